This design comes from an exercise in tuning for small area, a short achievable clock period and few clock cycles on the open sky130 flow, not from production work. RTL that was checked went through simulation tests only; none was proved equivalent to the original. The runs stand in the order in which they began. Some may have run side by side, so a run need not build on the results above it, and the first need not be the original design. Some runs may be left out. An edit can pass the tests and still lose a function that they never use. Function not checked in runs 3 to 6: the RTL went through the layout flow alone.

==> design/flow/config.mk <==
export PLATFORM = sky130hd
export DESIGN_NAME = MPQ
export DESIGN_NICKNAME = MPQ
export VERILOG_FILES = /design/flow/design.v
export SDC_FILE = /design/flow/constraint.sdc
export NUM_CORES = 4
export LEC_CHECK = 0
export CAP_MARGIN = 20
export CORE_MARGIN = 2
export CORE_UTILIZATION = 30
export PLACE_DENSITY = 0.5
export SLEW_MARGIN = 20
==> design/flow/run.sh <==
#!/bin/bash
# synth_recipe.tcl (not shown) runs the flow's synth.tcl, then flattens the netlist and writes it again
# the make line also repeats each setting of config.mk as NAME=value (left out here)
make -C /OpenROAD-flow-scripts/flow DESIGN_CONFIG=/design/flow/config.mk WORK_HOME=/design/flow/orfs CLKGATE_MAP_FILE= SYNTH_SCRIPT=/design/flow/synth_recipe.tcl finish
==> design/flow/constraint.sdc <==
create_clock -name core_clock -period 7.0 [get_ports {clk}]
set_input_delay 1.4000 -clock core_clock [delete_from_list [all_inputs] [get_ports {clk}]]
set_output_delay 1.4000 -clock core_clock [all_outputs]
set_load 0.01 [all_outputs]
==> design/flow/design.v <==
module MPQ(clk,rst,data_valid,data,cmd_valid,cmd,index,value,busy,RAM_valid,RAM_A,RAM_D,done);
input clk;
input rst;
input data_valid;
input [7:0] data;
input cmd_valid;
input [2:0] cmd;
input [7:0] index;
input [7:0] value;
output reg busy;
output reg RAM_valid;
output reg[7:0]RAM_A;
output reg [7:0]RAM_D;
output reg done;
reg [7:0] a [15:0]; 
reg [2:0] cs,ns;
reg [3:0] read_counter;
reg [2:0] up_counter;
reg [2:0] down_counter;
reg [3:0] write_counter,max_heap;
parameter read=3'd0,hold=3'd1,up_build=3'd2,down_build=3'd3,ex_max=3'd4,inc_val=3'd5,ins_val=3'd6,write=3'd7,finish=3'd8; 
always@(posedge clk or posedge rst)begin
	if(rst)begin	
		cs <= read;
	end
	else begin
		cs <= ns;
	end
end
always@(*)begin
	case(cs)
		read:
		begin
			if(read_counter==4'd11)begin 
				ns = hold;
			end
			else begin
				ns = read;
			end
		end
		hold: 
		begin
			if(cmd == 3'd0)begin
				ns = up_build;
			end
			else if(cmd == 3'd1)begin
				ns = ex_max;
			end
			else if(cmd == 3'd2)begin
				ns = inc_val;
			end
			else if(cmd == 3'd3)begin
				ns = ins_val;
			end
			else if(cmd == 3'd4)begin
				ns = write;
			end
			else begin
				ns = hold;
			end
		end
		up_build: 
		begin
			if(up_counter==3'd0)begin
				ns = down_build;
			end
			else begin
				ns = up_build;
			end
		end
		down_build: 
		begin
			if(((down_counter<<1)+4'd1)>=(max_heap-4'd1))begin
				ns = hold;
			end
			else begin
				ns = down_build;
			end
		end
		ex_max:ns=up_build;	 
		inc_val:ns=up_build;		 
		ins_val:ns=up_build;		 
		write: 
		begin
			if(write_counter== max_heap+4'd1)begin
				ns = finish;
			end
			else begin
				ns = write;
			end
		end
		finish:ns = read;
		default:ns = read;
	endcase
end
always@(*)begin
	if(cs==hold) busy = 1'd0;
	else busy = 1'd1;
end
always@(posedge clk or posedge rst)begin
	if(rst)begin
		done<=1'd0;
	end
	else begin
		if(cs==write && write_counter== max_heap+4'd1) done <= 1'd1;
		else done <= 1'd0;
	end
end
always@(*)begin
	if(cs==write) RAM_valid=1'd1;
	else RAM_valid=1'd0;
end
always@(posedge clk or posedge rst)begin
	if(rst)begin
		read_counter<=4'd0;
	end
	else begin
		if(cs==read && read_counter<4'd11)begin 
			read_counter<=read_counter+4'd1;
		end
		else begin
			read_counter<=4'd0;
		end
	end
end
always@(posedge clk or posedge rst)begin
	if(rst)begin
		up_counter<=3'd0;
	end
	else if(cs==hold && cmd ==3'd0)begin 
		up_counter<=(max_heap-4'd1)>>1;  
	end
	else if(cs==ex_max)begin 
		up_counter<=(max_heap-4'd2)>>1;
	end
	else if(cs==inc_val)begin 
		up_counter<=(max_heap-4'd1)>>1;
	end
	else if(cs==ins_val)begin 
		up_counter<=(max_heap)>>1;
	end		
	else if(cs==up_build && ((up_counter<<1)+4'd1)<= max_heap && up_counter>3'd0)begin 
		up_counter<=up_counter-3'd1;
	end
	else begin
		up_counter<=3'd0;
	end
end
always@(posedge clk or posedge rst)begin
	if(rst)begin
		down_counter<=3'd0;
	end
	else if(cs==down_build && down_counter>=3'd0 && ((down_counter<<1)+4'd1)< (max_heap-4'd1))begin 
		down_counter<=down_counter+3'd1;
	end
	else begin
		down_counter<=3'd0;
	end
end
always@(posedge clk or posedge rst)begin
	if(rst)begin
		write_counter<=4'd0;
	end
	else if(cs==hold && cmd==3'd4)begin
		write_counter<=write_counter+4'd1;
	end
	else if(cs==write && write_counter>=4'd0 && write_counter<max_heap+4'd1)begin 
		write_counter<=write_counter+4'd1;
	end
	else if(cs==write && write_counter>=4'd0 && write_counter== max_heap+4'd1)begin 
		write_counter<=4'd0;
	end
	else begin
		write_counter<=write_counter;
	end
end
always@(posedge clk or posedge rst)begin
	if(rst)begin
		max_heap<=4'd0;
	end
	else begin
		if(cs==read)begin
			max_heap<=4'd11;
		end
		else if(cs==ex_max)begin 
			max_heap<=max_heap-4'd1;
		end
		else if(cs==ins_val)begin  
			max_heap<=max_heap+4'd1;
		end
		else begin
			max_heap<=max_heap;
		end
	end
end
always@(posedge clk or posedge rst)begin
	if(rst)begin
		a[0]<=8'd0;
		a[1]<=8'd0;
		a[2]<=8'd0;
		a[3]<=8'd0;
		a[4]<=8'd0;
		a[5]<=8'd0;
		a[6]<=8'd0;
		a[7]<=8'd0;
		a[8]<=8'd0;
		a[9]<=8'd0;
		a[10]<=8'd0;
		a[11]<=8'd0;
		a[12]<=8'd0;
		a[13]<=8'd0;
		a[14]<=8'd0;
		a[15]<=8'd0;
	end
	else begin
		if(cs==read && read_counter>=4'd0 && read_counter<4'd12)begin 
			a[read_counter] <= data;
		end
		else if(cs==up_build)begin 
			if(((up_counter<<1)+4'd1)<= max_heap && a[(up_counter<<1)+4'd1]>a[up_counter] && a[(up_counter<<1)+4'd1]>=a[(up_counter<<1)+4'd2])begin 
				a[up_counter]<=a[(up_counter<<1)+4'd1];
				a[(up_counter<<1)+4'd1]<=a[up_counter];
			end
			else if(((up_counter<<1)+4'd2)<= max_heap && a[(up_counter<<1)+4'd2]>a[up_counter] && a[(up_counter<<1)+4'd2]>a[(up_counter<<1)+4'd1])begin 
				a[up_counter]<=a[(up_counter<<1)+4'd2];
				a[(up_counter<<1)+4'd2]<=a[up_counter];
			end
			else begin
				a[up_counter]<=a[up_counter];
			end
		end
		else if(cs==ex_max)begin
			a[0]<=a[max_heap]; 
			a[max_heap]<=8'd0;
		end
		else if(cs==down_build)begin  
			if(((down_counter<<1)+4'd1) <= max_heap && a[(down_counter<<1)+4'd1]>a[down_counter] && a[(down_counter<<1)+4'd1]>=a[(down_counter<<1)+4'd2])begin 
				a[down_counter]<=a[(down_counter<<1)+4'd1];
				a[(down_counter<<1)+4'd1]<=a[down_counter];
			end
			else if(((down_counter<<1)+4'd2)<= max_heap && a[(down_counter<<1)+4'd2]>a[down_counter] && a[(down_counter<<1)+4'd2]>a[(down_counter<<1)+4'd1])begin 
				a[down_counter]<=a[(down_counter<<1)+4'd2];
				a[(down_counter<<1)+4'd2]<=a[down_counter];
			end
			else begin
				a[down_counter]<=a[down_counter];
			end
		end	
		else if(cs==hold && cmd==3'd2)begin 
			if(value>a[index])begin	
				a[index]<=value;
			end
			else begin
				a[index]<=a[index];
			end
		end
		else if(cs==hold && cmd==3'd3)begin 
			a[max_heap+1]<=value;
		end
		else if(cs==finish)begin
			a[0]<=8'd0;
			a[1]<=8'd0;
			a[2]<=8'd0;
			a[3]<=8'd0;
			a[4]<=8'd0;
			a[5]<=8'd0;
			a[6]<=8'd0;
			a[7]<=8'd0;
			a[8]<=8'd0;
			a[9]<=8'd0;
			a[10]<=8'd0;
			a[11]<=8'd0;
			a[12]<=8'd0;
			a[13]<=8'd0;
			a[14]<=8'd0;
			a[15]<=8'd0;
		end
		else begin
			a[read_counter] <= a[read_counter];
		end
	end
end
always@(posedge clk or posedge rst)begin
	if(rst)begin
		RAM_D<=8'd0;
	end
	else begin
		if(cs==write && write_counter<max_heap+4'd1)begin 
			RAM_D<=a[write_counter];
		end
		else if(cs==hold &&cmd==3'd4)begin
			RAM_D<=a[write_counter];
		end
		else begin
			RAM_D<=RAM_D;
		end
	end
end
always@(posedge clk or posedge rst)begin
	if(rst)begin
		RAM_A<=8'd0;
	end
	else begin
		if(cs==write && write_counter<max_heap+4'd1)begin 
			RAM_A<=RAM_A+8'd1;
		end
		else if(cs==finish)begin
			RAM_A<=8'd0;
		end
		else begin
			RAM_A<=RAM_A;
		end
	end
end
endmodule
==> results of run 1 <==
-- registers in the layout (all words and copies together), names as in the netlist --
name and flops:
done 1, RAM_A 8, down_counter 3, a 128, up_counter 3, cs 3, max_heap 4, read_counter 4
RAM_D 8, write_counter 4
-- logic make-up (layout without fill, tap and decap cells) --
group | count (synthesis) | in the layout | share of synthesized area
compound gates | 1060 | 1060 | 0.366
simple gates | 743 | 743 | 0.168
buf+inv | 380 | 347 | 0.0735
mux | 227 | 227 | 0.118
flops | 166 | 166 | 0.196
fa+ha+maj | 123 | 123 | 0.0731
xor+xnor | 12 | 12 | 0.00497
other cells | 0 | 3 | 0
-- routing by layer --
metal  track usage  wire [um]  vias to the layer above
li1              -          -                    10400
met1         0.453      52000                    12200
met2         0.534      56300                     1806
met3         0.100      15000                      436
met4         0.194       8360                        6
met5             0         36                        -
-- Yosys cell counts, drive strengths merged, types with 14 or more instances --
cell / instances / area share
nand2: 241 / 0.043
nor2: 196 / 0.035
clkbuf: 185 / 0.033
a21oi: 179 / 0.043
o21ai: 178 / 0.044
dfrtp: 166 / 0.20
mux2: 146 / 0.078
ha: 122 / 0.072
buf: 106 / 0.025
inv: 86 / 0.015
nand3: 84 / 0.020
a22oi: 83 / 0.029
a222oi: 78 / 0.037
mux2i: 78 / 0.037
a31oi: 65 / 0.020
o211ai: 60 / 0.021
a211oi: 59 / 0.023
nor3: 49 / 0.013
a221oi: 44 / 0.019
nor2b: 40 / 0.012
a22o: 37 / 0.015
and2: 24 / 0.0072
a41oi: 22 / 0.0091
and3: 22 / 0.0065
o22ai: 22 / 0.0065
a21o: 21 / 0.0075
nand4: 20 / 0.0062
a311oi: 18 / 0.0080
a32oi: 17 / 0.0070
o21a: 16 / 0.0057
o2111ai: 14 / 0.0058
-- worst reg2reg max path: stages (launching register included) --
cell      delay (ns)
dfrtp_1         0.44
inv_1           0.09
ha_1            0.49
or3_1           0.61
or3_1           0.57
nor2_1          0.20
a31oi_2         0.05
buf_4           0.22
inv_1           0.27
ha_1            0.32
a211oi_1        0.24
nor2_1          0.09
o221ai_2        0.16
a221o_1         0.52
nand2_1         0.40
buf_4           0.35
a211oi_1        0.77
o311ai_0        0.28
o22a_1          0.21
-- how the worst min path moves through the flow --
stage                                          from  depth (start not counted)                         to
after detailed placement       RAM_D[7]$_DFFE_PP0P_                          2       RAM_D[7]$_DFFE_PP0P_
after floorplan           down_counter[0]$_DFF_PP0_                          1  down_counter[0]$_DFF_PP0_
final                          RAM_D[5]$_DFFE_PP0P_                          2       RAM_D[5]$_DFFE_PP0P_
after CTS                      RAM_D[7]$_DFFE_PP0P_                          2       RAM_D[7]$_DFFE_PP0P_
after global routing      down_counter[0]$_DFF_PP0_                          1  down_counter[0]$_DFF_PP0_
after global placement         RAM_A[7]$_DFFE_PP0P_                          1       RAM_A[7]$_DFFE_PP0P_
-- per-stage QoR --
| stage | setup WS [ns] | util | hold WS (ns) |
|---|---|---|---|
| final | 0.631 | 0.337 | 0.484 |
| after global routing | 0.516 | 0.337 | 0.523 |
| after CTS | 0.769 | 0.337 | 0.494 |
| after detailed placement | 0.790 | 0.328 | 0.476 |
| after global placement | 0.813 | 0.328 | 0.471 |
| after floorplan | 1.11 | - | 0.456 |
-- final cells by class --
| type | count | area share |
|---|---|---|
| antenna | 3 | 0.000318 |
| multi-input combinational | 2165 | 0.656 |
| sequential | 166 | 0.176 |
| tap | 940 | 0.0499 |
| timing repair buffer | 226 | 0.0768 |
| clock buffer | 17 | 0.0180 |
| clock inverter | 15 | 0.00849 |
| inverter | 89 | 0.0144 |
==> notes.md, run 1 <==
status no timing/DRC/antenna violations; flops & latches, synth about 170; Hold-fix buffers, CTS 0; RSZ-0062 raised after global routing no; Syn-to-layout area delta 11.5%; Crit. End Element register; Setup Viol. Count Final 0; startpoint types register; multi-input logic area 0.0155 sq mm; Synth Flop Type dfrtp_1; Die X about 270 um; H-Tree Depth 4; Clock Latency Late Sink ~0.54 ns; Critical path origin down_counter[1]$_DFF_PP0_; f_max about 0.16 GHz; GPL Wtd Cong between 1 and 1.5; DRC 0; total routed wirelength about 130 mm; first-pass GRT wire length 186 mm; critical path peak fanout 25; max cap viols 0; Initial Util 0.302; Worst Tran Pin Value ~1.1 ns; Via-to-Cell Ratio a little under 7; chip height approximately 270 um; placed cell area roughly 0.023 sq mm; Seq/Total Area, Yosys 0.196; Mapped Cells approximately 2700; vias in the first global route 23900; Buf/Inv on CP 4; CTS Sinks roughly 170; DRT Pass-1 Iters 10; period utilisation layout 0.910; setup TNS 0 ns; Total GRT Usage 0.353; I/O Pins 50; HPWL after DPL between 90 and 100 mm; Critical R2R Launch down_counter[1]$_DFF_PP0_; Worst R2R End a[7][1]$_DFFE_PP0P_; Critical Path RT 7.41 ns; Ys Warns 3; Inserted Clock Buffers 17; maximum number of pins on one net before global-route repair slightly above 90; reg2reg setup slack 0.63 ns; post-CTS sizing 0; number of cells on the critical path 18; Longest Clk Path Bufs 2; Vias 24900; relative slew slack 0.250; Final Hold Fails 0; critical path's top delay family compound AO/OA/AOI/OAI gates; slowest CP cell a211oi_1; Slowest Stage Delay on Critical Path approximately 0.75 ns; crit path capture a[7][1]$_DFFE_PP0P_; Tightest Hold Check Type register to register; Netlist cell types roughly 110; commonest cells after routing, fill and taps aside 241 x nand2_1, 195 x nor2_1, 182 x buf_4, 176 x a21oi_1; most common cell after layout, fill and taps aside nand2_1; Nets 2819; layout cells sized above 1 0.162; post-DR wirelength/cell 36.4 um; clock-pin slew on the worst setup and hold paths ~0.080 ns; port bufs between 40 and 50; Post-synth EDFFs 0; Root Driver clkbuf_16; Iter 0 DRT Violations between 4000 and 5000; core area roughly 0.070 sq mm; Fill cells 7509; CTS tree yes; Mapped Area 0.0211 sq mm; flip-flop and latch area just over 0.004 sq mm; Avg Inst Size Synth between 7 and 8 sq um; final clock skew ~0.026 ns; min Tclk post-route between 6 and 7 ns; post-CTS setup buffer count 0; Die Area about 0.073 sq mm; number of antenna violations at the first check in global routing 6; R2R cell count 18; FFs w/ async S/R, synth 1.00; CP arrival roughly 6.8 ns; Finished Cell Area 0.0236 sq mm; Post-Layout Cell Count between 3000 and 4000; Max Slew Vio Count 0; Routed Antenna Nets 0; Inst Count DP 3586; worst-path cell chain inv_1 > ha_1 > or3_1 > or3_1 > nor2_1 > a31oi_2 > buf_4 > inv_1 > ha_1 > a211oi_1 > nor2_1 > o221ai_2 > a221o_1 > nand2_1 > buf_4 > a211oi_1 > o311ai_0 > o22a_1; Setup CP Type register to register; Rows slightly below 100; total grt overflow 0
Testbench counts, summed over its fixed seeds: cycles 30,564.
Power of run 1 is not shown: the default activity estimate is doubtful for this run.
==> run 2, diff against run 1 <==
==> design/flow/design.v (replaced) <==
module MPQ(clk,rst,data_valid,data,cmd_valid,cmd,index,value,busy,RAM_valid,RAM_A,RAM_D,done);
input clk;
input rst;
input data_valid;
input [7:0] data;
input cmd_valid;
input [2:0] cmd;
input [7:0] index;
input [7:0] value;
output reg busy;
output reg RAM_valid;
output reg [7:0] RAM_A;
output reg [7:0] RAM_D;
output reg done;
localparam S_LOAD = 3'd0, S_IDLE = 3'd1, S_PRE = 3'd2, S_R1 = 3'd3,
           S_R2 = 3'd4, S_R3 = 3'd5, S_WR = 3'd6;
localparam C_BUILD = 3'd0, C_EXT = 3'd1, C_INC = 3'd2, C_INS = 3'd3, C_WR = 3'd4;
reg [2:0] st;
reg [3:0] cnt;     
reg [3:0] m;       
reg [3:0] rsel;    
reg [7:0] valr;    
reg [2:0] cr;      
reg       pend;    
reg       fixed;   
reg [119:0] A;
wire [7:0] a0 = A[7:0],   a1 = A[15:8],   a2 = A[23:16],  a3 = A[31:24];
wire [7:0] a4 = A[39:32], a5 = A[47:40],  a6 = A[55:48],  a7 = A[63:56];
wire [7:0] a8 = A[71:64], a9 = A[79:72],  a10 = A[87:80], a11 = A[95:88];
wire [7:0] a12 = A[103:96], a13 = A[111:104], a14 = A[119:112];
function [23:0] step;
	input [7:0] U, L, R;
	input lok, rok, en, frc;
	reg sl, sr;
	begin
		sl = en & lok & (L > U) & ((L >= R) | frc);
		sr = en & rok & (R > U) & ~(L >= R);
		step = sl ? {L, U, R} : (sr ? {R, L, U} : {U, L, R});
	end
endfunction
wire is_cmd = (cmd <= 3'd4);
wire issue  = is_cmd & ((st == S_IDLE) | (st == S_R2));
wire en1 = (st == S_R2) | (st == S_R3);
wire en0 = (st == S_R2);
wire en2 = (st == S_R1) | (st == S_R3);
wire r1ext = (st == S_R1) & (cr == C_EXT);
wire [6:0] lok, rok;
genvar g;
generate
	for (g = 0; g < 7; g = g + 1) begin : okg
		assign lok[g] = (2*g+1 <= m);
		assign rok[g] = (2*g+2 <= m);
	end
endgenerate
wire f3 = r1ext & (rsel == 4'd8);
wire f4 = r1ext & (rsel == 4'd10);
wire f5 = r1ext & (rsel == 4'd12);
wire f6 = r1ext & (rsel == 4'd14);
wire [23:0] s1 = step(a1, a3, a4, lok[1], rok[1], en1, 1'b0);
wire [23:0] s2 = step(a2, a5, a6, lok[2], rok[2], en1, 1'b0);
wire [23:0] s0 = step(a0, s1[23:16], s2[23:16], lok[0], rok[0], en0, 1'b0);
wire [23:0] s3 = step(s1[15:8], a7,  a8,  lok[3], rok[3], en2, f3);
wire [23:0] s4 = step(s1[7:0],  a9,  a10, lok[4], rok[4], en2, f4);
wire [23:0] s5 = step(s2[15:8], a11, a12, lok[5], rok[5], en2, f5);
wire [23:0] s6 = step(s2[7:0],  a13, a14, lok[6], rok[6], en2, f6);
wire [119:0] N = {s6[7:0], s6[15:8], s5[7:0], s5[15:8], s4[7:0], s4[15:8],
                  s3[7:0], s3[15:8], s6[23:16], s5[23:16], s4[23:16], s3[23:16],
                  s0[7:0], s0[15:8], s0[23:16]};
reg [7:0] rd;
always @(*) begin
	case (rsel)
		4'd0: rd = a0;   4'd1: rd = a1;   4'd2: rd = a2;   4'd3: rd = a3;
		4'd4: rd = a4;   4'd5: rd = a5;   4'd6: rd = a6;   4'd7: rd = a7;
		4'd8: rd = a8;   4'd9: rd = a9;   4'd10: rd = a10; 4'd11: rd = a11;
		4'd12: rd = a12; 4'd13: rd = a13; default: rd = a14;
	endcase
end
wire start = (st == S_PRE) | ((st == S_R3) & pend);
wire wval  = (start & (cr == C_INS)) | ((st == S_PRE) & (cr == C_INC) & (valr > rd));
reg [119:0] An;
integer k;
always @(*) begin
	An = N;
	for (k = 0; k < 15; k = k + 1) begin
		if (st == S_LOAD && cnt == k)
			An[8*k +: 8] = data;
		else if (wval && rsel == k)
			An[8*k +: 8] = valr;
		else if (r1ext && rsel == k)
			An[8*k +: 8] = 8'd0;
		else if (r1ext && k == 0)
			An[8*k +: 8] = rd;
	end
end
always @(posedge clk) begin
	A[95:0] <= An[95:0];
end
always @(posedge clk or posedge rst) begin
	if (rst) A[119:96] <= 24'd0;
	else     A[119:96] <= An[119:96];
end
reg [2:0] nst;
always @(*) begin
	nst = st;
	case (st)
		S_LOAD: if (cnt == 4'd11) nst = S_IDLE;
		S_IDLE: if (is_cmd) begin
			case (cmd)
				C_BUILD: nst = fixed ? S_R2 : S_R1;
				C_WR:    nst = S_WR;
				default: nst = S_PRE;
			endcase
		end
		S_PRE:  nst = ((cr == C_INC) && fixed && rsel <= 4'd6) ? S_R2 : S_R1;
		S_R1:   nst = S_R2;
		S_R2:   nst = S_R3;
		S_R3:   if (pend) begin
			case (cr)
				C_BUILD: nst = S_R2;
				C_INC:   nst = S_PRE;
				C_WR:    nst = S_WR;
				default: nst = S_R1;
			endcase
		end else nst = S_IDLE;
		S_WR:   if (RAM_A[3:0] == m) nst = S_LOAD;
		default: nst = S_LOAD;
	endcase
end
always @(posedge clk or posedge rst) begin
	if (rst) begin
		st <= S_LOAD;
		cnt <= 4'd0;
		m <= 4'd11;
		rsel <= 4'd0;
		valr <= 8'd0;
		cr <= 3'd0;
		pend <= 1'b0;
		fixed <= 1'b0;
		busy <= 1'b1;
		RAM_valid <= 1'b0;
		RAM_A <= 8'd0;
		RAM_D <= 8'd0;
		done <= 1'b0;
	end else begin
		st <= nst;
		busy <= ~((nst == S_IDLE) | (nst == S_R2));
		done <= 1'b0;
		if (st == S_LOAD) begin
			cnt <= cnt + 4'd1;
			fixed <= 1'b0;
			if (cnt == 4'd11) m <= 4'd11;
		end else
			cnt <= 4'd0;
		if (st == S_R3) begin
			fixed <= 1'b1;
			pend <= 1'b0;
		end
		if (issue) begin
			cr <= cmd;
			valr <= value;
			if (st == S_R2) pend <= 1'b1;
			case (cmd)
				C_EXT:   rsel <= m;
				C_INC:   rsel <= index[3:0];
				C_INS:   rsel <= m + 4'd1;
				default: rsel <= 4'd1;
			endcase
			if (cmd == C_WR) begin
				RAM_valid <= 1'b1;
				RAM_A <= 8'd0;
				RAM_D <= N[7:0];
			end
		end
		if (start) begin
			if (cr == C_INS) m <= m + 4'd1;
			if (cr == C_EXT) m <= m - 4'd1;
		end
		if (st == S_R3 && pend && cr == C_WR) begin
			RAM_A <= 8'd1;
			RAM_D <= N[15:8];
			rsel <= 4'd2;
		end
		if (st == S_WR) begin
			if (RAM_A[3:0] == m) begin
				RAM_valid <= 1'b0;
				done <= 1'b1;
			end else begin
				RAM_A <= RAM_A + 8'd1;
				RAM_D <= rd;
				rsel <= rsel + 4'd1;
			end
		end
	end
end
endmodule
==> notes.md, run 2 <==
Tightest Hold Check Type register to register; FFs w/ async S/R, synth 0.425 (-0.575); port bufs 43 (unchanged); Rows 82 (-15%); Finished Cell Area 0.0170 sq mm (-28%); Mapped Cells 1813 (-33%); largest area contributor in the netlist ha_1; Nets 2045 (-27%); post-CTS setup buffer count 0 (unchanged); Post-Layout Cell Count 2509 (-31%); Inserted Clock Buffers 17 (unchanged); period utilisation layout 0.843 (-0.0672); Synth Flop Type dfrtp_1; min Tclk post-route 5.90 ns (-0.471 ns); flops & latches, synth 167 (+0.60%); core area 0.0500 sq mm (-29%); Die Area 0.0522 sq mm (-28%); Via-to-Cell Ratio 6.24 (-9.0%); Mapped Area 0.0151 sq mm (-28%); max cap viols 0 (unchanged); chip height 229 um (-15%); H-Tree Depth 4 (unchanged); crit path capture RAM_D[3]$_DFF_PP0_; Inst Count DP 2477 (-31%); Hold-fix buffers, CTS 0 (unchanged); Ys Warns 1 (-2); Synth top area share 0.157 (-0.0393); Critical R2R Launch m[1]$_DFF_PP1_; f_max 0.170 GHz (+8.0%); Largest register FFs 120 (-6.3%); R2R cell count 16 (-2); vias in the first global route 15200 (-36%); Setup CP Type register to register; Initial Util 0.303 (about the same); CTS Sinks 167 (+0.60%); Iter 0 DRT Violations 2133 (-48%); DRC 0 (unchanged); total grt overflow 0 (unchanged); DRT Pass-1 Iters 9 (-1); Clock Latency Late Sink 0.47 ns (-0.07 ns); CP arrival 6.23 ns (-0.55 ns); Seq/Total Area, Yosys 0.271 (+0.0749); ranking of synthesized cells by area ha_1 16%, dfrtp_1 11%, edfxtp_1 7.9%, dfxtp_1 7.4%, a22oi_1 3.9%; startpoint types register; CTS tree yes; diode count 0 (-3); Crit. End Element register; final clock skew 0.00805 ns (-0.0183 ns); clock-pin slew on the worst setup and hold paths 0.07 ns (about the same); final hold slack 0.495 ns (+0.0111 ns); reg2reg setup slack 1.10 ns (+0.47 ns); Critical path origin m[1]$_DFF_PP1_; HPWL after DPL 51.2 mm (-48%); commonest cells after routing, fill and taps aside 190 x ha_1, 143 x nor2_1, 138 x nand2_1, 122 x inv_1, 97 x a21oi_1; Total GRT Usage 0.262 (-0.0916); top cells by instance count after synthesis 190 x ha_1, 144 x nor2_1, 138 x nand2_1; Longest Clk Path Bufs 2 (unchanged); Root Driver clkbuf_16; Syn-to-layout area delta 12.6%; Vias 15700 (-37%); Largest Register A; Max Slew Vio Count 0 (unchanged); placed cell area 0.0164 sq mm (-29%); number of antenna violations at the first check in global routing 2 (-4); total routed wirelength 69.3 mm (-47%); Setup Viol. Count Final 0 (unchanged); Die X 229 um (-15%); first-pass GRT wire length 102 mm (-45%); maximum number of pins on one net before global-route repair 60 (-35%); Routed Antenna Nets 0 (unchanged); Critical Path RT 7.33 ns (-0.08 ns); I/O Pins 50 (unchanged); Avg Inst Size Synth 8.34 sq um (+7.0%); Worst Tran Pin Value 1.23 ns (+0.110 ns); Netlist cell types 91 (-14%); layout cells sized above 1 0.0740 (-0.0884); critical path peak fanout 11 (-56%); most common cell after layout, fill and taps aside ha_1; Final Hold Fails 0 (unchanged); relative slew slack 0.179 (-0.0708); status no timing/DRC/antenna violations; Worst R2R End RAM_D[3]$_DFF_PP0_; setup TNS 0 ns (unchanged); post-CTS sizing 0 (unchanged); RSZ-0062 raised after global routing no; Post-synth EDFFs 40 (+40); GPL Wtd Cong 0.967 (-5.1%); most frequent cell after synthesis ha_1; post-DR wirelength/cell 27.6 um (-24%)
run 2: changes by cell type in the layout (fill, tap and decap cells not counted), moves of 40 or more:
cell | previous run | this run
edfxtp_1 | 0 | 40
o21ai_1 | 9 | 59
a21oi_1 | 176 | 97
a222oi_1 | 78 | 12
dfxtp_1 | 0 | 56
nand2_1 | 241 | 138
ha_1 | 121 | 190
o21ai_0 | 163 | 94
nor2_1 | 195 | 143
mux2_2 | 146 | 17
dfrtp_1 | 163 | 66
buf_4 | 182 | 54
run 2: kinds of logic (layout without fill, tap and decap cells):
| group | count (synthesis) | after routing | synth area share |
|---|---|---|---|
| xor gates and xnor gates | 15 | 15 | 0.00869 |
| adders and majority gates | 190 | 190 | 0.157 |
| buffers and inverters | 228 | 252 | 0.0600 |
| DFF | 167 | 167 | 0.271 |
| and+or+nand+nor | 509 | 509 | 0.160 |
| muxes | 63 | 63 | 0.0439 |
| AOI/OAI and AO/OA | 641 | 641 | 0.299 |
run 2: metal layers:
layer	GRT usage	part of all wire	vias to the layer above	routed length, um
li1	-	-	6912	-
met1	0.360	0.43	7648	29800
met2	0.392	0.42	907	29200
met3	0.0554	0.099	194	6880
met4	0.118	0.048	4	3320
met5	0	0.00039	-	27
run 2: worst min-delay path by stage:
| stage | startpoint | to | slack [ns] | depth (start not counted) |
|---|---|---|---|---|
| 6_report | RAM_valid$_DFF_PP0_ | RAM_valid$_DFF_PP0_ | 0.50 | 2 |
| 5_1_grt | cnt[0]$_DFF_PP0_ | cnt[0]$_DFF_PP0_ | 0.55 | 1 |
| 4_1_cts | RAM_valid$_DFF_PP0_ | RAM_valid$_DFF_PP0_ | 0.50 | 2 |
| 3_5_place_dp | RAM_valid$_DFF_PP0_ | RAM_valid$_DFF_PP0_ | 0.49 | 2 |
| 3_3_place_gp | RAM_valid$_DFF_PP0_ | RAM_valid$_DFF_PP0_ | 0.48 | 2 |
| 2_1_floorplan | cnt[0]$_DFF_PP0_ | cnt[0]$_DFF_PP0_ | 0.48 | 1 |
run 2: layout make-up:
| cell class | count | area (sq um) |
|---|---|---|
| Multi-Input combinational cell | 1418 | 10100 |
| Clock buffer | 19 | 454 |
| Inverter | 123 | 463 |
| Clock inverter | 13 | 200 |
| Fill cell | 5243 | 32900 |
| Tap cell | 672 | 841 |
| Timing Repair Buffer | 97 | 831 |
| Sequential cell | 167 | 4110 |
run 2: worst max-delay path: stages, from the launching register on:
cell and delay, ns:
dfstp_2 0.71, ha_1 0.53, o21ai_1 0.14, nand2_1 0.08, o21ai_0 0.12, a2111oi_4 0.80, mux2i_1 0.38, nand2_1 0.09
o21ai_1 0.31, ha_1 0.33, a211oi_1 0.21, o21ai_0 0.16, a211oi_1 0.49, o311a_1 0.63, nor2_1 0.14, a221oi_1 0.47
a22oi_1 0.16
run 2: through the flow:
stage	util	setup slack [ns]
final	0.341	1.10
after detailed placement	0.328	1.23
after global routing	0.341	0.595
after floorplan	-	2.49
after global placement	0.328	1.18
after CTS	0.341	1.20
Testbench counts for the RTL of run 2, summed over its fixed seeds: cycles 10,421.
Power of run 2 is not shown: the default activity estimate is doubtful for this run.
==> run 3, diff against run 2 <==
--- a/design/flow/design.v
+++ b/design/flow/design.v
@@ -30,2 +30,22 @@
 wire [7:0] a12 = A[103:96], a13 = A[111:104], a14 = A[119:112];
+function gt8;
+	input [7:0] a, b;
+	reg [7:0] g, l;
+	reg [3:0] g2, l2;
+	reg [1:0] g4, l4;
+	integer i;
+	begin
+		g = a & ~b;
+		l = ~a & b;
+		for (i = 0; i < 4; i = i + 1) begin
+			g2[i] = g[2*i+1] | (~l[2*i+1] & g[2*i]);
+			l2[i] = l[2*i+1] | (~g[2*i+1] & l[2*i]);
+		end
+		for (i = 0; i < 2; i = i + 1) begin
+			g4[i] = g2[2*i+1] | (~l2[2*i+1] & g2[2*i]);
+			l4[i] = l2[2*i+1] | (~g2[2*i+1] & l2[2*i]);
+		end
+		gt8 = g4[1] | (~l4[1] & g4[0]);
+	end
+endfunction
 function [23:0] step;
@@ -35,4 +55,4 @@
 	begin
-		sl = en & lok & (L > U) & ((L >= R) | frc);
-		sr = en & rok & (R > U) & ~(L >= R);
+		sl = en & lok & gt8(L, U) & (~gt8(R, L) | frc);
+		sr = en & rok & gt8(R, U) & gt8(R, L);
 		step = sl ? {L, U, R} : (sr ? {R, L, U} : {U, L, R});
@@ -46,10 +66,22 @@
 wire r1ext = (st == S_R1) & (cr == C_EXT);
-wire [6:0] lok, rok;
-genvar g;
-generate
-	for (g = 0; g < 7; g = g + 1) begin : okg
-		assign lok[g] = (2*g+1 <= m);
-		assign rok[g] = (2*g+2 <= m);
-	end
-endgenerate
+reg [6:0] lok, rok;
+always @(*) begin
+	case (m)
+		4'd0:  begin lok = 7'b0000000; rok = 7'b0000000; end
+		4'd1:  begin lok = 7'b0000001; rok = 7'b0000000; end
+		4'd2:  begin lok = 7'b0000001; rok = 7'b0000001; end
+		4'd3:  begin lok = 7'b0000011; rok = 7'b0000001; end
+		4'd4:  begin lok = 7'b0000011; rok = 7'b0000011; end
+		4'd5:  begin lok = 7'b0000111; rok = 7'b0000011; end
+		4'd6:  begin lok = 7'b0000111; rok = 7'b0000111; end
+		4'd7:  begin lok = 7'b0001111; rok = 7'b0000111; end
+		4'd8:  begin lok = 7'b0001111; rok = 7'b0001111; end
+		4'd9:  begin lok = 7'b0011111; rok = 7'b0001111; end
+		4'd10: begin lok = 7'b0011111; rok = 7'b0011111; end
+		4'd11: begin lok = 7'b0111111; rok = 7'b0011111; end
+		4'd12: begin lok = 7'b0111111; rok = 7'b0111111; end
+		4'd13: begin lok = 7'b1111111; rok = 7'b0111111; end
+		default: begin lok = 7'b1111111; rok = 7'b1111111; end
+	endcase
+end
 wire f3 = r1ext & (rsel == 4'd8);
@@ -78,3 +110,3 @@
 wire start = (st == S_PRE) | ((st == S_R3) & pend);
-wire wval  = (start & (cr == C_INS)) | ((st == S_PRE) & (cr == C_INC) & (valr > rd));
+wire wval  = (start & (cr == C_INS)) | ((st == S_PRE) & (cr == C_INC) & gt8(valr, rd));
 reg [119:0] An;
@@ -132,6 +164,2 @@
 		cnt <= 4'd0;
-		m <= 4'd11;
-		rsel <= 4'd0;
-		valr <= 8'd0;
-		cr <= 3'd0;
 		pend <= 1'b0;
@@ -140,4 +168,2 @@
 		RAM_valid <= 1'b0;
-		RAM_A <= 8'd0;
-		RAM_D <= 8'd0;
 		done <= 1'b0;
@@ -150,3 +176,2 @@
 			fixed <= 1'b0;
-			if (cnt == 4'd11) m <= 4'd11;
 		end else
@@ -158,36 +183,40 @@
 		if (issue) begin
-			cr <= cmd;
-			valr <= value;
 			if (st == S_R2) pend <= 1'b1;
-			case (cmd)
-				C_EXT:   rsel <= m;
-				C_INC:   rsel <= index[3:0];
-				C_INS:   rsel <= m + 4'd1;
-				default: rsel <= 4'd1;
-			endcase
-			if (cmd == C_WR) begin
-				RAM_valid <= 1'b1;
-				RAM_A <= 8'd0;
-				RAM_D <= N[7:0];
-			end
-		end
-		if (start) begin
-			if (cr == C_INS) m <= m + 4'd1;
-			if (cr == C_EXT) m <= m - 4'd1;
-		end
-		if (st == S_R3 && pend && cr == C_WR) begin
-			RAM_A <= 8'd1;
-			RAM_D <= N[15:8];
-			rsel <= 4'd2;
-		end
-		if (st == S_WR) begin
-			if (RAM_A[3:0] == m) begin
-				RAM_valid <= 1'b0;
-				done <= 1'b1;
-			end else begin
-				RAM_A <= RAM_A + 8'd1;
-				RAM_D <= rd;
-				rsel <= rsel + 4'd1;
-			end
-		end
+			if (cmd == C_WR) RAM_valid <= 1'b1;
+		end
+		if (st == S_WR && RAM_A[3:0] == m) begin
+			RAM_valid <= 1'b0;
+			done <= 1'b1;
+		end
+	end
+end
+always @(posedge clk) begin
+	if (st == S_LOAD && cnt == 4'd11) m <= 4'd11;
+	if (issue) begin
+		cr <= cmd;
+		valr <= value;
+		case (cmd)
+			C_EXT:   rsel <= m;
+			C_INC:   rsel <= index[3:0];
+			C_INS:   rsel <= m + 4'd1;
+			default: rsel <= 4'd1;
+		endcase
+		if (cmd == C_WR) begin
+			RAM_A <= 8'd0;
+			RAM_D <= N[7:0];
+		end
+	end
+	if (start) begin
+		if (cr == C_INS) m <= m + 4'd1;
+		if (cr == C_EXT) m <= m - 4'd1;
+	end
+	if (st == S_R3 && pend && cr == C_WR) begin
+		RAM_A <= 8'd1;
+		RAM_D <= N[15:8];
+		rsel <= 4'd2;
+	end
+	if (st == S_WR && RAM_A[3:0] != m) begin
+		RAM_A <= RAM_A + 8'd1;
+		RAM_D <= rd;
+		rsel <= rsel + 4'd1;
 	end
--- a/design/flow/config.mk
+++ b/design/flow/config.mk
@@ -11,2 +11,3 @@
 export PLACE_DENSITY = 0.5
+export SETUP_SLACK_MARGIN = 3.0
 export SLEW_MARGIN = 20
==> notes.md, run 3 <==
status no timing/DRC/antenna violations; Largest register FFs 120 (unchanged); Critical path origin A[51]$_DFF_P_; Inserted Clock Buffers 17 (unchanged); port bufs 43 (unchanged); min Tclk post-route 4.36 ns (-1.54 ns); FFs w/ async S/R, synth 0.200 (-0.225); total grt overflow 0 (unchanged); period utilisation layout 0.622 (-0.220); DRC 0 (unchanged); Mapped Area 0.0148 sq mm (-2.2%); number of cells on the critical path 18 (+2); Die X 226 um (-1.1%); Ys Warns 1 (unchanged); Setup Viol. Count Final 0 (unchanged); Synth Flop Type dfxtp_1; largest area contributor in the netlist edfxtp_1; layout cells sized above 1 0.337 (+0.263); GPL Wtd Cong 0.948 (-2.0%); Iter 0 DRT Violations 2162 (+1.4%); Vias 16900 (+7.9%); CTS Sinks 180 (+7.8%); Post-synth EDFFs 71 (+78%); startpoint types register; Synth top area share 0.144 (-0.0130); HPWL after DPL 47.2 mm (-7.9%); commonest cells after routing, fill and taps aside 175 x nand2_1, 152 x buf_4, 114 x nor2_1, 95 x a21oi_1, 82 x inv_1; Tightest Hold Check Type register to register; Die Area 0.0511 sq mm (-2.2%); CP arrival 4.65 ns (-1.58 ns); DRT Pass-1 Iters 8 (-1); chip height 226 um (-1.1%); clock-pin slew on the worst setup and hold paths 0.08 ns (about the same); critical path peak fanout 8 (-3); Crit. End Element register; Routed Antenna Nets 0 (unchanged); most common cell after layout, fill and taps aside nand2_1; Largest Register A; top cells by instance count after synthesis 184 x nand2_1, 125 x nor2_1, 124 x a21oi_1; most frequent cell after synthesis nand2_1; Post-Layout Cell Count 2662 (+6.1%); Setup CP Type register to register; core area 0.0487 sq mm (-2.4%); hold path cells 1 (-1); I/O Pins 50 (unchanged); Hold-fix buffers, CTS 0 (unchanged); flops & latches, synth 180 (+7.8%); H-Tree Depth 4 (unchanged); first-pass GRT wire length 107 mm (+4.6%); total routed wirelength 73.9 mm (+6.6%); Root Driver clkbuf_16; relative slew slack 0.352 (+0.173); Worst Tran Pin Value 0.970 ns (-0.258 ns); Syn-to-layout area delta 39.1%; vias in the first global route 16000 (+5.6%); Initial Util 0.303 (+0.000579); slowest CP cell dfxtp_2; Buf/Inv on CP 5 (+5); Slowest Stage Delay on Critical Path 0.42 ns (-0.38 ns); Clock Latency Late Sink 0.48 ns (about the same); Total GRT Usage 0.284 (+0.0219); max cap viols 0 (unchanged); post-DR wirelength/cell 27.7 um (+0.52%); Max Slew Vio Count 0 (unchanged); final clock skew 0.0124 ns (+0.00433 ns); RSZ-0062 raised after global routing yes; Fill cells 4741 (-9.6%); maximum number of pins on one net before global-route repair 37 (-38%); Mapped Cells 1825 (+0.66%); number of antenna violations at the first check in global routing 2 (unchanged); CTS tree yes; Netlist cell types 98 (+7.7%); ranking of synthesized cells by area edfxtp_1 14%, dfxtp_1 9.9%, dfrtp_1 5.9%, nand2_1 4.7%, a21oi_1 4.2%; worst-path cell chain inv_2 > o21ai_0 > a311o_1 > buf_4 > a211oi_4 > buf_4 > a211oi_2 > a311oi_4 > buf_6 > a21boi_4 > maj3_2 > a21oi_2 > o32a_1 > maj3_2 > nand2b_4 > buf_12 > mux2i_4 > o211ai_1; setup TNS 0 ns (unchanged); Inst Count DP 2423 (-2.2%); critical path's top delay family compound AO/OA/AOI/OAI gates; Final Hold Fails 0 (unchanged); Critical Path RT 7.29 ns (-0.04 ns); Longest Clk Path Bufs 2 (unchanged); f_max 0.230 GHz (+35%); Seq/Total Area, Yosys 0.304 (+0.0327); Via-to-Cell Ratio 6.35 (+1.7%); Nets 2024 (-1.0%); Critical R2R Launch A[51]$_DFF_P_; R2R cell count 18 (+2); Hold Startpoint cnt[0]$_DFF_PP0_; Avg Inst Size Synth 8.10 sq um (-2.9%); Rows 81 (-1.2%)
run 3: layout make-up:
type / count / area (sq um) / share of cell area
clock inverter: 14 / 125 / 0.00608
timing repair buffer: 281 / 2820 / 0.137
tap: 664 / 831 / 0.0404
clock buffer: 18 / 429 / 0.0209
inverter: 89 / 339 / 0.0165
sequential: 180 / 4580 / 0.223
antenna: 3 / 7.51 / 0.000365
multi-input combinational: 1413 / 11400 / 0.556
run 3: through the flow:
step	hold slack (ns)	setup slack, ns	utilization	cell area, sq um
2_1_floorplan	0.479	2.94	-	15000
3_3_place_gp	0.505	1.62	0.325	15900
3_5_place_dp	0.510	1.58	0.325	15900
4_1_cts	0.520	2.68	0.396	19300
5_1_grt	0.575	2.58	0.422	20600
6_report	0.533	2.64	0.422	20600
run 3: path summary, 6_finish.rpt:
kind | end | slack, ns
setup / recovery | RAM_D[0]$_DFFE_PP_ | 2.64
hold / removal | cnt[0]$_DFF_PP0_ | 0.53
setup reg to reg | RAM_D[0]$_DFFE_PP_ | 2.64
hold reg to reg | cnt[0]$_DFF_PP0_ | 0.53
max in group asynchronous | A[96]$_DFFE_PP0P_ | 5.25
min in group asynchronous | pend$_DFF_PP0_ | 1.36
run 3: metal layers:
metal  global-route usage  wire length, um
met5                    0                0
met4                0.146             4150
met3               0.0566             7480
met2                0.443            32900
met1                0.370            29300
run 3: what timing repair did:
action | CTS | global route
resized for setup | 380 | 212
setup buffers | 145 | 47
pin swaps | 119 | 98
setup endpoints to repair | 185 | 184
gates cloned | 9 | 3
run 3: kinds of logic (layout without fill, tap and decap cells):
kind of cell               Yosys count  in the layout  synth area share
AOI/OAI and AO/OA                  706            710             0.336
and+or+nand+nor                    530            532             0.172
buffers and inverters              238            402            0.0648
DFF                                180            180             0.304
muxes                               90             90            0.0674
adders and majority gates           62             62            0.0443
xor gates and xnor gates            19             19            0.0113
other                                0              3                 0
Power of run 3 is not shown: the default activity estimate is doubtful for this run.
==> run 4, diff against run 3 <==
--- a/design/flow/design.v
+++ b/design/flow/design.v
@@ -11,3 +11,3 @@
 output reg RAM_valid;
-output reg [7:0] RAM_A;
+output [7:0] RAM_A;
 output reg [7:0] RAM_D;
@@ -18,5 +18,5 @@
 reg [2:0] st;
-reg [3:0] cnt;     
 reg [3:0] m;       
 reg [3:0] rsel;    
+reg [3:0] wa;      
 reg [7:0] valr;    
@@ -25,2 +25,3 @@
 reg       fixed;   
+assign RAM_A = {4'd0, wa};
 reg [119:0] A;
@@ -50,18 +51,17 @@
 endfunction
-function [23:0] step;
-	input [7:0] U, L, R;
-	input lok, rok, en, frc;
-	reg sl, sr;
+function [7:0] pick;
+	input s0, s1, s2, s3, s4, s5, s6;
+	input [7:0] v0, v1, v2, v3, v4, v5, v6;
 	begin
-		sl = en & lok & gt8(L, U) & (~gt8(R, L) | frc);
-		sr = en & rok & gt8(R, U) & gt8(R, L);
-		step = sl ? {L, U, R} : (sr ? {R, L, U} : {U, L, R});
+		pick = ({8{s0}} & v0) | ({8{s1}} & v1) | ({8{s2}} & v2) | ({8{s3}} & v3) |
+		       ({8{s4}} & v4) | ({8{s5}} & v5) | ({8{s6}} & v6);
 	end
 endfunction
-wire is_cmd = (cmd <= 3'd4);
-wire issue  = is_cmd & ((st == S_IDLE) | (st == S_R2));
-wire en1 = (st == S_R2) | (st == S_R3);
-wire en0 = (st == S_R2);
-wire en2 = (st == S_R1) | (st == S_R3);
-wire r1ext = (st == S_R1) & (cr == C_EXT);
+wire r1 = (st == S_R1);
+wire r2 = (st == S_R2);
+wire r3 = (st == S_R3);
+wire en1 = r2 | r3;           
+wire en0 = r2;                
+wire en2 = r1 | r3;           
+wire r1ext = r1 & (cr == C_EXT);
 reg [6:0] lok, rok;
@@ -86,2 +86,31 @@
 end
+wire c31 = gt8(a3, a1), c41 = gt8(a4, a1), c43 = gt8(a4, a3);
+wire c52 = gt8(a5, a2), c62 = gt8(a6, a2), c65 = gt8(a6, a5);
+wire c10 = gt8(a1, a0), c30 = gt8(a3, a0), c40 = gt8(a4, a0);
+wire c20 = gt8(a2, a0), c50 = gt8(a5, a0), c60 = gt8(a6, a0);
+wire c21 = gt8(a2, a1), c23 = gt8(a2, a3), c24 = gt8(a2, a4);
+wire c51 = gt8(a5, a1), c53 = gt8(a5, a3), c54 = gt8(a5, a4);
+wire c61 = gt8(a6, a1), c63 = gt8(a6, a3), c64 = gt8(a6, a4);
+wire c73 = gt8(a7, a3),   c83 = gt8(a8, a3),    c87 = gt8(a8, a7);
+wire c71 = gt8(a7, a1),   c81 = gt8(a8, a1);
+wire c94 = gt8(a9, a4),   c104 = gt8(a10, a4),  c109 = gt8(a10, a9);
+wire c91 = gt8(a9, a1),   c101 = gt8(a10, a1);
+wire c115 = gt8(a11, a5), c125 = gt8(a12, a5),  c1211 = gt8(a12, a11);
+wire c112 = gt8(a11, a2), c122 = gt8(a12, a2);
+wire c136 = gt8(a13, a6), c146 = gt8(a14, a6),  c1413 = gt8(a14, a13);
+wire c132 = gt8(a13, a2), c142 = gt8(a14, a2);
+wire sl1 = en1 & lok[1] & c31 & ~c43;
+wire sr1 = en1 & rok[1] & c41 & c43;
+wire n1  = ~sl1 & ~sr1;
+wire sl2 = en1 & lok[2] & c52 & ~c65;
+wire sr2 = en1 & rok[2] & c62 & c65;
+wire n2  = ~sl2 & ~sr2;
+wire b1g0 = (n1 & c10) | (sl1 & c30) | (sr1 & c40);
+wire b2g0 = (n2 & c20) | (sl2 & c50) | (sr2 & c60);
+wire b2g1 = (n2 & ((n1 & c21) | (sl1 & c23) | (sr1 & c24))) |
+            (sl2 & ((n1 & c51) | (sl1 & c53) | (sr1 & c54))) |
+            (sr2 & ((n1 & c61) | (sl1 & c63) | (sr1 & c64)));
+wire sl0 = en0 & lok[0] & b1g0 & ~b2g1;
+wire sr0 = en0 & rok[0] & b2g0 & b2g1;
+wire n0  = ~sl0 & ~sr0;
 wire f3 = r1ext & (rsel == 4'd8);
@@ -90,12 +119,45 @@
 wire f6 = r1ext & (rsel == 4'd14);
-wire [23:0] s1 = step(a1, a3, a4, lok[1], rok[1], en1, 1'b0);
-wire [23:0] s2 = step(a2, a5, a6, lok[2], rok[2], en1, 1'b0);
-wire [23:0] s0 = step(a0, s1[23:16], s2[23:16], lok[0], rok[0], en0, 1'b0);
-wire [23:0] s3 = step(s1[15:8], a7,  a8,  lok[3], rok[3], en2, f3);
-wire [23:0] s4 = step(s1[7:0],  a9,  a10, lok[4], rok[4], en2, f4);
-wire [23:0] s5 = step(s2[15:8], a11, a12, lok[5], rok[5], en2, f5);
-wire [23:0] s6 = step(s2[7:0],  a13, a14, lok[6], rok[6], en2, f6);
-wire [119:0] N = {s6[7:0], s6[15:8], s5[7:0], s5[15:8], s4[7:0], s4[15:8],
-                  s3[7:0], s3[15:8], s6[23:16], s5[23:16], s4[23:16], s3[23:16],
-                  s0[7:0], s0[15:8], s0[23:16]};
+wire sl3 = en2 & lok[3] & (sl1 ? c71 : c73) & (~c87 | f3);
+wire sr3 = en2 & rok[3] & (sl1 ? c81 : c83) & c87;
+wire n3  = ~sl3 & ~sr3;
+wire sl4 = en2 & lok[4] & (sr1 ? c91 : c94) & (~c109 | f4);
+wire sr4 = en2 & rok[4] & (sr1 ? c101 : c104) & c109;
+wire n4  = ~sl4 & ~sr4;
+wire sl5 = en2 & lok[5] & (sl2 ? c112 : c115) & (~c1211 | f5);
+wire sr5 = en2 & rok[5] & (sl2 ? c122 : c125) & c1211;
+wire n5  = ~sl5 & ~sr5;
+wire sl6 = en2 & lok[6] & (sr2 ? c132 : c136) & (~c1413 | f6);
+wire sr6 = en2 & rok[6] & (sr2 ? c142 : c146) & c1413;
+wire n6  = ~sl6 & ~sr6;
+wire [7:0] n_0 = pick(n0, sl0 & n1, sl0 & sl1, sl0 & sr1, sr0 & n2, sr0 & sl2, sr0 & sr2,
+                      a0, a1, a3, a4, a2, a5, a6);
+wire [7:0] n_1 = pick(sl0, ~sl0 & n1, ~sl0 & sl1, ~sl0 & sr1, 1'b0, 1'b0, 1'b0,
+                      a0, a1, a3, a4, 8'd0, 8'd0, 8'd0);
+wire [7:0] n_2 = pick(sr0, ~sr0 & n2, ~sr0 & sl2, ~sr0 & sr2, 1'b0, 1'b0, 1'b0,
+                      a0, a2, a5, a6, 8'd0, 8'd0, 8'd0);
+wire [7:0] n_3 = pick(sl3, sr3, n3 & ~sl1, n3 & sl1, 1'b0, 1'b0, 1'b0,
+                      a7, a8, a3, a1, 8'd0, 8'd0, 8'd0);
+wire [7:0] n_4 = pick(sl4, sr4, n4 & ~sr1, n4 & sr1, 1'b0, 1'b0, 1'b0,
+                      a9, a10, a4, a1, 8'd0, 8'd0, 8'd0);
+wire [7:0] n_5 = pick(sl5, sr5, n5 & ~sl2, n5 & sl2, 1'b0, 1'b0, 1'b0,
+                      a11, a12, a5, a2, 8'd0, 8'd0, 8'd0);
+wire [7:0] n_6 = pick(sl6, sr6, n6 & ~sr2, n6 & sr2, 1'b0, 1'b0, 1'b0,
+                      a13, a14, a6, a2, 8'd0, 8'd0, 8'd0);
+wire [7:0] n_7  = pick(~sl3, sl3 & ~sl1, sl3 & sl1, 1'b0, 1'b0, 1'b0, 1'b0,
+                       a7, a3, a1, 8'd0, 8'd0, 8'd0, 8'd0);
+wire [7:0] n_8  = pick(~sr3, sr3 & ~sl1, sr3 & sl1, 1'b0, 1'b0, 1'b0, 1'b0,
+                       a8, a3, a1, 8'd0, 8'd0, 8'd0, 8'd0);
+wire [7:0] n_9  = pick(~sl4, sl4 & ~sr1, sl4 & sr1, 1'b0, 1'b0, 1'b0, 1'b0,
+                       a9, a4, a1, 8'd0, 8'd0, 8'd0, 8'd0);
+wire [7:0] n_10 = pick(~sr4, sr4 & ~sr1, sr4 & sr1, 1'b0, 1'b0, 1'b0, 1'b0,
+                       a10, a4, a1, 8'd0, 8'd0, 8'd0, 8'd0);
+wire [7:0] n_11 = pick(~sl5, sl5 & ~sl2, sl5 & sl2, 1'b0, 1'b0, 1'b0, 1'b0,
+                       a11, a5, a2, 8'd0, 8'd0, 8'd0, 8'd0);
+wire [7:0] n_12 = pick(~sr5, sr5 & ~sl2, sr5 & sl2, 1'b0, 1'b0, 1'b0, 1'b0,
+                       a12, a5, a2, 8'd0, 8'd0, 8'd0, 8'd0);
+wire [7:0] n_13 = pick(~sl6, sl6 & ~sr2, sl6 & sr2, 1'b0, 1'b0, 1'b0, 1'b0,
+                       a13, a6, a2, 8'd0, 8'd0, 8'd0, 8'd0);
+wire [7:0] n_14 = pick(~sr6, sr6 & ~sr2, sr6 & sr2, 1'b0, 1'b0, 1'b0, 1'b0,
+                       a14, a6, a2, 8'd0, 8'd0, 8'd0, 8'd0);
+wire [119:0] N = {n_14, n_13, n_12, n_11, n_10, n_9, n_8, n_7, n_6, n_5, n_4, n_3, n_2, n_1, n_0};
 reg [7:0] rd;
@@ -109,4 +171,9 @@
 end
-wire start = (st == S_PRE) | ((st == S_R3) & pend);
-wire wval  = (start & (cr == C_INS)) | ((st == S_PRE) & (cr == C_INC) & gt8(valr, rd));
+wire is_cmd = (cmd <= 3'd4);
+wire issue  = is_cmd & ((st == S_IDLE) | r2);
+wire start  = (st == S_PRE) | (r3 & pend);
+wire ld     = (st == S_LOAD);
+wire wval   = (start & (cr == C_INS)) | ((st == S_PRE) & (cr == C_INC) & gt8(valr, rd));
+wire wone   = ld | wval | r1ext;
+wire [7:0] bus = ld ? data : (r1ext ? 8'd0 : valr);
 reg [119:0] An;
@@ -116,8 +183,4 @@
 	for (k = 0; k < 15; k = k + 1) begin
-		if (st == S_LOAD && cnt == k)
-			An[8*k +: 8] = data;
-		else if (wval && rsel == k)
-			An[8*k +: 8] = valr;
-		else if (r1ext && rsel == k)
-			An[8*k +: 8] = 8'd0;
+		if (wone && rsel == k)
+			An[8*k +: 8] = bus;
 		else if (r1ext && k == 0)
@@ -137,3 +200,3 @@
 	case (st)
-		S_LOAD: if (cnt == 4'd11) nst = S_IDLE;
+		S_LOAD: if (rsel == 4'd11) nst = S_IDLE;
 		S_IDLE: if (is_cmd) begin
@@ -145,3 +208,3 @@
 		end
-		S_PRE:  nst = ((cr == C_INC) && fixed && rsel <= 4'd6) ? S_R2 : S_R1;
+		S_PRE:  nst = ((cr == C_INC) && fixed && (rsel <= 4'd6)) ? S_R2 : S_R1;
 		S_R1:   nst = S_R2;
@@ -156,3 +219,3 @@
 		end else nst = S_IDLE;
-		S_WR:   if (RAM_A[3:0] == m) nst = S_LOAD;
+		S_WR:   if (wa == m) nst = S_LOAD;
 		default: nst = S_LOAD;
@@ -163,3 +226,3 @@
 		st <= S_LOAD;
-		cnt <= 4'd0;
+		rsel <= 4'd0;
 		pend <= 1'b0;
@@ -173,8 +236,7 @@
 		done <= 1'b0;
-		if (st == S_LOAD) begin
-			cnt <= cnt + 4'd1;
+		if (ld) begin
+			rsel <= rsel + 4'd1;
 			fixed <= 1'b0;
-		end else
-			cnt <= 4'd0;
-		if (st == S_R3) begin
+		end
+		if (r3) begin
 			fixed <= 1'b1;
@@ -183,8 +245,20 @@
 		if (issue) begin
-			if (st == S_R2) pend <= 1'b1;
+			if (r2) pend <= 1'b1;
 			if (cmd == C_WR) RAM_valid <= 1'b1;
-		end
-		if (st == S_WR && RAM_A[3:0] == m) begin
-			RAM_valid <= 1'b0;
-			done <= 1'b1;
+			case (cmd)
+				C_EXT:   rsel <= m;
+				C_INC:   rsel <= index[3:0];
+				C_INS:   rsel <= m + 4'd1;
+				default: rsel <= 4'd1;
+			endcase
+		end
+		if (r3 && pend && cr == C_WR)
+			rsel <= 4'd2;
+		if (st == S_WR) begin
+			if (wa == m) begin
+				RAM_valid <= 1'b0;
+				done <= 1'b1;
+				rsel <= 4'd0;
+			end else
+				rsel <= rsel + 4'd1;
 		end
@@ -193,3 +267,3 @@
 always @(posedge clk) begin
-	if (st == S_LOAD && cnt == 4'd11) m <= 4'd11;
+	if (ld && rsel == 4'd11) m <= 4'd11;
 	if (issue) begin
@@ -197,11 +271,5 @@
 		valr <= value;
-		case (cmd)
-			C_EXT:   rsel <= m;
-			C_INC:   rsel <= index[3:0];
-			C_INS:   rsel <= m + 4'd1;
-			default: rsel <= 4'd1;
-		endcase
 		if (cmd == C_WR) begin
-			RAM_A <= 8'd0;
-			RAM_D <= N[7:0];
+			wa <= 4'd0;
+			RAM_D <= n_0;
 		end
@@ -212,11 +280,9 @@
 	end
-	if (st == S_R3 && pend && cr == C_WR) begin
-		RAM_A <= 8'd1;
-		RAM_D <= N[15:8];
-		rsel <= 4'd2;
-	end
-	if (st == S_WR && RAM_A[3:0] != m) begin
-		RAM_A <= RAM_A + 8'd1;
+	if (r3 && pend && cr == C_WR) begin
+		wa <= 4'd1;
+		RAM_D <= n_1;
+	end
+	if (st == S_WR && wa != m) begin
+		wa <= wa + 4'd1;
 		RAM_D <= rd;
-		rsel <= rsel + 4'd1;
 	end
--- a/design/flow/config.mk
+++ b/design/flow/config.mk
@@ -11,3 +11,2 @@
 export PLACE_DENSITY = 0.5
-export SETUP_SLACK_MARGIN = 3.0
 export SLEW_MARGIN = 20
==> notes.md, run 4 <==
Largest register FFs 120 (unchanged); layout cells sized above 1 0.0793 (-0.258); status no timing/DRC/antenna violations; Die X 231 um (+2.2%); clock-pin slew on the worst setup and hold paths 0.08 ns (about the same); Max Slew Vio Count 0 (unchanged); Mapped Area 0.0155 sq mm (+4.5%); worst-path cell chain inv_1 > ha_1 > clkinv_1 > o21ai_0 > a22oi_1 > o2111ai_1 > o21ai_1 > maj3_1 > a21o_1 > a211oi_4 > nor3_1 > nand2_1 > mux2_2; CTS Sinks 172 (-4.4%); startpoint types register; Place WS 1.80 ns (+0.221 ns); Worst Tran Pin Value 1.11 ns (+0.137 ns); Ys Warns 1 (unchanged); critical path peak fanout 10 (+2); GPL Wtd Cong 1.02 (+7.4%); Syn-to-layout area delta 9.07%; Largest Register A; Mapped Cells 2002 (+9.7%); total routed wirelength 73.0 mm (-1.2%); Initial Util 0.302 (-0.000899); Root Driver clkbuf_16; number of antenna violations at the first check in global routing 1 (-1); maximum number of pins on one net before global-route repair 42 (+14%); Crit. End Element register; I/O Pins 50 (unchanged); Synth Flop Type dfxtp_1; Iter 0 DRT Violations 2413 (+12%); setup TNS 0 ns (unchanged); Final Hold Fails 0 (unchanged); Compound-Gate Fraction of Synth Area 0.328 (-0.00742); Avg Inst Size Synth 7.72 sq um (-4.7%); Rows 83 (+2.5%); max cap viols 0 (unchanged); post-DR wirelength/cell 28.0 um (+0.77%); adder-cell share of the synthesized area 0.0643 (+0.0200); diode count 0 (-3); f_max 0.178 GHz (-22%); Regs by FF count A x120, RAM_D x8, valr x8; Inserted Clock Buffers 17 (unchanged); CTS tree yes; Nets 1955 (-3.4%); Setup CP Type register to register; main combinational cell family by area after synthesis compound AO/OA/AOI/OAI gates; most common cell after layout, fill and taps aside nand2_1; Via-to-Cell Ratio 6.48 (+2.1%); relative slew slack 0.258 (-0.0939); post-CTS setup buffer count 0 (-100%); Longest Clk Path Bufs 2 (unchanged); total grt overflow 0 (unchanged); most frequent cell after synthesis nand2_1; Routed Antenna Nets 0 (unchanged); first-pass GRT wire length 107 mm (-0.51%); Critical Path RT 7.40 ns (+0.11 ns); Post-synth EDFFs 23 (-68%); Clock Latency Late Sink 0.51 ns (+0.03 ns); HPWL after DPL 51.0 mm (+8.0%); slowest CP cell clkinv_1; Seq/Total Area, Yosys 0.249 (-0.0546); top cells by instance count after synthesis 180 x nand2_1, 142 x a21oi_1, 138 x nor2_1; port bufs 39 (-9.3%); post-synthesis xor/xnor area fraction 0.00680 (-0.00445); Setup Viol. Count Final 0 (unchanged); period utilisation layout 0.803 (+0.181); Netlist cell types 102 (+4.1%); Total GRT Usage 0.269 (-0.0150); chip height 231 um (+2.2%); fraction of synthesized area in multiplexers 0.0929 (+0.0255); DRC 0 (unchanged); final clock skew 0.0162 ns (+0.00378 ns); flops & latches, synth 172 (-4.4%); post-CTS sizing 0 (-100%); core area 0.0511 sq mm (+4.8%); Slowest Stage Delay on Critical Path 0.77 ns (+0.35 ns); vias in the first global route 15800 (-1.4%); Buf/Inv on CP 2 (-3); Synth top area share 0.146 (+0.00221); Tightest Hold Check Type register to register; FFs w/ async S/R, synth 0.209 (+0.00930); RSZ-0062 raised after global routing no; H-Tree Depth 4 (unchanged); critical path's top delay family compound AO/OA/AOI/OAI gates; Vias 16900 (+0.12%); Hold-fix buffers, CTS 0 (unchanged); ranking of synthesized cells by area dfxtp_1 15%, mux2i_1 7.9%, dfrtp_1 5.7%, maj3_1 5.0%, a21oi_1 4.6%; Die Area 0.0533 sq mm (+4.4%); Post-Synth Simple-Gate Area 0.177 (+0.00415); min Tclk post-route 5.62 ns (+1.26 ns); CP arrival 6.02 ns (+1.37 ns); commonest cells after routing, fill and taps aside 180 x nand2_1, 138 x nor2_1, 136 x a21oi_1, 123 x o21ai_0, 122 x mux2i_1; DRT Pass-1 Iters 6 (-2); largest area contributor in the netlist dfxtp_1; setup slack after layout 1.38 ns (-1.26 ns)
## run 4: cell count changes after synthesis, sizes merged, moves of 17 or more
cell / before / now
edfxtp: 71 / 23
dfxtp: 73 / 113
o211ai: 53 / 24
clkbuf: 98 / 123
a22oi: 66 / 49
maj3: 51 / 89
o21ai: 153 / 131
nor3: 8 / 34
inv: 87 / 111
mux2i: 63 / 122
a21oi: 126 / 144
## run 4: per-layer routing
layer,wire length (um),up-vias,share of wire,global-route usage
met5,10,-,0.00014,0
met4,3820,2,0.052,0.144
met3,7610,203,0.10,0.0589
met2,31100,1132,0.43,0.399
met1,30400,8230,0.42,0.361
li1,-,7357,-,-
## run 4: area by class of cell
class                   count  area, sq um
clock buffers              18          429
clock inverters            14          160
fillers                  5470        34200
inverters                 116          435
multi-input cells        1530        10400
flip-flops and latches    172         3850
well taps                 680          851
repair buffers             80          698
## run 4: final timing paths
path / depth (start not counted) / slack, ns / endpoint / start
max in group asynchronous: 3 / 5.29 / busy$_DFF_PP1_ / rst
worst max register to register: 13 / 1.38 / A[16]$_DFF_P_ / rsel[0]$_DFFE_PP0P_
worst max-delay path: 13 / 1.38 / A[16]$_DFF_P_ / rsel[0]$_DFFE_PP0P_
min in group asynchronous: 3 / 1.34 / A[103]$_DFF_PP0_ / rst
worst min-delay path: 2 / 0.53 / RAM_valid$_DFF_PP0_ / RAM_valid$_DFF_PP0_
worst min register to register: 2 / 0.53 / RAM_valid$_DFF_PP0_ / RAM_valid$_DFF_PP0_
## run 4: cells by family after synthesis
kind of cell | Yosys count
fa+ha+maj | 96
mux | 138
simple gates | 560
buf+inv | 303
other cells | 1
compound gates | 720
xor+xnor | 12
flops | 172
## run 4: worst register-to-register path, stage by stage (launching register included)
cell,delay [ns]
dfrtp_1,0.42
inv_1,0.13
ha_1,0.62
clkinv_1,0.77
o21ai_0,0.38
a22oi_1,0.12
o2111ai_1,0.26
o21ai_1,0.30
maj3_1,0.41
a21o_1,0.19
a211oi_4,0.72
nor3_1,0.28
nand2_1,0.50
mux2_2,0.40
## run 4: stage by stage
stage          instance area, sq um  utilization  hold slack [ns]  instances
3_5_place_dp                  16300        0.318            0.514       2578
6_report                      16900        0.330            0.527       2610
4_1_cts                       16900        0.330            0.539       2610
2_1_floorplan                 15500            -            0.496       2005
5_1_grt                       16900        0.330            0.584       2610
3_3_place_gp                  16300        0.318            0.499       2578
Power of run 4 is not shown: the default activity estimate is doubtful for this run.
==> run 5, diff against run 4 <==
--- a/design/flow/config.mk
+++ b/design/flow/config.mk
@@ -7,2 +7,3 @@
 export LEC_CHECK = 0
+export ABC_AREA = 1
 export CAP_MARGIN = 20
==> notes.md, run 5 <==
Final Util 0.330 (about the same); most common cell after layout, fill and taps aside nand2_1; Setup CP Type register to register; Largest Register A; status no timing/DRC/antenna violations; Synth top area share 0.175 (+0.0290); Nets 2776 (+42%); CP arrival 5.26 ns (-0.76 ns); Hold-fix buffers, CTS 0 (unchanged); DRC 0 (unchanged); largest area contributor in the netlist nand2_1; Max Slew Vio Count 0 (unchanged); Worst Tran Pin Value 1.22 ns (+0.110 ns); Vias 20900 (+23%); Regs by FF count A x120, RAM_D x8, valr x8; total routed wirelength 85.8 mm (+18%); post-CTS setup buffer count 0 (unchanged); Netlist cell types 62 (-39%); core area 0.0538 sq mm (+5.3%); Total GRT Usage 0.298 (+0.0294); HPWL after DPL 58.6 mm (+15%); final clock skew 0.0171 ns (+0.000900 ns); setup TNS 0 ns (unchanged); relative slew slack 0.183 (-0.0745); Routed Antenna Nets 0 (unchanged); critical path peak fanout 22 (+12); Final Hold Fails 0 (unchanged); Mapped Area 0.0163 sq mm (+5.7%); FFs w/ async S/R, synth 0.209 (unchanged); period utilisation layout 0.715 (-0.0876); maximum number of pins on one net before global-route repair 37 (-12%); Via-to-Cell Ratio 6.05 (-6.7%); top cells by instance count after synthesis 763 x nand2_1, 324 x nor2_1, 243 x inv_1; post-synthesis xor/xnor area fraction 0.00590 (-0.000902); Longest Clk Path Bufs 2 (unchanged); I/O Pins 50 (unchanged); Seq/Total Area, Yosys 0.236 (-0.0134); Critical Path RT 7.25 ns (-0.15 ns); first-pass GRT wire length 124 mm (+17%); Mapped Cells 2790 (+39%); Slowest Stage Delay on Critical Path 0.89 ns (+0.12 ns); post-CTS sizing 0 (unchanged); Setup Viol. Count Final 0 (unchanged); fraction of synthesized area in multiplexers 0 (-0.0929); layout cells sized above 1 0.0643 (-0.0149); Die Area 0.0563 sq mm (+5.6%); chip height 237 um (+2.8%); Post-synth EDFFs 23 (unchanged); startpoint types register; total grt overflow 0 (unchanged); worst-path cell chain inv_1 > nand2_1 > nand2_1 > nor2_1 > nand3_1 > nand2_2 > nand3_2 > inv_2 > nand2_1 > nand3_1 > nand2_1 > nand3_2 > nor2_2 > buf_4 > nand2_1 > nor2_1 > nor2_1 > nand2_1 > nand2_1 > nand3_1; vias in the first global route 19300 (+22%); number of antenna violations at the first check in global routing 0 (-1); Largest register FFs 120 (unchanged); Tightest Hold Check Type register to register; clock-pin slew on the worst setup and hold paths 0.08 ns (about the same); Ys Warns 1 (unchanged); Crit. End Element register; CTS tree yes; GPL Wtd Cong 0.997 (-2.1%); Clock Latency Late Sink 0.53 ns (+0.02 ns); DRT Pass-1 Iters 6 (unchanged); port bufs 39 (unchanged); Syn-to-layout area delta 8.75%; commonest cells after routing, fill and taps aside 763 x nand2_1, 324 x nor2_1, 243 x inv_1, 217 x o21ai_0, 200 x nand3_1; Inserted Clock Buffers 17 (unchanged); Post-Synth Simple-Gate Area 0.403 (+0.226); Compound-Gate Fraction of Synth Area 0.233 (-0.0954); main combinational cell family by area after synthesis simple AND/OR/NAND/NOR gates; slowest CP cell dfxtp_1; Rows 85 (+2.4%); Root Driver clkbuf_16; adder-cell share of the synthesized area 0.00536 (-0.0589); min Tclk post-route 5.01 ns (-0.613 ns); f_max 0.200 GHz (+12%); most frequent cell after synthesis nand2_1; CTS Sinks 172 (unchanged); max cap viols 0 (unchanged); crit-path most repeated cell nand2_1; Initial Util 0.303 (+0.00104); flops & latches, synth 172 (unchanged); ranking of synthesized cells by area nand2_1 18%, dfxtp_1 14%, nor2_1 7.4%, o21ai_0 6.7%, nand3_1 6.1%; Die X 237 um (+2.8%); Avg Inst Size Synth 5.85 sq um (-24%); Iter 0 DRT Violations 2816 (+17%); H-Tree Depth 4 (unchanged); Synth Flop Type dfxtp_1; RSZ-0062 raised after global routing no; post-DR wirelength/cell 24.9 um (-11%)
[run 5: critical path, delay by kind of cell, from the launching register on]
kind,cells,cell delay (ns)
buf+inv,3,1.32
flops,1,0.89
simple gates,17,2.52
[run 5: cell families after synthesis]
family,after synthesis
xor gates and xnor gates,11
and+or+nand+nor,1516
buffers and inverters,440
DFF,172
adders and majority gates,7
other,1
AOI/OAI and AO/OA,643
[run 5: per-layer routing]
metal	routed length [um]	track usage	up-vias
li1	-	-	9339
met1	33800	0.386	9662
met2	36500	0.452	1527
met3	10200	0.0634	323
met4	5290	0.185	0
met5	0	0	-
[run 5: worst paths after layout]
check | to | slack [ns] | start | cells after the start
worst min register to register | RAM_valid$_DFF_PP0_ | 0.52 | RAM_valid$_DFF_PP0_ | 2
max in group asynchronous | A[102]$_DFF_PP0_ | 5.29 | rst | 3
min in group asynchronous | RAM_valid$_DFF_PP0_ | 1.29 | rst | 3
worst max-delay path | RAM_D[0]$_DFFE_PP_ | 1.99 | A[39]$_DFF_P_ | 20
worst min-delay path | RAM_valid$_DFF_PP0_ | 0.52 | RAM_valid$_DFF_PP0_ | 2
worst max register to register | RAM_D[0]$_DFFE_PP_ | 1.99 | A[39]$_DFF_P_ | 20
[run 5: metrics by stage]
| stage | setup WS (ns) | instances | area, sq um | hold slack [ns] |
|---|---|---|---|---|
| floorplan | 3.98 | 2793 | 16300 | 0.487 |
| global placement | 2.26 | 3413 | 17100 | 0.493 |
| detailed placement | 2.22 | 3414 | 17100 | 0.507 |
| CTS | 2.21 | 3446 | 17700 | 0.526 |
| global route | 1.82 | 3447 | 17800 | 0.541 |
| finish | 1.99 | 3448 | 17800 | 0.516 |
[run 5: layout make-up]
| type | count | area [sq um] |
|---|---|---|
| Fill cell | 6046 | 36100 |
| Multi-Input combinational cell | 2181 | 10600 |
| Sequential cell | 172 | 3850 |
| Inverter | 278 | 1050 |
| Tap cell | 696 | 871 |
| Timing Repair Buffer | 88 | 798 |
| Clock buffer | 19 | 464 |
| Clock inverter | 13 | 140 |
| Antenna cell | 1 | 2.50 |
Power of run 5 is not shown: the default activity estimate is doubtful for this run.
==> run 6, diff against run 5 <==
--- a/design/flow/design.v
+++ b/design/flow/design.v
@@ -19,3 +19,3 @@
 reg [3:0] m;       
-reg [3:0] rsel;    
+reg [14:0] os;     
 reg [3:0] wa;      
@@ -64,3 +64,4 @@
 wire en0 = r2;                
-wire en2 = r1 | r3;           
+wire ib  = (st == S_IDLE) & ~fixed & (cmd == C_BUILD);
+wire en2 = r1 | r3 | ib;      
 wire r1ext = r1 & (cr == C_EXT);
@@ -115,6 +116,6 @@
 wire n0  = ~sl0 & ~sr0;
-wire f3 = r1ext & (rsel == 4'd8);
-wire f4 = r1ext & (rsel == 4'd10);
-wire f5 = r1ext & (rsel == 4'd12);
-wire f6 = r1ext & (rsel == 4'd14);
+wire f3 = r1ext & os[8];
+wire f4 = r1ext & os[10];
+wire f5 = r1ext & os[12];
+wire f6 = r1ext & os[14];
 wire sl3 = en2 & lok[3] & (sl1 ? c71 : c73) & (~c87 | f3);
@@ -163,9 +164,14 @@
 reg [7:0] rd;
-always @(*) begin
-	case (rsel)
-		4'd0: rd = a0;   4'd1: rd = a1;   4'd2: rd = a2;   4'd3: rd = a3;
-		4'd4: rd = a4;   4'd5: rd = a5;   4'd6: rd = a6;   4'd7: rd = a7;
-		4'd8: rd = a8;   4'd9: rd = a9;   4'd10: rd = a10; 4'd11: rd = a11;
-		4'd12: rd = a12; 4'd13: rd = a13; default: rd = a14;
-	endcase
+integer j;
+always @(*) begin
+	rd = 8'd0;
+	for (j = 0; j < 15; j = j + 1)
+		rd = rd | ({8{os[j]}} & A[8*j +: 8]);
+end
+reg [14:0] moh, ioh;
+always @(*) begin
+	for (j = 0; j < 15; j = j + 1) begin
+		moh[j] = (m == j);
+		ioh[j] = (index[3:0] == j);
+	end
 end
@@ -175,5 +181,5 @@
 wire ld     = (st == S_LOAD);
-wire wval   = (start & (cr == C_INS)) | ((st == S_PRE) & (cr == C_INC) & gt8(valr, rd));
-wire wone   = ld | wval | r1ext;
-wire [7:0] bus = ld ? data : (r1ext ? 8'd0 : valr);
+wire pinc   = (st == S_PRE) & (cr == C_INC);
+wire wone   = ld | (start & (cr == C_INS)) | pinc | r1ext;
+wire [7:0] bus = ld ? data : (r1ext ? 8'd0 : ((pinc & ~gt8(valr, rd)) ? rd : valr));
 reg [119:0] An;
@@ -183,3 +189,3 @@
 	for (k = 0; k < 15; k = k + 1) begin
-		if (wone && rsel == k)
+		if (wone && os[k])
 			An[8*k +: 8] = bus;
@@ -200,6 +206,6 @@
 	case (st)
-		S_LOAD: if (rsel == 4'd11) nst = S_IDLE;
+		S_LOAD: if (os[11]) nst = S_IDLE;
 		S_IDLE: if (is_cmd) begin
 			case (cmd)
-				C_BUILD: nst = fixed ? S_R2 : S_R1;
+				C_BUILD: nst = S_R2;
 				C_WR:    nst = S_WR;
@@ -208,3 +214,3 @@
 		end
-		S_PRE:  nst = ((cr == C_INC) && fixed && (rsel <= 4'd6)) ? S_R2 : S_R1;
+		S_PRE:  nst = ((cr == C_INC) && fixed && (|os[6:0])) ? S_R2 : S_R1;
 		S_R1:   nst = S_R2;
@@ -226,3 +232,3 @@
 		st <= S_LOAD;
-		rsel <= 4'd0;
+		os <= 15'd1;
 		pend <= 1'b0;
@@ -237,3 +243,3 @@
 		if (ld) begin
-			rsel <= rsel + 4'd1;
+			os <= {os[13:0], 1'b0};
 			fixed <= 1'b0;
@@ -248,6 +254,6 @@
 			case (cmd)
-				C_EXT:   rsel <= m;
-				C_INC:   rsel <= index[3:0];
-				C_INS:   rsel <= m + 4'd1;
-				default: rsel <= 4'd1;
+				C_EXT:   os <= moh;
+				C_INC:   os <= ioh;
+				C_INS:   os <= {moh[13:0], 1'b0};
+				default: os <= 15'd2;
 			endcase
@@ -255,3 +261,3 @@
 		if (r3 && pend && cr == C_WR)
-			rsel <= 4'd2;
+			os <= 15'd4;
 		if (st == S_WR) begin
@@ -260,5 +266,5 @@
 				done <= 1'b1;
-				rsel <= 4'd0;
+				os <= 15'd1;
 			end else
-				rsel <= rsel + 4'd1;
+				os <= {os[13:0], 1'b0};
 		end
@@ -267,3 +273,3 @@
 always @(posedge clk) begin
-	if (ld && rsel == 4'd11) m <= 4'd11;
+	if (ld && os[11]) m <= 4'd11;
 	if (issue) begin
--- a/design/flow/config.mk
+++ b/design/flow/config.mk
@@ -12,2 +12,3 @@
 export PLACE_DENSITY = 0.5
+export SETUP_SLACK_MARGIN = 3.0
 export SLEW_MARGIN = 20
==> notes.md, run 6 <==
Crit. End Element register; CTS Sinks 183 (+6.4%); Setup CP Type register to register; R2R cell count 17 (-15%); port bufs 39 (unchanged); placed cell area 0.0184 sq mm (+7.7%); Largest register FFs 120 (unchanged); f_max 0.251 GHz (+25%); M1 GR Usage 0.415 (+0.0285); Post-Layout Cell Count 3807 (+10%); clock-pin slew on the worst setup and hold paths 0.09 ns (about the same); Max Slew Vio Count 0 (unchanged); Finished Cell Area 0.0195 sq mm (+9.8%); CP arrival 4.38 ns (-0.88 ns); Die Area 0.0602 sq mm (+6.9%); Netlist cell types 59 (-4.8%); CTS tree yes; most frequent cell after synthesis nand2_1; Avg Inst Size Synth 5.72 sq um (-2.3%); Root Driver clkbuf_16; number of antenna violations at the first check in global routing 1 (+1); Worst Tran Pin Value 1.13 ns (-0.0829 ns); Syn-to-layout area delta 11.5%; status no timing/DRC/antenna violations; setup TNS 0 ns (unchanged); first-pass GRT wire length 138 mm (+11%); met3 usage 0.0742 (+0.0108); Setup Viol. Count Final 0 (unchanged); Largest Register A; Via-to-Cell Ratio 5.92 (-2.1%); chip height 245 um (+3.4%); RSZ-0062 raised after global routing no; I/O Pins 50 (unchanged); max cap viols 0 (unchanged); Mapped Cells 3058 (+9.6%); Die X 245 um (+3.4%); Synth top area share 0.200 (+0.0243); HPWL after DPL 65.7 mm (+12%); ranking of synthesized cells by area nand2_1 20%, dfxtp_1 13%, nand3_1 8.2%, nor2_1 8.0%, dfrtp_1 6.4%; setup slack after layout 3.01 ns (+1.02 ns); Post-synth EDFFs 23 (unchanged); hold path cells 2 (unchanged); Tightest Hold Check Type register to register; DRC 0 (unchanged); most common cell after layout, fill and taps aside nand2_1; flops & latches, synth 183 (+6.4%); Initial Util 0.303 (-0.000483); Inst Count DP 3749 (+9.8%); vias in the first global route 19800 (+3.0%); Vias 22500 (+8.1%); Clock Latency Late Sink 0.54 ns (about the same); startpoint types register; min Tclk post-route 3.99 ns (-1.02 ns); DRT Pass-1 Iters 8 (+2); Synth Flop Type dfxtp_1; total routed wirelength 96.7 mm (+13%); Mapped Area 0.0175 sq mm (+7.0%); layout cells sized above 1 0.0868 (+0.0225); Inserted Clock Buffers 17 (unchanged); Place WS 1.90 ns (-0.311 ns); GR peak layer met2; Rows 88 (+3.5%); Final Hold Fails 0 (unchanged); H-Tree Depth 4 (unchanged); post-DR wirelength/cell 25.4 um (+2.2%); Ys Warns 1 (unchanged); Fill cells 6595 (+9.1%); GPL Wtd Cong 1.03 (+3.1%); Nets 3064 (+10%); Routed Antenna Nets 0 (unchanged); relative slew slack 0.241 (+0.0574); Regs by FF count A x120, os x15; commonest cells after routing, fill and taps aside 926 x nand2_1, 364 x nor2_1, 284 x nand3_1, 239 x inv_1, 175 x o21ai_0; Iter 0 DRT Violations 3265 (+16%); final clock skew 0.0250 ns (+0.00798 ns); maximum number of pins on one net before global-route repair 48 (+30%); total grt overflow 0 (unchanged); period utilisation layout 0.570 (-0.145); top cells by instance count after synthesis 930 x nand2_1, 374 x nor2_1, 286 x nand3_1; largest area contributor in the netlist nand2_1; Total GRT Usage 0.315 (+0.0166); Critical Path RT 7.39 ns (+0.14 ns); Seq/Total Area, Yosys 0.236 (+0.000290); FFs w/ async S/R, synth 0.257 (+0.0475); core area 0.0577 sq mm (+7.2%); Longest Clk Path Bufs 2 (unchanged); met2 Usage GRT 0.462 (+0.0101); critical path peak fanout 16 (-27%)
## run 6: changes by cell type in the layout (fill, tap and decap cells not counted), sizes merged, moves of 13 or more
cell and delta:
a21oi +20, nand4 +41, o211ai +13, nand2 +158
a22oi -26, o21ai -64, buf +36, nor2 +50
inv +14, o22ai -61, nand3 +89, o221ai +14
## run 6: path summary, 6_finish.rpt
check / startpoint / end / slack (ns)
worst max-delay path: A[11]$_DFF_P_ / A[14]$_DFF_P_ / 3.01
worst min-delay path: pend$_DFF_PP0_ / pend$_DFF_PP0_ / 0.53
worst max register to register: A[11]$_DFF_P_ / A[14]$_DFF_P_ / 3.01
worst min register to register: pend$_DFF_PP0_ / pend$_DFF_PP0_ / 0.53
max in group asynchronous: rst / A[111]$_DFF_PP0_ / 5.04
min in group asynchronous: rst / A[96]$_DFF_PP0_ / 1.43
## run 6: cells by family after synthesis
| group | Yosys count | share of synthesized area |
|---|---|---|
| buffers and inverters | 482 | 0.116 |
| DFF | 183 | 0.236 |
| other | 1 | 0.000215 |
| and+or+nand+nor | 1851 | 0.459 |
| adders and majority gates | 5 | 0.00358 |
| xor gates and xnor gates | 9 | 0.00451 |
| AOI/OAI and AO/OA | 527 | 0.180 |
## run 6: per-stage QoR
| step | hold WS (ns) | utilization |
|---|---|---|
| after CTS | 0.533 | 0.332 |
| final | 0.529 | 0.338 |
| after global placement | 0.514 | 0.320 |
| after global routing | 0.568 | 0.338 |
| after detailed placement | 0.508 | 0.320 |
| after floorplan | 0.475 | - |
## run 6: critical path: stages (launching register included)
cell     delay [ns]
dfxtp_1        0.31
buf_4          0.23
inv_2          0.37
o21ai_0        0.24
nor3_1         0.41
nand2_1        0.34
inv_1          0.15
nand2_1        0.08
o21ai_0        0.08
nand2_1        0.08
nand2_1        0.08
nand3_2        0.18
nand2_2        0.20
nand2_1        0.08
nand3_1        0.11
nand2_1        0.35
inv_4          0.43
a21oi_1        0.11
## run 6: layout make-up
| type | instances | area, sq um | area share |
|---|---|---|---|
| Clock buffer | 17 | 425 | 0.0218 |
| Inverter | 303 | 1210 | 0.0621 |
| Timing Repair Buffer | 124 | 1060 | 0.0542 |
| Antenna cell | 1 | 2.50 | 0.000128 |
| Sequential cell | 183 | 4140 | 0.213 |
| Clock inverter | 15 | 194 | 0.00995 |
| Tap cell | 765 | 957 | 0.0491 |
| Multi-Input combinational cell | 2398 | 11500 | 0.590 |
| Timing Repair inverter | 1 | 7.51 | 0.000385 |
## run 6: timing repair
item,in CTS,in global routing
setup buffers,3,19
cloned,1,2
hold buffers,0,0
pin swaps,1,5
setup endpoints to repair,87,129
resized for setup,18,58
## run 6: layer usage
layer / share of wire / vias to the layer above
met4: 0.067 / 2
li1: - / 10200
met2: 0.42 / 1534
met1: 0.40 / 10500
met5: 0.00016 / -
met3: 0.11 / 370
Power of run 6 is not shown: the default activity estimate is doubtful for this run.
==> run 7, diff against run 6 <==
--- a/design/flow/design.v
+++ b/design/flow/design.v
@@ -12,8 +12,7 @@
 output [7:0] RAM_A;
-output reg [7:0] RAM_D;
+output [7:0] RAM_D;
 output reg done;
-localparam S_LOAD = 3'd0, S_IDLE = 3'd1, S_PRE = 3'd2, S_R1 = 3'd3,
-           S_R2 = 3'd4, S_R3 = 3'd5, S_WR = 3'd6;
+localparam S_LOAD = 0, S_IDLE = 1, S_PRE = 2, S_R1 = 3, S_R2 = 4, S_R3 = 5, S_WR = 6;
 localparam C_BUILD = 3'd0, C_EXT = 3'd1, C_INC = 3'd2, C_INS = 3'd3, C_WR = 3'd4;
-reg [2:0] st;
+reg [6:0] st;
 reg [3:0] m;       
@@ -26,2 +25,5 @@
 assign RAM_A = {4'd0, wa};
+reg [7:0] wd;
+reg       wf;
+assign RAM_D = wf ? a0 : wd;
 reg [119:0] A;
@@ -59,8 +61,8 @@
 endfunction
-wire r1 = (st == S_R1);
-wire r2 = (st == S_R2);
-wire r3 = (st == S_R3);
+wire r1 = st[S_R1];
+wire r2 = st[S_R2];
+wire r3 = st[S_R3];
 wire en1 = r2 | r3;           
 wire en0 = r2;                
-wire ib  = (st == S_IDLE) & ~fixed & (cmd == C_BUILD);
+wire ib  = st[S_IDLE] & ~fixed & (cmd == C_BUILD);
 wire en2 = r1 | r3 | ib;      
@@ -178,6 +180,6 @@
 wire is_cmd = (cmd <= 3'd4);
-wire issue  = is_cmd & ((st == S_IDLE) | r2);
-wire start  = (st == S_PRE) | (r3 & pend);
-wire ld     = (st == S_LOAD);
-wire pinc   = (st == S_PRE) & (cr == C_INC);
+wire issue  = is_cmd & (st[S_IDLE] | r2);
+wire start  = st[S_PRE] | (r3 & pend);
+wire ld     = st[S_LOAD];
+wire pinc   = st[S_PRE] & (cr == C_INC);
 wire wone   = ld | (start & (cr == C_INS)) | pinc | r1ext;
@@ -202,32 +204,18 @@
 end
-reg [2:0] nst;
-always @(*) begin
-	nst = st;
-	case (st)
-		S_LOAD: if (os[11]) nst = S_IDLE;
-		S_IDLE: if (is_cmd) begin
-			case (cmd)
-				C_BUILD: nst = S_R2;
-				C_WR:    nst = S_WR;
-				default: nst = S_PRE;
-			endcase
-		end
-		S_PRE:  nst = ((cr == C_INC) && fixed && (|os[6:0])) ? S_R2 : S_R1;
-		S_R1:   nst = S_R2;
-		S_R2:   nst = S_R3;
-		S_R3:   if (pend) begin
-			case (cr)
-				C_BUILD: nst = S_R2;
-				C_INC:   nst = S_PRE;
-				C_WR:    nst = S_WR;
-				default: nst = S_R1;
-			endcase
-		end else nst = S_IDLE;
-		S_WR:   if (wa == m) nst = S_LOAD;
-		default: nst = S_LOAD;
-	endcase
-end
+wire wlast = (wa == m);
+wire skip1 = (cr == C_INC) & fixed & (|os[6:0]);
+wire [6:0] nst;
+assign nst[S_LOAD] = (st[S_LOAD] & ~os[11]) | (st[S_WR] & wlast);
+assign nst[S_IDLE] = (st[S_LOAD] & os[11]) | (st[S_IDLE] & ~is_cmd) | (r3 & ~pend);
+assign nst[S_PRE]  = (st[S_IDLE] & is_cmd & (cmd != C_BUILD) & (cmd != C_WR)) |
+                     (r3 & pend & (cr == C_INC));
+assign nst[S_R1]   = (st[S_PRE] & ~skip1) | (r3 & pend & ((cr == C_EXT) | (cr == C_INS)));
+assign nst[S_R2]   = r1 | (st[S_IDLE] & (cmd == C_BUILD)) | (st[S_PRE] & skip1) |
+                     (r3 & pend & (cr == C_BUILD));
+assign nst[S_R3]   = r2;
+assign nst[S_WR]   = (st[S_IDLE] & (cmd == C_WR)) | (r3 & pend & (cr == C_WR)) |
+                     (st[S_WR] & ~wlast);
 always @(posedge clk or posedge rst) begin
 	if (rst) begin
-		st <= S_LOAD;
+		st <= 7'd1 << S_LOAD;
 		os <= 15'd1;
@@ -238,5 +226,7 @@
 		done <= 1'b0;
+		wf <= 1'b0;
 	end else begin
+		wf <= issue & (cmd == C_WR);
 		st <= nst;
-		busy <= ~((nst == S_IDLE) | (nst == S_R2));
+		busy <= ~(nst[S_IDLE] | nst[S_R2]);
 		done <= 1'b0;
@@ -262,4 +252,4 @@
 			os <= 15'd4;
-		if (st == S_WR) begin
-			if (wa == m) begin
+		if (st[S_WR]) begin
+			if (wlast) begin
 				RAM_valid <= 1'b0;
@@ -277,6 +267,3 @@
 		valr <= value;
-		if (cmd == C_WR) begin
-			wa <= 4'd0;
-			RAM_D <= n_0;
-		end
+		if (cmd == C_WR) wa <= 4'd0;
 	end
@@ -288,7 +275,7 @@
 		wa <= 4'd1;
-		RAM_D <= n_1;
-	end
-	if (st == S_WR && wa != m) begin
+		wd <= n_1;
+	end
+	if (st[S_WR] && !wlast) begin
 		wa <= wa + 4'd1;
-		RAM_D <= rd;
+		wd <= rd;
 	end
--- a/design/flow/config.mk
+++ b/design/flow/config.mk
@@ -7,3 +7,2 @@
 export LEC_CHECK = 0
-export ABC_AREA = 1
 export CAP_MARGIN = 20
==> notes.md, run 7 <==
status no timing/DRC/antenna violations; first-pass GRT wire length 117 mm (-15%); Final Hold Fails 0 (unchanged); FFs w/ async S/R, synth 0.277 (+0.0198); Longest Clk Path Bufs 2 (unchanged); Fill cells 5707 (-13%); Avg Inst Size Synth 7.54 sq um (+32%); flops & latches, synth 188 (+2.7%); post-DR wirelength/cell 28.9 um (+14%); Rows 85 (-3.4%); chip height 238 um (-2.8%); HPWL after DPL 56.5 mm (-14%); CTS tree yes; ranking of synthesized cells by area dfxtp_1 14%, dfrtp_1 7.4%, nand2_1 5.4%, mux2i_1 5.2%, maj3_1 4.6%; CTS Sinks 188 (+2.7%); Initial Util 0.305 (+0.00177); Largest Register A; Mapped Cells 2189 (-28%); slowest CP cell a222oi_1; Routed Antenna Nets 0 (unchanged); final clock skew 0.0213 ns (-0.00379 ns); Post-synth EDFFs 23 (unchanged); setup TNS 0 ns (unchanged); Worst Tran Pin Value 1.15 ns (+0.0144 ns); number of antenna violations at the first check in global routing 2 (+1); final hold slack 0.500 ns (-0.0292 ns); DRC 0 (unchanged); Crit. End Element register; Root Driver clkbuf_16; Vias 18500 (-18%); most frequent cell after synthesis nand2_1; f_max 0.253 GHz (+0.90%); Total GRT Usage 0.281 (-0.0337); total routed wirelength 81.5 mm (-16%); Synth Flop Type dfxtp_1; clock-pin slew on the worst setup and hold paths 0.08 ns (about the same); relative slew slack 0.233 (-0.00827); DRT Pass-1 Iters 7 (-1); Regs by FF count A x120, os x15; H-Tree Depth 4 (unchanged); Setup Viol. Count Final 0 (unchanged); total grt overflow 0 (unchanged); Tightest Hold Check Type register to register; core area 0.0541 sq mm (-6.2%); Syn-to-layout area delta 11.0%; Die X 238 um (-2.8%); vias in the first global route 16600 (-16%); Setup CP Type register to register; Synth top area share 0.137 (-0.0626); most common cell after layout, fill and taps aside nand2_1; max cap viols 0 (unchanged); Critical Path RT 7.40 ns (about the same); Mapped Area 0.0165 sq mm (-5.6%); Seq/Total Area, Yosys 0.258 (+0.0218); Die Area 0.0569 sq mm (-5.5%); critical path peak fanout 15 (-1); CP arrival 4.36 ns (-0.02 ns); Via-to-Cell Ratio 6.56 (+11%); Inserted Clock Buffers 17 (unchanged); Clock Latency Late Sink 0.52 ns (-0.02 ns); RSZ-0062 raised after global routing yes; top cells by instance count after synthesis 237 x nand2_1, 158 x nor2_1, 142 x clkbuf_1; Netlist cell types 99 (+68%); Largest register FFs 120 (unchanged); layout cells sized above 1 0.114 (+0.0268); maximum number of pins on one net before global-route repair 53 (+10%); min Tclk post-route 3.95 ns (-0.0356 ns); diode count 0 (-1); commonest cells after routing, fill and taps aside 237 x nand2_1, 157 x nor2_1, 125 x o21ai_0, 120 x a21oi_1, 102 x inv_1; I/O Pins 50 (unchanged); period utilisation layout 0.565 (-0.00509); GPL Wtd Cong 0.980 (-4.7%); startpoint types register; port bufs 39 (unchanged); worst-path cell chain a222oi_1 > nand3_2 > o21ai_2 > o21ai_0 > a311oi_2 > buf_4 > a31oi_2 > mux2_2 > a22oi_2 > buf_6 > nand2_1 > a22o_1; Slowest Stage Delay on Critical Path 0.80 ns (+0.37 ns); largest area contributor in the netlist dfxtp_1; Nets 2145 (-30%); Max Slew Vio Count 0 (unchanged); Ys Warns 1 (unchanged); Iter 0 DRT Violations 2651 (-19%)
==> run 7: cell type report <==
type,instances,area [sq um],share of cell area
multi-input cells,1675,11100,0.606
repair buffers,111,965,0.0527
clock buffers,17,425,0.0232
well taps,696,871,0.0476
inverters,116,454,0.0248
flip-flops and latches,188,4310,0.235
clock inverters,15,195,0.0107
==> run 7: logic make-up after synthesis <==
| family | count (synthesis) | share of synthesized area |
|---|---|---|
| AO/OA/AOI/OAI | 771 | 0.330 |
| AND/OR/NAND/NOR | 700 | 0.206 |
| adder cells (fa/ha/maj) | 87 | 0.0540 |
| XOR/XNOR | 7 | 0.00372 |
| other | 1 | 0.000227 |
| buffers and inverters | 329 | 0.0817 |
| flip-flops | 188 | 0.258 |
| multiplexers | 106 | 0.0660 |
==> run 7: path summary, 6_finish.rpt <==
path	startpoint	end	slack, ns	depth (start not counted)
worst max-delay path	os[5]$_DFFE_PP0P_	A[27]$_DFF_P_	3.05	12
worst min-delay path	RAM_valid$_DFF_PP0_	RAM_valid$_DFF_PP0_	0.50	2
worst max register to register	os[5]$_DFFE_PP0P_	A[27]$_DFF_P_	3.05	12
worst min register to register	RAM_valid$_DFF_PP0_	RAM_valid$_DFF_PP0_	0.50	2
max in group asynchronous	rst	os[5]$_DFFE_PP0P_	5.03	3
min in group asynchronous	rst	st[5]$_DFF_PP0_	1.42	3
==> run 7: worst max-delay path: cells and delay by family (launching register included) <==
family,cells,cell delay (ns)
AOI/OAI and AO/OA,7,1.98
DFF,1,0.61
buffers and inverters,2,0.48
and+or+nand+nor,2,0.39
muxes,1,0.35
==> run 7: metal layers <==
metal,up-vias,track usage,part of all wire
li1,8029,-,-
met1,9019,0.378,0.41
met2,1215,0.422,0.43
met3,226,0.0604,0.11
met4,2,0.145,0.053
met5,-,0,0.00016
==> run 7: repair_timing <==
action / in CTS / in global routing
resized for setup: 41 / 45
pin swaps: 5 / 7
endpoints found under the setup margin: 125 / 122
buffers inserted: 16 / 6
gates cloned: 0 / 0
hold buffers: 0 / 0
endpoints found under the hold margin: 0 / 0
==> run 7: through the flow <==
step / cell area [sq um] / worst slack (ns) / util / std cells
2_1_floorplan: 16500 / 3.12 / - / 2192
4_1_cts: 18100 / 2.92 / 0.335 / 2812
3_3_place_gp: 17300 / 1.96 / 0.319 / 2764
6_report: 18300 / 3.05 / 0.338 / 2818
3_5_place_dp: 17300 / 1.93 / 0.319 / 2764
5_1_grt: 18300 / 2.99 / 0.338 / 2818
Testbench counts for the RTL of run 7, summed over its fixed seeds: cycles 10,229.
Power of run 7 is not shown: the default activity estimate is doubtful for this run.
==> run 8, diff against run 7 <==
==> design/flow/design.v (replaced) <==
module MPQ(clk,rst,data_valid,data,cmd_valid,cmd,index,value,busy,RAM_valid,RAM_A,RAM_D,done);
input clk;
input rst;
input data_valid;
input [7:0] data;
input cmd_valid;
input [2:0] cmd;
input [7:0] index;
input [7:0] value;
output reg busy;
output reg RAM_valid;
output [7:0] RAM_A;
output [7:0] RAM_D;
output reg done;
localparam S_LOAD = 0, S_IDLE = 1, S_PRE = 2, S_R1 = 3, S_R2 = 4, S_R3 = 5, S_R4 = 6, S_WR = 7, S_RD = 8;
localparam C_BUILD = 3'd0, C_EXT = 3'd1, C_INC = 3'd2, C_INS = 3'd3, C_WR = 3'd4;
reg [8:0] st;
reg [3:0] m;       
reg [14:0] os;     
reg [3:0] wa;      
reg [7:0] valr;    
reg [7:0] rdr;     
reg [2:0] cr;      
reg       pend;    
reg       fixed;   
assign RAM_A = {4'd0, wa};
reg [7:0] wd;
reg       wf;
assign RAM_D = wf ? a0 : wd;
reg [119:0] A;
wire [7:0] a0 = A[7:0],   a1 = A[15:8],   a2 = A[23:16],  a3 = A[31:24];
wire [7:0] a4 = A[39:32], a5 = A[47:40],  a6 = A[55:48],  a7 = A[63:56];
wire [7:0] a8 = A[71:64], a9 = A[79:72],  a10 = A[87:80], a11 = A[95:88];
wire [7:0] a12 = A[103:96], a13 = A[111:104], a14 = A[119:112];
function gt8;
	input [7:0] a, b;
	reg [7:0] g, l;
	reg [3:0] g2, l2;
	reg [1:0] g4, l4;
	integer i;
	begin
		g = a & ~b;
		l = ~a & b;
		for (i = 0; i < 4; i = i + 1) begin
			g2[i] = g[2*i+1] | (~l[2*i+1] & g[2*i]);
			l2[i] = l[2*i+1] | (~g[2*i+1] & l[2*i]);
		end
		for (i = 0; i < 2; i = i + 1) begin
			g4[i] = g2[2*i+1] | (~l2[2*i+1] & g2[2*i]);
			l4[i] = l2[2*i+1] | (~g2[2*i+1] & l2[2*i]);
		end
		gt8 = g4[1] | (~l4[1] & g4[0]);
	end
endfunction
function [7:0] pick;
	input s0, s1, s2, s3, s4, s5, s6;
	input [7:0] v0, v1, v2, v3, v4, v5, v6;
	begin
		pick = ({8{s0}} & v0) | ({8{s1}} & v1) | ({8{s2}} & v2) | ({8{s3}} & v3) |
		       ({8{s4}} & v4) | ({8{s5}} & v5) | ({8{s6}} & v6);
	end
endfunction
wire r1 = st[S_R1];
wire r2 = st[S_R2];
wire r3 = st[S_R3];
wire r4 = st[S_R4];
wire en1 = r2 | r3;           
wire en0 = r3;                
wire ib  = st[S_IDLE] & ~fixed & (cmd == C_BUILD);
wire en2 = r1 | r4 | ib;      
wire r1ext = r1 & (cr == C_EXT);
reg [6:0] lok, rok;
always @(*) begin
	case (m)
		4'd0:  begin lok = 7'b0000000; rok = 7'b0000000; end
		4'd1:  begin lok = 7'b0000001; rok = 7'b0000000; end
		4'd2:  begin lok = 7'b0000001; rok = 7'b0000001; end
		4'd3:  begin lok = 7'b0000011; rok = 7'b0000001; end
		4'd4:  begin lok = 7'b0000011; rok = 7'b0000011; end
		4'd5:  begin lok = 7'b0000111; rok = 7'b0000011; end
		4'd6:  begin lok = 7'b0000111; rok = 7'b0000111; end
		4'd7:  begin lok = 7'b0001111; rok = 7'b0000111; end
		4'd8:  begin lok = 7'b0001111; rok = 7'b0001111; end
		4'd9:  begin lok = 7'b0011111; rok = 7'b0001111; end
		4'd10: begin lok = 7'b0011111; rok = 7'b0011111; end
		4'd11: begin lok = 7'b0111111; rok = 7'b0011111; end
		4'd12: begin lok = 7'b0111111; rok = 7'b0111111; end
		4'd13: begin lok = 7'b1111111; rok = 7'b0111111; end
		default: begin lok = 7'b1111111; rok = 7'b1111111; end
	endcase
end
wire c10 = gt8(a1, a0), c20 = gt8(a2, a0), c21 = gt8(a2, a1);
wire c31 = gt8(a3, a1), c41 = gt8(a4, a1), c43 = gt8(a4, a3);
wire c30 = gt8(a3, a0), c40 = gt8(a4, a0);
wire c52 = gt8(a5, a2), c62 = gt8(a6, a2), c65 = gt8(a6, a5);
wire c50 = gt8(a5, a0), c60 = gt8(a6, a0);
wire c73 = gt8(a7, a3),   c83 = gt8(a8, a3),    c87 = gt8(a8, a7);
wire c94 = gt8(a9, a4),   c104 = gt8(a10, a4),  c109 = gt8(a10, a9);
wire c115 = gt8(a11, a5), c125 = gt8(a12, a5),  c1211 = gt8(a12, a11);
wire c136 = gt8(a13, a6), c146 = gt8(a14, a6),  c1413 = gt8(a14, a13);
wire sl0 = en0 & lok[0] & c10 & ~c21;
wire sr0 = en0 & rok[0] & c20 & c21;
wire sl1 = en1 & lok[1] & (sl0 ? c30 : c31) & ~c43;
wire sr1 = en1 & rok[1] & (sl0 ? c40 : c41) & c43;
wire n1  = ~sl1 & ~sr1;
wire sl2 = en1 & lok[2] & (sr0 ? c50 : c52) & ~c65;
wire sr2 = en1 & rok[2] & (sr0 ? c60 : c62) & c65;
wire n2  = ~sl2 & ~sr2;
wire f3 = r1ext & os[8];
wire f4 = r1ext & os[10];
wire f5 = r1ext & os[12];
wire f6 = r1ext & os[14];
wire sl3 = en2 & lok[3] & c73 & (~c87 | f3);
wire sr3 = en2 & rok[3] & c83 & c87;
wire sl4 = en2 & lok[4] & c94 & (~c109 | f4);
wire sr4 = en2 & rok[4] & c104 & c109;
wire sl5 = en2 & lok[5] & c115 & (~c1211 | f5);
wire sr5 = en2 & rok[5] & c125 & c1211;
wire sl6 = en2 & lok[6] & c136 & (~c1413 | f6);
wire sr6 = en2 & rok[6] & c146 & c1413;
wire [7:0] n_0 = pick(~sl0 & ~sr0, sl0, sr0, 1'b0, 1'b0, 1'b0, 1'b0,
                      a0, a1, a2, 8'd0, 8'd0, 8'd0, 8'd0);
wire [7:0] n_1 = pick(sl1, sr1, n1 & sl0, n1 & ~sl0, 1'b0, 1'b0, 1'b0,
                      a3, a4, a0, a1, 8'd0, 8'd0, 8'd0);
wire [7:0] n_2 = pick(sl2, sr2, n2 & sr0, n2 & ~sr0, 1'b0, 1'b0, 1'b0,
                      a5, a6, a0, a2, 8'd0, 8'd0, 8'd0);
wire [7:0] n_3 = pick(sl1 & sl0, sl1 & ~sl0, sl3, sr3, ~sl1 & ~sl3 & ~sr3, 1'b0, 1'b0,
                      a0, a1, a7, a8, a3, 8'd0, 8'd0);
wire [7:0] n_4 = pick(sr1 & sl0, sr1 & ~sl0, sl4, sr4, ~sr1 & ~sl4 & ~sr4, 1'b0, 1'b0,
                      a0, a1, a9, a10, a4, 8'd0, 8'd0);
wire [7:0] n_5 = pick(sl2 & sr0, sl2 & ~sr0, sl5, sr5, ~sl2 & ~sl5 & ~sr5, 1'b0, 1'b0,
                      a0, a2, a11, a12, a5, 8'd0, 8'd0);
wire [7:0] n_6 = pick(sr2 & sr0, sr2 & ~sr0, sl6, sr6, ~sr2 & ~sl6 & ~sr6, 1'b0, 1'b0,
                      a0, a2, a13, a14, a6, 8'd0, 8'd0);
wire [7:0] n_7  = sl3 ? a3 : a7;
wire [7:0] n_8  = sr3 ? a3 : a8;
wire [7:0] n_9  = sl4 ? a4 : a9;
wire [7:0] n_10 = sr4 ? a4 : a10;
wire [7:0] n_11 = sl5 ? a5 : a11;
wire [7:0] n_12 = sr5 ? a5 : a12;
wire [7:0] n_13 = sl6 ? a6 : a13;
wire [7:0] n_14 = sr6 ? a6 : a14;
wire [119:0] N = {n_14, n_13, n_12, n_11, n_10, n_9, n_8, n_7, n_6, n_5, n_4, n_3, n_2, n_1, n_0};
reg [7:0] rd;
integer j;
always @(*) begin
	rd = 8'd0;
	for (j = 0; j < 15; j = j + 1)
		rd = rd | ({8{os[j]}} & A[8*j +: 8]);
end
reg [14:0] moh, ioh;
always @(*) begin
	for (j = 0; j < 15; j = j + 1) begin
		moh[j] = (m == j);
		ioh[j] = (index[3:0] == j);
	end
end
wire is_cmd = (cmd <= 3'd4);
wire issue  = is_cmd & (st[S_IDLE] | r3);
wire start  = st[S_PRE] | (r4 & pend);
wire ld     = st[S_LOAD];
wire pinc   = st[S_PRE] & (cr == C_INC);
wire wone   = ld | (start & (cr == C_INS)) | pinc | r1ext;
wire [7:0] bus = ld ? data : (r1ext ? 8'd0 : ((pinc & ~gt8(valr, rdr)) ? rdr : valr));
reg [119:0] An;
integer k;
always @(*) begin
	An = N;
	for (k = 0; k < 15; k = k + 1) begin
		if (wone && os[k])
			An[8*k +: 8] = bus;
		else if (r1ext && k == 0)
			An[8*k +: 8] = rd;
	end
end
always @(posedge clk) begin
	A[95:0] <= An[95:0];
end
always @(posedge clk or posedge rst) begin
	if (rst) A[119:96] <= 24'd0;
	else     A[119:96] <= An[119:96];
end
wire wcyc  = st[S_WR] | (r4 & pend & (cr == C_WR));
wire wlast = (wa == m);
wire skip1 = (cr == C_INC) & fixed & (|os[6:0]);
wire [8:0] nst;
assign nst[S_LOAD] = (st[S_LOAD] & ~os[11]) | (wcyc & wlast);
assign nst[S_IDLE] = (st[S_LOAD] & os[11]) | (st[S_IDLE] & ~is_cmd) | (r4 & ~pend);
assign nst[S_RD]   = (st[S_IDLE] & (cmd == C_INC)) | (r4 & pend & (cr == C_INC));
assign nst[S_PRE]  = (st[S_IDLE] & ((cmd == C_EXT) | (cmd == C_INS))) | st[S_RD];
assign nst[S_R1]   = (st[S_PRE] & ~skip1) | (r4 & pend & ((cr == C_EXT) | (cr == C_INS)));
assign nst[S_R2]   = r1 | (st[S_IDLE] & (cmd == C_BUILD)) | (st[S_PRE] & skip1) |
                     (r4 & pend & (cr == C_BUILD));
assign nst[S_R3]   = r2;
assign nst[S_R4]   = r3;
assign nst[S_WR]   = (st[S_IDLE] & (cmd == C_WR)) | (wcyc & ~wlast);
always @(posedge clk or posedge rst) begin
	if (rst) begin
		st <= 9'd1 << S_LOAD;
		os <= 15'd1;
		pend <= 1'b0;
		fixed <= 1'b0;
		busy <= 1'b1;
		RAM_valid <= 1'b0;
		done <= 1'b0;
		wf <= 1'b0;
	end else begin
		wf <= issue & (cmd == C_WR);
		st <= nst;
		busy <= ~(nst[S_IDLE] | nst[S_R3]);
		done <= 1'b0;
		if (ld) begin
			os <= {os[13:0], 1'b0};
			fixed <= 1'b0;
		end
		if (r4) begin
			fixed <= 1'b1;
			pend <= 1'b0;
		end
		if (issue) begin
			if (r3) pend <= 1'b1;
			if (cmd == C_WR) RAM_valid <= 1'b1;
			case (cmd)
				C_EXT:   os <= moh;
				C_INC:   os <= ioh;
				C_INS:   os <= {moh[13:0], 1'b0};
				default: os <= 15'd2;
			endcase
		end
		if (wcyc) begin
			if (wlast) begin
				RAM_valid <= 1'b0;
				done <= 1'b1;
				os <= 15'd1;
			end else
				os <= {os[13:0], 1'b0};
		end
	end
end
always @(posedge clk) begin
	if (ld && os[11]) m <= 4'd11;
	rdr <= rd;
	if (issue) begin
		cr <= cmd;
		valr <= value;
		if (cmd == C_WR) wa <= 4'd0;
	end
	if (start) begin
		if (cr == C_INS) m <= m + 4'd1;
		if (cr == C_EXT) m <= m - 4'd1;
	end
	if (wcyc && !wlast) begin
		wa <= wa + 4'd1;
		wd <= rd;
	end
end
endmodule
--- a/design/flow/config.mk
+++ b/design/flow/config.mk
@@ -11,3 +11,3 @@
 export PLACE_DENSITY = 0.5
-export SETUP_SLACK_MARGIN = 3.0
+export SETUP_SLACK_MARGIN = 4.0
 export SLEW_MARGIN = 20
==> notes.md, run 8 <==
Setup CP Type register to primary output; flip-flop and latch area 0.00497 sq mm (+15%); port bufs 39 (unchanged); Fill cells 4666 (-18%); worst-path cell chain buf_6 > buf_4 > mux2_2 > buf_6; diode count 0 (unchanged); Tightest Hold Check Type register to register; I/O Pins 50 (unchanged); Ys Warns 1 (unchanged); chip height 217 um (-9.0%); Seq/Total Area, Yosys 0.358 (+0.0999); first-pass GRT wire length 88.0 mm (-25%); Mapped Cells 1601 (-27%); Place WS 2.14 ns (+0.210 ns); total grt overflow 0 (unchanged); most frequent cell after synthesis nand2_1; Iter 0 DRT Violations 1908 (-28%); critical path's top delay family flip-flops; Netlist cell types 90 (-9.1%); post-DR wirelength/cell 26.9 um (-7.1%); setup TNS 0 ns (unchanged); Critical Path RT 5.60 ns (-1.80 ns); startpoint types register; Rows 78 (-8.2%); Mapped Area 0.0136 sq mm (-18%); critical path peak fanout 6 (-9); Root Driver clkbuf_16; Synth Flop Type dfxtp_1; Syn-to-layout area delta 19.0%; crit-path most repeated cell buf_6; DRT Pass-1 Iters 10 (+3); maximum number of pins on one net before global-route repair 55 (+3.8%); Synth top area share 0.139 (+0.00198); relative slew slack 0.460 (+0.227); total routed wirelength 60.1 mm (-26%); Finished Cell Area 0.0162 sq mm (-12%); Buf/Inv on CP 3 (+1); most common cell after layout, fill and taps aside nand2_1; vias in the first global route 13000 (-22%); clock-pin slew on the worst setup and hold paths 0.08 ns (about the same); multi-input logic area 0.00820 sq mm (-26%); Vias 14000 (-24%); CP arrival 1.65 ns (-2.71 ns); FFs w/ async S/R, synth 0.273 (-0.00387); core area 0.0451 sq mm (-17%); Regs by FF count A x120, os x15, st x9; Total GRT Usage 0.250 (-0.0306); Avg Inst Size Synth 8.49 sq um (+13%); Largest register FFs 120 (unchanged); Post-synth EDFFs 63 (+170%); final clock skew 0.0169 ns (-0.00435 ns); status no timing/DRC/antenna violations; Crit. End Element primary output; slowest CP cell dfrtp_2; largest area contributor in the netlist edfxtp_1; RSZ-0062 raised after global routing yes; min Tclk post-route 3.05 ns (-0.909 ns); number of antenna violations at the first check in global routing 0 (-2); flops & latches, synth 198 (+5.3%); Slowest Stage Delay on Critical Path 0.45 ns (-0.35 ns); CTS tree yes; ranking of synthesized cells by area edfxtp_1 14%, dfxtp_1 12%, dfrtp_1 9.4%, a22oi_1 5.2%, maj3_1 4.6%; Longest Clk Path Bufs 2 (unchanged); Initial Util 0.302 (-0.00311); CTS Sinks 198 (+5.3%); H-Tree Depth 4 (unchanged); Routed Antenna Nets 0 (unchanged); setup slack after layout 3.95 ns (+0.909 ns); HPWL after DPL 40.3 mm (-29%); DRC 0 (unchanged); GPL Wtd Cong 0.961 (-1.9%); Max Slew Vio Count 0 (unchanged); Nets 1659 (-23%); top cells by instance count after synthesis 139 x nand2_1, 112 x a21oi_1, 102 x nor2_1; placed cell area 0.0144 sq mm (-16%); Largest Register A; Worst Tran Pin Value 0.808 ns (-0.341 ns); Setup Viol. Count Final 0 (unchanged); Via-to-Cell Ratio 6.26 (-4.5%); Inserted Clock Buffers 17 (unchanged); Final Hold Fails 0 (unchanged); f_max 0.328 GHz (+30%); period utilisation layout 0.435 (-0.130); max cap viols 0 (unchanged); commonest cells after routing, fill and taps aside 137 x nand2_1, 103 x a21oi_1, 100 x nor2_1, 92 x a22oi_1, 89 x inv_1; Die Area 0.0470 sq mm (-17%); Clock Latency Late Sink 0.48 ns (-0.04 ns); Die X 217 um (-9.0%); layout cells sized above 1 0.193 (+0.0791)
[run 8: worst paths after layout]
check / start / end / slack, ns / depth (start not counted)
setup / recovery: wf$_DFF_PP0_ / RAM_D[6] / 3.95 / 4
hold / removal: st[4]$_DFF_PP0_ / st[5]$_DFF_PP0_ / 0.42 / 0
setup reg to reg: A[53]$_DFF_P_ / A[45]$_DFF_P_ / 4.04 / 10
hold reg to reg: st[4]$_DFF_PP0_ / st[5]$_DFF_PP0_ / 0.42 / 0
max in group asynchronous: rst / st[5]$_DFF_PP0_ / 4.96 / 3
min in group asynchronous: rst / A[106]$_DFFE_PP0P_ / 1.47 / 3
[run 8: through the flow]
| step | util | std cells | hold WS (ns) |
|---|---|---|---|
| final | 0.359 | 2235 | 0.418 |
| after global routing | 0.359 | 2235 | 0.439 |
| after CTS | 0.348 | 2206 | 0.427 |
| after detailed placement | 0.320 | 2123 | 0.409 |
| after global placement | 0.320 | 2123 | 0.411 |
| after floorplan | - | 1604 | 0.367 |
[run 8: cells by family (layout without fill, tap and decap cells)]
group / count (synthesis) / count (layout) / share of synthesized area
muxes: 44 / 44 / 0.0338
DFF: 198 / 198 / 0.358
adders and majority gates: 70 / 70 / 0.0528
and+or+nand+nor: 473 / 474 / 0.178
other: 1 / 4 / 0.000276
AOI/OAI and AO/OA: 569 / 570 / 0.301
xor gates and xnor gates: 7 / 7 / 0.00451
buffers and inverters: 239 / 268 / 0.0719
[run 8: final cells by class]
class                   instances  area share
multi-input cells            1169       0.507
well taps                     600      0.0464
clock buffers                  18      0.0278
flip-flops and latches        198       0.307
inverters                      99      0.0237
repair buffers                137      0.0802
clock inverters                14     0.00781
[run 8: timing repair]
| item | in CTS | in global routing |
|---|---|---|
| setup buffers | 49 | 29 |
| gates resized for setup | 141 | 84 |
| hold endpoints to repair | 0 | 0 |
| gates cloned | 2 | 0 |
| hold buffers | 0 | 0 |
| endpoints found under the setup margin | 194 | 130 |
| pin swaps | 15 | 28 |
[run 8: metal layers]
metal,GRT usage,vias to the layer above,routed length [um]
li1,-,6112,-
met1,0.337,6799,24200
met2,0.387,919,26400
met3,0.0574,170,6710
met4,0.103,0,2670
met5,0,-,0
Testbench counts for the RTL of run 8, summed over its fixed seeds: cycles 12,661.
Power of run 8 is not shown: the default activity estimate is doubtful for this run.
==> run 9, diff against run 8 <==
--- a/design/flow/design.v
+++ b/design/flow/design.v
@@ -188,4 +188,8 @@
 assign nst[S_IDLE] = (st[S_LOAD] & os[11]) | (st[S_IDLE] & ~is_cmd) | (r4 & ~pend);
-assign nst[S_RD]   = (st[S_IDLE] & (cmd == C_INC)) | (r4 & pend & (cr == C_INC));
-assign nst[S_PRE]  = (st[S_IDLE] & ((cmd == C_EXT) | (cmd == C_INS))) | st[S_RD];
+wire moved = |(os[6:3] & {sl6 | sr6, sl5 | sr5, sl4 | sr4, sl3 | sr3}) |
+             |(os[14:7] & {sr6, sl6, sr5, sl5, sr4, sl4, sr3, sl3});
+wire pinc4 = r4 & pend & (cr == C_INC);
+assign nst[S_RD]   = (st[S_IDLE] & (cmd == C_INC)) | (pinc4 & moved);
+assign nst[S_PRE]  = (st[S_IDLE] & ((cmd == C_EXT) | (cmd == C_INS))) | st[S_RD] |
+                     (pinc4 & ~moved);
 assign nst[S_R1]   = (st[S_PRE] & ~skip1) | (r4 & pend & ((cr == C_EXT) | (cr == C_INS)));
==> notes.md, run 9 <==
DRC 0 (unchanged); RSZ-0062 raised after global routing yes; Longest Clk Path Bufs 2 (unchanged); GPL Wtd Cong 0.962 (+0.15%); Netlist cell types 96 (+6.7%); Seq/Total Area, Yosys 0.348 (-0.0103); Synth top area share 0.135 (-0.00400); Root Driver clkbuf_16; Die X 220 um (+1.4%); HPWL after DPL 41.4 mm (+2.9%); H-Tree Depth 4 (unchanged); diode count 0 (unchanged); setup TNS 0 ns (unchanged); Worst Tran Pin Value 0.791 ns (-0.0172 ns); post-DR wirelength/cell 27.0 um (+0.49%); Post-Layout Cell Count 2292 (+2.6%); port bufs 39 (unchanged); Nets 1709 (+3.0%); Iter 0 DRT Violations 1970 (+3.2%); critical path peak fanout 4 (-2); Setup CP Type register to primary output; most frequent cell after synthesis nand2_1; max cap viols 0 (unchanged); FFs w/ async S/R, synth 0.273 (unchanged); Syn-to-layout area delta 18.9% (about the same); Max Slew Vio Count 0 (unchanged); Largest Register A; placed cell area 0.0148 sq mm (+2.6%); commonest cells after routing, fill and taps aside 185 x nand2_1, 126 x o21ai_0, 112 x inv_1, 103 x a22oi_1, 70 x nor2_1; min Tclk post-route 3.11 ns (+0.0634 ns); number of antenna violations at the first check in global routing 1 (+1); Post-synth EDFFs 63 (unchanged); startpoint types register; ranking of synthesized cells by area edfxtp_1 14%, dfxtp_1 12%, dfrtp_1 9.1%, a22oi_1 5.5%, nand2_1 5.3%; Final Util 0.359 (+0.000428); most common cell after layout, fill and taps aside nand2_1; vias in the first global route 13500 (+3.9%); chip height 220 um (+1.4%); Hold-fix buffers, CTS 0 (unchanged); period utilisation layout 0.444 (+0.00906); Inserted Clock Buffers 17 (unchanged); relative slew slack 0.473 (+0.0126); Largest register FFs 120 (unchanged); Mapped Area 0.0140 sq mm (+3.0%); CP arrival 1.71 ns (+0.06 ns); top cells by instance count after synthesis 196 x nand2_1, 134 x o21ai_0, 114 x inv_1; largest area contributor in the netlist edfxtp_1; clock-pin slew on the worst setup and hold paths 0.08 ns (about the same); Crit. End Element primary output; Vias 14300 (+1.9%); Setup Viol. Count Final 0 (unchanged); Die Area 0.0484 sq mm (+2.9%); Total GRT Usage 0.253 (+0.00305); total grt overflow 0 (unchanged); Regs by FF count A x120, os x15, st x9; maximum number of pins on one net before global-route repair 55 (unchanged); Mapped Cells 1654 (+3.3%); Clock Latency Late Sink 0.50 ns (+0.02 ns); status no timing/DRC/antenna violations; Via-to-Cell Ratio 6.22 (-0.65%); Tightest Hold Check Type register to register; CTS tree yes; Avg Inst Size Synth 8.47 sq um (-0.34%); CTS Sinks 198 (unchanged); flops & latches, synth 198 (unchanged); total routed wirelength 61.9 mm (+3.1%); I/O Pins 50 (unchanged); f_max 0.322 GHz (-2.0%); Inst Count DP 2188 (+3.1%); Final Hold Fails 0 (unchanged); Initial Util 0.302 (+0.000428); final clock skew 0.0160 ns (-0.000904 ns); layout cells sized above 1 0.192 (-0.000376); Ys Warns 1 (unchanged); Synth Flop Type dfxtp_1; first-pass GRT wire length 89.9 mm (+2.1%); core area 0.0464 sq mm (+2.8%); Finished Cell Area 0.0167 sq mm (+2.9%); Critical Path RT 5.60 ns (about the same); Routed Antenna Nets 0 (unchanged); Rows 79 (+1.3%); DRT Pass-1 Iters 6 (-4)
-- run 9: cell types whose count changed after synthesis, sizes merged, moves of 22 or more --
| cell | change |
|---|---|
| nand2 | +57 |
| a21oi | -50 |
| a221oi | -22 |
| nor2 | -29 |
| inv | +23 |
| o21ai | +62 |
-- run 9: worst paths after layout --
| kind | start | end | slack, ns | cells after the start |
|---|---|---|---|---|
| setup / recovery | wf$_DFF_PP0_ | RAM_D[5] | 3.89 | 5 |
| hold / removal | st[8]$_DFF_PP0_ | st[2]$_DFF_PP0_ | 0.48 | 1 |
| setup reg to reg | A[81]$_DFFE_PP_ | st[2]$_DFF_PP0_ | 3.97 | 10 |
| hold reg to reg | st[8]$_DFF_PP0_ | st[2]$_DFF_PP0_ | 0.48 | 1 |
| max in group asynchronous | rst | wf$_DFF_PP0_ | 4.97 | 3 |
| min in group asynchronous | rst | A[111]$_DFFE_PP0P_ | 1.46 | 3 |
-- run 9: worst max-delay path, stage by stage, from the launching register on --
cell	delay, ns
dfrtp_2	0.43
buf_12	0.14
buf_6	0.11
buf_6	0.10
mux2_4	0.31
buf_6	0.12
-- run 9: timing repair --
| action | in CTS | in global routing |
|---|---|---|
| buffers inserted | 41 | 29 |
| setup endpoints to repair | 184 | 128 |
| pin swaps | 15 | 14 |
| cloned | 1 | 1 |
| gates resized for setup | 124 | 99 |
-- run 9: area by class of cell --
| class | instances | area [sq um] |
|---|---|---|
| Clock buffer | 17 | 425 |
| Clock inverter | 15 | 234 |
| Fill cell | 4702 | 29700 |
| Inverter | 120 | 455 |
| Multi-Input combinational cell | 1200 | 8470 |
| Sequential cell | 198 | 4940 |
| Tap cell | 607 | 759 |
| Timing Repair Buffer | 135 | 1370 |
-- run 9: metal layers --
metal | global-route usage | wire (um) | share of wire
met1 | 0.335 | 25500 | 0.41
met2 | 0.388 | 27300 | 0.44
met3 | 0.0537 | 5920 | 0.096
met4 | 0.131 | 3220 | 0.052
met5 | 0 | 0 | 0
-- run 9: kinds of logic after synthesis --
| logic type | synth area share |
|---|---|
| compound gates | 0.290 |
| simple gates | 0.172 |
| buf+inv | 0.0796 |
| other cells | 0.000268 |
| mux | 0.0397 |
| fa+ha+maj | 0.0668 |
| xor+xnor | 0.00438 |
| flops | 0.348 |
-- run 9: through the flow --
step / setup WS [ns] / hold slack (ns)
floorplan: 3.81 / 0.367
global placement: 1.72 / 0.437
detailed placement: 1.72 / 0.447
CTS: 3.88 / 0.475
global route: 3.86 / 0.489
finish: 3.89 / 0.482
Testbench counts for the RTL of run 9, summed over its fixed seeds: cycles 12,171.
Power of run 9 is not shown: the default activity estimate is doubtful for this run.
==> run 10, diff against run 9 <==
--- a/design/flow/design.v
+++ b/design/flow/design.v
@@ -12,3 +12,3 @@
 output [7:0] RAM_A;
-output [7:0] RAM_D;
+output reg [7:0] RAM_D;
 output reg done;
@@ -26,5 +26,2 @@
 assign RAM_A = {4'd0, wa};
-reg [7:0] wd;
-reg       wf;
-assign RAM_D = wf ? a0 : wd;
 reg [119:0] A;
@@ -209,5 +206,3 @@
 		done <= 1'b0;
-		wf <= 1'b0;
 	end else begin
-		wf <= issue & (cmd == C_WR);
 		st <= nst;
@@ -249,3 +244,6 @@
 		valr <= value;
-		if (cmd == C_WR) wa <= 4'd0;
+		if (cmd == C_WR) begin
+			wa <= 4'd0;
+			RAM_D <= n_0;    
+		end
 	end
@@ -257,3 +255,3 @@
 		wa <= wa + 4'd1;
-		wd <= rd;
+		RAM_D <= rd;
 	end
==> notes.md, run 10 <==
status no timing/DRC/antenna violations; Avg Inst Size Synth 8.34 sq um (-1.4%); Regs by FF count A x120, os x15, st x9; Root Driver clkbuf_16; Ys Warns 1 (unchanged); flip-flop and latch area 0.00492 sq mm (-0.33%); Post-synth EDFFs 63 (unchanged); RSZ-0062 raised after global routing yes; Finished Cell Area 0.0164 sq mm (-1.3%); Largest register FFs 120 (unchanged); Inserted Clock Buffers 17 (unchanged); commonest cells after routing, fill and taps aside 143 x nand2_1, 131 x nor2_1, 118 x a22oi_1, 111 x a21oi_1, 104 x inv_1; FFs w/ async S/R, synth 0.269 (-0.00369); CTS Sinks 197 (-0.51%); port bufs 39 (unchanged); top cells by instance count after synthesis 146 x nand2_1, 133 x nor2_1, 119 x a22oi_1; Largest Register A; Seq/Total Area, Yosys 0.345 (-0.00317); Initial Util 0.303 (+0.00121); clock-pin slew on the worst setup and hold paths 0.08 ns (about the same); f_max 0.330 GHz (+2.6%); Fill cells 4712 (+0.21%); Critical Path RT 7.26 ns (+1.66 ns); most common cell after layout, fill and taps aside nand2_1; min Tclk post-route 3.03 ns (-0.0784 ns); Iter 0 DRT Violations 2142 (+8.7%); Syn-to-layout area delta 16.9%; Die Area 0.0486 sq mm (+0.40%); HPWL after DPL 41.4 mm (-0.21%); Mapped Area 0.0141 sq mm (+0.40%); Total GRT Usage 0.251 (-0.00264); diode count 0 (unchanged); ranking of synthesized cells by area edfxtp_1 13%, dfxtp_1 12%, dfrtp_1 8.9%, a22oi_1 6.4%, a21oi_1 4.1%; Clock Latency Late Sink 0.48 ns (-0.02 ns); Inst Count DP 2200 (+0.55%); final clock skew 0.0177 ns (+0.00168 ns); Via-to-Cell Ratio 6.28 (+0.85%); met2 WL 27.3 mm (about the same); Die X 220 um (+0.20%); flops & latches, synth 197 (-0.51%); Top Metal Used met5; Routed Antenna Nets 0 (unchanged); largest area contributor in the netlist edfxtp_1; Nets 1719 (+0.59%); Netlist cell types 98 (+2.1%); post-DR wirelength/cell 27.0 um (-0.18%); Setup Viol. Count Final 0 (unchanged); CP arrival 3.29 ns (+1.58 ns); Mapped Cells 1685 (+1.9%); layout cells sized above 1 0.184 (-0.00821); Synth Flop Type dfxtp_1; Worst Tran Pin Value 0.852 ns (+0.0605 ns); Max Slew Vio Count 0 (unchanged); core area 0.0464 sq mm (unchanged); Tightest Hold Check Type register to register; Setup CP Type register to register; chip height 220 um (+0.20%); Final Hold Fails 0 (unchanged); first-pass GRT wire length 89.5 mm (-0.40%); Vias 14400 (+1.3%); H-Tree Depth 4 (unchanged); Synth top area share 0.135 (-0.000541); critical path peak fanout 12 (+8); DRT Pass-1 Iters 8 (+2); placed cell area 0.0148 sq mm (-0.43%); startpoint types register; max cap viols 0 (unchanged); Post-Layout Cell Count 2302 (+0.44%); most frequent cell after synthesis nand2_1; total grt overflow 0 (unchanged); total routed wirelength 62.1 mm (+0.26%); DRC 0 (unchanged); maximum number of pins on one net before global-route repair 54 (-1.8%); Crit. End Element register; vias in the first global route 13200 (-1.7%); period utilisation layout 0.433 (-0.0112); routed wl met3 6.85 mm (+16%); setup TNS 0 ns (unchanged); GPL Wtd Cong 0.988 (+2.7%); relative slew slack 0.432 (-0.0403); Longest Clk Path Bufs 2 (unchanged); I/O Pins 50 (unchanged); met1 wire length 25.3 mm (-0.53%); number of antenna violations at the first check in global routing 1 (unchanged); Final Util 0.355 (-0.00462); multi-input logic area 0.00849 sq mm (+0.24%); Rows 79 (unchanged); CTS tree yes
[run 10: changes by cell type after synthesis, moves of 16 or more]
cell and change:
a22oi_1 +16, a21oi_1 +55, mux2_2 -18, nand2_1 -50, o21ai_0 -35, nor2_1 +61
[run 10: worst max-delay path, stage by stage (launching register included)]
cell and delay [ns]:
dfxtp_2 0.56, nor2b_1 0.10, maj3_2 0.32, or4_1 0.56, o22ai_4 0.17, nor2b_4 0.26
buf_12 0.15, a22oi_1 0.08, o21ai_1 0.25, nor2_1 0.07, a21oi_1 0.29
[run 10: worst paths after layout]
path | start | end | slack, ns | cells after the start
worst max-delay path | A[12]$_DFF_P_ | RAM_D[4]$_DFFE_PP_ | 3.97 | 10
worst min-delay path | st[8]$_DFF_PP0_ | st[2]$_DFF_PP0_ | 0.49 | 1
worst max register to register | A[12]$_DFF_P_ | RAM_D[4]$_DFFE_PP_ | 3.97 | 10
worst min register to register | st[8]$_DFF_PP0_ | st[2]$_DFF_PP0_ | 0.49 | 1
max in group asynchronous | rst | A[104]$_DFFE_PP0P_ | 5.02 | 3
min in group asynchronous | rst | A[116]$_DFFE_PP0P_ | 1.46 | 3
[run 10: layout make-up]
cell class                      count  share of cell area
Sequential cell                   197               0.300
Tap cell                          607              0.0462
Inverter                          110              0.0260
Multi-Input combinational cell   1226               0.516
Clock buffer                       22              0.0295
Timing Repair Buffer              130              0.0776
Clock inverter                     10             0.00480
[run 10: cells by family (layout without fill, tap and decap cells)]
group,after synthesis,after routing,share of synthesized area
and+or+nand+nor,509,509,0.182
other,1,4,0.000267
DFF,197,197,0.345
muxes,21,21,0.0151
buffers and inverters,265,272,0.0842
adders and majority gates,75,75,0.0556
xor gates and xnor gates,7,7,0.00436
AOI/OAI and AO/OA,610,610,0.314
[run 10: what timing repair did]
item	4_1_cts	5_1_grt
resized for setup	85	106
pin swaps	15	23
gates cloned	0	1
setup buffers	32	37
hold endpoints to repair	0	0
endpoints found under the setup margin	185	166
hold buffers	0	0
[run 10: per-layer routing]
layer,global-route usage,vias to the layer above
li1,-,6304
met1,0.336,7032
met2,0.383,941
met3,0.0660,169
met4,0.101,2
met5,0,-
[run 10: metrics by stage]
stage | worst slack [ns] | hold slack, ns
after floorplan | 3.79 | 0.349
after global placement | 2.18 | 0.433
after detailed placement | 2.13 | 0.448
after CTS | 4.00 | 0.465
after global routing | 3.97 | 0.504
final | 3.97 | 0.488
Testbench counts for the RTL of run 10, summed over its fixed seeds: cycles 12,171.
Power of run 10 is not shown: the default activity estimate is doubtful for this run.
==> run 11, diff against run 10 <==
--- a/design/flow/design.v
+++ b/design/flow/design.v
@@ -12,3 +12,3 @@
 output [7:0] RAM_A;
-output reg [7:0] RAM_D;
+output reg [7:0] RAM_D;    
 output reg done;
@@ -21,3 +21,2 @@
 reg [7:0] valr;    
-reg [7:0] rdr;     
 reg [2:0] cr;      
@@ -25,2 +24,3 @@
 reg       fixed;   
+reg       xw;      
 assign RAM_A = {4'd0, wa};
@@ -68,2 +68,3 @@
 wire r1ext = r1 & (cr == C_EXT);
+wire x0 = r1ext | (r2 & xw);
 reg [6:0] lok, rok;
@@ -99,6 +100,8 @@
 wire sr0 = en0 & rok[0] & c20 & c21;
-wire sl1 = en1 & lok[1] & (sl0 ? c30 : c31) & ~c43;
+wire f1 = r2 & xw & os[4];
+wire f2 = r2 & xw & os[6];
+wire sl1 = en1 & lok[1] & (sl0 ? c30 : c31) & (~c43 | f1);
 wire sr1 = en1 & rok[1] & (sl0 ? c40 : c41) & c43;
 wire n1  = ~sl1 & ~sr1;
-wire sl2 = en1 & lok[2] & (sr0 ? c50 : c52) & ~c65;
+wire sl2 = en1 & lok[2] & (sr0 ? c50 : c52) & (~c65 | f2);
 wire sr2 = en1 & rok[2] & (sr0 ? c60 : c62) & c65;
@@ -159,4 +162,4 @@
 wire pinc   = st[S_PRE] & (cr == C_INC);
-wire wone   = ld | (start & (cr == C_INS)) | pinc | r1ext;
-wire [7:0] bus = ld ? data : (r1ext ? 8'd0 : ((pinc & ~gt8(valr, rdr)) ? rdr : valr));
+wire wone   = ld | (start & (cr == C_INS)) | pinc | x0;
+wire [7:0] bus = ld ? data : (x0 ? 8'd0 : ((pinc & ~gt8(valr, RAM_D)) ? RAM_D : valr));
 reg [119:0] An;
@@ -168,3 +171,3 @@
 			An[8*k +: 8] = bus;
-		else if (r1ext && k == 0)
+		else if (x0 && k == 0)
 			An[8*k +: 8] = rd;
@@ -181,3 +184,3 @@
 wire wlast = (wa == m);
-wire skip1 = (cr == C_INC) & fixed & (|os[6:0]);
+wire skip1 = fixed & (((cr == C_INC) & (|os[6:0])) | (cr == C_EXT));
 wire [8:0] nst;
@@ -191,5 +194,5 @@
                      (pinc4 & ~moved);
-assign nst[S_R1]   = (st[S_PRE] & ~skip1) | (r4 & pend & ((cr == C_EXT) | (cr == C_INS)));
+assign nst[S_R1]   = (st[S_PRE] & ~skip1) | (r4 & pend & (cr == C_INS));
 assign nst[S_R2]   = r1 | (st[S_IDLE] & (cmd == C_BUILD)) | (st[S_PRE] & skip1) |
-                     (r4 & pend & (cr == C_BUILD));
+                     (r4 & pend & ((cr == C_BUILD) | (cr == C_EXT)));
 assign nst[S_R3]   = r2;
@@ -203,2 +206,3 @@
 		fixed <= 1'b0;
+		xw <= 1'b0;
 		busy <= 1'b1;
@@ -208,2 +212,3 @@
 		st <= nst;
+		xw <= (cr == C_EXT) & ((st[S_PRE] & skip1) | (r4 & pend));
 		busy <= ~(nst[S_IDLE] | nst[S_R3]);
@@ -240,3 +245,4 @@
 	if (ld && os[11]) m <= 4'd11;
-	rdr <= rd;
+	if (issue && cmd == C_WR) RAM_D <= n_0;
+	else                      RAM_D <= rd;
 	if (issue) begin
@@ -244,6 +250,3 @@
 		valr <= value;
-		if (cmd == C_WR) begin
-			wa <= 4'd0;
-			RAM_D <= n_0;    
-		end
+		if (cmd == C_WR) wa <= 4'd0;
 	end
@@ -253,6 +256,3 @@
 	end
-	if (wcyc && !wlast) begin
-		wa <= wa + 4'd1;
-		RAM_D <= rd;
-	end
+	if (wcyc && !wlast) wa <= wa + 4'd1;
 end
==> notes.md, run 11 <==
critical path's top delay family simple AND/OR/NAND/NOR gates; number of cells on the critical path 10 (unchanged); period utilisation layout 0.445 (+0.0118); vias in the first global route 13200 (-0.20%); Nets 1742 (+1.3%); Worst Tran Pin Value 0.923 ns (+0.0716 ns); I/O Pins 50 (unchanged); Clock Latency Late Sink 0.48 ns (about the same); crit-path most repeated cell buf_12; Synth top area share 0.119 (-0.0153); f_max 0.321 GHz (-2.6%); Initial Util 0.305 (+0.00124); CP arrival 3.52 ns (+0.23 ns); top cells by instance count after synthesis 181 x nand2_1, 122 x a21oi_1, 119 x o21ai_0; Largest register FFs 120 (unchanged); ranking of synthesized cells by area edfxtp_1 12%, dfxtp_1 12%, dfrtp_1 9.2%, a22oi_1 5.1%, nand2_1 4.9%; first-pass GRT wire length 89.4 mm (-0.13%); Mapped Area 0.0138 sq mm (-1.5%); core area 0.0455 sq mm (-1.9%); Via-to-Cell Ratio 6.29 (+0.24%); commonest cells after routing, fill and taps aside 170 x nand2_1, 116 x o21ai_0, 110 x a21oi_1, 99 x inv_1, 93 x a22oi_1; GR peak layer met2; Iter 0 DRT Violations 1756 (-18%); HPWL after DPL 41.3 mm (-0.12%); Max Slew Vio Count 0 (unchanged); Critical path origin cmd[2]; Syn-to-layout area delta 18.4%; crit path capture st[8]$_DFF_PP0_; diode count 0 (unchanged); Worst R2R End A[23]$_DFF_P_; CTS tree yes; Final Hold Fails 0 (unchanged); largest area contributor in the netlist edfxtp_1; Tightest Hold Check Type register to register; relative slew slack 0.385 (-0.0477); Post-synth EDFFs 55 (-13%); met2 Usage GRT 0.382 (-0.000480); Longest Clk Path Bufs 2 (unchanged); Regs by FF count A x120, os x15, st x9; max cap viols 0 (unchanged); Die Area 0.0479 sq mm (-1.5%); final clock skew 0.0159 ns (-0.00178 ns); status no timing/DRC/antenna violations; flops & latches, synth 190 (-3.6%); FFs w/ async S/R, synth 0.284 (+0.0152); Routed Antenna Nets 0 (unchanged); min Tclk post-route 3.11 ns (+0.0823 ns); most frequent cell after synthesis nand2_1; Critical Path RT 7.41 ns (+0.15 ns); met3 usage 0.0545 (-0.0115); Netlist cell types 95 (-3.1%); Buf/Inv on CP 2 (+1); Rows 78 (-1.3%); M1 GR Usage 0.341 (+0.00520); port bufs 39 (unchanged); slowest CP cell nor3b_1; most common cell after layout, fill and taps aside nand2_1; Ys Warns 1 (unchanged); Setup Viol. Count Final 0 (unchanged); clock-pin slew on the worst setup and hold paths 0.08 ns (about the same); DRT Pass-1 Iters 6 (-2); post-DR wirelength/cell 26.7 um (-1.1%); Crit. End Element register; DRC 0 (unchanged); startpoint types input pin; maximum number of pins on one net before global-route repair 55 (+1.9%); Mapped Cells 1702 (+1.0%); Inserted Clock Buffers 17 (unchanged); critical path peak fanout 5 (-7); layout cells sized above 1 0.180 (-0.00363); Root Driver clkbuf_16; setup TNS 0 ns (unchanged); Largest Register A; RSZ-0062 raised after global routing yes; Vias 14600 (+0.94%); Synth Flop Type dfxtp_1; chip height 219 um (-0.74%); worst-path cell chain buf_12 > nor4_4 > a211o_4 > buf_12 > and3_1 > o21ai_2 > nor3b_1 > a2111oi_4 > nand3_2 > a22o_1; reg2reg setup slack 3.97 ns (about the same); Critical R2R Launch A[51]$_DFF_P_; Setup CP Type input pin to register; Die X 219 um (-0.74%); CTS Sinks 190 (-3.6%); R2R cell count 9 (-1); Slowest Stage Delay on Critical Path 0.72 ns (+0.16 ns); number of antenna violations at the first check in global routing 1 (unchanged); H-Tree Depth 4 (unchanged); Total GRT Usage 0.252 (+0.00165); Avg Inst Size Synth 8.14 sq um (-2.5%); total routed wirelength 61.8 mm (-0.39%); total grt overflow 0 (unchanged); GPL Wtd Cong 0.983 (-0.45%); Seq/Total Area, Yosys 0.334 (-0.0103)
[run 11: cell count changes in the layout (fill, tap and decap cells not counted), moves of 12 or more]
cell | before | now
nor2_1 | 131 | 87
mux2_2 | 2 | 14
a22oi_1 | 118 | 93
a221oi_1 | 50 | 28
nand2_1 | 143 | 170
a221o_1 | 12 | 27
o21ai_0 | 82 | 116
[run 11: cell families after synthesis]
| family | synth area share |
|---|---|
| other | 0.000271 |
| and+or+nand+nor | 0.184 |
| xor gates and xnor gates | 0.00443 |
| AOI/OAI and AO/OA | 0.324 |
| buffers and inverters | 0.0765 |
| adders and majority gates | 0.0521 |
| muxes | 0.0251 |
| DFF | 0.334 |
[run 11: worst min path at each step]
stage	from	to	slack [ns]	depth (start not counted)
5_1_grt	st[8]$_DFF_PP0_	st[2]$_DFF_PP0_	0.45	2
6_report	st[8]$_DFF_PP0_	st[2]$_DFF_PP0_	0.44	2
2_1_floorplan	st[8]$_DFF_PP0_	st[2]$_DFF_PP0_	0.41	2
3_3_place_gp	st[8]$_DFF_PP0_	st[2]$_DFF_PP0_	0.42	2
4_1_cts	st[8]$_DFF_PP0_	st[2]$_DFF_PP0_	0.44	2
3_5_place_dp	st[8]$_DFF_PP0_	st[2]$_DFF_PP0_	0.43	2
[run 11: area by class of cell]
type	instances	area, sq um
fillers	4743	29100
multi-input cells	1260	8710
flip-flops and latches	190	4690
repair buffers	130	1230
well taps	600	751
clock buffers	17	425
inverters	106	410
clock inverters	15	193
[run 11: worst reg2reg max path, delay by kind of cell, from the launching register on]
| kind | cells | cell delay, ns |
|---|---|---|
| AO/OA/AOI/OAI | 6 | 1.64 |
| flip-flops | 1 | 0.50 |
| adder cells (fa/ha/maj) | 1 | 0.30 |
| AND/OR/NAND/NOR | 1 | 0.30 |
| buffers and inverters | 1 | 0.22 |
[run 11: per-layer routing]
metal  vias to the layer above  share of wire
li1                       6412              -
met1                      7116           0.41
met2                       853           0.44
met3                       201           0.10
met4                         2          0.052
met5                         -        0.00021
[run 11: through the flow]
stage / hold WS (ns) / worst slack (ns) / util / instance area [sq um] / std cells
finish: 0.444 / 3.89 / 0.361 / 16400 / 2318
detailed placement: 0.426 / 2.09 / 0.324 / 14700 / 2223
floorplan: 0.411 / 3.78 / - / 13900 / 1705
global placement: 0.420 / 2.10 / 0.324 / 14700 / 2223
global route: 0.451 / 3.88 / 0.361 / 16400 / 2318
CTS: 0.440 / 3.85 / 0.347 / 15800 / 2284
[run 11: what timing repair did]
action                                  CTS  global route
gates resized for setup                  90            83
endpoints found under the setup margin  201           108
hold buffers                              0             0
buffers inserted                         27            31
pin swaps                                18            32
cloned                                    2             3
Testbench counts for the RTL of run 11, summed over its fixed seeds: cycles 11,648.
Power of run 11 is not shown: the default activity estimate is doubtful for this run.
==> run 12, diff against run 11 <==
--- a/design/flow/config.mk
+++ b/design/flow/config.mk
@@ -9,4 +9,4 @@
 export CORE_MARGIN = 2
-export CORE_UTILIZATION = 30
-export PLACE_DENSITY = 0.5
+export CORE_UTILIZATION = 40
+export PLACE_DENSITY = 0.65
 export SETUP_SLACK_MARGIN = 4.0
==> notes.md, run 12 <==
ranking of synthesized cells by area edfxtp_1 12%, dfxtp_1 12%, dfrtp_1 9.2%, a22oi_1 5.1%, nand2_1 4.9%; critical path peak fanout 6 (+1); Vias 14800 (+1.7%); Largest register FFs 120 (unchanged); GR peak layer met2; setup TNS 0 ns (unchanged); flops & latches, synth 190 (unchanged); min Tclk post-route 3.07 ns (-0.0394 ns); Inserted Clock Buffers 17 (unchanged); max cap viols 0 (unchanged); core area 0.0343 sq mm (-25%); relative slew slack 0.480 (+0.0959); vias in the first global route 13400 (+1.5%); FFs w/ async S/R, synth 0.284 (unchanged); Hold-fix buffers, CTS 0 (unchanged); post-DR wirelength/cell 26.3 um (-1.3%); Root Driver clkbuf_16; Die Area 0.0361 sq mm (-25%); met2 Usage GRT 0.447 (+0.0651); Initial Util 0.404 (+0.0994); Crit. End Element register; CTS tree yes; DRT Pass-1 Iters 9 (+3); final hold slack 0.452 ns (+0.00834 ns); period utilisation layout 0.439 (-0.00563); most frequent cell after synthesis nand2_1; Via-to-Cell Ratio 6.85 (+8.9%); HPWL after DPL 37.2 mm (-10%); Routed Antenna Nets 0 (unchanged); Mapped Cells 1702 (unchanged); f_max 0.325 GHz (+1.3%); Clock Latency Late Sink 0.47 ns (about the same); Total GRT Usage 0.303 (+0.0509); Nets 1734 (-0.46%); M1 GR Usage 0.406 (+0.0645); Setup CP Type input pin to register; Rows 68 (-13%); Post-synth EDFFs 55 (unchanged); first-pass GRT wire length 83.2 mm (-6.9%); commonest cells after routing, fill and taps aside 168 x nand2_1, 116 x o21ai_0, 112 x a21oi_1, 97 x inv_1, 94 x a22oi_1; final clock skew 0.0141 ns (-0.00177 ns); I/O Pins 50 (unchanged); Tightest Hold Check Type register to register; most common cell after layout, fill and taps aside nand2_1; CP arrival 3.41 ns (-0.11 ns); met3 usage 0.0725 (+0.0180); maximum number of pins on one net before global-route repair 55 (unchanged); startpoint types input pin; total routed wirelength 57.0 mm (-7.8%); status no timing/DRC/antenna violations; RSZ-0062 raised after global routing yes; placed cell area 0.0144 sq mm (-2.2%); Die X 190 um (-13%); chip height 190 um (-13%); Ys Warns 1 (unchanged); diode count 0 (unchanged); Setup Viol. Count Final 0 (unchanged); R2R cell count 9 (unchanged); Worst Tran Pin Value 0.779 ns (-0.144 ns); Synth Flop Type dfxtp_1; Critical Path RT 7.34 ns (-0.07 ns); number of antenna violations at the first check in global routing 0 (-1); top cells by instance count after synthesis 181 x nand2_1, 122 x a21oi_1, 119 x o21ai_0; total grt overflow 0 (unchanged); port bufs 39 (unchanged); Finished Cell Area 0.0161 sq mm (-1.7%); hold path cells 2 (unchanged); Regs by FF count A x120, os x15, st x9; reg2reg setup slack 3.98 ns (about the same); GPL Wtd Cong 1.01 (+2.2%); H-Tree Depth 4 (unchanged); Longest Clk Path Bufs 2 (unchanged); Netlist cell types 95 (unchanged); Final Hold Fails 0 (unchanged); Mapped Area 0.0138 sq mm (unchanged); Largest Register A; DRC 0 (unchanged); Max Slew Vio Count 0 (unchanged); CTS Sinks 190 (unchanged); Iter 0 DRT Violations 2516 (+43%); Seq/Total Area, Yosys 0.334 (unchanged); Syn-to-layout area delta 16.4%; Synth top area share 0.119 (unchanged); clock-pin slew on the worst setup and hold paths 0.09 ns (about the same); Avg Inst Size Synth 8.14 sq um (unchanged); layout cells sized above 1 0.178 (-0.00266); largest area contributor in the netlist edfxtp_1
## run 12: cell counts after synthesis
Identical to the previous run, type by type.
## run 12: cell families after synthesis
| group | synth area share |
|---|---|
| other | 0.000271 |
| AND/OR/NAND/NOR | 0.184 |
| XOR/XNOR | 0.00443 |
| AO/OA/AOI/OAI | 0.324 |
| buffers and inverters | 0.0765 |
| multiplexers | 0.0251 |
| flip-flops | 0.334 |
| adder cells (fa/ha/maj) | 0.0521 |
## run 12: path summary, 6_finish.rpt
path	startpoint	endpoint
min in group asynchronous	rst	RAM_valid$_DFF_PP0_
max in group asynchronous	rst	A[112]$_DFFE_PP0P_
hold / removal	st[8]$_DFF_PP0_	st[2]$_DFF_PP0_
setup / recovery	cmd[0]	A[26]$_DFF_P_
hold reg to reg	st[8]$_DFF_PP0_	st[2]$_DFF_PP0_
setup reg to reg	A[43]$_DFF_P_	A[23]$_DFF_P_
## run 12: repair_timing
action	CTS	global route
gates resized for setup	104	74
setup buffers	32	29
endpoints found under the setup margin	205	127
pin swaps	27	23
cloned	2	2
## run 12: per-layer routing
metal,wire (um),vias up
met5,37,-
met4,3430,2
met3,6750,248
met2,24300,1070
met1,22500,7115
li1,-,6398
## run 12: per-stage QoR
step	setup WS [ns]	std cells	util
4_1_cts	3.91	2134	0.455
3_5_place_dp	2.12	2068	0.421
5_1_grt	3.90	2165	0.470
3_3_place_gp	2.20	2068	0.421
6_report	3.93	2165	0.470
2_1_floorplan	3.78	1705	-
## run 12: final cells by class
cell class	count	area, sq um
clock buffer	17	425
timing repair buffer	122	1140
multi-input combinational	1260	8670
sequential	190	4710
tap	455	569
inverter	106	417
fill	3237	18200
clock inverter	15	196
## run 12: critical path, cell delays in order
cell and delay (ns):
buf_8 0.08, nor4_4 0.04, a211o_4 0.41, buf_12 0.16, o211ai_1 0.14, a2111oi_4 0.07, buf_4 0.19, buf_6 0.13
a221o_1 0.34, a221o_1 0.26, a21oi_1 0.11, a21oi_1 0.06
Power of run 12 is not shown: the default activity estimate is doubtful for this run.
==> run 13, diff against run 12 <==
--- a/design/flow/config.mk
+++ b/design/flow/config.mk
@@ -9,5 +9,5 @@
 export CORE_MARGIN = 2
-export CORE_UTILIZATION = 40
-export PLACE_DENSITY = 0.65
-export SETUP_SLACK_MARGIN = 4.0
+export CORE_UTILIZATION = 30
+export PLACE_DENSITY = 0.5
+export SETUP_SLACK_MARGIN = 4.2
 export SLEW_MARGIN = 20
==> notes.md, run 13 <==
Routed Antenna Nets 0 (unchanged); Hold Startpoint st[8]$_DFF_PP0_; Initial Util 0.305 (-0.0994); Crit. End Element register; max cap viols 0 (unchanged); core area 0.0455 sq mm (+33%); slowest CP cell a211o_4; DRC 0 (unchanged); Via-to-Cell Ratio 6.29 (-8.2%); Longest Clk Path Bufs 2 (unchanged); Ys Warns 1 (unchanged); top cells by instance count after synthesis 181 x nand2_1, 122 x a21oi_1, 119 x o21ai_0; largest area contributor in the netlist edfxtp_1; Synth top area share 0.119 (unchanged); chip height 219 um (+15%); final clock skew 0.0212 ns (+0.00706 ns); Netlist cell types 95 (unchanged); most frequent cell after synthesis nand2_1; maximum number of pins on one net before global-route repair 55 (unchanged); GPL Wtd Cong 0.938 (-6.7%); HPWL after DPL 40.3 mm (+8.5%); period utilisation layout 0.436 (-0.00285); worst-path cell chain buf_12 > nor4_4 > a211o_4 > buf_6 > o211ai_1 > a2111oi_4 > buf_4 > a222oi_1 > and4_4 > nand3_4 > a22o_1; Critical R2R Launch A[29]$_DFF_P_; clock-pin slew on the worst setup and hold paths 0.08 ns (about the same); Hold-fix buffers, CTS 0 (unchanged); Syn-to-layout area delta 23.6%; Synth Flop Type dfxtp_1; Total GRT Usage 0.255 (-0.0487); Setup Viol. Count Final 0 (unchanged); Root Driver clkbuf_16; vias in the first global route 13800 (+2.8%); relative slew slack 0.294 (-0.186); Avg Inst Size Synth 8.14 sq um (unchanged); post-DR wirelength/cell 26.4 um (+0.28%); port bufs 39 (unchanged); Regs by FF count A x120, os x15, st x9; I/O Pins 50 (unchanged); R2R cell count 9 (unchanged); Hold Path Sink st[2]$_DFF_PP0_; Vias 14800 (-0.10%); hold path cells 2 (unchanged); layout cells sized above 1 0.228 (+0.0501); diode count 0 (unchanged); Mapped Cells 1702 (unchanged); f_max 0.328 GHz (+0.65%); Slowest Stage Delay on Critical Path 0.42 ns (about the same); CTS Sinks 190 (unchanged); H-Tree Depth 4 (unchanged); Critical Path RT 7.38 ns (+0.04 ns); Iter 0 DRT Violations 1996 (-21%); critical path peak fanout 6 (unchanged); ranking of synthesized cells by area edfxtp_1 12%, dfxtp_1 12%, dfrtp_1 9.2%, a22oi_1 5.1%, nand2_1 4.9%; Max Slew Vio Count 0 (unchanged); flops & latches, synth 190 (unchanged); total routed wirelength 62.1 mm (+9.1%); Die X 219 um (+15%); Post-synth EDFFs 55 (unchanged); status no timing/DRC/antenna violations; RSZ-0062 raised after global routing yes; DRT Pass-1 Iters 9 (unchanged); FFs w/ async S/R, synth 0.284 (unchanged); startpoint types input pin; Largest register FFs 120 (unchanged); Die Area 0.0479 sq mm (+33%); Nets 1779 (+2.6%); Setup CP Type input pin to register; Largest Register A; Worst Tran Pin Value 1.06 ns (+0.279 ns); Inserted Clock Buffers 17 (unchanged); total grt overflow 0 (unchanged); Tightest Hold Check Type register to register; setup TNS 0 ns (unchanged); most common cell after layout, fill and taps aside nand2_1; Fill cells 4689 (+45%); Seq/Total Area, Yosys 0.334 (unchanged); CP arrival 3.43 ns (+0.02 ns); Rows 78 (+15%); min Tclk post-route 3.05 ns (-0.0200 ns); Final Hold Fails 0 (unchanged); CTS tree yes; Worst R2R End st[8]$_DFF_PP0_; commonest cells after routing, fill and taps aside 157 x nand2_1, 112 x a21oi_1, 109 x o21ai_0, 95 x inv_1, 94 x buf_4; number of antenna violations at the first check in global routing 3 (+3); reg2reg setup slack 4.03 ns (+0.05 ns); Mapped Area 0.0138 sq mm (unchanged); first-pass GRT wire length 90.6 mm (+8.8%); Clock Latency Late Sink 0.50 ns (+0.03 ns)
## run 13: cell counts after synthesis
Identical to the previous run, type by type.
## run 13: worst max path at each step
| stage | startpoint | to | slack, ns | depth (start not counted) |
|---|---|---|---|---|
| floorplan | cmd[0] | st[2]$_DFF_PP0_ | 3.78 | 9 |
| detailed placement | cmd[1] | st[2]$_DFF_PP0_ | 2.05 | 9 |
| CTS | cmd[2] | A[47]$_DFF_P_ | 3.96 | 11 |
| finish | cmd[1] | st[8]$_DFF_PP0_ | 3.95 | 11 |
| global placement | cmd[1] | st[2]$_DFF_PP0_ | 2.09 | 9 |
| global route | cmd[0] | A[31]$_DFF_P_ | 3.94 | 12 |
## run 13: area by class of cell
| type | count | area (sq um) | area share |
|---|---|---|---|
| clock buffers | 17 | 425 | 0.0249 |
| clock inverters | 15 | 211 | 0.0124 |
| inverters | 106 | 418 | 0.0244 |
| multi-input cells | 1262 | 9000 | 0.526 |
| flip-flops and latches | 190 | 4730 | 0.276 |
| well taps | 600 | 751 | 0.0439 |
| repair buffers | 165 | 1580 | 0.0921 |
## run 13: worst max-delay path, delay by kind of cell
family | cells | cell delay (ns)
AND/OR/NAND/NOR | 3 | 0.45
AO/OA/AOI/OAI | 5 | 1.15
buffers and inverters | 3 | 0.42
## run 13: per-stage QoR
step,hold WS [ns],std cells,setup WS [ns],utilization,cell area (sq um)
finish,0.481,2355,3.95,0.376,17100
global route,0.495,2355,3.94,0.376,17100
CTS,0.463,2300,3.96,0.357,16200
detailed placement,0.434,2216,2.05,0.325,14800
global placement,0.421,2216,2.09,0.325,14800
floorplan,0.411,1705,3.78,-,14000
## run 13: cells by family after synthesis
family	Yosys count	synth area share
AOI/OAI and AO/OA	635	0.324
xor gates and xnor gates	7	0.00443
adders and majority gates	69	0.0521
buffers and inverters	258	0.0765
DFF	190	0.334
muxes	33	0.0251
other	1	0.000271
and+or+nand+nor	509	0.184
## run 13: layer usage
metal  GRT usage  up-vias  share of wire
met5           0        -        0.00018
met4       0.129        2          0.051
met3      0.0568      203           0.10
met2       0.374      907           0.43
met1       0.349     7223           0.42
li1            -     6483              -
## run 13: repair_timing
action                                 CTS  global route
cloned                                   3             6
endpoints found under the hold margin    0             0
buffers inserted                        49            49
pin swaps                               31            50
setup endpoints to repair              222           165
gates resized for setup                165           108
Power of run 13 is not shown: the default activity estimate is doubtful for this run.
==> run 14, diff against run 13 <==
--- a/design/flow/design.v
+++ b/design/flow/design.v
@@ -14,5 +14,5 @@
 output reg done;
-localparam S_LOAD = 0, S_IDLE = 1, S_PRE = 2, S_R1 = 3, S_R2 = 4, S_R3 = 5, S_R4 = 6, S_WR = 7, S_RD = 8;
+localparam S_LOAD = 0, S_IDLE = 1, S_PRE = 2, S_R1 = 3, S_R2 = 4, S_R3 = 5, S_R4 = 6, S_WR = 7;
 localparam C_BUILD = 3'd0, C_EXT = 3'd1, C_INC = 3'd2, C_INS = 3'd3, C_WR = 3'd4;
-reg [8:0] st;
+reg [7:0] st;
 reg [3:0] m;       
@@ -25,2 +25,4 @@
 reg       xw;      
+reg       ie;      
+reg       mq;      
 assign RAM_A = {4'd0, wa};
@@ -160,6 +162,7 @@
 wire start  = st[S_PRE] | (r4 & pend);
+wire iearly = r3 & (cmd == C_INS) & (~m[0] | (m <= 4'd5));
 wire ld     = st[S_LOAD];
-wire pinc   = st[S_PRE] & (cr == C_INC);
-wire wone   = ld | (start & (cr == C_INS)) | pinc | x0;
-wire [7:0] bus = ld ? data : (x0 ? 8'd0 : ((pinc & ~gt8(valr, RAM_D)) ? RAM_D : valr));
+wire pinc   = st[S_PRE] & (cr == C_INC) & ~mq;
+wire wone   = ld | (start & (cr == C_INS) & ~ie) | pinc | x0;
+wire [7:0] bus = ld ? data : iearly ? value : (x0 ? 8'd0 : ((pinc & ~gt8(valr, RAM_D)) ? RAM_D : valr));
 reg [119:0] An;
@@ -169,3 +172,3 @@
 	for (k = 0; k < 15; k = k + 1) begin
-		if (wone && os[k])
+		if ((wone && os[k]) || (iearly && k > 0 && moh[k-1]))
 			An[8*k +: 8] = bus;
@@ -185,3 +188,3 @@
 wire skip1 = fixed & (((cr == C_INC) & (|os[6:0])) | (cr == C_EXT));
-wire [8:0] nst;
+wire [7:0] nst;
 assign nst[S_LOAD] = (st[S_LOAD] & ~os[11]) | (wcyc & wlast);
@@ -191,8 +194,7 @@
 wire pinc4 = r4 & pend & (cr == C_INC);
-assign nst[S_RD]   = (st[S_IDLE] & (cmd == C_INC)) | (pinc4 & moved);
-assign nst[S_PRE]  = (st[S_IDLE] & ((cmd == C_EXT) | (cmd == C_INS))) | st[S_RD] |
-                     (pinc4 & ~moved);
-assign nst[S_R1]   = (st[S_PRE] & ~skip1) | (r4 & pend & (cr == C_INS));
-assign nst[S_R2]   = r1 | (st[S_IDLE] & (cmd == C_BUILD)) | (st[S_PRE] & skip1) |
-                     (r4 & pend & ((cr == C_BUILD) | (cr == C_EXT)));
+assign nst[S_PRE]  = (st[S_IDLE] & ((cmd == C_EXT) | (cmd == C_INS) | (cmd == C_INC))) |
+                     pinc4 | (st[S_PRE] & mq);
+assign nst[S_R1]   = (st[S_PRE] & ~mq & ~skip1) | (r4 & pend & (cr == C_INS) & ~ie);
+assign nst[S_R2]   = r1 | (st[S_IDLE] & (cmd == C_BUILD)) | (st[S_PRE] & ~mq & skip1) |
+                     (r4 & pend & ((cr == C_BUILD) | (cr == C_EXT) | ((cr == C_INS) & ie)));
 assign nst[S_R3]   = r2;
@@ -202,3 +204,3 @@
 	if (rst) begin
-		st <= 9'd1 << S_LOAD;
+		st <= 8'd1 << S_LOAD;
 		os <= 15'd1;
@@ -207,2 +209,4 @@
 		xw <= 1'b0;
+		ie <= 1'b0;
+		mq <= 1'b0;
 		busy <= 1'b1;
@@ -213,2 +217,3 @@
 		xw <= (cr == C_EXT) & ((st[S_PRE] & skip1) | (r4 & pend));
+		mq <= (st[S_IDLE] & (cmd == C_INC)) | (pinc4 & moved);
 		busy <= ~(nst[S_IDLE] | nst[S_R3]);
@@ -222,3 +227,5 @@
 			pend <= 1'b0;
-		end
+			ie <= 1'b0;
+		end
+		if (iearly) ie <= 1'b1;
 		if (issue) begin
@@ -252,4 +259,5 @@
 	end
+	if (iearly) m <= m + 4'd1;
 	if (start) begin
-		if (cr == C_INS) m <= m + 4'd1;
+		if (cr == C_INS && !ie) m <= m + 4'd1;
 		if (cr == C_EXT) m <= m - 4'd1;
--- a/design/flow/config.mk
+++ b/design/flow/config.mk
@@ -9,5 +9,5 @@
 export CORE_MARGIN = 2
-export CORE_UTILIZATION = 30
-export PLACE_DENSITY = 0.5
-export SETUP_SLACK_MARGIN = 4.2
+export CORE_UTILIZATION = 40
+export PLACE_DENSITY = 0.65
+export SETUP_SLACK_MARGIN = 4.0
 export SLEW_MARGIN = 20
==> notes.md, run 14 <==
Rows 69 (-12%); Final Hold Fails 0 (unchanged); critical path peak fanout 7 (+1); Nets 1790 (+0.62%); status no timing/DRC/antenna violations; Worst Tran Pin Value 1.04 ns (-0.0182 ns); maximum number of pins on one net before global-route repair 56 (+1.8%); core area 0.0353 sq mm (-22%); Critical Path RT 7.37 ns (about the same); number of antenna violations at the first check in global routing 1 (-2); Tightest Hold Check Type register to register; Setup Viol. Count Final 0 (unchanged); CP arrival 3.48 ns (+0.05 ns); Crit. End Element register; Hold-fix buffers, CTS 0 (unchanged); Iter 0 DRT Violations 2286 (+15%); Mapped Cells 1743 (+2.4%); crit path capture mq$_DFF_PP0_; Largest Register A; post-DR wirelength/cell 27.6 um (+4.4%); HPWL after DPL 41.5 mm (+2.9%); Synth top area share 0.116 (-0.00314); most frequent cell after synthesis nor2_1; DRC 0 (unchanged); CTS tree yes; total grt overflow 0 (unchanged); period utilisation layout 0.444 (+0.00794); R2R cell count 11 (+2); Seq/Total Area, Yosys 0.327 (-0.00703); Max Slew Vio Count 0 (unchanged); flops & latches, synth 191 (+0.53%); Slowest Stage Delay on Critical Path 0.57 ns (+0.15 ns); Critical path origin cmd[1]; first-pass GRT wire length 90.4 mm (-0.21%); Routed Antenna Nets 0 (unchanged); Synth Flop Type dfxtp_1; Syn-to-layout area delta 20.8%; startpoint types input pin; H-Tree Depth 4 (unchanged); Critical R2R Launch A[104]$_DFFE_PP0P_; setup TNS 0 ns (unchanged); slowest CP cell or4b_4; Largest register FFs 120 (unchanged); I/O Pins 50 (unchanged); ranking of synthesized cells by area edfxtp_1 12%, dfxtp_1 11%, dfrtp_1 9.1%, a21oi_1 4.3%, a22oi_1 4.2%; reg2reg setup slack 3.98 ns (-0.05 ns); Netlist cell types 102 (+7.4%); largest area contributor in the netlist edfxtp_1; Longest Clk Path Bufs 2 (unchanged); clock-pin slew on the worst setup and hold paths 0.08 ns (about the same); Ys Warns 2 (+1); RSZ-0062 raised after global routing yes; Worst R2R End A[55]$_DFF_P_; Vias 15400 (+4.1%); most common cell after layout, fill and taps aside nor2_1; Mapped Area 0.0142 sq mm (+2.7%); FFs w/ async S/R, synth 0.288 (+0.00375); port bufs 39 (unchanged); Clock Latency Late Sink 0.47 ns (-0.03 ns); final clock skew 0.0165 ns (-0.00471 ns); top cells by instance count after synthesis 147 x nor2_1, 127 x nand2_1, 123 x a21oi_1; max cap viols 0 (unchanged); crit-path most repeated cell buf_12; vias in the first global route 14100 (+2.7%); Setup CP Type input pin to register; Inserted Clock Buffers 17 (unchanged); Avg Inst Size Synth 8.16 sq um (+0.29%); Via-to-Cell Ratio 6.92 (+10%); Post-synth EDFFs 55 (unchanged); Root Driver clkbuf_16; Total GRT Usage 0.327 (+0.0724); GPL Wtd Cong 1.02 (+8.3%); Initial Util 0.403 (+0.0983); worst-path cell chain buf_12 > or4b_4 > o21ai_4 > buf_12 > buf_6 > o211a_1 > o211a_4 > a22oi_1 > and4_1 > a41oi_2; DRT Pass-1 Iters 11 (+2); total routed wirelength 61.4 mm (-1.2%); Regs by FF count A x120, os x15; relative slew slack 0.306 (+0.0122); min Tclk post-route 3.11 ns (+0.0556 ns); layout cells sized above 1 0.235 (+0.00707); commonest cells after routing, fill and taps aside 140 x nor2_1, 111 x nand2_1, 94 x inv_1, 79 x a21oi_1, 69 x a22oi_1; chip height 193 um (-12%); Die Area 0.0371 sq mm (-23%); CTS Sinks 191 (+0.53%); f_max 0.322 GHz (-1.8%); Die X 193 um (-12%)
-- run 14: cell types whose count changed after synthesis, moves of 11 or more --
cell	previous run	this run
a22oi_1	94	80
a32oi_1	27	38
clkbuf_1	101	80
mux2_2	14	2
nand2_1	181	127
nand3_1	38	61
nand4_1	22	9
nor2_1	88	147
nor2b_1	57	42
o21a_1	2	14
o21ai_0	119	62
o21ai_1	7	34
o22ai_1	18	34
-- run 14: worst max-delay path: cells and delay by family --
family	cells	cell delay, ns
and+or+nand+nor	2	0.80
buffers and inverters	3	0.36
AOI/OAI and AO/OA	5	0.92
-- run 14: what timing repair did --
item,CTS,global route
hold endpoints to repair,0,0
setup endpoints to repair,201,172
gates resized for setup,119,109
cloned,6,3
setup buffers,33,40
pin swaps,21,36
-- run 14: stage by stage --
stage | area (sq um) | setup WS, ns | hold slack (ns) | utilization | instances
final | 17200 | 3.89 | 0.478 | 0.487 | 2229
after global routing | 17200 | 3.84 | 0.496 | 0.487 | 2227
after detailed placement | 15100 | 2.03 | 0.453 | 0.427 | 2113
after CTS | 16400 | 3.92 | 0.470 | 0.464 | 2184
after global placement | 15100 | 2.10 | 0.445 | 0.427 | 2113
after floorplan | 15000 | 3.51 | 0.387 | - | 1746
-- run 14: worst min-delay path by stage --
stage	from	end	slack, ns	cells past startpoint
after CTS	st[4]$_DFF_PP0_	st[5]$_DFF_PP0_	0.47	0
final	st[4]$_DFF_PP0_	st[5]$_DFF_PP0_	0.48	0
after detailed placement	st[4]$_DFF_PP0_	st[5]$_DFF_PP0_	0.45	0
after floorplan	st[4]$_DFF_PP0_	st[5]$_DFF_PP0_	0.39	0
after global placement	st[4]$_DFF_PP0_	st[5]$_DFF_PP0_	0.45	0
after global routing	st[4]$_DFF_PP0_	st[5]$_DFF_PP0_	0.50	0
-- run 14: logic make-up after synthesis --
logic type	Yosys count	share of synthesized area
adder cells (fa/ha/maj)	66	0.0484
multiplexers	27	0.0192
other	1	0.000264
XOR/XNOR	8	0.00493
AO/OA/AOI/OAI	646	0.328
buffers and inverters	262	0.0808
AND/OR/NAND/NOR	542	0.192
flip-flops	191	0.327
-- run 14: per-layer routing --
metal,GRT usage,part of all wire,wire length (um),up-vias
met2,0.490,0.43,26300,1104
met5,0,0,0,-
met1,0.428,0.39,24000,7435
met3,0.0940,0.12,7460,250
li1,-,-,-,6634
met4,0.166,0.059,3630,0
-- run 14: final cells by class --
| cell class | instances | area (sq um) |
|---|---|---|
| Fill cell | 3349 | 18100 |
| Multi-Input combinational cell | 1299 | 9470 |
| Sequential cell | 191 | 4730 |
| Timing Repair Buffer | 136 | 1400 |
| Tap cell | 461 | 577 |
| Clock buffer | 17 | 425 |
| Inverter | 108 | 418 |
| Clock inverter | 15 | 159 |
| Antenna cell | 2 | 5.00 |
Testbench counts for the RTL of run 14, summed over its fixed seeds: cycles 11,429.
Power of run 14 is not shown: the default activity estimate is doubtful for this run.
==> run 15, diff against run 14 <==
==> design/flow/design.v: back to that of run 11 <==
--- a/design/flow/config.mk
+++ b/design/flow/config.mk
@@ -9,4 +9,4 @@
 export CORE_MARGIN = 2
-export CORE_UTILIZATION = 40
-export PLACE_DENSITY = 0.65
+export CORE_UTILIZATION = 45
+export PLACE_DENSITY = 0.7
 export SETUP_SLACK_MARGIN = 4.0
==> notes.md, run 15 <==
FFs w/ async S/R, synth 0.284 (-0.00375); Max Slew Vio Count 0 (unchanged); HPWL after DPL 36.4 mm (-12%); Place WS 2.03 ns (-0.00143 ns); Critical R2R Launch A[31]$_DFF_P_; total routed wirelength 56.7 mm (-7.7%); core area 0.0304 sq mm (-14%); Synth Flop Type dfxtp_1; reg2reg setup slack 3.95 ns (-0.03 ns); clock-pin slew on the worst setup and hold paths 0.09 ns (about the same); Crit. End Element register; first-pass GRT wire length 83.4 mm (-7.7%); Mapped Cells 1702 (-2.4%); Final Hold Fails 0 (unchanged); layout cells sized above 1 0.181 (-0.0535); commonest cells after routing, fill and taps aside 172 x nand2_1, 110 x o21ai_0, 109 x a21oi_1, 98 x inv_1, 94 x a22oi_1; R2R cell count 9 (-2); Seq/Total Area, Yosys 0.334 (+0.00703); relative slew slack 0.349 (+0.0433); Setup CP Type register to register; diode count 0 (-2); H-Tree Depth 4 (unchanged); CTS tree yes; Final Util 0.530 (+0.0436); min Tclk post-route 3.05 ns (-0.0608 ns); Regs by FF count A x120, os x15, st x9; Ys Warns 1 (-1); status no timing/DRC/antenna violations; Tightest Hold Check Type register to register; period utilisation layout 0.435 (-0.00869); DRC 0 (unchanged); Vias 15000 (-2.7%); top cells by instance count after synthesis 181 x nand2_1, 122 x a21oi_1, 119 x o21ai_0; Inst Count DP 2006 (-5.1%); flops & latches, synth 190 (-0.52%); Worst Tran Pin Value 0.976 ns (-0.0649 ns); total grt overflow 0 (unchanged); Inserted Clock Buffers 17 (unchanged); Largest Register A; largest area contributor in the netlist edfxtp_1; setup TNS 0 ns (unchanged); DRT Pass-1 Iters 12 (+1); most frequent cell after synthesis nand2_1; Via-to-Cell Ratio 7.13 (+3.1%); Longest Clk Path Bufs 2 (unchanged); CTS Sinks 190 (-0.52%); Critical Path RT 7.36 ns (about the same); port bufs 39 (unchanged); RSZ-0062 raised after global routing yes; most common cell after layout, fill and taps aside nand2_1; Nets 1732 (-3.2%); max cap viols 0 (unchanged); Clock Latency Late Sink 0.47 ns (about the same); ranking of synthesized cells by area edfxtp_1 12%, dfxtp_1 12%, dfrtp_1 9.2%, a22oi_1 5.1%, nand2_1 4.9%; Netlist cell types 95 (-6.9%); Avg Inst Size Synth 8.14 sq um (-0.28%); Fill cells 2754 (-18%); Setup Viol. Count Final 0 (unchanged); post-DR wirelength/cell 26.9 um (-2.2%); Post-Layout Cell Count 2104 (-5.6%); critical path peak fanout 10 (+3); I/O Pins 50 (unchanged); Worst R2R End st[2]$_DFF_PP0_; chip height 179 um (-6.8%); Routed Antenna Nets 0 (unchanged); Synth top area share 0.119 (+0.00314); Root Driver clkbuf_16; GPL Wtd Cong 0.987 (-2.9%); vias in the first global route 13600 (-3.9%); CP arrival 3.41 ns (-0.07 ns); Iter 0 DRT Violations 3041 (+33%); setup slack after layout 3.95 ns (+0.0608 ns); f_max 0.328 GHz (+2.0%); Post-synth EDFFs 55 (unchanged); final clock skew 0.0158 ns (-0.000634 ns); startpoint types register; Die X 179 um (-6.8%); maximum number of pins on one net before global-route repair 55 (-1.8%); Hold Path Sink st[2]$_DFF_PP0_; Mapped Area 0.0138 sq mm (-2.6%); Largest register FFs 120 (unchanged); Syn-to-layout area delta 16.5%; Rows 64 (-7.2%); Die Area 0.0322 sq mm (-13%); number of antenna violations at the first check in global routing 0 (-1); Hold Startpoint st[8]$_DFF_PP0_; hold path cells 2 (+2); Initial Util 0.455 (+0.0523); Total GRT Usage 0.334 (+0.00647)
-- run 15: cell types whose count changed in the layout (fill, tap and decap cells not counted), moves of 12 or more --
cell	delta
a21oi_1	+30
a21oi_2	-29
a22oi_1	+25
a22oi_2	-12
nand2_1	+61
nand3_1	-12
nand4_1	+13
nor2_1	-54
nor2b_1	+13
o21ai_0	+58
o21ai_1	-23
o22ai_1	-16
-- run 15: kinds of logic after synthesis --
kind of cell / synth area share
xor+xnor: 0.00443
flops: 0.334
other cells: 0.000271
buf+inv: 0.0765
mux: 0.0251
simple gates: 0.184
fa+ha+maj: 0.0521
compound gates: 0.324
-- run 15: metal layers --
metal | wire [um] | global-route usage | vias up | part of all wire
li1 | - | - | 6392 | -
met2 | 23600 | 0.476 | 1227 | 0.42
met3 | 7840 | 0.0942 | 304 | 0.14
met4 | 4050 | 0.219 | 0 | 0.071
met5 | 0 | 0 | - | 0
met1 | 21200 | 0.440 | 7082 | 0.37
-- run 15: repair_timing --
| action | 4_1_cts | 5_1_grt |
|---|---|---|
| cloned | 4 | 2 |
| hold buffers | 0 | 0 |
| setup buffers | 30 | 30 |
| gates resized for setup | 106 | 100 |
| pin swaps | 26 | 32 |
| endpoints found under the setup margin | 205 | 161 |
-- run 15: cell type report --
class | count | area [sq um] | share of cell area
multi-input combinational | 1261 | 8720 | 0.540
sequential | 190 | 4710 | 0.292
timing repair buffer | 119 | 1190 | 0.0737
tap | 396 | 495 | 0.0307
clock buffer | 18 | 450 | 0.0279
inverter | 106 | 413 | 0.0256
clock inverter | 14 | 154 | 0.00954
-- run 15: how the worst max path moves through the flow --
stage                  start              end  slack [ns]
2_1_floorplan         cmd[0]  st[2]$_DFF_PP0_        3.78
3_3_place_gp          cmd[1]  st[2]$_DFF_PP0_        2.06
3_5_place_dp          cmd[1]  st[8]$_DFF_PP0_        2.03
4_1_cts        A[46]$_DFF_P_  st[2]$_DFF_PP0_        3.87
5_1_grt        A[20]$_DFF_P_    A[43]$_DFF_P_        3.87
6_report       A[31]$_DFF_P_  st[2]$_DFF_PP0_        3.95
-- run 15: metrics by stage --
step                hold slack, ns  area, sq um
floorplan                    0.411        13900
global placement             0.431        14300
detailed placement           0.423        14300
CTS                          0.460        15600
global route                 0.507        16100
finish                       0.465        16100
-- run 15: worst max-delay path: stages (launching register included) --
cell and delay [ns]:
dfxtp_1 0.61, inv_1 0.29, o2bb2ai_1 0.21, a31o_2 0.23, nor4_2 0.45, a2111oi_4 0.15, a222oi_1 0.36, and4_4 0.32
nand3_4 0.09, o41ai_2 0.22
Testbench counts for the RTL of run 15, summed over its fixed seeds: cycles 11,648.
Power of run 15 is not shown: the default activity estimate is doubtful for this run.
==> run 16, diff against run 15 <==
--- a/design/flow/design.v
+++ b/design/flow/design.v
@@ -162,3 +162,3 @@
 wire pinc   = st[S_PRE] & (cr == C_INC);
-wire wone   = ld | (start & (cr == C_INS)) | pinc | x0;
+wire wsel   = ld | (start & (cr == C_INS)) | pinc | x0;
 wire [7:0] bus = ld ? data : (x0 ? 8'd0 : ((pinc & ~gt8(valr, RAM_D)) ? RAM_D : valr));
@@ -169,3 +169,3 @@
 	for (k = 0; k < 15; k = k + 1) begin
-		if (wone && os[k])
+		if (wsel && os[k])
 			An[8*k +: 8] = bus;
--- a/design/flow/config.mk
+++ b/design/flow/config.mk
@@ -9,4 +9,4 @@
 export CORE_MARGIN = 2
-export CORE_UTILIZATION = 45
-export PLACE_DENSITY = 0.7
+export CORE_UTILIZATION = 40
+export PLACE_DENSITY = 0.65
 export SETUP_SLACK_MARGIN = 4.0
==> notes.md, run 16 <==
flops & latches, synth 190 (unchanged); Worst Tran Pin Value 0.779 ns (-0.196 ns); setup TNS 0 ns (unchanged); Synth Flop Type dfxtp_1; Regs by FF count A x120, os x15, st x9; Nets 1734 (+0.12%); number of antenna violations at the first check in global routing 0 (unchanged); Tightest Hold Check Type register to register; Clock Latency Late Sink 0.47 ns (about the same); Avg Inst Size Synth 8.14 sq um (unchanged); Mapped Cells 1702 (unchanged); critical path peak fanout 6 (-4); Inserted Clock Buffers 17 (unchanged); chip height 190 um (+5.9%); HPWL after DPL 37.2 mm (+2.1%); Die Area 0.0361 sq mm (+12%); ranking of synthesized cells by area edfxtp_1 12%, dfxtp_1 12%, dfrtp_1 9.2%, a22oi_1 5.1%, nand2_1 4.9%; DRT Pass-1 Iters 9 (-3); Final Hold Fails 0 (unchanged); FFs w/ async S/R, synth 0.284 (unchanged); diode count 0 (unchanged); relative slew slack 0.480 (+0.131); layout cells sized above 1 0.178 (-0.00372); Vias 14800 (-1.1%); final clock skew 0.0141 ns (-0.00172 ns); Root Driver clkbuf_16; max cap viols 0 (unchanged); Initial Util 0.404 (-0.0512); Routed Antenna Nets 0 (unchanged); clock-pin slew on the worst setup and hold paths 0.09 ns (about the same); port bufs 39 (unchanged); Netlist cell types 95 (unchanged); Ys Warns 1 (unchanged); DRC 0 (unchanged); Synth top area share 0.119 (unchanged); Die X 190 um (+5.9%); Largest register FFs 120 (unchanged); status no timing/DRC/antenna violations; Setup CP Type input pin to register; RSZ-0062 raised after global routing yes; CTS tree yes; Syn-to-layout area delta 16.4% (about the same); Crit. End Element register; total grt overflow 0 (unchanged); vias in the first global route 13400 (-1.4%); total routed wirelength 57.0 mm (+0.52%); most common cell after layout, fill and taps aside nand2_1; Post-synth EDFFs 55 (unchanged); Mapped Area 0.0138 sq mm (unchanged); post-DR wirelength/cell 26.3 um (-2.3%); f_max 0.325 GHz (-0.82%); first-pass GRT wire length 83.2 mm (-0.24%); Setup Viol. Count Final 0 (unchanged); Via-to-Cell Ratio 6.85 (-3.9%); Rows 68 (+6.3%); Total GRT Usage 0.303 (-0.0302); min Tclk post-route 3.07 ns (+0.0253 ns); Longest Clk Path Bufs 2 (unchanged); core area 0.0343 sq mm (+13%); largest area contributor in the netlist edfxtp_1; I/O Pins 50 (unchanged); Seq/Total Area, Yosys 0.334 (unchanged); H-Tree Depth 4 (unchanged); top cells by instance count after synthesis 181 x nand2_1, 122 x a21oi_1, 119 x o21ai_0; CTS Sinks 190 (unchanged); Largest Register A; CP arrival 3.41 ns (about the same); Max Slew Vio Count 0 (unchanged); commonest cells after routing, fill and taps aside 168 x nand2_1, 116 x o21ai_0, 112 x a21oi_1, 97 x inv_1, 94 x a22oi_1; Iter 0 DRT Violations 2516 (-17%); Critical Path RT 7.34 ns (-0.02 ns); period utilisation layout 0.439 (+0.00361); maximum number of pins on one net before global-route repair 55 (unchanged); GPL Wtd Cong 1.01 (+1.9%); startpoint types input pin; most frequent cell after synthesis nand2_1
run 16: cell counts after synthesis:
Identical to the previous run, type by type.
run 16: metal layers:
layer | share of wire | global-route usage | routed length (um)
met5 | 0.00065 | 0 | 37
met2 | 0.43 | 0.447 | 24300
met1 | 0.39 | 0.406 | 22500
met3 | 0.12 | 0.0725 | 6750
met4 | 0.060 | 0.171 | 3430
run 16: timing repair:
item                                    4_1_cts  5_1_grt
pin swaps                                    27       23
hold buffers                                  0        0
buffers inserted                             32       29
endpoints found under the setup margin      205      127
gates resized for setup                     104       74
gates cloned                                  2        2
endpoints found under the hold margin         0        0
run 16: logic make-up after synthesis:
family / Yosys count / share of synthesized area
AOI/OAI and AO/OA: 635 / 0.324
and+or+nand+nor: 509 / 0.184
buffers and inverters: 258 / 0.0765
DFF: 190 / 0.334
adders and majority gates: 69 / 0.0521
muxes: 33 / 0.0251
xor gates and xnor gates: 7 / 0.00443
other: 1 / 0.000271
run 16: cell type report:
class / count / area (sq um)
flip-flops and latches: 190 / 4710
clock inverters: 15 / 196
well taps: 455 / 569
fillers: 3237 / 18200
clock buffers: 17 / 425
inverters: 106 / 417
repair buffers: 122 / 1140
multi-input cells: 1260 / 8670
run 16: final timing paths:
check | startpoint | endpoint | slack [ns] | depth (start not counted)
worst max-delay path | cmd[0] | A[26]$_DFF_P_ | 3.93 | 12
worst min-delay path | st[8]$_DFF_PP0_ | st[2]$_DFF_PP0_ | 0.45 | 2
worst max register to register | A[43]$_DFF_P_ | A[23]$_DFF_P_ | 3.98 | 9
worst min register to register | st[8]$_DFF_PP0_ | st[2]$_DFF_PP0_ | 0.45 | 2
max in group asynchronous | rst | A[112]$_DFFE_PP0P_ | 5.02 | 3
min in group asynchronous | rst | RAM_valid$_DFF_PP0_ | 1.45 | 3
run 16: metrics by stage:
stage | area, sq um | hold WS (ns) | cells | worst slack [ns] | utilization
floorplan | 13900 | 0.411 | 1705 | 3.78 | -
global placement | 14400 | 0.428 | 2068 | 2.20 | 0.421
detailed placement | 14400 | 0.431 | 2068 | 2.12 | 0.421
CTS | 15600 | 0.452 | 2134 | 3.91 | 0.455
global route | 16100 | 0.482 | 2165 | 3.90 | 0.470
finish | 16100 | 0.452 | 2165 | 3.93 | 0.470
run 16: critical path: stages:
cell       delay [ns]
buf_8            0.08
nor4_4           0.04
a211o_4          0.41
buf_12           0.16
o211ai_1         0.14
a2111oi_4        0.07
buf_4            0.19
buf_6            0.13
a221o_1          0.34
a221o_1          0.26
a21oi_1          0.11
a21oi_1          0.06
Testbench counts for the RTL of run 16, summed over its fixed seeds: cycles 11,648.
Power of run 16 is not shown: the default activity estimate is doubtful for this run.
==> run 17, diff against run 16 <==
--- a/design/flow/design.v
+++ b/design/flow/design.v
@@ -18,2 +18,3 @@
 reg [3:0] m;       
+reg [3:0] ob;      
 reg [14:0] os;     
@@ -27,2 +28,3 @@
 reg [119:0] A;
+integer j;
 wire [7:0] a0 = A[7:0],   a1 = A[15:8],   a2 = A[23:16],  a3 = A[31:24];
@@ -31,2 +33,6 @@
 wire [7:0] a12 = A[103:96], a13 = A[111:104], a14 = A[119:112];
+always @(*) begin
+	for (j = 0; j < 15; j = j + 1)
+		os[j] = (ob == j);
+end
 function gt8;
@@ -144,3 +150,2 @@
 reg [7:0] rd;
-integer j;
 always @(*) begin
@@ -149,9 +154,2 @@
 		rd = rd | ({8{os[j]}} & A[8*j +: 8]);
-end
-reg [14:0] moh, ioh;
-always @(*) begin
-	for (j = 0; j < 15; j = j + 1) begin
-		moh[j] = (m == j);
-		ioh[j] = (index[3:0] == j);
-	end
 end
@@ -203,3 +201,3 @@
 		st <= 9'd1 << S_LOAD;
-		os <= 15'd1;
+		ob <= 4'd0;
 		pend <= 1'b0;
@@ -216,3 +214,3 @@
 		if (ld) begin
-			os <= {os[13:0], 1'b0};
+			ob <= ob + 4'd1;
 			fixed <= 1'b0;
@@ -227,6 +225,6 @@
 			case (cmd)
-				C_EXT:   os <= moh;
-				C_INC:   os <= ioh;
-				C_INS:   os <= {moh[13:0], 1'b0};
-				default: os <= 15'd2;
+				C_EXT:   ob <= m;
+				C_INC:   ob <= index[3:0];
+				C_INS:   ob <= m + 4'd1;
+				default: ob <= 4'd1;
 			endcase
@@ -237,5 +235,5 @@
 				done <= 1'b1;
-				os <= 15'd1;
+				ob <= 4'd0;
 			end else
-				os <= {os[13:0], 1'b0};
+				ob <= ob + 4'd1;
 		end
==> notes.md, run 17 <==
Initial Util 0.406 (+0.00198); Worst R2R End A[37]$_DFF_P_; M1 GR Usage 0.427 (+0.0208); FFs w/ async S/R, synth 0.240 (-0.0440); most frequent cell after synthesis nand2_1; Netlist cell types 93 (-2.1%); Final Hold Fails 0 (unchanged); HPWL after DPL 38.7 mm (+4.1%); Setup CP Type input pin to register; ranking of synthesized cells by area edfxtp_1 12%, dfxtp_1 12%, dfrtp_1 7.5%, nand2_1 4.5%, a21oi_1 4.2%; Die X 188 um (-0.85%); clock-pin slew on the worst setup and hold paths 0.08 ns (about the same); total routed wirelength 58.2 mm (+2.2%); relative slew slack 0.284 (-0.197); Root Driver clkbuf_16; Hold-fix buffers, CTS 0 (unchanged); Post-synth EDFFs 55 (unchanged); Rows 67 (-1.5%); Worst Tran Pin Value 1.07 ns (+0.295 ns); final clock skew 0.0226 ns (+0.00849 ns); met3 usage 0.0814 (+0.00890); Critical path origin cmd[0]; Seq/Total Area, Yosys 0.320 (-0.0144); critical path peak fanout 7 (+1); number of antenna violations at the first check in global routing 3 (+3); Total GRT Usage 0.318 (+0.0146); total grt overflow 0 (unchanged); Synth top area share 0.121 (+0.00209); first-pass GRT wire length 86.1 mm (+3.5%); hold path cells 1 (-1); Mapped Area 0.0136 sq mm (-1.7%); top cells by instance count after synthesis 163 x nand2_1, 135 x nor2_1, 115 x a21oi_1; chip height 188 um (-0.85%); GPL Wtd Cong 1.01 (+0.18%); port bufs 39 (unchanged); Slowest Stage Delay on Critical Path 0.34 ns (-0.07 ns); Mapped Cells 1672 (-1.8%); Critical Path RT 7.34 ns (about the same); most common cell after layout, fill and taps aside nand2_1; Max Slew Vio Count 0 (unchanged); met2 Usage GRT 0.471 (+0.0238); reg2reg setup slack 3.91 ns (-0.07 ns); Routed Antenna Nets 0 (unchanged); Ys Warns 1 (unchanged); maximum number of pins on one net before global-route repair 48 (-13%); crit-path most repeated cell buf_12; min Tclk post-route 3.14 ns (+0.0632 ns); Synth Flop Type dfxtp_1; Nets 1732 (-0.12%); status no timing/DRC/antenna violations; diode count 0 (unchanged); I/O Pins 50 (unchanged); Clock Latency Late Sink 0.46 ns (about the same); setup TNS 0 ns (unchanged); RSZ-0062 raised after global routing yes; Regs by FF count A x120, st x9; Vias 14700 (-0.93%); Crit. End Element register; CTS tree yes; flops & latches, synth 179 (-5.8%); f_max 0.319 GHz (-2.0%); commonest cells after routing, fill and taps aside 152 x nand2_1, 124 x nor2_1, 110 x a21oi_1, 98 x inv_1, 79 x buf_4; worst-path cell chain buf_12 > or2_4 > o31ai_4 > buf_12 > buf_12 > o211ai_1 > a211oi_1 > buf_4 > a22oi_2 > o2111ai_4 > a2111oi_4 > a221o_1; DRT Pass-1 Iters 7 (-2); Hold Startpoint st[8]$_DFF_PP0_; Die Area 0.0355 sq mm (-1.7%); post-DR wirelength/cell 27.0 um (+2.6%); max cap viols 0 (unchanged); Critical R2R Launch A[14]$_DFF_P_; slowest CP cell a221o_1; Syn-to-layout area delta 18.6%; Iter 0 DRT Violations 2458 (-2.3%); layout cells sized above 1 0.192 (+0.0138); Hold Path Sink st[2]$_DFF_PP0_; core area 0.0335 sq mm (-2.2%); vias in the first global route 13600 (+1.6%); CTS Sinks 179 (-5.8%); Tightest Hold Check Type register to register; startpoint types input pin; R2R cell count 9 (unchanged); period utilisation layout 0.448 (+0.00903); Longest Clk Path Bufs 2 (unchanged); DRC 0 (unchanged); GR peak layer met2; Avg Inst Size Synth 8.14 sq um (about the same); H-Tree Depth 4 (unchanged); Largest register FFs 120 (unchanged); Largest Register A; Inserted Clock Buffers 17 (unchanged); CP arrival 3.48 ns (+0.07 ns); Setup Viol. Count Final 0 (unchanged); largest area contributor in the netlist edfxtp_1; Via-to-Cell Ratio 6.82 (-0.47%)
==> run 17: area by class of cell <==
| type | instances | area (sq um) |
|---|---|---|
| clock buffers | 17 | 425 |
| repair buffers | 140 | 1340 |
| fillers | 3229 | 17400 |
| multi-input cells | 1246 | 8770 |
| inverters | 110 | 430 |
| flip-flops and latches | 179 | 4420 |
| clock inverters | 15 | 201 |
| well taps | 448 | 561 |
==> run 17: worst max-delay path by stage <==
stage / end / slack [ns] / cells after the start
6_report: st[2]$_DFF_PP0_ / 3.86 / 12
2_1_floorplan: A[112]$_DFFE_PP0P_ / 3.50 / 11
5_1_grt: st[2]$_DFF_PP0_ / 3.87 / 12
3_5_place_dp: st[2]$_DFF_PP0_ / 1.97 / 10
3_3_place_gp: st[2]$_DFF_PP0_ / 2.05 / 10
4_1_cts: st[2]$_DFF_PP0_ / 3.93 / 10
==> run 17: repair_timing <==
action / CTS / global route
cloned: 2 / 1
pin swaps: 14 / 19
resized for setup: 107 / 83
setup buffers: 41 / 27
endpoints found under the setup margin: 175 / 140
==> run 17: per-layer routing <==
metal	up-vias	routed length, um
met3	258	7380
met2	1161	24300
met1	6963	23100
met5	-	0
li1	6313	-
met4	0	3490
==> run 17: per-stage QoR <==
stage                     cells  setup slack [ns]  utilization  hold WS, ns  cell area (sq um)
final                      2155              3.86        0.481        0.468              16100
after global routing       2155              3.87        0.481        0.491              16100
after CTS                  2127              3.93        0.466        0.469              15600
after detailed placement   2052              1.97        0.426        0.449              14300
after global placement     2052              2.05        0.426        0.433              14300
after floorplan            1675              3.50            -        0.423              13800
==> run 17: kinds of logic (layout without fill, tap and decap cells) <==
group	Yosys count	in the layout	synth area share
compound gates	595	596	0.321
simple gates	524	524	0.188
buf+inv	252	282	0.0770
flops	179	179	0.320
fa+ha+maj	65	65	0.0497
mux	47	48	0.0389
xor+xnor	9	9	0.00579
other cells	1	4	0.000276
==> run 17: worst max-delay path: cells and delay by family <==
family / cells / cell delay [ns]
buf+inv: 4 / 0.57
simple gates: 1 / 0.27
compound gates: 7 / 1.23
Testbench counts for the RTL of run 17, summed over its fixed seeds: cycles 11,648.
Power of run 17 is not shown: the default activity estimate is doubtful for this run.
==> run 18, diff against run 17 <==
--- a/design/flow/design.v
+++ b/design/flow/design.v
@@ -18,3 +18,2 @@
 reg [3:0] m;       
-reg [3:0] ob;      
 reg [14:0] os;     
@@ -28,3 +27,2 @@
 reg [119:0] A;
-integer j;
 wire [7:0] a0 = A[7:0],   a1 = A[15:8],   a2 = A[23:16],  a3 = A[31:24];
@@ -33,6 +31,2 @@
 wire [7:0] a12 = A[103:96], a13 = A[111:104], a14 = A[119:112];
-always @(*) begin
-	for (j = 0; j < 15; j = j + 1)
-		os[j] = (ob == j);
-end
 function gt8;
@@ -150,2 +144,3 @@
 reg [7:0] rd;
+integer j;
 always @(*) begin
@@ -154,2 +149,9 @@
 		rd = rd | ({8{os[j]}} & A[8*j +: 8]);
+end
+reg [14:0] moh, ioh;
+always @(*) begin
+	for (j = 0; j < 15; j = j + 1) begin
+		moh[j] = (m == j);
+		ioh[j] = (index[3:0] == j);
+	end
 end
@@ -201,3 +203,3 @@
 		st <= 9'd1 << S_LOAD;
-		ob <= 4'd0;
+		os <= 15'd1;
 		pend <= 1'b0;
@@ -214,3 +216,3 @@
 		if (ld) begin
-			ob <= ob + 4'd1;
+			os <= {os[13:0], 1'b0};
 			fixed <= 1'b0;
@@ -225,6 +227,6 @@
 			case (cmd)
-				C_EXT:   ob <= m;
-				C_INC:   ob <= index[3:0];
-				C_INS:   ob <= m + 4'd1;
-				default: ob <= 4'd1;
+				C_EXT:   os <= moh;
+				C_INC:   os <= ioh;
+				C_INS:   os <= {moh[13:0], 1'b0};
+				default: os <= 15'd2;
 			endcase
@@ -235,5 +237,5 @@
 				done <= 1'b1;
-				ob <= 4'd0;
+				os <= 15'd1;
 			end else
-				ob <= ob + 4'd1;
+				os <= {os[13:0], 1'b0};
 		end
--- a/design/flow/config.mk
+++ b/design/flow/config.mk
@@ -11,3 +11,3 @@
 export PLACE_DENSITY = 0.65
-export SETUP_SLACK_MARGIN = 4.0
+export SETUP_SLACK_MARGIN = 3.9
 export SLEW_MARGIN = 20
==> notes.md, run 18 <==
period utilisation layout 0.459 (+0.0108); HPWL after DPL 37.5 mm (-3.1%); flops & latches, synth 190 (+6.1%); Die X 190 um (+0.85%); GPL Wtd Cong 1.01 (+0.43%); final clock skew 0.0271 ns (+0.00443 ns); Avg Inst Size Synth 8.14 sq um (about the same); adder-cell share of the synthesized area 0.0521 (+0.00239); core area 0.0343 sq mm (+2.3%); maximum number of pins on one net before global-route repair 55 (+15%); number of antenna violations at the first check in global routing 0 (-3); post-synthesis xor/xnor area fraction 0.00443 (-0.00136); Synth Flop Type dfxtp_1; Fill cells 3254 (+0.77%); Tightest Hold Check Type register to register; Die Area 0.0361 sq mm (+1.7%); chip height 190 um (+0.85%); multi-input logic area 0.00852 sq mm (-2.8%); Hold-fix buffers, CTS 0 (unchanged); startpoint types register; DRC 0 (unchanged); CP arrival 3.61 ns (+0.13 ns); Iter 0 DRT Violations 2725 (+11%); Clock Latency Late Sink 0.50 ns (+0.04 ns); CTS tree yes; layout cells sized above 1 0.157 (-0.0344); Hold Startpoint st[8]$_DFF_PP0_; final hold slack 0.465 ns (-0.00329 ns); hold path cells 2 (+1); Seq/Total Area, Yosys 0.334 (+0.0144); Largest register FFs 120 (unchanged); top cells by instance count after synthesis 181 x nand2_1, 122 x a21oi_1, 119 x o21ai_0; R2R cell count 10 (+1); Via-to-Cell Ratio 6.88 (+0.86%); total routed wirelength 57.5 mm (-1.2%); post-DR wirelength/cell 26.6 um (-1.5%); clock-pin slew on the worst setup and hold paths 0.09 ns (about the same); critical path peak fanout 14 (+7); Critical R2R Launch A[1]$_DFF_P_; CTS Sinks 190 (+6.1%); total grt overflow 0 (unchanged); Compound-Gate Fraction of Synth Area 0.324 (+0.00305); Post-Synth Simple-Gate Area 0.184 (-0.00424); largest area contributor in the netlist edfxtp_1; fraction of synthesized area in multiplexers 0.0251 (-0.0138); status no timing/DRC/antenna violations; Critical Path RT 7.40 ns (+0.06 ns); min Tclk post-route 3.21 ns (+0.0754 ns); Root Driver clkbuf_16; placed cell area 0.0144 sq mm (+1.0%); first-pass GRT wire length 84.6 mm (-1.7%); setup TNS 0 ns (unchanged); Max Slew Vio Count 0 (unchanged); vias in the first global route 13700 (+0.70%); Post-synth EDFFs 55 (unchanged); Worst Tran Pin Value 0.961 ns (-0.114 ns); Setup Viol. Count Final 0 (unchanged); main combinational cell family by area after synthesis compound AO/OA/AOI/OAI gates; Finished Cell Area 0.0159 sq mm (-1.5%); Worst R2R End A[23]$_DFF_P_; Final Hold Fails 0 (unchanged); H-Tree Depth 4 (unchanged); Synth top area share 0.119 (-0.00209); ranking of synthesized cells by area edfxtp_1 12%, dfxtp_1 12%, dfrtp_1 9.2%, a22oi_1 5.1%, nand2_1 4.9%; Initial Util 0.404 (-0.00198); Inserted Clock Buffers 17 (unchanged); FFs w/ async S/R, synth 0.284 (+0.0440); Rows 68 (+1.5%); Nets 1729 (-0.17%); most common cell after layout, fill and taps aside nand2_1; most frequent cell after synthesis nand2_1; relative slew slack 0.359 (+0.0758); Syn-to-layout area delta 14.8%; port bufs 39 (unchanged); RSZ-0062 raised after global routing yes; DRT Pass-1 Iters 12 (+5); reg2reg setup slack 3.79 ns (-0.12 ns); Ys Warns 1 (unchanged); Longest Clk Path Bufs 2 (unchanged); I/O Pins 50 (unchanged); flip-flop and latch area 0.00468 sq mm (+6.0%); Crit. End Element register; Largest Register A; Vias 14900 (+1.1%); commonest cells after routing, fill and taps aside 177 x nand2_1, 121 x a21oi_1, 117 x o21ai_0, 98 x inv_1, 94 x a22oi_1; Mapped Area 0.0138 sq mm (+1.8%); Total GRT Usage 0.309 (-0.00920); Regs by FF count A x120, os x15, st x9; f_max 0.311 GHz (-2.3%); Netlist cell types 95 (+2.2%); setup slack after layout 3.79 ns (-0.0754 ns); Mapped Cells 1702 (+1.8%); max cap viols 0 (unchanged); Routed Antenna Nets 0 (unchanged); Setup CP Type register to register; Place WS 2.02 ns (+0.0461 ns); Hold Path Sink st[2]$_DFF_PP0_
## run 18: final cells by class
| cell class | count | share of cell area |
|---|---|---|
| sequential | 190 | 0.294 |
| timing repair buffer | 118 | 0.0673 |
| antenna | 1 | 0.000157 |
| multi-input combinational | 1259 | 0.536 |
| tap | 455 | 0.0358 |
| clock inverter | 15 | 0.0135 |
| clock buffer | 17 | 0.0268 |
| inverter | 106 | 0.0257 |
## run 18: metrics by stage
step           utilization  instances
2_1_floorplan            -       1705
3_3_place_gp         0.421       2070
3_5_place_dp         0.421       2070
4_1_cts              0.448       2123
5_1_grt              0.464       2160
6_report             0.464       2161
## run 18: cell families after synthesis
family / Yosys count
multiplexers: 33
other: 1
flip-flops: 190
adder cells (fa/ha/maj): 69
buffers and inverters: 258
XOR/XNOR: 7
AO/OA/AOI/OAI: 635
AND/OR/NAND/NOR: 509
## run 18: worst max-delay path by stage
stage | to | from | slack (ns)
2_1_floorplan | st[2]$_DFF_PP0_ | cmd[0] | 3.78
3_5_place_dp | st[8]$_DFF_PP0_ | cmd[1] | 2.02
6_report | A[23]$_DFF_P_ | A[1]$_DFF_P_ | 3.79
5_1_grt | st[2]$_DFF_PP0_ | A[39]$_DFF_P_ | 3.79
4_1_cts | A[42]$_DFF_P_ | A[22]$_DFF_P_ | 3.87
3_3_place_gp | st[2]$_DFF_PP0_ | cmd[1] | 2.05
## run 18: critical path: stages, from the launching register on
cell	delay [ns]
dfxtp_2	0.71
inv_1	0.17
a31o_2	0.26
a41oi_1	0.28
a21o_1	0.20
a2bb2oi_4	0.09
buf_4	0.17
nor2b_1	0.46
a311o_2	0.41
o221ai_1	0.16
o22a_1	0.21
## run 18: repair_timing
action / CTS / global route
hold endpoints to repair: 0 / 0
gates resized for setup: 64 / 64
buffers inserted: 20 / 36
pin swaps: 8 / 20
cloned: 1 / 1
setup endpoints to repair: 201 / 131
## run 18: routing by layer
layer,part of all wire,track usage
met1,0.39,0.407
met2,0.42,0.462
met3,0.12,0.0753
met4,0.067,0.173
met5,0,0
Testbench counts for the RTL of run 18, summed over its fixed seeds: cycles 11,648.
Power of run 18 is not shown: the default activity estimate is doubtful for this run.
==> run 19, diff against run 18 <==
--- a/design/flow/config.mk
+++ b/design/flow/config.mk
@@ -9,5 +9,5 @@
 export CORE_MARGIN = 2
-export CORE_UTILIZATION = 40
-export PLACE_DENSITY = 0.65
-export SETUP_SLACK_MARGIN = 3.9
+export CORE_UTILIZATION = 35
+export PLACE_DENSITY = 0.6
+export SETUP_SLACK_MARGIN = 4.0
 export SLEW_MARGIN = 20
==> notes.md, run 19 <==
clock-pin slew on the worst setup and hold paths 0.08 ns (about the same); startpoint types register; Largest register FFs 120 (unchanged); port bufs 39 (unchanged); Post-synth EDFFs 55 (unchanged); flops & latches, synth 190 (unchanged); Setup Viol. Count Final 0 (unchanged); first-pass GRT wire length 86.3 mm (+2.0%); max cap viols 0 (unchanged); RSZ-0062 raised after global routing yes; f_max 0.328 GHz (+5.2%); Avg Inst Size Synth 8.14 sq um (unchanged); Die X 203 um (+6.8%); most common cell after layout, fill and taps aside nand2_1; setup TNS 0 ns (unchanged); Largest Register A; Final Hold Fails 0 (unchanged); status no timing/DRC/antenna violations; total routed wirelength 58.2 mm (+1.2%); vias in the first global route 13600 (-0.66%); period utilisation layout 0.436 (-0.0228); Clock Latency Late Sink 0.47 ns (-0.03 ns); CP arrival 3.45 ns (-0.16 ns); Syn-to-layout area delta 15.7%; Netlist cell types 95 (unchanged); largest area contributor in the netlist edfxtp_1; DRT Pass-1 Iters 8 (-4); Setup CP Type register to register; Initial Util 0.357 (-0.0472); FFs w/ async S/R, synth 0.284 (unchanged); total grt overflow 0 (unchanged); top cells by instance count after synthesis 181 x nand2_1, 122 x a21oi_1, 119 x o21ai_0; Seq/Total Area, Yosys 0.334 (unchanged); Post-Layout Cell Count 2222 (+2.8%); number of antenna violations at the first check in global routing 1 (+1); chip height 203 um (+6.8%); Mapped Cells 1702 (unchanged); Synth top area share 0.119 (unchanged); critical path peak fanout 18 (+4); Longest Clk Path Bufs 2 (unchanged); Root Driver clkbuf_16; Routed Antenna Nets 0 (unchanged); layout cells sized above 1 0.167 (+0.00948); Nets 1728 (-0.058%); ranking of synthesized cells by area edfxtp_1 12%, dfxtp_1 12%, dfrtp_1 9.2%, a22oi_1 5.1%, nand2_1 4.9%; DRC 0 (unchanged); Iter 0 DRT Violations 2351 (-14%); Inserted Clock Buffers 17 (unchanged); diode count 0 (-1); CTS tree yes; Inst Count DP 2135 (+3.1%); Rows 72 (+5.9%); Final Util 0.413 (-0.0508); Tightest Hold Check Type register to register; GPL Wtd Cong 0.965 (-4.6%); Vias 14700 (-1.3%); Synth Flop Type dfxtp_1; Die Area 0.0412 sq mm (+14%); post-DR wirelength/cell 26.2 um (-1.6%); final clock skew 0.0130 ns (-0.0140 ns); Ys Warns 1 (unchanged); maximum number of pins on one net before global-route repair 55 (unchanged); HPWL after DPL 38.5 mm (+2.7%); Critical Path RT 7.40 ns (about the same); core area 0.0388 sq mm (+13%); relative slew slack 0.472 (+0.113); H-Tree Depth 4 (unchanged); Worst Tran Pin Value 0.792 ns (-0.169 ns); most frequent cell after synthesis nand2_1; Mapped Area 0.0138 sq mm (unchanged); Max Slew Vio Count 0 (unchanged); I/O Pins 50 (unchanged); Crit. End Element register; Via-to-Cell Ratio 6.60 (-4.0%); Regs by FF count A x120, os x15, st x9; commonest cells after routing, fill and taps aside 167 x nand2_1, 116 x a21oi_1, 112 x o21ai_0, 97 x inv_1, 94 x a22oi_1; Total GRT Usage 0.275 (-0.0341); min Tclk post-route 3.05 ns (-0.160 ns); CTS Sinks 190 (unchanged)
-- run 19: cell counts after synthesis --
No cell type changed its count.
-- run 19: worst max-delay path, cell delays in order, from the launching register on --
cell and delay, ns:
dfxtp_2 0.61, o21ai_0 0.19, a221oi_1 0.32, a211oi_2 0.12, buf_4 0.17, nor4_4 0.44, nor3_4 0.15, buf_4 0.18
nor4_4 0.49, a21oi_1 0.15, a21oi_1 0.15
-- run 19: cell families after synthesis --
| family | after synthesis | synth area share |
|---|---|---|
| AOI/OAI and AO/OA | 635 | 0.324 |
| adders and majority gates | 69 | 0.0521 |
| muxes | 33 | 0.0251 |
| DFF | 190 | 0.334 |
| buffers and inverters | 258 | 0.0765 |
| other | 1 | 0.000271 |
| xor gates and xnor gates | 7 | 0.00443 |
| and+or+nand+nor | 509 | 0.184 |
-- run 19: what timing repair did --
action / CTS / global route
endpoints found under the setup margin: 205 / 151
pin swaps: 15 / 24
hold buffers: 0 / 0
gates resized for setup: 86 / 78
buffers inserted: 29 / 22
cloned: 2 / 2
-- run 19: cell type report --
type | instances | area [sq um]
clock buffer | 18 | 429
multi-input combinational | 1259 | 8580
inverter | 106 | 410
fill | 3874 | 22800
tap | 518 | 648
timing repair buffer | 117 | 1110
clock inverter | 14 | 148
sequential | 190 | 4700
-- run 19: per-stage QoR --
stage / setup slack [ns] / hold WS (ns) / cell area [sq um]
final: 3.95 / 0.462 / 16000
after global placement: 2.19 / 0.425 / 14500
after floorplan: 3.78 / 0.411 / 13900
after CTS: 3.96 / 0.461 / 15600
after detailed placement: 2.13 / 0.435 / 14500
after global routing: 3.85 / 0.486 / 16000
-- run 19: layer usage --
layer | routed length (um) | global-route usage
met5 | 0 | 0
met4 | 3470 | 0.144
met3 | 6120 | 0.0526
met2 | 25200 | 0.414
met1 | 23400 | 0.372
-- run 19: worst paths after layout --
check	slack (ns)	depth (start not counted)	startpoint	endpoint
max in group asynchronous	4.94	3	rst	A[112]$_DFFE_PP0P_
setup reg to reg	3.95	10	A[13]$_DFF_P_	A[29]$_DFF_P_
setup / recovery	3.95	10	A[13]$_DFF_P_	A[29]$_DFF_P_
min in group asynchronous	1.46	3	rst	RAM_valid$_DFF_PP0_
hold / removal	0.46	2	st[8]$_DFF_PP0_	st[2]$_DFF_PP0_
hold reg to reg	0.46	2	st[8]$_DFF_PP0_	st[2]$_DFF_PP0_
Power of run 19 is not shown: the default activity estimate is doubtful for this run.

==> afterwards: timing with drivers on the ports <==
No port has a modelled driver above. Below, the same layouts with a new extraction and two added sets of constraints. Step 1 sets driving cells, clkbuf_16 on the clock port and buf_2 on the other inputs (assumed; they add their load-dependent delay and slew). Step 2 also shifts input and output timing later by t, the mid clock arrival at the registers, as if the neighbouring blocks saw the same clock. a / b / c = ideal / step 1 / step 2; a / b = the first two.
| run | t, ns | setup WS [ns] | worst hold slack (ns) | worst setup path after step 2 | worst data-port slew with drivers (ns) |
|---|---|---|---|---|---|
| run 1 | 0.586 | 0.631 / 0.631 / 0.631 | 0.484 / 0.484 / 0.484 | register to register | 0.06 |
| run 2 | 0.512 | 1.101 / 1.101 / 1.101 | 0.495 / 0.495 / 0.495 | register to register | 0.05 |
| run 3 | 0.530 | 2.644 / 2.644 / 2.644 | 0.533 / 0.533 / 0.533 | register to register | 0.04 |
| run 4 | 0.560 | 1.379 / 1.379 / 1.379 | 0.527 / 0.527 / 0.527 | register to register | 0.04 |
| run 5 | 0.577 | 1.993 / 1.993 / 1.993 | 0.516 / 0.516 / 0.516 | register to register | 0.03 |
| run 6 | 0.593 | 3.010 / 3.010 / 2.621 | 0.529 / 0.529 / 0.529 | input to register | 0.05 |
| run 7 | 0.565 | 3.045 / 3.045 / 2.674 | 0.500 / 0.500 / 0.500 | input to register | 0.04 |
| run 8 | 0.520 | 3.955 / 3.903 / 3.536 | 0.418 / 0.418 / 0.418 | input to register | 0.06 |
| run 9 | 0.548 | 3.891 / 3.832 / 3.388 | 0.482 / 0.482 / 0.482 | input to register | 0.06 |
| run 10 | 0.524 | 3.969 / 3.969 / 3.525 | 0.488 / 0.488 / 0.488 | input to register | 0.06 |
| run 11 | 0.527 | 3.887 / 3.895 / 3.368 | 0.444 / 0.444 / 0.444 | input to register | 0.07 |
| run 12 | 0.519 | 3.927 / 3.929 / 3.410 | 0.452 / 0.452 / 0.452 | input to register | 0.06 |
| run 13 | 0.542 | 3.947 / 3.936 / 3.393 | 0.481 / 0.481 / 0.481 | input to register | 0.06 |
| run 14 | 0.518 | 3.891 / 3.897 / 3.379 | 0.478 / 0.478 / 0.478 | input to register | 0.07 |
| run 15 | 0.516 | 3.952 / 3.952 / 3.449 | 0.465 / 0.465 / 0.465 | input to register | 0.07 |
| run 16 | 0.519 | 3.927 / 3.929 / 3.410 | 0.452 / 0.452 / 0.452 | input to register | 0.06 |
| run 17 | 0.500 | 3.863 / 3.870 / 3.369 | 0.468 / 0.468 / 0.468 | input to register | 0.06 |
| run 18 | 0.544 | 3.788 / 3.788 / 3.330 | 0.465 / 0.465 / 0.465 | input to register | 0.07 |
| run 19 | 0.520 | 3.948 / 3.948 / 3.433 | 0.462 / 0.462 / 0.462 | input to register | 0.08 |
After both steps setup and hold are still met in every run listed. The setup slack of run 13, which loses most, moves by -0.011 ns with the drivers and by -0.554 ns with both steps.
